Background: an optimization exercise with open tools, aiming at small area. Do not read the settings as production practice.
Only simulation tests tie the RTL to the original design; equivalence was not proved.
Runs are listed by start time; runs that overlapped did not see each other's results, and the first one shown may already differ from the original design.
The series may have gaps, and a smaller design here may also do less where the tests do not look.
No activity file was given, so power comes from the tool's default toggle rates.

<file path="flow/config.mk">
export PLATFORM = sky130hd
export DESIGN_NAME = interpreter
export DESIGN_NICKNAME = interpreter
export VERILOG_FILES = /design/flow/design.v
export SDC_FILE = /design/flow/constraint.sdc
export NUM_CORES = 4
export LEC_CHECK = 0
export CAP_MARGIN = 20
export CORE_MARGIN = 2
export CORE_UTILIZATION = 40
export SLEW_MARGIN = 20
</file>
<file path="flow/design.v">
module interpreter (
            packet_type_compact,
            data_out,
            data_update_out,
            sampler_idle,
            clk,
            rst_n,
            packet_type,
            payload,
            payload_valid);
parameter integer CHANNEL = 16;
parameter integer DATA_BITS = 16;
parameter integer NUM_BUF_BLOCKS = 6;  
input clk;     
input rst_n;   
input wire[5:0] packet_type;
input wire[47:0] payload;
input wire payload_valid;
output reg[2:0] packet_type_compact;
output reg[DATA_BITS*CHANNEL-1:0] data_out;
output reg data_update_out;
output reg sampler_idle;
reg [47:0] payload_buf[0:NUM_BUF_BLOCKS-1];
reg [2:0]  buf_idx;
reg [12:0] nop_count;
reg update;
always @(*) begin : proc_packet_type
    case (packet_type)
        6'h2a,
        6'h00: begin
            packet_type_compact <= 0;
        end
        6'h11: begin 
            packet_type_compact <= 1;
        end
        6'h22: begin 
            packet_type_compact <= 2;
        end
        6'h33: begin 
            packet_type_compact <= 3;
        end
        default : 
            packet_type_compact <= 4;
    endcase
end
always @(posedge clk or negedge rst_n) begin : proc_payload_buf
    if(~rst_n) begin
        buf_idx <= 0;
        nop_count <= 0;
        update <= 0;
        sampler_idle <= 1;
    end else begin
        update <= 0;
        if(payload_valid)
            case (packet_type)
                6'h2a: begin
                    sampler_idle <= 1;
                end
                6'h00: begin
                    nop_count <= nop_count+1;
                end
                6'h11,
                6'h22: begin 
                    sampler_idle <= 0;
                    buf_idx <= buf_idx+1;
                end
                6'h33: begin 
                    update <= 1;
                    buf_idx <= 0;
                end
                default :  ;
            endcase
    end
end
always @(posedge clk) begin : proc_payload_buf_data
    if(payload_valid)
        case (packet_type)
            6'h11,
            6'h22,
            6'h33: begin 
                if(buf_idx < NUM_BUF_BLOCKS)
                    payload_buf[buf_idx] <= payload;
            end
            default :  ;
        endcase
end
integer i;
reg [CHANNEL*DATA_BITS-1:0] flat_buf;
reg [CHANNEL-1:0] bitset_buf;
wire [CHANNEL*DATA_BITS-1:0] zip_pipeline[0:CHANNEL];
wire [CHANNEL*DATA_BITS-1:0] unzip_pipeline[0:CHANNEL];
wire [CHANNEL-1:0] bitset_pipeline[0:CHANNEL];
reg [CHANNEL:0] update_pipeline;
always @(posedge clk or negedge rst_n) begin : proc_flat_buf
    if(~rst_n) begin
        bitset_buf <= 0;
        for (i = 0; i <= CHANNEL; i=i+1)
            update_pipeline[i] <= 0;
    end else begin
        bitset_buf <= payload_buf[0][15:0];
        update_pipeline[CHANNEL] <= update;
        for (i = 0; i < CHANNEL; i=i+1)
            update_pipeline[i] <= update_pipeline[i+1];
    end
end
always @(posedge clk) begin : proc_flat_buf_data
    for (i = 0; i < CHANNEL; i=i+1)
        flat_buf[i*DATA_BITS +: DATA_BITS] <= payload_buf[(i+1)/3][(i+1)%3*16 +: 16];
end
assign zip_pipeline[CHANNEL] = flat_buf;
assign unzip_pipeline[CHANNEL] = 0;
assign bitset_pipeline[CHANNEL] = bitset_buf;
genvar j;
generate
    for (j = CHANNEL-1; j >= 0; j=j-1) begin : gen_unzip
        uncompress_pipeline
        #(  .CHANNEL(CHANNEL),
            .DATA_BITS(DATA_BITS),
            .INDEX(j))
        pipeline(
            .clk(clk),
            .rst_n(rst_n),
            .zip_in(zip_pipeline[j+1]),
            .zip_out(zip_pipeline[j]),
            .unzip_in(unzip_pipeline[j+1]),
            .unzip_out(unzip_pipeline[j]),
            .bitset_in(bitset_pipeline[j+1]),
            .bitset_out(bitset_pipeline[j])
        );
    end
endgenerate
integer k;
always @(posedge clk or negedge rst_n) begin : proc_data_out
    if(~rst_n) begin
        data_update_out <= 0;
    end else if(update_pipeline[0]) begin
        data_update_out <= 1;
    end else begin 
        data_update_out <= 0;
    end
end
always @(posedge clk) begin : proc_data_out_data
    if(update_pipeline[0]) begin
        for (k = 0; k < CHANNEL; k=k+1) begin
            if(bitset_pipeline[0][k])
                data_out[k*DATA_BITS +: DATA_BITS] <= unzip_pipeline[0][k*DATA_BITS +: DATA_BITS];
        end
    end
end
endmodule
module uncompress_pipeline (
            zip_out,
            bitset_out,
            unzip_out,
            clk,
            rst_n,
            zip_in,
            bitset_in,
            unzip_in);
parameter integer CHANNEL = 16;
parameter integer DATA_BITS = 16;
parameter integer INDEX = 0;
input wire clk;     
input wire rst_n;   
input wire [CHANNEL*DATA_BITS-1:0] zip_in;
input wire [CHANNEL-1:0] bitset_in;
input wire [CHANNEL*DATA_BITS-1:0] unzip_in;
output reg [CHANNEL*DATA_BITS-1:0] zip_out;
output reg [CHANNEL-1:0] bitset_out;
output reg [CHANNEL*DATA_BITS-1:0] unzip_out;
always @(posedge clk or negedge rst_n) begin : proc_bitset_out
    if(~rst_n) begin
        bitset_out <= 0;
    end else begin
        bitset_out <= bitset_in;
    end
end
always @(posedge clk) begin : proc_unzip_out
    unzip_out <= unzip_in;
    if(bitset_in[INDEX])begin 
        unzip_out[INDEX*DATA_BITS +: DATA_BITS] <= zip_in[DATA_BITS-1:0];
        zip_out <= zip_in >> DATA_BITS;
    end else begin 
        zip_out <= zip_in;
    end
end
endmodule
</file>
<file path="flow/constraint.sdc">
create_clock -name core_clock -period 5.0 [get_ports {clk}]
set_input_delay 1.0000 -clock core_clock [delete_from_list [all_inputs] [get_ports {clk}]]
set_output_delay 1.0000 -clock core_clock [all_outputs]
set_load 0.01 [all_outputs]
</file>
<file path="flow/run.sh">
#!/bin/bash
# synth_recipe.tcl (not shown) runs the flow's synth.tcl, then flattens the netlist and writes it again
# the make line also repeats each setting of config.mk as NAME=value (left out here)
make -C /OpenROAD-flow-scripts/flow DESIGN_CONFIG=/design/flow/config.mk WORK_HOME=/design/flow/orfs CLKGATE_MAP_FILE= SYNTH_SCRIPT=/design/flow/synth_recipe.tcl finish
</file>
==> Flow_metrics.wiki, run 1 <==
{| class="wikitable"
! Metric !! Value
|-
| Status || no timing/DRC/antenna violations
|-
| CTS tree || done
|-
| Ys Warns || 17
|-
| Cell types with the largest area share after synthesis || dfxtp_1 64%, mux2_2 16%, edfxtp_1 12%, dfrtp_1 5.4%, and2_1 1.3%
|-
| DRC || 0
|-
| Final-report hold violation count || 0
|-
| Detailed-router iteration count before antenna repair || 7
|-
| Initial Utilization || 0.402
|-
| Type of element launching the critical path || primary input
|-
| Clock transition time at the flip-flop clock pins of the worst setup and hold paths || 0.06 ns
|-
| Most instantiated flip-flop cell in the synthesis netlist || dfxtp_1
|-
| Worst Hold Class || flip-flop to flip-flop
|-
| Critical path endpoint category || primary output
|-
| IO Port Bufs || 317
|-
| Count of unique library cells instantiated by Yosys || 36
|-
| Setup repair after global routing missed its margin || no
|-
| Post-CTS Setup Inserts || 0
|-
| Synthesized area per cell || 17.7 µm²
|-
| Post-synthesis sequential area ratio || 0.816
|-
| Max-cap violations || 0
|-
| Number of pins exceeding their max-slew limit in the final report || 0
|-
| Weighted congestion at the end of routability-driven global placement || 0.779
|-
| Data required, critical path || 4.00 ns
|-
| Area of the mapped netlist || 135000 µm²
|-
| Vertical extent of the die || 585 µm
|-
| Number of vias per cell || 4.14
|-
| Detailed placer's ending HPWL || 162000 µm
|-
| Iter 0 DRT Violations || 2472
|-
| Via count of the first global-routing pass || 58200
|-
| Buffer levels on the longest clock path || 4
|-
| Remaining max-slew budget at the tightest pin || 0.277
|-
| Number of antenna violations at the first check in global routing || 51
|-
| Clock Skews || 0.0892 ns
|-
| Number of H-tree branching levels || 5
|-
| GR Util All Layers || 0.139
|-
| Post-Syn Nets || 7715
|-
| Worst Path Max Fanout || 6
|-
| Residual antenna-violating net count after detailed routing || 0
|-
| Cell at the root of the clock tree || clkbuf_16
|-
| Setup slack after placement || 1.07 ns
|-
| Cell count after synthesis || 7657
|-
| Core area || 337000 µm²
|-
| Post-synthesis sequential element count || 5175
|-
| Shortest clock period the worst path allows after layout || 3.93 ns
|-
| Num ports || 318
|-
| Layout-stage area growth over the synthesis result || 17.7%
|-
| Worst setup path category || primary input to primary output
|-
| Die ar. || 343000 µm²
|-
| Most frequent cell after synthesis || dfxtp_1
|-
| Slew @ Worst Pin || 1.08 ns
|-
| Layout cell share with drive strength beyond 1 || 0.314
|-
| Die boundary width || 585 µm
|-
| Total grt overflow || 0
|-
| Wire per inst || 18.3 µm
|-
| Area share of the largest cell type after synthesis || 0.644
|-
| Clock latency of the later-clocked register in the worst-skew pair || 0.96 ns
|-
| Post-route worst setup slack || 1.07 ns
|-
| Commonest cells post-synth || 4352 x dfxtp_1, 1920 x mux2_2, 528 x edfxtp_1, 294 x dfrtp_1, 272 x and2_1
|-
| Final clock period utilization by the worst path || 0.785
|-
| EDFF count, synth || 528
|-
| Library cell occupying the most area in the post-synthesis netlist || dfxtp_1
|-
| Fmax achieved || 255 MHz
|-
| Num rows || 213
|-
| Fillcell total || 28200
|-
| Net total in the final layout || 8292
|-
| Total vias in the final route || 54600
|-
| WL final || 241000 µm
|-
| Global-route wire length before repair || 364000 µm
|-
| TritonCTS Sinks || 5175
|-
| Proportion of synthesized flip-flops having asynchronous set or reset || 0.0570
|-
| Pin count of the biggest net entering global routing || 162
|-
| CTS buffer count || 467
|-
| Total setup violations reported at the end of the flow || 0
|-
| Arr. time, crit path || 2.93 ns
|}
-- what timing repair did --
item,in CTS,in global routing
hold buffers,1,0
gates resized for setup,0,0
hold endpoints to repair,24,0
-- critical path, stage by stage --
cell	delay (ns)
clkdlybuf4s50_1	0.61
nand2_1	0.20
nor4_1	0.40
buf_4	0.18
clkdlybuf4s50_1	0.53
-- cells by family (layout without fill, tap and decap cells) --
| group | after synthesis | after routing | share of synthesized area |
|---|---|---|---|
| other | 0 | 18 | 0 |
| buffers and inverters | 243 | 1234 | 0.00877 |
| flip-flops | 5175 | 5175 | 0.816 |
| XOR/XNOR | 2 | 2 | 0.000130 |
| adder cells (fa/ha/maj) | 1 | 1 | 0.0000925 |
| multiplexers | 1920 | 1920 | 0.160 |
| AND/OR/NAND/NOR | 304 | 304 | 0.0141 |
| AO/OA/AOI/OAI | 12 | 12 | 0.000685 |
-- per-stage QoR --
stage                util  cell area [µm²]  hold WS, ns  setup TNS (ns)  cells
finish              0.473           159000        0.294               0  13200
floorplan               -           135000        0.310         -254.84   7657
CTS                 0.473           159000        0.292               0  13200
global placement    0.426           143000        0.313               0  12300
global route        0.473           159000        0.302               0  13200
detailed placement  0.426           143000        0.312               0  12300
-- worst paths after layout --
kind | slack (ns) | from | to | depth (start not counted)
min in group asynchronous | 0.59 | rst_n | gen_unzip[7].pipeline.bitset_out[7] | 2
max in group asynchronous | 3.01 | rst_n | bitset_buf[15] | 3
worst max-delay path | 1.07 | packet_type[1] | packet_type_compact[1] | 5
worst min-delay path | 0.29 | gen_unzip[7].pipeline.unzip_out[200] | gen_unzip[6].pipeline.unzip_out[200] | 0
worst max register to register | 2.69 | gen_unzip[11].pipeline.bitset_out[10] | gen_unzip[10].pipeline.zip_out[45] | 2
worst min register to register | 0.29 | gen_unzip[7].pipeline.unzip_out[200] | gen_unzip[6].pipeline.unzip_out[200] | 0
-- sequential cells by signal (all words and copies together) (netlist names) --
register,count
data_out,256
data_update_out,1
update,1
flat_buf,256
gen_unzip.pipeline.bitset_out,256
update_pipeline,17
payload_buf,272
gen_unzip.pipeline.zip_out,1920
gen_unzip.pipeline.unzip_out,2176
bitset_buf,16
sampler_idle,1
buf_idx,3
-- cell usage in the layout (no fill, tap or decap), types with 18 or more instances in the layout --
cell and n:
clkbuf_8 98, bufinv_16 28, mux2_2 1920, clkbuf_16 476
diode_2 18, dfrtp_1 279, and2_1 272, buf_4 23
dfxtp_1 4352, clkdlybuf4s50_1 316, clkinv_1 27, clkbuf_1 124
edfxtp_1 528, clkinv_2 80
-- layout make-up --
type	count	area, µm²	share of cell area
clock buffer	698	13700	0.0862
timing repair buffer	351	3560	0.0224
tap	4515	5650	0.0355
clock inverter	185	2050	0.0129
antenna	18	45.0	0.000283
sequential	5175	110000	0.694
multi-input combinational	2239	23700	0.149
-- metal layers --
metal  wire [µm]  vias to the layer above  global-route usage
met2      111000                      886               0.222
met3       10000                      398              0.0271
met1      115000                    26100               0.192
met5         182                        -                   0
met4        5250                       30              0.0375
li1            -                    27200                   -
Power of run 1 is not shown: the default activity estimate is doubtful for this run.
==> run 2, diff against run 1 <==
==> flow/design.v (replaced) <==
module interpreter (
            packet_type_compact,
            data_out,
            data_update_out,
            sampler_idle,
            clk,
            rst_n,
            packet_type,
            payload,
            payload_valid);
parameter integer CHANNEL = 16;
parameter integer DATA_BITS = 16;
input clk;     
input rst_n;   
input wire[5:0] packet_type;
input wire[47:0] payload;
input wire payload_valid;
output reg[2:0] packet_type_compact;
output reg[DATA_BITS*CHANNEL-1:0] data_out;
output reg data_update_out;
output reg sampler_idle;
always @(*) begin : proc_packet_type
    case (packet_type)
        6'h2a,
        6'h00:   packet_type_compact = 3'd0;
        6'h11: packet_type_compact = 3'd1;
        6'h22:  packet_type_compact = 3'd2;
        6'h33:  packet_type_compact = 3'd3;
        default:         packet_type_compact = 3'd4;
    endcase
end
wire is_idle = payload_valid && packet_type == 6'h2a;
wire is_fn   = payload_valid && (packet_type == 6'h11 || packet_type == 6'h22);
wire is_last = payload_valid && packet_type == 6'h33;
reg [2:0] buf_idx;
reg update;
always @(posedge clk or negedge rst_n) begin : proc_ctrl
    if(~rst_n) begin
        buf_idx <= 0;
        update <= 0;
        sampler_idle <= 1;
        data_update_out <= 0;
    end else begin
        update <= is_last;
        data_update_out <= update;
        if (is_idle)
            sampler_idle <= 1;
        else if (is_fn)
            sampler_idle <= 0;
        if (is_last)
            buf_idx <= 0;
        else if (is_fn)
            buf_idx <= buf_idx + 1;
    end
end
reg [47:0] buf0, buf1, buf2, buf3, buf4;
reg [31:0] buf5;
wire wr = is_fn || is_last;
always @(posedge clk) begin : proc_payload_buf
    if (wr && buf_idx == 3'd0) buf0 <= payload;
    if (wr && buf_idx == 3'd1) buf1 <= payload;
    if (wr && buf_idx == 3'd2) buf2 <= payload;
    if (wr && buf_idx == 3'd3) buf3 <= payload;
    if (wr && buf_idx == 3'd4) buf4 <= payload;
    if (wr && buf_idx == 3'd5) buf5 <= payload[31:0];
end
wire [CHANNEL*DATA_BITS-1:0] words = {buf5, buf4, buf3, buf2, buf1, buf0[47:16]};
wire [CHANNEL-1:0] bitset = buf0[15:0];
wire [CHANNEL*DATA_BITS-1:0] unpacked;
uncompress_pipeline #(.CHANNEL(CHANNEL), .DATA_BITS(DATA_BITS)) expand (
    .bitset(bitset),
    .words(words),
    .unpacked(unpacked)
);
integer k;
always @(posedge clk) begin : proc_data_out
    for (k = 0; k < CHANNEL; k = k + 1)
        if (update && bitset[k])
            data_out[k*DATA_BITS +: DATA_BITS] <= unpacked[k*DATA_BITS +: DATA_BITS];
end
endmodule
module uncompress_pipeline (
            bitset,
            words,
            unpacked);
parameter integer CHANNEL = 16;
parameter integer DATA_BITS = 16;
input wire [CHANNEL-1:0] bitset;
input wire [CHANNEL*DATA_BITS-1:0] words;
output reg [CHANNEL*DATA_BITS-1:0] unpacked;
reg [CHANNEL-1:0] m;
reg [3:0] zeros [0:CHANNEL-1];    
reg [CHANNEL-1:0] sel [0:3];      
reg [DATA_BITS-1:0] v [0:4][0:CHANNEL-1];
integer p, j, x, t;
always @(*) begin : proc_ctrl
    for (p = 0; p < CHANNEL; p = p + 1)
        m[p] = bitset[CHANNEL-1-p];
    zeros[0] = 0;
    for (p = 1; p < CHANNEL; p = p + 1)
        zeros[p] = zeros[p-1] + {3'd0, ~m[p-1]};
    for (j = 0; j < 4; j = j + 1)
        for (x = 0; x < CHANNEL; x = x + 1) begin
            sel[j][x] = 1'b0;
            for (t = 0; t < (1 << j); t = t + 1)
                if (x + t < CHANNEL && x >= (1 << j))
                    if (m[x+t] && zeros[x+t][j] && (zeros[x+t] & ((1 << j) - 1)) == t)
                        sel[j][x] = 1'b1;
        end
end
always @(*) begin : proc_net
    for (x = 0; x < CHANNEL; x = x + 1)
        v[4][x] = words[x*DATA_BITS +: DATA_BITS];
    for (j = 3; j >= 0; j = j - 1)
        for (x = 0; x < CHANNEL; x = x + 1)
            if (x >= (1 << j) && sel[j][x])
                v[j][x] = v[j+1][x - (1 << j)];
            else
                v[j][x] = v[j+1][x];
    for (x = 0; x < CHANNEL; x = x + 1)
        unpacked[(CHANNEL-1-x)*DATA_BITS +: DATA_BITS] = v[0][x];
end
endmodule
--- a/flow/config.mk
+++ b/flow/config.mk
@@ -5,6 +5,7 @@
 export SDC_FILE = /design/flow/constraint.sdc
 export NUM_CORES = 4
 export LEC_CHECK = 0
+export ABC_AREA = 1
 export CAP_MARGIN = 20
 export CORE_MARGIN = 2
 export CORE_UTILIZATION = 40
==> run 2 against run 1 <==
Now fails the layout checks on negative setup slack; worst hold slack gained 0.19 ns; non-clock buffer count grew 290; count of clock-buffer cells in the layout shrank 626; setup slack lost 2.0 ns; utilization grew 9.7 points; largest cell class unchanged; clock skew shrank 0.027 ns.
==> Flow_metrics.wiki, run 2 <==
{| class="wikitable"
! Metric !! Value
|-
| TritonCTS Sinks || 534 (was 5175)
|-
| WL final || 132000 µm (was 241000 µm)
|-
| Total power consumption of the routed design || 12.2 mW
|-
| Detailed-router iteration count before antenna repair || 8 (was 7)
|-
| CTS tree || done (unchanged)
|-
| Startpoint of the lowest-slack register-to-register path || buf0[14] (was gen_unzip[11].pipeline.bitset_out[10])
|-
| Iter 0 DRT Violations || 2992 (was 2472)
|-
| Cell types with the largest area share after synthesis || edfxtp_1 55%, nand3_1 15%, nand2_1 9.8%, inv_1 4.5%, o21ai_0 3.9% (was dfxtp_1 64%, mux2_2 16%, edfxtp_1 12%, dfrtp_1 5.4%, and2_1 1.3%)
|-
| Detailed placer's ending HPWL || 102000 µm (was 162000 µm)
|-
| DRC || 0 (unchanged)
|-
| Most instantiated flip-flop cell in the synthesis netlist || edfxtp_1 (was dfxtp_1)
|-
| Cell at the root of the clock tree || clkbuf_16 (unchanged)
|-
| Pin count of the biggest net entering global routing || 49 (was 162)
|-
| Type of element launching the critical path || flip-flop (was primary input)
|-
| Post-synthesis sequential element count || 534 (was 5175)
|-
| Area share of the largest cell type after synthesis || 0.547 (was 0.644)
|-
| Most frequent standard cell in the layout excluding fill and tap cells || nand2_1 (was dfxtp_1)
|-
| Global-route wire length before repair || 184000 µm (was 364000 µm)
|-
| Cell count after synthesis || 3221 (was 7657)
|-
| Remaining max-slew budget at the tightest pin || 0.165 (was 0.277)
|-
| Total grt overflow || 0 (unchanged)
|-
| Via count of the first global-routing pass || 26800 (was 58200)
|-
| Wire per inst || 27.7 µm (was 18.3 µm)
|-
| Ys Warns || 5 (was 17)
|-
| Violated checks || negative setup slack
|-
| Clock transition time at the flip-flop clock pins of the worst setup and hold paths || 0.06 ns (about the same)
|-
| Lkg Pwr || 16.5 nW
|-
| Number of H-tree branching levels || 2 (was 5)
|-
| Commonest cells post-synth || 866 x nand3_1, 753 x nand2_1, 528 x edfxtp_1, 350 x inv_1, 223 x o21ai_0 (was 4352 x dfxtp_1, 1920 x mux2_2, 528 x edfxtp_1, 294 x dfrtp_1, 272 x and2_1)
|-
| Count of unique library cells instantiated by Yosys || 48 (was 36)
|-
| Number of vias per cell || 5.73 (was 4.14)
|-
| Die boundary width || 273 µm (was 585 µm)
|-
| Worst Hold Class || flip-flop to flip-flop (unchanged)
|-
| Critical path endpoint category || flip-flop (was primary output)
|-
| Total setup violations reported at the end of the flow || 128 (was 0)
|-
| Total vias in the final route || 27400 (was 54600)
|-
| Post-detailed-placement cell area || 35700 µm² (was 143000 µm²)
|-
| Vertical extent of the die || 273 µm (was 585 µm)
|-
| Residual antenna-violating net count after detailed routing || 0 (unchanged)
|-
| Peak supply drop || 0.307 mV
|-
| Layout cell share with drive strength beyond 1 || 0.242 (was 0.314)
|-
| GR Util All Layers || 0.348 (was 0.139)
|-
| Combinational share of power || 0.204
|-
| EDFF count, synth || 528 (unchanged)
|-
| Num ports || 318 (unchanged)
|-
| Core area || 71600 µm² (was 337000 µm²)
|-
| Post-route worst setup slack || -0.946 ns (was 1.07 ns)
|-
| Shortest clock period the worst path allows after layout || 5.95 ns (was 3.93 ns)
|-
| Setup repair after global routing missed its margin || yes (was no)
|-
| CTS Hold Bufs || 0 (was 1)
|-
| Worst Min Path Start || buf0[19] (was gen_unzip[7].pipeline.unzip_out[200])
|-
| Proportion of total power due to net switching || 0.296
|-
| Net switching power figure || 3.61 mW
|-
| Worst Path Max Fanout || 30 (was 6)
|-
| Number of pins exceeding their max-slew limit in the final report || 0 (unchanged)
|-
| Status || complete, but fails checks (was no timing/DRC/antenna violations)
|-
| Slew @ Worst Pin || 1.25 ns (was 1.08 ns)
|-
| Power per cell area || 300 nW/µm²
|-
| Die ar. || 74600 µm² (was 343000 µm²)
|-
| Arr. time, crit path || 6.38 ns (was 2.93 ns)
|-
| Number of antenna violations at the first check in global routing || 4 (was 51)
|-
| Seq pwr share || 0.409
|-
| Number of flip-flops under the largest register name || 256 (was 2176)
|-
| Clock power share || 0.387
|-
| Num rows || 98 (was 213)
|-
| Net total in the final layout || 3880 (was 8292)
|-
| Final clock period utilization by the worst path || 1.19 (was 0.785)
|-
| Fmax achieved || 168 MHz (was 255 MHz)
|-
| Buffer levels on the longest clock path || 3 (was 4)
|-
| Initial Utilization || 0.405 (was 0.402)
|-
| First element of the critical path || buf0[14] (was packet_type[1])
|-
| Clock latency of the later-clocked register in the worst-skew pair || 0.70 ns (was 0.96 ns)
|-
| Reg with most FFs || data_out (was gen_unzip.pipeline.unzip_out)
|-
| Weighted congestion at the end of routability-driven global placement || 1.03 (was 0.779)
|-
| Layout-stage area growth over the synthesis result || 40.7% (was 17.7%)
|-
| Worst setup path category || flip-flop to flip-flop (was primary input to primary output)
|-
| Most frequent cell after synthesis || nand3_1 (was dfxtp_1)
|-
| Clock Skews || 0.0621 ns (was 0.0892 ns)
|-
| Data required, critical path || 5.44 ns (was 4.00 ns)
|-
| Max-cap violations || 0 (unchanged)
|-
| Synthesized area per cell || 9.00 µm² (was 17.7 µm²)
|-
| Proportion of synthesized flip-flops having asynchronous set or reset || 0.0112 (was 0.0570)
|-
| Post-synthesis sequential area ratio || 0.552 (was 0.816)
|-
| Highest-count cells in the layout ignoring fill and taps || 666 x nand2_1, 613 x nand3_1, 528 x edfxtp_1, 344 x inv_1, 317 x clkdlybuf4s50_1 (was 4352 x dfxtp_1, 1920 x mux2_2, 528 x edfxtp_1, 476 x clkbuf_16, 316 x clkdlybuf4s50_1)
|-
| Area of all placed cells without fillers || 40800 µm² (was 159000 µm²)
|-
| CTS buffer count || 60 (was 467)
|-
| Final-report hold violation count || 0 (unchanged)
|-
| Library cell occupying the most area in the post-synthesis netlist || edfxtp_1 (was dfxtp_1)
|-
| IO Port Bufs || 317 (unchanged)
|-
| Post-Syn Nets || 3325 (was 7715)
|-
| Cell-internal power || 8.61 mW
|-
| Area of the mapped netlist || 29000 µm² (was 135000 µm²)
|}
-- run 2: cell types whose count changed in the layout (fill, tap and decap cells not counted), sizes merged, moves of 45 or more --
cell	previous run	this run
dfxtp	4352	0
mux2	1920	32
nand3	1	882
nand2	5	791
clkbuf	698	75
inv	20	357
dfrtp	294	5
buf	34	321
and2	274	1
o21ai	1	235
clkinv	122	27
nor2	3	64
ha	1	46
-- run 2: logic make-up after synthesis --
kind of cell               after synthesis  share of synthesized area
muxes                                   48                     0.0180
AOI/OAI and AO/OA                      273                     0.0508
DFF                                    534                      0.552
buffers and inverters                  506                     0.0685
xor gates and xnor gates                 2                   0.000863
and+or+nand+nor                       1811                      0.289
adders and majority gates               47                     0.0205
-- run 2: worst paths after layout --
path	end	slack (ns)	cells after the start
max	data_out[23]	-0.95	27
min	data_out[243]	0.48	0
max reg2reg	data_out[23]	-0.95	27
min reg2reg	data_out[243]	0.48	0
max in group asynchronous	sampler_idle	4.16	1
min in group asynchronous	data_update_out	0.56	1
-- run 2: final cells by class --
class | instances | area [µm²]
Antenna cell | 1 | 2.50
Clock buffer | 72 | 1570
Clock inverter | 40 | 505
Fill cell | 6349 | 30800
Inverter | 358 | 1350
Multi-Input combinational cell | 2181 | 13800
Sequential cell | 534 | 16000
Tap cell | 950 | 1190
Timing Repair Buffer | 641 | 6340
-- run 2: metrics by stage --
step           hold WS (ns)  std cells  TNS [ns]  worst slack (ns)   util
3_3_place_gp          0.468       4624   -128.67             -1.18  0.498
4_1_cts               0.482       4757    -93.58            -0.823  0.550
5_1_grt               0.491       4776   -124.26             -1.09  0.570
2_1_floorplan         0.352       3221   -161.99            -0.918      -
6_report              0.485       4777   -107.18            -0.946  0.570
3_5_place_dp          0.472       4624   -137.83             -1.24  0.498
-- run 2: repair_timing --
| item | in CTS | in global routing |
|---|---|---|
| hold endpoints to repair | 0 | 0 |
| gates cloned | 2 | 3 |
| setup buffers | 22 | 15 |
| resized for setup | 303 | 232 |
| pin swaps | 80 | 56 |
| endpoints found under the setup margin | 144 | 144 |
-- run 2: critical path, stage by stage, from the launching register on --
cell      delay (ns)
edfxtp_1        0.37
inv_2           0.06
fa_2            0.63
ha_4            0.22
ha_4            0.28
ha_4            0.20
ha_4            0.28
ha_4            0.20
ha_4            0.28
ha_4            0.20
ha_4            0.28
ha_4            0.21
ha_4            0.27
ha_4            0.25
ha_4            0.17
ha_4            0.30
inv_4           0.04
nor3_4          0.24
clkinv_2        0.13
nor2_4          0.14
buf_4           0.14
nor3_4          0.04
buf_4           0.14
buf_12          0.16
nand3_1         0.15
nand3_2         0.13
nand3_1         0.09
nand2_1         0.05
-- run 2: layer usage --
layer | vias up | track usage | share of wire
met5 | - | 0 | 0
met4 | 0 | 0.261 | 0.093
met3 | 420 | 0.0546 | 0.071
met2 | 1420 | 0.573 | 0.47
met1 | 13200 | 0.412 | 0.37
li1 | 12300 | - | -
-- run 2: power by group through the flow --
stage / clock network (mW) / registers, mW / logic (mW)
3_3_place_gp: 0 / 5.10 / 1.99
4_1_cts: 4.74 / 5.00 / 2.22
3_5_place_dp: 0 / 5.10 / 2.00
6_report: 4.73 / 5.01 / 2.49
5_1_grt: 4.92 / 5.00 / 2.64
2_1_floorplan: 0 / 5.09 / 1.06
==> run 3, diff against run 2 <==
--- a/flow/design.v
+++ b/flow/design.v
@@ -56,8 +56,20 @@
 reg [47:0] buf0, buf1, buf2, buf3, buf4;
 reg [31:0] buf5;
 wire wr = is_fn || is_last;
+wire [CHANNEL-1:0] sel8_in, sel4_in;
+reg [CHANNEL-1:8] sel8;
+reg [CHANNEL-1:4] sel4;
+uncompress_ctl #(.CHANNEL(CHANNEL)) expand_ctl (
+    .bitset(payload[CHANNEL-1:0]),
+    .sel8(sel8_in),
+    .sel4(sel4_in)
+);
 always @(posedge clk) begin : proc_payload_buf
-    if (wr && buf_idx == 3'd0) buf0 <= payload;
+    if (wr && buf_idx == 3'd0) begin
+        buf0 <= payload;
+        sel8 <= sel8_in[CHANNEL-1:8];
+        sel4 <= sel4_in[CHANNEL-1:4];
+    end
     if (wr && buf_idx == 3'd1) buf1 <= payload;
     if (wr && buf_idx == 3'd2) buf2 <= payload;
     if (wr && buf_idx == 3'd3) buf3 <= payload;
@@ -66,58 +78,126 @@
 end
 wire [CHANNEL*DATA_BITS-1:0] words = {buf5, buf4, buf3, buf2, buf1, buf0[47:16]};
 wire [CHANNEL-1:0] bitset = buf0[15:0];
-wire [CHANNEL*DATA_BITS-1:0] unpacked;
+wire [CHANNEL*DATA_BITS-1:0] near;
+wire [CHANNEL-1:0] last_shift;
 uncompress_pipeline #(.CHANNEL(CHANNEL), .DATA_BITS(DATA_BITS)) expand (
     .bitset(bitset),
+    .sel8({sel8, 8'd0}),
+    .sel4({sel4, 4'd0}),
     .words(words),
-    .unpacked(unpacked)
+    .near(near),
+    .last_shift(last_shift)
 );
 integer k;
+reg [DATA_BITS-1:0] up;
+reg take, take_up, take_here;
 always @(posedge clk) begin : proc_data_out
-    for (k = 0; k < CHANNEL; k = k + 1)
-        if (update && bitset[k])
-            data_out[k*DATA_BITS +: DATA_BITS] <= unpacked[k*DATA_BITS +: DATA_BITS];
+    if (update && bitset[CHANNEL-1])
+        data_out[(CHANNEL-1)*DATA_BITS +: DATA_BITS] <= near[(CHANNEL-1)*DATA_BITS +: DATA_BITS];
+    for (k = 0; k < CHANNEL-1; k = k + 1) begin
+        take = update & bitset[k];
+        take_up = take & last_shift[k];
+        take_here = take & ~last_shift[k];
+        up = near[(k+1)*DATA_BITS +: DATA_BITS];
+        data_out[k*DATA_BITS +: DATA_BITS] <=
+              ({DATA_BITS{take_here}} & near[k*DATA_BITS +: DATA_BITS])
+            | ({DATA_BITS{take_up}}   & up)
+            | ({DATA_BITS{~take}}     & data_out[k*DATA_BITS +: DATA_BITS]);
+    end
+end
+endmodule
+module uncompress_ctl (
+            bitset,
+            sel8,
+            sel4);
+parameter integer CHANNEL = 16;
+input wire [CHANNEL-1:0] bitset;
+output reg [CHANNEL-1:0] sel8;    
+output reg [CHANNEL-1:0] sel4;    
+reg [CHANNEL-1:0] m;
+reg [3:0] zeros [0:CHANNEL-1];    
+reg [3:0] pre [0:4][0:CHANNEL-1];  
+integer p, j, x, t;
+always @(*) begin : proc_ctl
+    for (p = 0; p < CHANNEL; p = p + 1)
+        m[p] = bitset[CHANNEL-1-p];
+    for (p = 0; p < CHANNEL; p = p + 1)
+        pre[0][p] = {3'd0, ~m[p]};
+    for (j = 0; j < 4; j = j + 1)
+        for (p = 0; p < CHANNEL; p = p + 1)
+            if ((p >> j) & 1)
+                pre[j+1][p] = pre[j][p] + pre[j][((p >> j) << j) - 1];
+            else
+                pre[j+1][p] = pre[j][p];
+    zeros[0] = 0;
+    for (p = 1; p < CHANNEL; p = p + 1)
+        zeros[p] = pre[4][p-1];
+    for (x = 0; x < CHANNEL; x = x + 1) begin
+        sel8[x] = x >= 8 && zeros[x][3];
+        sel4[x] = 1'b0;
+        for (t = 0; t < 4; t = t + 1)
+            if (x + t < CHANNEL && x >= 4)
+                if (m[x+t] && zeros[x+t][2] && zeros[x+t][1:0] == t)
+                    sel4[x] = 1'b1;
+    end
 end
 endmodule
 module uncompress_pipeline (
             bitset,
+            sel8,
+            sel4,
             words,
-            unpacked);
+            near,
+            last_shift);
 parameter integer CHANNEL = 16;
 parameter integer DATA_BITS = 16;
 input wire [CHANNEL-1:0] bitset;
+input wire [CHANNEL-1:0] sel8;
+input wire [CHANNEL-1:0] sel4;
 input wire [CHANNEL*DATA_BITS-1:0] words;
-output reg [CHANNEL*DATA_BITS-1:0] unpacked;
+output reg [CHANNEL*DATA_BITS-1:0] near;
+output reg [CHANNEL-1:0] last_shift;
 reg [CHANNEL-1:0] m;
-reg [3:0] zeros [0:CHANNEL-1];    
-reg [CHANNEL-1:0] sel [0:3];      
-reg [DATA_BITS-1:0] v [0:4][0:CHANNEL-1];
+reg [1:0] zeros [0:CHANNEL-1];    
+reg [1:0] pre [0:4][0:CHANNEL-1];  
+reg [CHANNEL-1:0] sel2;           
+reg [DATA_BITS-1:0] v [1:4][0:CHANNEL-1];
 integer p, j, x, t;
-always @(*) begin : proc_ctrl
+always @(*) begin : proc_ctl
     for (p = 0; p < CHANNEL; p = p + 1)
         m[p] = bitset[CHANNEL-1-p];
+    for (p = 0; p < CHANNEL; p = p + 1)
+        pre[0][p] = {1'b0, ~m[p]};
+    for (j = 0; j < 4; j = j + 1)
+        for (p = 0; p < CHANNEL; p = p + 1)
+            if ((p >> j) & 1)
+                pre[j+1][p] = pre[j][p] + pre[j][((p >> j) << j) - 1];
+            else
+                pre[j+1][p] = pre[j][p];
     zeros[0] = 0;
     for (p = 1; p < CHANNEL; p = p + 1)
-        zeros[p] = zeros[p-1] + {3'd0, ~m[p-1]};
-    for (j = 0; j < 4; j = j + 1)
-        for (x = 0; x < CHANNEL; x = x + 1) begin
-            sel[j][x] = 1'b0;
-            for (t = 0; t < (1 << j); t = t + 1)
-                if (x + t < CHANNEL && x >= (1 << j))
-                    if (m[x+t] && zeros[x+t][j] && (zeros[x+t] & ((1 << j) - 1)) == t)
-                        sel[j][x] = 1'b1;
-        end
+        zeros[p] = pre[4][p-1];
+    for (x = 0; x < CHANNEL; x = x + 1) begin
+        sel2[x] = 1'b0;
+        for (t = 0; t < 2; t = t + 1)
+            if (x + t < CHANNEL && x >= 2)
+                if (m[x+t] && zeros[x+t][1] && zeros[x+t][0] == t)
+                    sel2[x] = 1'b1;
+    end
+    for (p = 0; p < CHANNEL; p = p + 1)
+        last_shift[CHANNEL-1-p] = zeros[p][0];
 end
 always @(*) begin : proc_net
     for (x = 0; x < CHANNEL; x = x + 1)
         v[4][x] = words[x*DATA_BITS +: DATA_BITS];
-    for (j = 3; j >= 0; j = j - 1)
-        for (x = 0; x < CHANNEL; x = x + 1)
-            if (x >= (1 << j) && sel[j][x])
-                v[j][x] = v[j+1][x - (1 << j)];
-            else
-                v[j][x] = v[j+1][x];
-    for (x = 0; x < CHANNEL; x = x + 1)
-        unpacked[(CHANNEL-1-x)*DATA_BITS +: DATA_BITS] = v[0][x];
+    for (x = 0; x < CHANNEL; x = x + 1) begin
+        v[3][x] = (x >= 8 && sel8[x]) ? v[4][(x+8)%CHANNEL] : v[4][x];
+    end
+    for (x = 0; x < CHANNEL; x = x + 1)
+        v[2][x] = (x >= 4 && sel4[x]) ? v[3][(x+12)%CHANNEL] : v[3][x];
+    for (x = 0; x < CHANNEL; x = x + 1)
+        v[1][x] = (x >= 2 && sel2[x]) ? v[2][(x+14)%CHANNEL] : v[2][x];
+    for (x = 0; x < CHANNEL; x = x + 1)
+        near[(CHANNEL-1-x)*DATA_BITS +: DATA_BITS] = v[1][x];
 end
 endmodule
==> flow/flow/run.sh (new file) <==
#!/bin/bash
# Own flow: the standard layout (standard.sh), with these changes:
# - synthesis maps the logic with an area-oriented ABC script (flow/area.abc)
#   instead of ORFS's one, and leaves adders to ABC as plain logic;
#   registers, flattening and renaming are the standard synthesis's;
# - ports are buffered with the smallest buffer (buf_1);
# - CTS inserts no dummy loads;
# - power recovery (downsizing where there is slack) after global route.
set -euo pipefail
W=$PWD
{
    echo 'proc abc {args} {'
    echo '    set i [lsearch -exact $args -script]'
    echo '    if {$i >= 0} { lset args [expr {$i + 1}] $::env(OWN_ABC_SCRIPT) }'
    echo '    puts "own abc: $args"'
    echo '    yosys abc {*}$args'
    echo '}'
    cat "$W/synth_recipe.tcl"
} > "$W/own_synth.tcl"
sed "s#SYNTH_SCRIPT=[^ ]*#SYNTH_SCRIPT=$W/own_synth.tcl#" "$W/standard.sh" > "$W/own_standard.sh"
grep -q "SYNTH_SCRIPT=$W/own_synth.tcl" "$W/own_standard.sh"
export OWN_ABC_SCRIPT="$W/flow/area.abc"
ARGS=(
    "ADDER_MAP_FILE="
    "BUFFER_PORTS_ARGS=-buffer_cell sky130_fd_sc_hd__buf_1"
    "CTS_ARGS=-sink_clustering_enable -repair_clock_nets -dont_use_dummy_load -buf_list {sky130_fd_sc_hd__clkbuf_4 sky130_fd_sc_hd__clkbuf_8}"
    "RECOVER_POWER=100"
)
bash "$W/own_standard.sh" "${ARGS[@]}" synth > "$W/synth.log" 2>&1
grep -q "own abc:" "$W/orfs/logs/$FLOW_PLATFORM/interpreter/base/1_2_yosys.log"
bash "$W/own_standard.sh" "${ARGS[@]}" finish > "$W/layout.log" 2>&1
test -f "$W/out/final.def"
==> flow/flow/area.abc (new file) <==
strash
dch -f
amap
==> flow/standard.sh (new file) <==
#!/bin/bash
# synth_recipe.tcl (not shown) runs the flow's synth.tcl, then flattens the netlist and writes it again
# the make line also repeats each setting of config.mk as NAME=value (left out here)
make -C /OpenROAD-flow-scripts/flow DESIGN_CONFIG=/design/flow/config.mk WORK_HOME=/design/flow/orfs CLKGATE_MAP_FILE= SYNTH_SCRIPT=/design/flow/synth_recipe.tcl "${@:-finish}"
removed: flow/run.sh
==> run 3 against run 2 <==
Fails layout checks on max-capacitance violations, max-slew violations; die area down 18%; setup slack better by 1.2 ns; count of clock-buffer cells in the layout up 24; register-to-register slack better by 1.3 ns; via count down 13%; synthesized area down 19%; combinational power down 55%.
==> Flow_metrics.wiki, run 3 <==
{| class="wikitable"
! Metric !! Value
|-
| Status || complete, but fails checks (unchanged)
|-
| Violated checks || max-capacitance violations, max-slew violations (was negative setup slack)
|-
| Shortest clock period the worst path allows after layout || 4.78 ns (was 5.95 ns)
|-
| Global-route wire length before repair || 166000 µm (was 184000 µm)
|-
| Die boundary width || 247 µm (was 273 µm)
|-
| Count of unique library cells instantiated by Yosys || 35 (was 48)
|-
| Total vias in the final route || 23900 (was 27400)
|-
| Proportion of synthesized flip-flops having asynchronous set or reset || 0.0108 (was 0.0112)
|-
| DRC || 0 (unchanged)
|-
| Clock latency of the later-clocked register in the worst-skew pair || 0.71 ns (was 0.70 ns)
|-
| Fillcell total || 5594 (was 6349)
|-
| Reg with most FFs || data_out (unchanged)
|-
| Residual antenna-violating net count after detailed routing || 0 (unchanged)
|-
| EDFF count, synth || 308 (was 528)
|-
| CTS tree || done (unchanged)
|-
| Highest-count cells in the layout ignoring fill and taps || 380 x nand2_1, 308 x edfxtp_1, 307 x o22ai_1, 276 x buf_1, 240 x dfxtp_1 (was 666 x nand2_1, 613 x nand3_1, 528 x edfxtp_1, 344 x inv_1, 317 x clkdlybuf4s50_1)
|-
| Worst Path Max Fanout || 35 (was 30)
|-
| Commonest cells post-synth || 380 x nand2_1, 319 x o22ai_1, 308 x edfxtp_1, 240 x dfxtp_1, 220 x o221ai_1 (was 866 x nand3_1, 753 x nand2_1, 528 x edfxtp_1, 350 x inv_1, 223 x o21ai_0)
|-
| Cell with the largest stage delay on the worst path || nor2_1 (was fa_2)
|-
| Post-route worst setup slack || 0.223 ns (was -0.946 ns)
|-
| Data required, critical path || 5.28 ns (was 5.44 ns)
|-
| Power per cell area || 338 nW/µm² (was 300 nW/µm²)
|-
| Setup slack after placement || -0.408 ns (was -1.24 ns)
|-
| Vertical extent of the die || 247 µm (was 273 µm)
|-
| Post-synthesis sequential element count || 554 (was 534)
|-
| Aggregate negative setup slack || 0 ns (was -107.18 ns)
|-
| Critical path endpoint category || flip-flop (unchanged)
|-
| Library cell occupying the most area in the post-synthesis netlist || edfxtp_1 (unchanged)
|-
| Detailed-router iteration count before antenna repair || 10 (was 8)
|-
| Slew @ Worst Pin || 2.37 ns (was 1.25 ns)
|-
| Net total in the final layout || 2902 (was 3880)
|-
| Layout Utilization || 0.492 (was 0.570)
|-
| Number of flip-flops under the largest register name || 256 (unchanged)
|-
| Lkg Pwr || 9.52 nW (was 16.5 nW)
|-
| Longest individual stage delay on the worst path || 1.29 ns (was 0.63 ns)
|-
| Most frequent cell after synthesis || nand2_1 (was nand3_1)
|-
| Iter 0 DRT Violations || 2801 (was 2992)
|-
| Number of buffer and inverter stages on the critical path || 3 (was 6)
|-
| Cell count after synthesis || 2249 (was 3221)
|-
| WL final || 122000 µm (was 132000 µm)
|-
| Total setup violations reported at the end of the flow || 0 (was 128)
|-
| Clock transition time at the flip-flop clock pins of the worst setup and hold paths || 0.05 ns (was 0.06 ns)
|-
| Layout cell share with drive strength beyond 1 || 0.102 (was 0.242)
|-
| CTS buffer count || 96 (was 60)
|-
| Inst Count DP || 3509 (was 4624)
|-
| Max-cap violations || 5 (was 0)
|-
| Ys Warns || 8 (was 5)
|-
| Number of H-tree branching levels || 3 (was 2)
|-
| Clock Skews || 0.0841 ns (was 0.0621 ns)
|-
| Non-filler instance count after layout || 3612 (was 4777)
|-
| Final-report hold violation count || 0 (unchanged)
|-
| Worst setup path category || primary input to flip-flop (was flip-flop to flip-flop)
|-
| Num rows || 88 (was 98)
|-
| Post-synthesis sequential area ratio || 0.603 (was 0.552)
|-
| Number of pins exceeding their max-slew limit in the final report || 196 (was 0)
|-
| Most frequent standard cell in the layout excluding fill and tap cells || nand2_1 (unchanged)
|-
| Area of the mapped netlist || 23600 µm² (was 29000 µm²)
|-
| Fmax achieved || 209 MHz (was 168 MHz)
|-
| Post-Syn Nets || 2306 (was 3325)
|-
| Arr. time, crit path || 5.06 ns (was 6.38 ns)
|-
| Pin count of the biggest net entering global routing || 69 (was 49)
|-
| Weighted congestion at the end of routability-driven global placement || 0.994 (was 1.03)
|-
| Num ports || 318 (unchanged)
|-
| Wire per inst || 33.7 µm (was 27.7 µm)
|-
| Most instantiated flip-flop cell in the synthesis netlist || edfxtp_1 (unchanged)
|-
| CTS Hold Bufs || 0 (unchanged)
|-
| Area share of the largest cell type after synthesis || 0.393 (was 0.547)
|-
| IO Port Bufs || 317 (unchanged)
|-
| Layout-stage area growth over the synthesis result || 20.9% (was 40.7%)
|-
| Ordered cell list for the critical path || buf_1 > or2_0 > or3_1 > nor2_1 > or2_0 > o21ai_0 > clkinv_1 > nand3_1 > nor2_1 > clkbuf_2
|-
| TritonCTS Sinks || 554 (was 534)
|-
| Setup repair after global routing missed its margin || yes (unchanged)
|-
| Post-detailed-placement cell area || 27200 µm² (was 35700 µm²)
|-
| Total grt overflow || 0 (unchanged)
|-
| Initial Utilization || 0.407 (was 0.405)
|-
| Area of all placed cells without fillers || 28500 µm² (was 40800 µm²)
|-
| Number of vias per cell || 6.62 (was 5.73)
|-
| Number of antenna violations at the first check in global routing || 4 (unchanged)
|-
| Core area || 57900 µm² (was 71600 µm²)
|-
| Worst Hold Class || primary input to async pin (was flip-flop to flip-flop)
|-
| Remaining max-slew budget at the tightest pin || -0.580 (was 0.165)
|-
| Cell at the root of the clock tree || clkbuf_8 (was clkbuf_16)
|-
| Via count of the first global-routing pass || 22700 (was 26800)
|-
| Detailed placer's ending HPWL || 90800 µm (was 102000 µm)
|-
| GR Util All Layers || 0.389 (was 0.348)
|-
| Cell types with the largest area share after synthesis || edfxtp_1 39%, dfxtp_1 20%, o22ai_1 8.5%, o221ai_1 8.2%, nand2_1 6.1% (was edfxtp_1 55%, nand3_1 15%, nand2_1 9.8%, inv_1 4.5%, o21ai_0 3.9%)
|-
| Synthesized area per cell || 10.5 µm² (was 9.00 µm²)
|-
| Peak supply drop || 0.174 mV (was 0.307 mV)
|-
| Type of element launching the critical path || primary input (was flip-flop)
|-
| Buffer levels on the longest clock path || 3 (unchanged)
|-
| Die ar. || 60800 µm² (was 74600 µm²)
|-
| Final clock period utilization by the worst path || 0.955 (was 1.19)
|-
| Family with the most delay on the worst path || simple AND/OR/NAND/NOR gates (was adder cells)
|}
-- run 3: cell count changes in the layout (fill, tap and decap cells not counted), moves of 240 or more --
cell	change
clkdlybuf4s50_1	-317
inv_1	-344
dfxtp_1	+240
buf_1	+276
nand2_1	-286
nand3_1	-608
o22ai_1	+305
-- run 3: layer usage --
layer,vias to the layer above,global-route usage,routed length [µm]
met5,-,0.000817,26
met4,4,0.257,8900
met3,375,0.123,14000
met2,1677,0.608,55100
met1,11700,0.461,43700
li1,10100,-,-
-- run 3: logic make-up after synthesis --
logic type             share of synthesized area
AOI/OAI and AO/OA                          0.264
buffers and inverters                     0.0312
DFF                                        0.603
and+or+nand+nor                            0.101
-- run 3: area by class of cell --
type	count	area [µm²]	area share
Inverter	196	741	0.0260
Timing Repair Buffer	497	2440	0.0856
Multi-Input combinational cell	1499	8800	0.309
Timing Repair inverter	1	8.76	0.000307
Clock buffer	96	1320	0.0464
Antenna cell	4	10.0	0.000351
Tap cell	765	957	0.0336
Sequential cell	554	14200	0.499
-- run 3: metrics by stage --
stage	hold slack (ns)	total power, mW
2_1_floorplan	0.438	5.71
3_3_place_gp	0.445	6.28
3_5_place_dp	0.448	6.30
4_1_cts	0.188	9.63
5_1_grt	0.239	9.91
6_report	0.228	9.63
-- run 3: worst paths after layout --
kind	startpoint	to	slack, ns	depth (start not counted)
worst min register to register	data_out[98]	data_out[98]	0.46	2
worst max-delay path	packet_type[2]	buf3[32]	0.22	10
worst max register to register	buf0[15]	data_out[121]	0.32	15
worst min-delay path	rst_n	data_update_out	0.23	1
min in group core_clock	data_out[98]	data_out[98]	0.46	2
max in group asynchronous	rst_n	sampler_idle	4.47	1
-- run 3: power by group --
part	internal (mW)	leakage, nW	total, mW	switching (mW)
sequential	4.99	4.81	5.12	0.131
combinational	0.384	4.02	1.11	0.729
clock	1.68	0.690	3.40	1.72
total	7.05	9.52	9.63	2.58
-- run 3: what timing repair did --
item                                    CTS  global route
pin swaps                                 2             2
endpoints found under the setup margin   32           138
buffers inserted                          2             0
gates resized for setup                   8            22
cloned                                    1             0
==> run 4, diff against run 3 <==
==> flow/run.sh (new file) <==
#!/bin/bash
# synth_recipe.tcl (not shown) runs the flow's synth.tcl, then flattens the netlist and writes it again
# the make line also repeats each setting of config.mk as NAME=value (left out here)
make -C /OpenROAD-flow-scripts/flow DESIGN_CONFIG=/design/flow/config.mk WORK_HOME=/design/flow/orfs CLKGATE_MAP_FILE= SYNTH_SCRIPT=/design/flow/synth_recipe.tcl finish
--- a/flow/config.mk
+++ b/flow/config.mk
@@ -8,5 +8,5 @@
 export ABC_AREA = 1
 export CAP_MARGIN = 20
 export CORE_MARGIN = 2
-export CORE_UTILIZATION = 40
+export CORE_UTILIZATION = 50
 export SLEW_MARGIN = 20
removed: flow/flow/run.sh
removed: flow/flow/area.abc
removed: flow/standard.sh
==> run 4 against run 3 <==
Maximum frequency decreased by 0.39%; critical path depth increased by 7; power increased by 18%; now clean on timing, DRC and antenna; sequential cell count unchanged; critical endpoint is now sel4[11]; highest routed layer is now met4.
==> Flow_metrics.wiki, run 4 <==
{| class="wikitable"
! Metric !! Value
|-
| Reg with most FFs || data_out (unchanged)
|-
| Post-Syn Nets || 3423 (was 2306)
|-
| Grt peak-use layer || met2 (unchanged)
|-
| Setup repair after global routing missed its margin || no (was yes)
|-
| Area of the mapped netlist || 27700 µm² (was 23600 µm²)
|-
| Die boundary width || 239 µm (was 247 µm)
|-
| Type of element launching the critical path || primary input (unchanged)
|-
| Global Route met2 Usage || 0.658 (was 0.608)
|-
| XOR/XNOR Fraction of Synth Area || 0.00502 (was 0)
|-
| Arr. time, crit path || 5.16 ns (was 5.06 ns)
|-
| Inst Count DP || 4265 (was 3509)
|-
| Highest-count cells in the layout ignoring fill and taps || 988 x nand2_1, 678 x nand3_1, 317 x clkdlybuf4s50_1, 308 x edfxtp_1, 245 x inv_1 (was 380 x nand2_1, 308 x edfxtp_1, 307 x o22ai_1, 276 x buf_1, 240 x dfxtp_1)
|-
| Pin count of the biggest net entering global routing || 69 (unchanged)
|-
| Number of buffer and inverter stages on the critical path || 4 (was 3)
|-
| Post-synthesis sequential area ratio || 0.514 (was 0.603)
|-
| Critical path endpoint category || flip-flop (unchanged)
|-
| Residual antenna-violating net count after detailed routing || 0 (unchanged)
|-
| Adder-cell share of the synthesized area || 0.0382 (was 0)
|-
| Number of pins exceeding their max-slew limit in the final report || 0 (was 196)
|-
| Core area || 54900 µm² (was 57900 µm²)
|-
| Reg area || 14200 µm² (unchanged)
|-
| Multi-input gate area || 11900 µm² (was 8800 µm²)
|-
| Wire per inst || 26.4 µm (was 33.7 µm)
|-
| IO Port Bufs || 317 (unchanged)
|-
| Post-synthesis sequential element count || 554 (unchanged)
|-
| Aggregate negative setup slack || 0 ns (unchanged)
|-
| Post-Synth Simple-Gate Area || 0.304 (was 0.101)
|-
| Num rows || 86 (was 88)
|-
| Dominant combinational cell family by area after synthesis || simple AND/OR/NAND/NOR gates (was compound AO/OA/AOI/OAI gates)
|-
| Fmax achieved || 209 MHz (about the same)
|-
| GR Util All Layers || 0.400 (was 0.389)
|-
| Total vias in the final route || 27000 (was 23900)
|-
| Family with the most delay on the worst path || adder cells (was simple AND/OR/NAND/NOR gates)
|-
| Slack of the worst reg-to-reg path || 0.25 ns (was 0.32 ns)
|-
| Library cell occupying the most area in the post-synthesis netlist || edfxtp_1 (unchanged)
|-
| Post-CTS Setup Inserts || 0 (was 2)
|-
| Most instantiated flip-flop cell in the synthesis netlist || edfxtp_1 (unchanged)
|-
| Global-route wire length before repair || 166000 µm (about the same)
|-
| Number of H-tree branching levels || 2 (was 3)
|-
| Iter 0 DRT Violations || 3413 (was 2801)
|-
| Worst Min Path Start || data_out[218]
|-
| Die ar. || 57200 µm² (was 60800 µm²)
|-
| Detailed-router iteration count before antenna repair || 7 (was 10)
|-
| Fillcell total || 4702 (was 5594)
|-
| Cell with the largest stage delay on the worst path || fa_1 (was nor2_1)
|-
| Worst setup path category || primary input to flip-flop (unchanged)
|-
| Number of vias per cell || 6.16 (was 6.62)
|-
| EDFF count, synth || 308 (unchanged)
|-
| Worst Path Max Fanout || 3 (was 35)
|-
| Count of unique library cells instantiated by Yosys || 52 (was 35)
|-
| Number of flip-flops under the largest register name || 256 (unchanged)
|-
| Clock latency of the later-clocked register in the worst-skew pair || 0.65 ns (was 0.71 ns)
|-
| Vertical extent of the die || 239 µm (was 247 µm)
|-
| Most frequent standard cell in the layout excluding fill and tap cells || nand2_1 (unchanged)
|-
| Worst Hold Class || flip-flop to flip-flop (was primary input to async pin)
|-
| Total grt overflow || 0 (unchanged)
|-
| WL final || 116000 µm (was 122000 µm)
|-
| Dominant cell type by count on the critical path || fa_1
|-
| Layout cell share with drive strength beyond 1 || 0.0824 (was 0.102)
|-
| Cell types with the largest area share after synthesis || edfxtp_1 33%, dfxtp_1 17%, nand2_1 13%, nand3_1 12%, o21ai_0 3.8% (was edfxtp_1 39%, dfxtp_1 20%, o22ai_1 8.5%, o221ai_1 8.2%, nand2_1 6.1%)
|-
| Weighted congestion at the end of routability-driven global placement || 1.09 (was 0.994)
|-
| Cell count after synthesis || 3299 (was 2249)
|-
| Met3 global-route usage || 0.0569 (was 0.123)
|-
| Met1 Use GR || 0.488 (was 0.461)
|-
| Slew @ Worst Pin || 1.18 ns (was 2.37 ns)
|-
| Number of antenna violations at the first check in global routing || 3 (was 4)
|-
| CTS tree || done (unchanged)
|-
| Num ports || 318 (unchanged)
|-
| CTS buffer count || 59 (was 96)
|-
| Commonest cells post-synth || 988 x nand2_1, 678 x nand3_1, 308 x edfxtp_1, 246 x inv_1, 240 x dfxtp_1 (was 380 x nand2_1, 319 x o22ai_1, 308 x edfxtp_1, 240 x dfxtp_1, 220 x o221ai_1)
|-
| Non-filler instance count after layout || 4383 (was 3612)
|-
| Buffer levels on the longest clock path || 3 (unchanged)
|-
| Startpoint of the lowest-slack register-to-register path || buf0[15] (unchanged)
|-
| Initial Utilization || 0.504 (was 0.407)
|-
| Ys Warns || 8 (unchanged)
|-
| Cell at the root of the clock tree || clkbuf_16 (was clkbuf_8)
|-
| Fraction of the mapped netlist area in compound gates || 0.0713 (was 0.264)
|-
| Lkg Pwr || 13.7 nW (was 9.52 nW)
|-
| Longest individual stage delay on the worst path || 0.52 ns (was 1.29 ns)
|-
| TritonCTS Sinks || 554 (unchanged)
|-
| Total setup violations reported at the end of the flow || 0 (unchanged)
|-
| DRC || 0 (unchanged)
|-
| Proportion of synthesized area in mux cells || 0.00868 (was 0)
|-
| Shortest clock period the worst path allows after layout || 4.80 ns (was 4.78 ns)
|-
| Power per cell area || 335 nW/µm² (was 338 nW/µm²)
|-
| Net total in the final layout || 3750 (was 2902)
|-
| Peak supply drop || 0.334 mV (was 0.174 mV)
|-
| Proportion of synthesized flip-flops having asynchronous set or reset || 0.0108 (unchanged)
|-
| Final clock period utilization by the worst path || 0.959 (was 0.955)
|-
| Ordered cell list for the critical path || clkdlybuf4s50_1 > buf_4 > fa_1 > inv_1 > ha_1 > ha_1 > fa_1 > ha_4 > fa_1 > ha_1 > fa_1 > nand2_1 > inv_1 > nand3_1 > nand2_1 > a31oi_1 > o31ai_1 (was buf_1 > or2_0 > or3_1 > nor2_1 > or2_0 > o21ai_0 > clkinv_1 > nand3_1 > nor2_1 > clkbuf_2)
|-
| Layout-stage area growth over the synthesis result || 22.3% (was 20.9%)
|-
| Number of cells upsized or downsized after cts || 0 (was 8)
|-
| Total power consumption of the routed design || 11.3 mW (was 9.63 mW)
|-
| Final-report hold violation count || 0 (unchanged)
|-
| Status || no timing/DRC/antenna violations (was complete, but fails checks)
|-
| CTS Hold Bufs || 0 (unchanged)
|-
| Clock transition time at the flip-flop clock pins of the worst setup and hold paths || 0.06 ns (was 0.05 ns)
|-
| Max-cap violations || 0 (was 5)
|-
| Synthesized area per cell || 8.39 µm² (was 10.5 µm²)
|-
| Detailed placer's ending HPWL || 88700 µm (was 90800 µm)
|-
| Data required, critical path || 5.36 ns (was 5.28 ns)
|-
| Area share of the largest cell type after synthesis || 0.334 (was 0.393)
|-
| Most frequent cell after synthesis || nand2_1 (unchanged)
|-
| Remaining max-slew budget at the tightest pin || 0.203 (was -0.580)
|-
| First element of the critical path || payload[15] (was packet_type[2])
|-
| Clock Skews || 0.0266 ns (was 0.0841 ns)
|-
| Via count of the first global-routing pass || 25600 (was 22700)
|}
run 4: cell count changes after synthesis, sizes merged, moves of 38 or more:
cell,before,now
clkbuf,0,118
clkinv,196,4
ha,0,38
inv,0,249
nand2,380,1035
nand3,5,686
nand4,0,38
nor2,198,87
o21ai,113,223
o221ai,220,0
o22ai,319,2
run 4: area by class of cell:
type                    instances  share of cell area
diodes                          3            0.000222
flip-flops and latches        554               0.420
well taps                     704              0.0260
repair buffers                416               0.118
inverters                     253              0.0281
clock inverters                27             0.00673
clock buffers                  84              0.0497
multi-input cells            2342               0.352
run 4: final timing paths:
| check | endpoint | cells past startpoint |
|---|---|---|
| max | sel4[11] | 17 |
| min reg2reg | data_out[218] | 2 |
| min in group asynchronous | buf_idx[0] | 1 |
| max in group asynchronous | sampler_idle | 1 |
| min | data_out[218] | 2 |
| max reg2reg | data_out[1] | 17 |
run 4: cells by family after synthesis:
| family | after synthesis |
|---|---|
| buffers and inverters | 403 |
| AO/OA/AOI/OAI | 358 |
| XOR/XNOR | 15 |
| adder cells (fa/ha/maj) | 67 |
| AND/OR/NAND/NOR | 1880 |
| flip-flops | 554 |
| multiplexers | 22 |
run 4: power by group:
part / total [mW] / internal, mW / switching (mW)
clock network: 4.42 / 2.49 / 1.92
registers: 5.12 / 4.99 / 0.128
logic: 1.78 / 0.785 / 0.997
total: 11.3 / 8.27 / 3.05
run 4: tightest hold or removal path: stages (launching register included):
cell and delay [ns]:
dfxtp_1 0.32, nand2_1 0.05, nand3_1 0.06
run 4: per-stage QoR:
stage	utilization	hold slack [ns]	cell area (µm²)	setup WS [ns]
2_1_floorplan	-	0.349	27700	-0.600
3_3_place_gp	0.580	0.459	31800	-0.377
3_5_place_dp	0.580	0.456	31800	-0.416
4_1_cts	0.615	0.471	33700	0.160
5_1_grt	0.616	0.490	33800	0.00599
6_report	0.617	0.471	33800	0.204
run 4: metal layers:
metal / routed length, µm / share of wire
met5: 0 / 0
met4: 9480 / 0.082
met3: 10800 / 0.093
met2: 54300 / 0.47
met1: 41300 / 0.36
==> run 5, diff against run 4 <==
--- a/flow/design.v
+++ b/flow/design.v
@@ -116,22 +116,22 @@
 output reg [CHANNEL-1:0] sel4;    
 reg [CHANNEL-1:0] m;
 reg [3:0] zeros [0:CHANNEL-1];    
-reg [3:0] pre [0:4][0:CHANNEL-1];  
+reg [3:0] pre [0:CHANNEL-1];       
 integer p, j, x, t;
 always @(*) begin : proc_ctl
     for (p = 0; p < CHANNEL; p = p + 1)
         m[p] = bitset[CHANNEL-1-p];
     for (p = 0; p < CHANNEL; p = p + 1)
-        pre[0][p] = {3'd0, ~m[p]};
-    for (j = 0; j < 4; j = j + 1)
-        for (p = 0; p < CHANNEL; p = p + 1)
-            if ((p >> j) & 1)
-                pre[j+1][p] = pre[j][p] + pre[j][((p >> j) << j) - 1];
-            else
-                pre[j+1][p] = pre[j][p];
+        pre[p] = {3'd0, ~m[p]};
+    for (j = 1; j < CHANNEL; j = j * 2)
+        for (p = 2*j - 1; p < CHANNEL; p = p + 2*j)
+            pre[p] = pre[p] + pre[p-j];
+    for (j = CHANNEL / 4; j >= 1; j = j / 2)
+        for (p = 3*j - 1; p < CHANNEL; p = p + 2*j)
+            pre[p] = pre[p] + pre[p-j];
     zeros[0] = 0;
     for (p = 1; p < CHANNEL; p = p + 1)
-        zeros[p] = pre[4][p-1];
+        zeros[p] = pre[p-1];
     for (x = 0; x < CHANNEL; x = x + 1) begin
         sel8[x] = x >= 8 && zeros[x][3];
         sel4[x] = 1'b0;
==> flow/flow/run.sh (new file) <==
#!/bin/bash
# Own flow: the standard layout (standard.sh), with these changes:
# - synthesis maps the logic with an area-oriented ABC script (flow/area.abc)
#   instead of ORFS's one, and leaves adders to ABC as plain logic;
#   registers, flattening and renaming are the standard synthesis's;
# - ports are buffered with the smallest buffer (buf_1);
# - CTS inserts no dummy loads, and clusters up to 16 sinks within 60 um
#   under clkbuf_4/clkbuf_8 buffers.
set -euo pipefail
W=$PWD
{
    echo 'proc abc {args} {'
    echo '    set i [lsearch -exact $args -script]'
    echo '    if {$i >= 0} { lset args [expr {$i + 1}] $::env(OWN_ABC_SCRIPT) }'
    echo '    puts "own abc: $args"'
    echo '    yosys abc {*}$args'
    echo '}'
    cat "$W/synth_recipe.tcl"
} > "$W/own_synth.tcl"
sed "s#SYNTH_SCRIPT=[^ ]*#SYNTH_SCRIPT=$W/own_synth.tcl#" "$W/standard.sh" > "$W/own_standard.sh"
grep -q "SYNTH_SCRIPT=$W/own_synth.tcl" "$W/own_standard.sh"
export OWN_ABC_SCRIPT="$W/flow/area.abc"
ARGS=(
    "ADDER_MAP_FILE="
    "BUFFER_PORTS_ARGS=-buffer_cell sky130_fd_sc_hd__buf_1"
    "CTS_ARGS=-sink_clustering_enable -repair_clock_nets -dont_use_dummy_load -sink_clustering_size 16 -sink_clustering_max_diameter 60 -buf_list {sky130_fd_sc_hd__clkbuf_4 sky130_fd_sc_hd__clkbuf_8}"
)
bash "$W/own_standard.sh" "${ARGS[@]}" synth > "$W/synth.log" 2>&1
grep -q "own abc:" "$W/orfs/logs/$FLOW_PLATFORM/interpreter/base/1_2_yosys.log"
bash "$W/own_standard.sh" "${ARGS[@]}" finish > "$W/layout.log" 2>&1
test -f "$W/out/final.def"
==> flow/flow/area.abc (new file) <==
strash
dch -f
amap
==> flow/standard.sh (new file) <==
#!/bin/bash
# synth_recipe.tcl (not shown) runs the flow's synth.tcl, then flattens the netlist and writes it again
# the make line also repeats each setting of config.mk as NAME=value (left out here)
make -C /OpenROAD-flow-scripts/flow DESIGN_CONFIG=/design/flow/config.mk WORK_HOME=/design/flow/orfs CLKGATE_MAP_FILE= SYNTH_SCRIPT=/design/flow/synth_recipe.tcl "${@:-finish}"
--- a/flow/config.mk
+++ b/flow/config.mk
@@ -8,5 +8,6 @@
 export ABC_AREA = 1
 export CAP_MARGIN = 20
 export CORE_MARGIN = 2
-export CORE_UTILIZATION = 50
+export CORE_UTILIZATION = 42
+export SETUP_SLACK_MARGIN = 0.3
 export SLEW_MARGIN = 20
removed: flow/run.sh
==> run 5 against run 4 <==
Final cell count down 20%; critical path type is now flip-flop to flip-flop; power fell by 27%; synthesized area decreased by 15%; setup slack better by 0.19 ns; clock power is 46% lower; still clean on timing, DRC and antenna; non-clock buffer count rose by 70; first-iteration DRC count is 5.0% higher; wire length up 1.9%; sequential cell count stayed put; highest routed layer is now met5; sequential power is 0.8% lower; utilization shrank 11 points.
==> Flow_metrics.wiki, run 5 <==
{| class="wikitable"
! Metric !! Value
|-
| Status || no timing/DRC/antenna violations (unchanged)
|-
| Count of unique library cells instantiated by Yosys || 40 (was 52)
|-
| Proportion of synthesized flip-flops having asynchronous set or reset || 0.0108 (unchanged)
|-
| Clock latency of the later-clocked register in the worst-skew pair || 0.73 ns (was 0.65 ns)
|-
| Reg with most FFs || data_out (unchanged)
|-
| Worst setup path category || flip-flop to flip-flop (was primary input to flip-flop)
|-
| Number of pins exceeding their max-slew limit in the final report || 0 (unchanged)
|-
| Post-route worst setup slack || 0.397 ns (was 0.204 ns)
|-
| Worst flop-to-flop path endpoint || data_out[118] (was data_out[1])
|-
| Buffer levels on the longest clock path || 3 (unchanged)
|-
| Total grt overflow || 0 (unchanged)
|-
| Proportion of total power due to net switching || 0.261 (was 0.269)
|-
| Net total in the final layout || 2814 (was 3750)
|-
| Remaining max-slew budget at the tightest pin || 0.222 (was 0.203)
|-
| Die ar. || 57700 µm² (was 57200 µm²)
|-
| CTS tree || done (unchanged)
|-
| Weighted congestion at the end of routability-driven global placement || 1.08 (was 1.09)
|-
| Post-Syn Nets || 2275 (was 3423)
|-
| Setup repair after global routing missed its margin || yes (was no)
|-
| Total vias in the final route || 23500 (was 27000)
|-
| Worst Path Max Fanout || 16 (was 3)
|-
| Final-report hold violation count || 0 (unchanged)
|-
| Shortest clock period the worst path allows after layout || 4.60 ns (was 4.80 ns)
|-
| CTS buffer count || 48 (was 59)
|-
| Clock power share || 0.288 (was 0.390)
|-
| Via count of the first global-routing pass || 21900 (was 25600)
|-
| Setup slack after placement || -0.137 ns (was -0.416 ns)
|-
| Area share of the largest cell type after synthesis || 0.395 (was 0.334)
|-
| Layout cell share with drive strength beyond 1 || 0.102 (was 0.0824)
|-
| Cell-internal power || 6.11 mW (was 8.27 mW)
|-
| Layout-stage area growth over the synthesis result || 19.3% (was 22.3%)
|-
| GR Util All Layers || 0.399 (was 0.400)
|-
| Area of the mapped netlist || 23400 µm² (was 27700 µm²)
|-
| Post-detailed-placement cell area || 27000 µm² (was 31800 µm²)
|-
| Fmax achieved || 217 MHz (was 209 MHz)
|-
| Num ports || 318 (unchanged)
|-
| Longest individual stage delay on the worst path || 0.99 ns (was 0.52 ns)
|-
| Post-synthesis sequential area ratio || 0.606 (was 0.514)
|-
| Dominant cell type by count on the critical path || buf_4 (was fa_1)
|-
| Total power consumption of the routed design || 8.26 mW (was 11.3 mW)
|-
| Slew @ Worst Pin || 1.17 ns (was 1.18 ns)
|-
| Initial Utilization || 0.425 (was 0.504)
|-
| Lkg Pwr || 9.24 nW (was 13.7 nW)
|-
| Commonest cells post-synth || 377 x nand2_1, 315 x o22ai_1, 308 x edfxtp_1, 240 x dfxtp_1, 213 x o221ai_1 (was 988 x nand2_1, 678 x nand3_1, 308 x edfxtp_1, 246 x inv_1, 240 x dfxtp_1)
|-
| Vertical extent of the die || 240 µm (was 239 µm)
|-
| Non-filler instance count after layout || 3505 (was 4383)
|-
| Inst Count DP || 3442 (was 4265)
|-
| Post-synthesis sequential element count || 554 (unchanged)
|-
| Worst-case reg-to-reg path depth || 20 (was 17)
|-
| Type of element launching the critical path || flip-flop (was primary input)
|-
| Arr. time, crit path || 5.17 ns (was 5.16 ns)
|-
| WL final || 118000 µm (was 116000 µm)
|-
| DRC || 0 (unchanged)
|-
| Die boundary width || 240 µm (was 239 µm)
|-
| Ys Warns || 8 (unchanged)
|-
| Iter 0 DRT Violations || 3585 (was 3413)
|-
| Cell count after synthesis || 2218 (was 3299)
|-
| Cell at the root of the clock tree || clkbuf_8 (was clkbuf_16)
|-
| Detailed-router iteration count before antenna repair || 8 (was 7)
|-
| Number of vias per cell || 6.70 (was 6.16)
|-
| Total setup violations reported at the end of the flow || 0 (unchanged)
|-
| Cell with the largest stage delay on the worst path || o22ai_1 (was fa_1)
|-
| Global-route wire length before repair || 160000 µm (was 166000 µm)
|-
| Num rows || 86 (unchanged)
|-
| Startpoint of the lowest-slack register-to-register path || buf0[15] (unchanged)
|-
| Ordered cell list for the critical path || nor2_2 > a21oi_2 > clkinv_1 > nor2_4 > nor2_4 > clkinv_1 > o22ai_2 > buf_4 > o22ai_2 > buf_4 > a21oi_2 > nand2_1 > nor2_1 > a21oi_2 > buf_4 > buf_4 > o32ai_2 > clkinv_1 > o22ai_1 > o221ai_1 (was clkdlybuf4s50_1 > buf_4 > fa_1 > inv_1 > ha_1 > ha_1 > fa_1 > ha_4 > fa_1 > ha_1 > fa_1 > nand2_1 > inv_1 > nand3_1 > nand2_1 > a31oi_1 > o31ai_1)
|-
| Highest-count cells in the layout ignoring fill and taps || 377 x nand2_1, 317 x buf_1, 308 x edfxtp_1, 295 x o22ai_1, 240 x dfxtp_1 (was 988 x nand2_1, 678 x nand3_1, 317 x clkdlybuf4s50_1, 308 x edfxtp_1, 245 x inv_1)
|-
| Area of all placed cells without fillers || 27900 µm² (was 33800 µm²)
|-
| Worst Hold Class || primary input to async pin (was flip-flop to flip-flop)
|-
| Detailed placer's ending HPWL || 88400 µm (was 88700 µm)
|-
| Net switching power figure || 2.15 mW (was 3.05 mW)
|-
| Peak supply drop || 0.182 mV (was 0.334 mV)
|-
| Most instantiated flip-flop cell in the synthesis netlist || edfxtp_1 (unchanged)
|-
| Critical path endpoint category || flip-flop (unchanged)
|-
| Final clock period utilization by the worst path || 0.921 (was 0.959)
|-
| Synthesized area per cell || 10.6 µm² (was 8.39 µm²)
|-
| Number of H-tree branching levels || 2 (unchanged)
|-
| CTS Hold Bufs || 0 (unchanged)
|-
| Number of flip-flops under the largest register name || 256 (unchanged)
|-
| Wire per inst || 33.7 µm (was 26.4 µm)
|-
| Clock Skews || 0.0821 ns (was 0.0266 ns)
|-
| Combinational share of power || 0.098 (was 0.157)
|-
| Power per cell area || 296 nW/µm² (was 335 nW/µm²)
|-
| Seq pwr share || 0.614 (was 0.452)
|-
| Residual antenna-violating net count after detailed routing || 0 (unchanged)
|-
| Most frequent standard cell in the layout excluding fill and tap cells || nand2_1 (unchanged)
|-
| Data required, critical path || 5.57 ns (was 5.36 ns)
|-
| Core area || 55100 µm² (was 54900 µm²)
|-
| Layout Utilization || 0.507 (was 0.617)
|-
| Cell types with the largest area share after synthesis || edfxtp_1 39%, dfxtp_1 21%, o22ai_1 8.4%, o221ai_1 8.0%, nand2_1 6.0% (was edfxtp_1 33%, dfxtp_1 17%, nand2_1 13%, nand3_1 12%, o21ai_0 3.8%)
|-
| Slack of the worst reg-to-reg path || 0.40 ns (was 0.25 ns)
|-
| Library cell occupying the most area in the post-synthesis netlist || edfxtp_1 (unchanged)
|-
| TritonCTS Sinks || 554 (unchanged)
|-
| EDFF count, synth || 308 (unchanged)
|-
| Pin count of the biggest net entering global routing || 49 (was 69)
|-
| Clock transition time at the flip-flop clock pins of the worst setup and hold paths || 0.10 ns (was 0.06 ns)
|-
| Most frequent cell after synthesis || nand2_1 (unchanged)
|-
| IO Port Bufs || 317 (unchanged)
|-
| Number of antenna violations at the first check in global routing || 3 (unchanged)
|-
| Max-cap violations || 0 (unchanged)
|}
-- run 5: cell types whose count changed in the layout (fill, tap and decap cells not counted), moves of 39 or more --
| cell | previous run | this run |
|---|---|---|
| nand3_1 | 678 | 4 |
| clkbuf_8 | 9 | 48 |
| clkinv_1 | 11 | 165 |
| o221ai_1 | 0 | 212 |
| buf_4 | 93 | 162 |
| nand2_1 | 988 | 377 |
| o21ai_0 | 208 | 104 |
| clkbuf_16 | 60 | 0 |
| inv_1 | 245 | 0 |
| nor2_1 | 81 | 180 |
| clkdlybuf4s50_1 | 317 | 0 |
| buf_1 | 0 | 317 |
| o211ai_1 | 41 | 2 |
| o22ai_1 | 2 | 295 |
-- run 5: final cells by class --
cell class                      count  area, µm²
Antenna cell                        2       5.00
Tap cell                          748        936
Timing Repair inverter              3       20.0
Multi-Input combinational cell   1489       8900
Fill cell                        5129      27200
Sequential cell                   554      14200
Timing Repair Buffer              486       2540
Clock buffer                       48        661
Inverter                          175        679
-- run 5: through the flow --
stage | TNS (ns) | hold WS [ns]
floorplan | 0 | 0.438
global placement | -0.00495 | 0.445
detailed placement | -3.11 | 0.445
CTS | 0 | 0.129
global route | 0 | 0.152
finish | 0 | 0.132
-- run 5: timing repair --
action	in CTS	in global routing
gates cloned	2	1
endpoints found under the setup margin	84	99
endpoints found under the hold margin	0	0
buffers inserted	6	4
pin swaps	4	6
gates resized for setup	23	33
-- run 5: cells by family (layout without fill, tap and decap cells) --
| kind of cell | after synthesis | count (layout) | share of synthesized area |
|---|---|---|---|
| buffers and inverters | 175 | 712 | 0.0280 |
| other | 0 | 2 | 0 |
| flip-flops | 554 | 554 | 0.606 |
| AO/OA/AOI/OAI | 883 | 883 | 0.265 |
| AND/OR/NAND/NOR | 606 | 606 | 0.100 |
-- run 5: worst max-delay path by stage --
stage / depth (start not counted) / slack, ns / to / start
after floorplan: 6 / 0.23 / buf4[0] / packet_type[3]
after global placement: 26 / -0.005 / data_out[31] / buf0[15]
after detailed placement: 26 / -0.14 / data_out[31] / buf0[15]
after CTS: 28 / 0.32 / data_out[14] / buf0[15]
after global routing: 31 / 0.23 / data_out[27] / buf0[15]
final: 20 / 0.40 / data_out[118] / buf0[15]
-- run 5: routing by layer --
metal / track usage / wire (µm)
met5: 0 / 11
met4: 0.233 / 7650
met3: 0.0975 / 14300
met2: 0.630 / 53600
met1: 0.498 / 42500
-- run 5: worst max-delay path, delay by kind of cell (launching register included) --
| kind | cells | cell delay, ns |
|---|---|---|
| buf+inv | 7 | 1.31 |
| simple gates | 5 | 0.69 |
| flops | 1 | 0.48 |
| compound gates | 8 | 1.97 |
-- run 5: power groups by stage --
stage               clock (mW)  sequential, mW  combinational (mW)
floorplan                    0            5.21               0.358
global placement             0            5.17               0.778
detailed placement           0            5.18               0.791
CTS                       2.37            5.07               0.796
global route              2.51            5.09               0.888
finish                    2.38            5.08               0.810
==> run 6, diff against run 5 <==
--- a/flow/design.v
+++ b/flow/design.v
@@ -56,19 +56,25 @@
 reg [47:0] buf0, buf1, buf2, buf3, buf4;
 reg [31:0] buf5;
 wire wr = is_fn || is_last;
-wire [CHANNEL-1:0] sel8_in, sel4_in;
+wire [CHANNEL-1:0] sel8_in, sel4_in, sel2_in, last_in;
 reg [CHANNEL-1:8] sel8;
 reg [CHANNEL-1:4] sel4;
+reg [CHANNEL-1:2] sel2;
+reg [CHANNEL-2:0] last_shift;
 uncompress_ctl #(.CHANNEL(CHANNEL)) expand_ctl (
     .bitset(payload[CHANNEL-1:0]),
     .sel8(sel8_in),
-    .sel4(sel4_in)
+    .sel4(sel4_in),
+    .sel2(sel2_in),
+    .last_shift(last_in)
 );
 always @(posedge clk) begin : proc_payload_buf
     if (wr && buf_idx == 3'd0) begin
         buf0 <= payload;
         sel8 <= sel8_in[CHANNEL-1:8];
         sel4 <= sel4_in[CHANNEL-1:4];
+        sel2 <= sel2_in[CHANNEL-1:2];
+        last_shift <= last_in[CHANNEL-2:0];
     end
     if (wr && buf_idx == 3'd1) buf1 <= payload;
     if (wr && buf_idx == 3'd2) buf2 <= payload;
@@ -79,14 +85,12 @@
 wire [CHANNEL*DATA_BITS-1:0] words = {buf5, buf4, buf3, buf2, buf1, buf0[47:16]};
 wire [CHANNEL-1:0] bitset = buf0[15:0];
 wire [CHANNEL*DATA_BITS-1:0] near;
-wire [CHANNEL-1:0] last_shift;
 uncompress_pipeline #(.CHANNEL(CHANNEL), .DATA_BITS(DATA_BITS)) expand (
-    .bitset(bitset),
     .sel8({sel8, 8'd0}),
     .sel4({sel4, 4'd0}),
+    .sel2({sel2, 2'd0}),
     .words(words),
-    .near(near),
-    .last_shift(last_shift)
+    .near(near)
 );
 integer k;
 reg [DATA_BITS-1:0] up;
@@ -109,11 +113,15 @@
 module uncompress_ctl (
             bitset,
             sel8,
-            sel4);
+            sel4,
+            sel2,
+            last_shift);
 parameter integer CHANNEL = 16;
 input wire [CHANNEL-1:0] bitset;
-output reg [CHANNEL-1:0] sel8;    
-output reg [CHANNEL-1:0] sel4;    
+output reg [CHANNEL-1:0] sel8;        
+output reg [CHANNEL-1:0] sel4;        
+output reg [CHANNEL-1:0] sel2;        
+output reg [CHANNEL-1:0] last_shift;  
 reg [CHANNEL-1:0] m;
 reg [3:0] zeros [0:CHANNEL-1];    
 reg [3:0] pre [0:CHANNEL-1];       
@@ -139,60 +147,35 @@
             if (x + t < CHANNEL && x >= 4)
                 if (m[x+t] && zeros[x+t][2] && zeros[x+t][1:0] == t)
                     sel4[x] = 1'b1;
-    end
-end
-endmodule
-module uncompress_pipeline (
-            bitset,
-            sel8,
-            sel4,
-            words,
-            near,
-            last_shift);
-parameter integer CHANNEL = 16;
-parameter integer DATA_BITS = 16;
-input wire [CHANNEL-1:0] bitset;
-input wire [CHANNEL-1:0] sel8;
-input wire [CHANNEL-1:0] sel4;
-input wire [CHANNEL*DATA_BITS-1:0] words;
-output reg [CHANNEL*DATA_BITS-1:0] near;
-output reg [CHANNEL-1:0] last_shift;
-reg [CHANNEL-1:0] m;
-reg [1:0] zeros [0:CHANNEL-1];    
-reg [1:0] pre [0:4][0:CHANNEL-1];  
-reg [CHANNEL-1:0] sel2;           
-reg [DATA_BITS-1:0] v [1:4][0:CHANNEL-1];
-integer p, j, x, t;
-always @(*) begin : proc_ctl
-    for (p = 0; p < CHANNEL; p = p + 1)
-        m[p] = bitset[CHANNEL-1-p];
-    for (p = 0; p < CHANNEL; p = p + 1)
-        pre[0][p] = {1'b0, ~m[p]};
-    for (j = 0; j < 4; j = j + 1)
-        for (p = 0; p < CHANNEL; p = p + 1)
-            if ((p >> j) & 1)
-                pre[j+1][p] = pre[j][p] + pre[j][((p >> j) << j) - 1];
-            else
-                pre[j+1][p] = pre[j][p];
-    zeros[0] = 0;
-    for (p = 1; p < CHANNEL; p = p + 1)
-        zeros[p] = pre[4][p-1];
-    for (x = 0; x < CHANNEL; x = x + 1) begin
         sel2[x] = 1'b0;
         for (t = 0; t < 2; t = t + 1)
             if (x + t < CHANNEL && x >= 2)
                 if (m[x+t] && zeros[x+t][1] && zeros[x+t][0] == t)
                     sel2[x] = 1'b1;
+        last_shift[CHANNEL-1-x] = zeros[x][0];
     end
-    for (p = 0; p < CHANNEL; p = p + 1)
-        last_shift[CHANNEL-1-p] = zeros[p][0];
 end
+endmodule
+module uncompress_pipeline (
+            sel8,
+            sel4,
+            sel2,
+            words,
+            near);
+parameter integer CHANNEL = 16;
+parameter integer DATA_BITS = 16;
+input wire [CHANNEL-1:0] sel8;
+input wire [CHANNEL-1:0] sel4;
+input wire [CHANNEL-1:0] sel2;
+input wire [CHANNEL*DATA_BITS-1:0] words;
+output reg [CHANNEL*DATA_BITS-1:0] near;
+reg [DATA_BITS-1:0] v [1:4][0:CHANNEL-1];
+integer x;
 always @(*) begin : proc_net
     for (x = 0; x < CHANNEL; x = x + 1)
         v[4][x] = words[x*DATA_BITS +: DATA_BITS];
-    for (x = 0; x < CHANNEL; x = x + 1) begin
+    for (x = 0; x < CHANNEL; x = x + 1)
         v[3][x] = (x >= 8 && sel8[x]) ? v[4][(x+8)%CHANNEL] : v[4][x];
-    end
     for (x = 0; x < CHANNEL; x = x + 1)
         v[2][x] = (x >= 4 && sel4[x]) ? v[3][(x+12)%CHANNEL] : v[3][x];
     for (x = 0; x < CHANNEL; x = x + 1)
--- a/flow/config.mk
+++ b/flow/config.mk
@@ -9,5 +9,5 @@
 export CAP_MARGIN = 20
 export CORE_MARGIN = 2
 export CORE_UTILIZATION = 42
-export SETUP_SLACK_MARGIN = 0.3
+export SETUP_SLACK_MARGIN = 0.1
 export SLEW_MARGIN = 20
==> run 6 against run 5 <==
Utilization down 1.3 points; register-to-register slack better by 0.86 ns; clock power barely moved; maximum frequency increased by 4.3%; power increased by 5.7%.
==> Flow_metrics.wiki, run 6 <==
{| class="wikitable"
! Metric !! Value
|-
| Status || no timing/DRC/antenna violations (unchanged)
|-
| Detailed-router iteration count before antenna repair || 7 (was 8)
|-
| Critical path endpoint category || flip-flop (unchanged)
|-
| Weighted congestion at the end of routability-driven global placement || 1.01 (was 1.08)
|-
| Area of all placed cells without fillers || 27900 µm² (about the same)
|-
| Number of vias per cell || 6.86 (was 6.70)
|-
| Peak supply drop || 0.168 mV (was 0.182 mV)
|-
| Worst Hold Class || primary input to async pin (unchanged)
|-
| Library cell occupying the most area in the post-synthesis netlist || edfxtp_1 (unchanged)
|-
| CTS tree || done (unchanged)
|-
| Total grt overflow || 0 (unchanged)
|-
| Final-report hold violation count || 0 (unchanged)
|-
| TritonCTS Sinks || 583 (was 554)
|-
| Number of flip-flops under the largest register name || 256 (unchanged)
|-
| GR Util All Layers || 0.378 (was 0.399)
|-
| Proportion of synthesized flip-flops having asynchronous set or reset || 0.0103 (was 0.0108)
|-
| Wire per inst || 34.5 µm (was 33.7 µm)
|-
| Most frequent cell after synthesis || nand2_1 (unchanged)
|-
| Worst setup path category || primary input to flip-flop (was flip-flop to flip-flop)
|-
| Post-detailed-placement cell area || 27300 µm² (was 27000 µm²)
|-
| Clock latency of the later-clocked register in the worst-skew pair || 0.70 ns (was 0.73 ns)
|-
| Fmax achieved || 227 MHz (was 217 MHz)
|-
| Shortest clock period the worst path allows after layout || 4.41 ns (was 4.60 ns)
|-
| Detailed placer's ending HPWL || 81600 µm (was 88400 µm)
|-
| Commonest cells post-synth || 347 x nand2_1, 337 x edfxtp_1, 240 x dfxtp_1, 218 x o22ai_1, 209 x o221ai_1 (was 377 x nand2_1, 315 x o22ai_1, 308 x edfxtp_1, 240 x dfxtp_1, 213 x o221ai_1)
|-
| Post-route worst setup slack || 0.589 ns (was 0.397 ns)
|-
| Setup slack after placement || -0.281 ns (was -0.137 ns)
|-
| Pin count of the biggest net entering global routing || 81 (was 49)
|-
| Count of unique library cells instantiated by Yosys || 39 (was 40)
|-
| Cell count after synthesis || 2069 (was 2218)
|-
| DRC || 0 (unchanged)
|-
| Post-synthesis sequential element count || 583 (was 554)
|-
| Area of the mapped netlist || 24000 µm² (was 23400 µm²)
|-
| Data required, critical path || 5.40 ns (was 5.57 ns)
|-
| Die boundary width || 243 µm (was 240 µm)
|-
| Cell at the root of the clock tree || clkbuf_8 (unchanged)
|-
| Number of pins exceeding their max-slew limit in the final report || 0 (unchanged)
|-
| Ys Warns || 6 (was 8)
|-
| Net switching power figure || 2.28 mW (was 2.15 mW)
|-
| Area share of the largest cell type after synthesis || 0.422 (was 0.395)
|-
| Die ar. || 59100 µm² (was 57700 µm²)
|-
| Clock Skews || 0.0590 ns (was 0.0821 ns)
|-
| Most instantiated flip-flop cell in the synthesis netlist || edfxtp_1 (unchanged)
|-
| Cell-internal power || 6.46 mW (was 6.11 mW)
|-
| Proportion of total power due to net switching || 0.261 (about the same)
|-
| Num rows || 87 (was 86)
|-
| Total setup violations reported at the end of the flow || 0 (unchanged)
|-
| Synthesized area per cell || 11.6 µm² (was 10.6 µm²)
|-
| Power per cell area || 313 nW/µm² (was 296 nW/µm²)
|-
| Clock power share || 0.273 (was 0.288)
|-
| Worst Path Max Fanout || 4 (was 16)
|-
| Post-CTS Setup Inserts || 0 (was 6)
|-
| Worst-case reg-to-reg path depth || 4 (was 20)
|-
| Cell types with the largest area share after synthesis || edfxtp_1 42%, dfxtp_1 20%, o221ai_1 7.6%, o22a_1 7.3%, o22ai_1 5.7% (was edfxtp_1 39%, dfxtp_1 21%, o22ai_1 8.4%, o221ai_1 8.0%, nand2_1 6.0%)
|-
| EDFF count, synth || 337 (was 308)
|-
| Total power consumption of the routed design || 8.73 mW (was 8.26 mW)
|-
| Post-synthesis sequential area ratio || 0.628 (was 0.606)
|-
| Slew @ Worst Pin || 1.27 ns (was 1.17 ns)
|-
| Via count of the first global-routing pass || 22000 (was 21900)
|-
| Arr. time, crit path || 4.81 ns (was 5.17 ns)
|-
| Max-cap violations || 0 (unchanged)
|-
| Most frequent standard cell in the layout excluding fill and tap cells || nand2_1 (unchanged)
|-
| Vertical extent of the die || 243 µm (was 240 µm)
|-
| Combinational share of power || 0.109 (was 0.098)
|-
| Total vias in the final route || 22800 (was 23500)
|-
| Net total in the final layout || 2623 (was 2814)
|-
| Core area || 56500 µm² (was 55100 µm²)
|-
| Inst Count DP || 3273 (was 3442)
|-
| IO Port Bufs || 317 (unchanged)
|-
| Global-route wire length before repair || 159000 µm (was 160000 µm)
|-
| Clock transition time at the flip-flop clock pins of the worst setup and hold paths || 0.10 ns (about the same)
|-
| Buffer levels on the longest clock path || 3 (unchanged)
|-
| Non-filler instance count after layout || 3322 (was 3505)
|-
| Seq pwr share || 0.618 (was 0.614)
|-
| WL final || 115000 µm (was 118000 µm)
|-
| Layout-stage area growth over the synthesis result || 16.3% (was 19.3%)
|-
| Type of element launching the critical path || primary input (was flip-flop)
|-
| Initial Utilization || 0.425 (about the same)
|-
| Number of antenna violations at the first check in global routing || 3 (unchanged)
|-
| Num ports || 318 (unchanged)
|-
| Iter 0 DRT Violations || 3309 (was 3585)
|-
| Reg with most FFs || data_out (unchanged)
|-
| Aggregate negative setup slack || 0 ns (unchanged)
|-
| Residual antenna-violating net count after detailed routing || 0 (unchanged)
|-
| Lkg Pwr || 9.13 nW (was 9.24 nW)
|-
| Remaining max-slew budget at the tightest pin || 0.148 (was 0.222)
|-
| Final clock period utilization by the worst path || 0.882 (was 0.921)
|-
| CTS buffer count || 46 (was 48)
|-
| Post-Syn Nets || 2126 (was 2275)
|-
| Setup repair after global routing missed its margin || no (was yes)
|-
| Layout cell share with drive strength beyond 1 || 0.0753 (was 0.102)
|-
| Highest-count cells in the layout ignoring fill and taps || 346 x nand2_1, 337 x edfxtp_1, 317 x buf_1, 240 x dfxtp_1, 216 x o22ai_1 (was 377 x nand2_1, 317 x buf_1, 308 x edfxtp_1, 295 x o22ai_1, 240 x dfxtp_1)
|-
| Number of H-tree branching levels || 2 (unchanged)
|}
## run 6: cell count changes in the layout (fill, tap and decap cells not counted), sizes merged, moves of 30 or more
cell	before	now
o22a	8	199
nand2	377	347
nor2	191	128
o32ai	36	3
a21oi	97	29
a32oi	31	1
clkinv	171	109
o21ai	111	53
buf	486	449
a31oi	4	50
o22ai	315	218
## run 6: worst max-delay path, stage by stage
cell and delay (ns):
buf_1 0.11, buf_12 0.15, buf_4 0.14, a21oi_2 0.18, clkinv_1 0.14, buf_4 0.15, a21oi_1 0.29, a21oi_1 0.20
a21oi_1 0.30, nor2_1 0.11, a21oi_2 0.14, clkinv_1 0.19, a21oi_1 0.23, nand2_1 0.09, buf_4 0.14, a21oi_1 0.17
clkinv_1 0.16, buf_4 0.18, o221ai_1 0.28, clkinv_1 0.15, a22oi_1 0.21, o21ai_0 0.10
## run 6: repair_timing
| item | 4_1_cts | 5_1_grt |
|---|---|---|
| setup endpoints to repair | 0 | 6 |
| resized for setup | 0 | 6 |
| hold buffers | 0 | 0 |
## run 6: area by class of cell
type	count	area, µm²
well taps	756	946
clock buffers	46	633
fillers	5186	28600
multi-input cells	1377	8610
flip-flops and latches	583	15100
repair buffers	449	2240
inverters	109	409
diodes	2	5.00
## run 6: cell families (layout without fill, tap and decap cells)
group | Yosys count | count (layout) | share of synthesized area
AO/OA/AOI/OAI | 832 | 832 | 0.264
flip-flops | 583 | 583 | 0.628
other | 0 | 2 | 0
AND/OR/NAND/NOR | 545 | 545 | 0.0907
buffers and inverters | 109 | 604 | 0.0170
## run 6: metrics by stage
step	hold WS, ns	utilization
6_report	0.159	0.494
5_1_grt	0.181	0.494
4_1_cts	0.151	0.494
3_5_place_dp	0.446	0.482
3_3_place_gp	0.445	0.482
2_1_floorplan	0.481	-
## run 6: final timing paths
path	start	end	slack, ns
max in group asynchronous	rst_n	sampler_idle	4.55
worst max register to register	update	data_out[11]	1.26
worst min-delay path	rst_n	buf_idx[0]	0.16
worst min register to register	data_out[78]	data_out[78]	0.47
min in group core_clock	data_out[78]	data_out[78]	0.47
worst max-delay path	payload[14]	sel4[12]	0.59
## run 6: routing by layer
metal  track usage  share of wire  up-vias
li1              -              -     9449
met3        0.0910           0.12      366
met2         0.578           0.44     1837
met5             0        0.00011        -
met1         0.497           0.37    11100
met4         0.204          0.064        2
## run 6: power groups by stage
stage / Clock [mW] / Sequential, mW / Combinational, mW
CTS: 2.37 / 5.39 / 0.943
detailed placement: 0 / 5.50 / 0.939
global placement: 0 / 5.49 / 0.922
floorplan: 0 / 5.52 / 0.403
global route: 2.53 / 5.41 / 1.05
finish: 2.38 / 5.40 / 0.954
==> run 7, diff against run 6 <==
--- a/flow/config.mk
+++ b/flow/config.mk
@@ -9,5 +9,6 @@
 export CAP_MARGIN = 20
 export CORE_MARGIN = 2
 export CORE_UTILIZATION = 42
+export GPL_TIMING_DRIVEN = 0
 export SETUP_SLACK_MARGIN = 0.1
 export SLEW_MARGIN = 20
==> run 7 against run 6 <==
Still clean; clock power rose by 3%; setup slack worse by 0.27 ns; sequential power about the same; design area shrank 1.4%; via count rose by 0.28%; first-iteration DRC count up 13%; non-clock buffer count shrank 98; synthesized cell count unchanged; wire length shrank 4.1%; register-to-register slack worse by 0.27 ns; critical path type unchanged.
==> Flow_metrics.wiki, run 7 <==
{| class="wikitable"
! Metric !! Value
|-
| CTS Hold Bufs || 0 (unchanged)
|-
| Slew @ Worst Pin || 1.27 ns (about the same)
|-
| Total vias in the final route || 22900 (was 22800)
|-
| Cell count after synthesis || 2069 (unchanged)
|-
| Post-synthesis sequential element count || 583 (unchanged)
|-
| Max-cap violations || 0 (unchanged)
|-
| Post-Syn Nets || 2126 (unchanged)
|-
| Highest-count cells in the layout ignoring fill and taps || 344 x nand2_1, 337 x edfxtp_1, 311 x buf_1, 240 x dfxtp_1, 217 x o22ai_1 (was 346 x nand2_1, 337 x edfxtp_1, 317 x buf_1, 240 x dfxtp_1, 216 x o22ai_1)
|-
| Number of pins exceeding their max-slew limit in the final report || 0 (unchanged)
|-
| Number of buffer and inverter stages on the critical path || 5 (was 10)
|-
| Vertical extent of the die || 243 µm (unchanged)
|-
| Ys Warns || 6 (unchanged)
|-
| Wire per inst || 34.1 µm (was 34.5 µm)
|-
| Most frequent cell after synthesis || nand2_1 (unchanged)
|-
| Cell with the largest stage delay on the worst path || clkdlybuf4s15_2 (was a21oi_1)
|-
| Die ar. || 59100 µm² (unchanged)
|-
| Layout Utilization || 0.487 (was 0.494)
|-
| Number of antenna violations at the first check in global routing || 5 (was 3)
|-
| Synthesized area per cell || 11.6 µm² (unchanged)
|-
| Dominant cell type by count on the critical path || clkinv_1 (was a21oi_1)
|-
| Area share of the largest cell type after synthesis || 0.422 (unchanged)
|-
| Die boundary width || 243 µm (unchanged)
|-
| Ordered cell list for the critical path || clkdlybuf4s15_2 > clkinv_1 > o22ai_1 > o22ai_2 > nand2_2 > o21ai_2 > buf_4 > o21ai_0 > nor2_1 > o22ai_1 > clkinv_1 > a21oi_1 > clkinv_1 > o221ai_1 > nor3_1 > a211oi_1 > o21ai_0 (was buf_1 > buf_12 > buf_4 > a21oi_2 > clkinv_1 > buf_4 > a21oi_1 > a21oi_1 > a21oi_1 > nor2_1 > a21oi_2 > clkinv_1 > a21oi_1 > nand2_1 > buf_4 > a21oi_1 > clkinv_1 > buf_4 > o221ai_1 > clkinv_1 > a22oi_1 > o21ai_0)
|-
| Most frequent standard cell in the layout excluding fill and tap cells || nand2_1 (unchanged)
|-
| Peak supply drop || 0.156 mV (was 0.168 mV)
|-
| Data required, critical path || 5.45 ns (was 5.40 ns)
|-
| Power per cell area || 315 nW/µm² (was 313 nW/µm²)
|-
| Reg with most FFs || data_out (unchanged)
|-
| Worst Path Max Fanout || 10 (was 4)
|-
| Critical path endpoint category || flip-flop (unchanged)
|-
| Type of element launching the critical path || primary input (unchanged)
|-
| Post-detailed-placement cell area || 26700 µm² (was 27300 µm²)
|-
| Number of vias per cell || 7.09 (was 6.86)
|-
| Weighted congestion at the end of routability-driven global placement || 1.01 (about the same)
|-
| Proportion of synthesized flip-flops having asynchronous set or reset || 0.0103 (unchanged)
|-
| TritonCTS Sinks || 583 (unchanged)
|-
| Post-route worst setup slack || 0.316 ns (was 0.589 ns)
|-
| Total grt overflow || 0 (unchanged)
|-
| Most instantiated flip-flop cell in the synthesis netlist || edfxtp_1 (unchanged)
|-
| Lkg Pwr || 8.80 nW (was 9.13 nW)
|-
| Num ports || 318 (unchanged)
|-
| Number of H-tree branching levels || 2 (unchanged)
|-
| Worst Hold Class || primary input to async pin (unchanged)
|-
| Count of unique library cells instantiated by Yosys || 39 (unchanged)
|-
| Buffer levels on the longest clock path || 3 (unchanged)
|-
| DRC || 0 (unchanged)
|-
| Commonest cells post-synth || 347 x nand2_1, 337 x edfxtp_1, 240 x dfxtp_1, 218 x o22ai_1, 209 x o221ai_1 (unchanged)
|-
| Net total in the final layout || 2527 (was 2623)
|-
| GR Util All Layers || 0.361 (was 0.378)
|-
| Remaining max-slew budget at the tightest pin || 0.154 (was 0.148)
|-
| Layout-stage area growth over the synthesis result || 14.7% (was 16.3%)
|-
| Cell types with the largest area share after synthesis || edfxtp_1 42%, dfxtp_1 20%, o221ai_1 7.6%, o22a_1 7.3%, o22ai_1 5.7% (unchanged)
|-
| Final clock period utilization by the worst path || 0.937 (was 0.882)
|-
| Pin count of the biggest net entering global routing || 33 (was 81)
|-
| EDFF count, synth || 337 (unchanged)
|-
| Clock Skews || 0.0631 ns (was 0.0590 ns)
|-
| Library cell occupying the most area in the post-synthesis netlist || edfxtp_1 (unchanged)
|-
| Arr. time, crit path || 5.13 ns (was 4.81 ns)
|-
| Post-synthesis sequential area ratio || 0.628 (unchanged)
|-
| Family with the most delay on the worst path || compound AO/OA/AOI/OAI gates (unchanged)
|-
| Initial Utilization || 0.425 (unchanged)
|-
| Longest individual stage delay on the worst path || 0.54 ns (was 0.30 ns)
|-
| WL final || 110000 µm (was 115000 µm)
|-
| Hold_ws || 0.134 ns (was 0.159 ns)
|-
| Setup slack after placement || -2.09 ns (was -0.281 ns)
|-
| CTS buffer count || 48 (was 46)
|-
| Num rows || 87 (unchanged)
|-
| Global-route wire length before repair || 153000 µm (was 159000 µm)
|-
| Total setup violations reported at the end of the flow || 0 (unchanged)
|-
| Status || no timing/DRC/antenna violations (unchanged)
|-
| Worst setup path category || primary input to flip-flop (unchanged)
|-
| Fmax achieved || 213 MHz (was 227 MHz)
|-
| IO Port Bufs || 317 (unchanged)
|-
| Residual antenna-violating net count after detailed routing || 0 (unchanged)
|-
| Aggregate negative setup slack || 0 ns (unchanged)
|-
| CTS tree || done (unchanged)
|-
| Layout cell share with drive strength beyond 1 || 0.0506 (was 0.0753)
|-
| Core area || 56500 µm² (unchanged)
|-
| Setup repair after global routing missed its margin || no (unchanged)
|-
| Clock transition time at the flip-flop clock pins of the worst setup and hold paths || 0.10 ns (about the same)
|-
| Number of flip-flops under the largest register name || 256 (unchanged)
|-
| Cell at the root of the clock tree || clkbuf_8 (unchanged)
|-
| Via count of the first global-routing pass || 21700 (was 22000)
|-
| Detailed-router iteration count before antenna repair || 7 (unchanged)
|-
| Area of the mapped netlist || 24000 µm² (unchanged)
|-
| Iter 0 DRT Violations || 3753 (was 3309)
|-
| Clock latency of the later-clocked register in the worst-skew pair || 0.71 ns (was 0.70 ns)
|-
| Final-report hold violation count || 0 (unchanged)
|-
| Shortest clock period the worst path allows after layout || 4.68 ns (was 4.41 ns)
|-
| Detailed placer's ending HPWL || 79100 µm (was 81600 µm)
|-
| Area of all placed cells without fillers || 27500 µm² (was 27900 µm²)
|}
-- run 7: metrics by stage --
stage | instances | power, mW
2_1_floorplan | 2069 | 5.92
3_3_place_gp | 3142 | 6.26
3_5_place_dp | 3170 | 6.30
4_1_cts | 3220 | 8.64
5_1_grt | 3224 | 8.93
6_report | 3226 | 8.68
-- run 7: cell families after synthesis --
group	after synthesis	share of synthesized area
buffers and inverters	109	0.0170
AO/OA/AOI/OAI	832	0.264
AND/OR/NAND/NOR	545	0.0907
flip-flops	583	0.628
-- run 7: where the power goes --
part / switching, mW / internal [mW] / leakage (nW)
logic: 0.567 / 0.276 / 3.38
registers: 0.145 / 5.25 / 5.07
clock network: 1.58 / 0.857 / 0.345
total: 2.29 / 6.39 / 8.80
-- run 7: final cells by class --
| type | instances | area (µm²) |
|---|---|---|
| fillers | 5157 | 29000 |
| flip-flops and latches | 583 | 15100 |
| diodes | 2 | 5.00 |
| multi-input cells | 1377 | 8690 |
| well taps | 756 | 946 |
| clock buffers | 48 | 661 |
| inverters | 109 | 413 |
| repair buffers | 351 | 1730 |
-- run 7: what timing repair did --
| action | CTS | global route |
|---|---|---|
| setup buffers | 2 | 1 |
| setup endpoints to repair | 22 | 10 |
| resized for setup | 30 | 17 |
| pin swaps | 1 | 1 |
-- run 7: metal layers --
metal	part of all wire	routed length, µm	vias to the layer above	global-route usage
met5	0.00017	19	-	0
met4	0.056	6160	6	0.177
met3	0.13	14000	311	0.0908
met2	0.45	49100	1949	0.560
met1	0.37	40700	11300	0.471
li1	-	-	9267	-
-- run 7: final timing paths --
check	depth (start not counted)	to	slack (ns)	startpoint
max in group asynchronous	1	data_update_out	4.58	rst_n
min in group core_clock	2	data_out[64]	0.47	data_out[64]
worst max-delay path	17	sel4[9]	0.32	payload[12]
worst min-delay path	1	buf_idx[1]	0.13	rst_n
worst min register to register	2	data_out[64]	0.47	data_out[64]
worst max register to register	5	data_out[107]	0.99	sel8[8]
-- run 7: worst reg2reg max path, stage by stage, from the launching register on --
cell and delay [ns]:
edfxtp_1 1.14, clkinv_1 1.12, o22a_1 0.48, o22a_1 0.26, o22ai_1 0.61, o221ai_1 0.23
==> run 8, diff against run 7 <==
--- a/flow/design.v
+++ b/flow/design.v
@@ -56,25 +56,23 @@
 reg [47:0] buf0, buf1, buf2, buf3, buf4;
 reg [31:0] buf5;
 wire wr = is_fn || is_last;
-wire [CHANNEL-1:0] sel8_in, sel4_in, sel2_in, last_in;
+wire [CHANNEL-1:0] sel8_in, sel4_in;
+wire [5:0] zq_in;
 reg [CHANNEL-1:8] sel8;
 reg [CHANNEL-1:4] sel4;
-reg [CHANNEL-1:2] sel2;
-reg [CHANNEL-2:0] last_shift;
+reg [5:0] zq;
 uncompress_ctl #(.CHANNEL(CHANNEL)) expand_ctl (
     .bitset(payload[CHANNEL-1:0]),
     .sel8(sel8_in),
     .sel4(sel4_in),
-    .sel2(sel2_in),
-    .last_shift(last_in)
+    .zq(zq_in)
 );
 always @(posedge clk) begin : proc_payload_buf
     if (wr && buf_idx == 3'd0) begin
         buf0 <= payload;
         sel8 <= sel8_in[CHANNEL-1:8];
         sel4 <= sel4_in[CHANNEL-1:4];
-        sel2 <= sel2_in[CHANNEL-1:2];
-        last_shift <= last_in[CHANNEL-2:0];
+        zq <= zq_in;
     end
     if (wr && buf_idx == 3'd1) buf1 <= payload;
     if (wr && buf_idx == 3'd2) buf2 <= payload;
@@ -85,12 +83,15 @@
 wire [CHANNEL*DATA_BITS-1:0] words = {buf5, buf4, buf3, buf2, buf1, buf0[47:16]};
 wire [CHANNEL-1:0] bitset = buf0[15:0];
 wire [CHANNEL*DATA_BITS-1:0] near;
+wire [CHANNEL-1:0] last_shift;
 uncompress_pipeline #(.CHANNEL(CHANNEL), .DATA_BITS(DATA_BITS)) expand (
+    .bitset(bitset),
+    .zq(zq),
     .sel8({sel8, 8'd0}),
     .sel4({sel4, 4'd0}),
-    .sel2({sel2, 2'd0}),
     .words(words),
-    .near(near)
+    .near(near),
+    .last_shift(last_shift)
 );
 integer k;
 reg [DATA_BITS-1:0] up;
@@ -114,14 +115,12 @@
             bitset,
             sel8,
             sel4,
-            sel2,
-            last_shift);
+            zq);
 parameter integer CHANNEL = 16;
 input wire [CHANNEL-1:0] bitset;
 output reg [CHANNEL-1:0] sel8;        
 output reg [CHANNEL-1:0] sel4;        
-output reg [CHANNEL-1:0] sel2;        
-output reg [CHANNEL-1:0] last_shift;  
+output reg [5:0] zq;                  
 reg [CHANNEL-1:0] m;
 reg [3:0] zeros [0:CHANNEL-1];    
 reg [3:0] pre [0:CHANNEL-1];       
@@ -147,30 +146,51 @@
             if (x + t < CHANNEL && x >= 4)
                 if (m[x+t] && zeros[x+t][2] && zeros[x+t][1:0] == t)
                     sel4[x] = 1'b1;
-        sel2[x] = 1'b0;
-        for (t = 0; t < 2; t = t + 1)
-            if (x + t < CHANNEL && x >= 2)
-                if (m[x+t] && zeros[x+t][1] && zeros[x+t][0] == t)
-                    sel2[x] = 1'b1;
-        last_shift[CHANNEL-1-x] = zeros[x][0];
-    end
+    end
+    zq = {zeros[12][1:0], zeros[8][1:0], zeros[4][1:0]};
 end
 endmodule
 module uncompress_pipeline (
+            bitset,
+            zq,
             sel8,
             sel4,
-            sel2,
             words,
-            near);
+            near,
+            last_shift);
 parameter integer CHANNEL = 16;
 parameter integer DATA_BITS = 16;
+input wire [CHANNEL-1:0] bitset;
+input wire [5:0] zq;
 input wire [CHANNEL-1:0] sel8;
 input wire [CHANNEL-1:0] sel4;
-input wire [CHANNEL-1:0] sel2;
 input wire [CHANNEL*DATA_BITS-1:0] words;
 output reg [CHANNEL*DATA_BITS-1:0] near;
+output reg [CHANNEL-1:0] last_shift;
+reg [CHANNEL:0] m;
+reg [1:0] zeros [0:CHANNEL-1];    
+reg [CHANNEL-1:0] sel2;           
 reg [DATA_BITS-1:0] v [1:4][0:CHANNEL-1];
-integer x;
+integer p, x;
+always @(*) begin : proc_ctl
+    for (p = 0; p < CHANNEL; p = p + 1)
+        m[p] = bitset[CHANNEL-1-p];
+    m[CHANNEL] = 1'b0;
+    for (p = 0; p < CHANNEL; p = p + 1)
+        if (p % 4 == 0)
+            zeros[p] = (p == 0) ? 2'd0 : zq[(p/4-1)*2 +: 2];
+        else
+            zeros[p] = zeros[p-1] + {1'b0, ~m[p-1]};
+    for (x = 0; x < CHANNEL; x = x + 1) begin
+        if (x < 2)
+            sel2[x] = 1'b0;
+        else if (m[x])
+            sel2[x] = zeros[x][1] & (~zeros[x][0] | m[x+1]);
+        else
+            sel2[x] = m[x+1] & zeros[x][1] & ~zeros[x][0];
+        last_shift[CHANNEL-1-x] = zeros[x][0];
+    end
+end
 always @(*) begin : proc_net
     for (x = 0; x < CHANNEL; x = x + 1)
         v[4][x] = words[x*DATA_BITS +: DATA_BITS];
--- a/flow/config.mk
+++ b/flow/config.mk
@@ -10,5 +10,5 @@
 export CORE_MARGIN = 2
 export CORE_UTILIZATION = 42
 export GPL_TIMING_DRIVEN = 0
-export SETUP_SLACK_MARGIN = 0.1
+export SETUP_SLACK_MARGIN = 0.25
 export SLEW_MARGIN = 20
==> run 8 against run 7 <==
Still clean on timing, DRC and antenna; critical path depth is 5 higher; global-route usage grew 0.68 points; setup slack improved by 0.23 ns; register-to-register slack worse by 0.33 ns; combinational power fell by 5.8%; non-clock buffer count up 3; synthesized cell count up 2.6%; via count down 2.1%; count of clock-buffer cells in the layout shrank 2; power down 4.5%; sequential power is 4.4% lower; critical endpoint is now sel4[12]; highest routed layer unchanged.
==> Flow_metrics.wiki, run 8 <==
{| class="wikitable"
! Metric !! Value
|-
| Clock Skews || 0.0694 ns (was 0.0631 ns)
|-
| Number of pins exceeding their max-slew limit in the final report || 0 (unchanged)
|-
| Total vias in the final route || 22400 (was 22900)
|-
| Num ports || 318 (unchanged)
|-
| Iter 0 DRT Violations || 2931 (was 3753)
|-
| IO Port Bufs || 317 (unchanged)
|-
| Path length in cells of the critical path || 22 (was 17)
|-
| Post-synthesis sequential area ratio || 0.611 (was 0.628)
|-
| Cell types with the largest area share after synthesis || edfxtp_1 40%, dfxtp_1 20%, o221ai_1 8.3%, o22a_1 7.0%, o22ai_1 5.8% (was edfxtp_1 42%, dfxtp_1 20%, o221ai_1 7.6%, o22a_1 7.3%, o22ai_1 5.7%)
|-
| Shortest clock period the worst path allows after layout || 4.45 ns (was 4.68 ns)
|-
| Clock latency of the later-clocked register in the worst-skew pair || 0.71 ns (about the same)
|-
| Wire per inst || 33.4 µm (was 34.1 µm)
|-
| Highest-count cells in the layout ignoring fill and taps || 338 x nand2_1, 314 x edfxtp_1, 310 x buf_1, 240 x dfxtp_1, 220 x o221ai_1 (was 344 x nand2_1, 337 x edfxtp_1, 311 x buf_1, 240 x dfxtp_1, 217 x o22ai_1)
|-
| Family with the most delay on the worst path || compound AO/OA/AOI/OAI gates (unchanged)
|-
| Final clock period utilization by the worst path || 0.891 (was 0.937)
|-
| Die ar. || 57900 µm² (was 59100 µm²)
|-
| Number of antenna violations at the first check in global routing || 7 (was 5)
|-
| Data required, critical path || 5.49 ns (was 5.45 ns)
|-
| Layout Utilization || 0.491 (was 0.487)
|-
| Total power consumption of the routed design || 8.29 mW (was 8.68 mW)
|-
| Vertical extent of the die || 241 µm (was 243 µm)
|-
| Number of vias per cell || 6.84 (was 7.09)
|-
| Detailed placer's ending HPWL || 81100 µm (was 79100 µm)
|-
| TritonCTS Sinks || 560 (was 583)
|-
| Total grt overflow || 0 (unchanged)
|-
| Power per cell area || 306 nW/µm² (was 315 nW/µm²)
|-
| Commonest cells post-synth || 339 x nand2_1, 314 x edfxtp_1, 240 x dfxtp_1, 223 x o221ai_1, 217 x o22ai_1 (was 347 x nand2_1, 337 x edfxtp_1, 240 x dfxtp_1, 218 x o22ai_1, 209 x o221ai_1)
|-
| Reg with most FFs || data_out (unchanged)
|-
| Final-report hold violation count || 0 (unchanged)
|-
| Ordered cell list for the critical path || buf_4 > nor2_1 > a21o_1 > nor2_1 > a21oi_1 > o21ai_0 > o21ai_1 > o21ai_2 > inv_4 > o21ai_4 > nor2_2 > a21oi_4 > inv_4 > nor2_4 > clkinv_1 > o22ai_4 > nor2_1 > a21oi_1 > nand2_1 > nor3_2 > nor3_2 > o31ai_1 (was clkdlybuf4s15_2 > clkinv_1 > o22ai_1 > o22ai_2 > nand2_2 > o21ai_2 > buf_4 > o21ai_0 > nor2_1 > o22ai_1 > clkinv_1 > a21oi_1 > clkinv_1 > o221ai_1 > nor3_1 > a211oi_1 > o21ai_0)
|-
| Proportion of synthesized flip-flops having asynchronous set or reset || 0.0107 (was 0.0103)
|-
| Longest individual stage delay on the worst path || 0.61 ns (was 0.54 ns)
|-
| WL final || 109000 µm (was 110000 µm)
|-
| Num rows || 86 (was 87)
|-
| Core area || 55200 µm² (was 56500 µm²)
|-
| CTS buffer count || 46 (was 48)
|-
| Post-Syn Nets || 2180 (was 2126)
|-
| Synthesized area per cell || 11.1 µm² (was 11.6 µm²)
|-
| Arr. time, crit path || 4.94 ns (was 5.13 ns)
|-
| Worst setup path category || primary input to flip-flop (unchanged)
|-
| Residual antenna-violating net count after detailed routing || 0 (unchanged)
|-
| DRC || 0 (unchanged)
|-
| Status || no timing/DRC/antenna violations (unchanged)
|-
| Global-route wire length before repair || 150000 µm (was 153000 µm)
|-
| First element of the critical path || payload[12] (unchanged)
|-
| Inst Count DP || 3222 (was 3170)
|-
| Library cell occupying the most area in the post-synthesis netlist || edfxtp_1 (unchanged)
|-
| Cell at the root of the clock tree || clkbuf_8 (unchanged)
|-
| Initial Utilization || 0.426 (was 0.425)
|-
| CTS Hold Bufs || 0 (unchanged)
|-
| Number of H-tree branching levels || 2 (unchanged)
|-
| CTS tree || done (unchanged)
|-
| Setup repair after global routing missed its margin || no (unchanged)
|-
| Number of flip-flops under the largest register name || 256 (unchanged)
|-
| Slew @ Worst Pin || 1.28 ns (was 1.27 ns)
|-
| Layout-stage area growth over the synthesis result || 15.1% (was 14.7%)
|-
| Critical path endpoint category || flip-flop (unchanged)
|-
| Area of the mapped netlist || 23500 µm² (was 24000 µm²)
|-
| Most instantiated flip-flop cell in the synthesis netlist || edfxtp_1 (unchanged)
|-
| Detailed-router iteration count before antenna repair || 7 (unchanged)
|-
| Layout cell share with drive strength beyond 1 || 0.0527 (was 0.0506)
|-
| Non-filler instance count after layout || 3275 (was 3226)
|-
| Net total in the final layout || 2582 (was 2527)
|-
| Worst Path Max Fanout || 8 (was 10)
|-
| GR Util All Layers || 0.368 (was 0.361)
|-
| Weighted congestion at the end of routability-driven global placement || 1.01 (about the same)
|-
| Cell count after synthesis || 2123 (was 2069)
|-
| Via count of the first global-routing pass || 21200 (was 21700)
|-
| Ys Warns || 7 (was 6)
|-
| Fmax achieved || 225 MHz (was 213 MHz)
|-
| Buffer levels on the longest clock path || 3 (unchanged)
|-
| Pin count of the biggest net entering global routing || 35 (was 33)
|-
| Type of element launching the critical path || primary input (unchanged)
|-
| Most frequent standard cell in the layout excluding fill and tap cells || nand2_1 (unchanged)
|-
| Count of unique library cells instantiated by Yosys || 35 (was 39)
|-
| Worst-case reg-to-reg path depth || 12 (was 5)
|-
| Dominant cell type by count on the critical path || nor2_1 (was clkinv_1)
|-
| Worst Hold Class || primary input to async pin (unchanged)
|-
| Most frequent cell after synthesis || nand2_1 (unchanged)
|-
| Clock transition time at the flip-flop clock pins of the worst setup and hold paths || 0.09 ns (was 0.10 ns)
|-
| Die boundary width || 241 µm (was 243 µm)
|-
| Lkg Pwr || 8.70 nW (was 8.80 nW)
|-
| Post-synthesis sequential element count || 560 (was 583)
|-
| Remaining max-slew budget at the tightest pin || 0.147 (was 0.154)
|-
| Max-cap violations || 0 (unchanged)
|-
| Area share of the largest cell type after synthesis || 0.401 (was 0.422)
|-
| Startpoint of the lowest-slack register-to-register path || buf0[7] (was sel8[8])
|-
| Cell with the largest stage delay on the worst path || o21ai_0 (was clkdlybuf4s15_2)
|-
| Number of buffer and inverter stages on the critical path || 4 (was 5)
|-
| Aggregate negative setup slack || 0 ns (unchanged)
|-
| Total setup violations reported at the end of the flow || 0 (unchanged)
|-
| Fillcell total || 5145 (was 5157)
|-
| EDFF count, synth || 314 (was 337)
|-
| Peak supply drop || 0.168 mV (was 0.156 mV)
|}
==> run 8: changes by cell type after synthesis, sizes merged, moves of 14 or more <==
cell    before  now
o221ai     209  223
a31oi       50   16
a32oi        1   19
clkinv     109  131
a21oi       29  117
nor2       128  165
edfxtp     337  314
a221oi      16    0
==> run 8: worst paths after layout <==
path                           endpoint  slack, ns
max in group asynchronous  sampler_idle       4.52
setup reg to reg           data_out[88]       0.66
min in group core_clock    data_out[92]       0.46
hold reg to reg            data_out[92]       0.46
hold / removal               buf_idx[0]       0.18
setup / recovery               sel4[12]       0.55
==> run 8: metrics by stage <==
step                      hold slack, ns  setup slack [ns]  instance area (µm²)
after floorplan                    0.487            -0.209                23600
after global placement             0.445             -3.20                25700
after detailed placement           0.445             -1.77                26300
after CTS                          0.166             0.253                27000
after global routing               0.186             0.228                27100
final                              0.183             0.547                27100
==> run 8: worst reg2reg max path: cells and delay by family (launching register included) <==
kind	cells	cell delay, ns
DFF	1	0.38
AOI/OAI and AO/OA	5	1.30
and+or+nand+nor	2	0.67
buffers and inverters	5	1.80
==> run 8: where the power goes <==
| group | switching [mW] | total, mW | internal (mW) |
|---|---|---|---|
| Sequential | 0.139 | 5.16 | 5.02 |
| Clock | 1.51 | 2.33 | 0.823 |
| Combinational | 0.526 | 0.794 | 0.268 |
| Total | 2.18 | 8.29 | 6.12 |
==> run 8: cell families (layout without fill, tap and decap cells) <==
logic type             count (synthesis)  count (layout)  share of synthesized area
other                                  0               4                          0
AND/OR/NAND/NOR                      563             563                     0.0943
buffers and inverters                131             531                     0.0209
AO/OA/AOI/OAI                        869             869                      0.273
flip-flops                           560             560                      0.611
==> run 8: layer usage <==
metal,GRT usage,vias up,share of wire
li1,-,9382,-
met1,0.458,11000,0.36
met2,0.577,1679,0.45
met3,0.0904,348,0.11
met4,0.226,8,0.071
met5,0,-,0.00053
==> run 8: timing repair <==
action	CTS	global route
setup buffers	0	2
gates resized for setup	28	18
endpoints found under the setup margin	10	8
==> run 8: cell type report <==
cell class / count / area (µm²) / area share
flip-flops and latches: 560 / 14400 / 0.531
well taps: 748 / 936 / 0.0346
diodes: 4 / 10.0 / 0.000370
repair buffers: 354 / 1750 / 0.0647
multi-input cells: 1432 / 8870 / 0.327
clock buffers: 46 / 633 / 0.0234
inverters: 131 / 498 / 0.0184
==> run 9, diff against run 8 <==
--- a/flow/design.v
+++ b/flow/design.v
@@ -123,22 +123,22 @@
 output reg [5:0] zq;                  
 reg [CHANNEL-1:0] m;
 reg [3:0] zeros [0:CHANNEL-1];    
-reg [3:0] pre [0:CHANNEL-1];       
+reg [3:0] pre [0:4][0:CHANNEL-1];  
 integer p, j, x, t;
 always @(*) begin : proc_ctl
     for (p = 0; p < CHANNEL; p = p + 1)
         m[p] = bitset[CHANNEL-1-p];
     for (p = 0; p < CHANNEL; p = p + 1)
-        pre[p] = {3'd0, ~m[p]};
-    for (j = 1; j < CHANNEL; j = j * 2)
-        for (p = 2*j - 1; p < CHANNEL; p = p + 2*j)
-            pre[p] = pre[p] + pre[p-j];
-    for (j = CHANNEL / 4; j >= 1; j = j / 2)
-        for (p = 3*j - 1; p < CHANNEL; p = p + 2*j)
-            pre[p] = pre[p] + pre[p-j];
+        pre[0][p] = {3'd0, ~m[p]};
+    for (j = 0; j < 4; j = j + 1)
+        for (p = 0; p < CHANNEL; p = p + 1)
+            if ((p >> j) & 1)
+                pre[j+1][p] = pre[j][p] + pre[j][((p >> j) << j) - 1];
+            else
+                pre[j+1][p] = pre[j][p];
     zeros[0] = 0;
     for (p = 1; p < CHANNEL; p = p + 1)
-        zeros[p] = pre[p-1];
+        zeros[p] = pre[4][p-1];
     for (x = 0; x < CHANNEL; x = x + 1) begin
         sel8[x] = x >= 8 && zeros[x][3];
         sel4[x] = 1'b0;
--- a/flow/config.mk
+++ b/flow/config.mk
@@ -10,5 +10,5 @@
 export CORE_MARGIN = 2
 export CORE_UTILIZATION = 42
 export GPL_TIMING_DRIVEN = 0
-export SETUP_SLACK_MARGIN = 0.25
+export SETUP_SLACK_MARGIN = 0.15
 export SLEW_MARGIN = 20
==> run 9 against run 8 <==
Sequential cell count unchanged; critical endpoint unchanged; utilization up 0.15 points; critical path type unchanged; synthesized cell count up 1.1%.
==> Flow_metrics.wiki, run 9 <==
{| class="wikitable"
! Metric !! Value
|-
| Area of all placed cells without fillers || 27300 µm² (was 27100 µm²)
|-
| Buffer levels on the longest clock path || 3 (unchanged)
|-
| Peak supply drop || 0.200 mV (was 0.168 mV)
|-
| Highest-count cells in the layout ignoring fill and taps || 337 x nand2_1, 314 x edfxtp_1, 314 x buf_1, 240 x dfxtp_1, 218 x o221ai_1 (was 338 x nand2_1, 314 x edfxtp_1, 310 x buf_1, 240 x dfxtp_1, 220 x o221ai_1)
|-
| DRC || 0 (unchanged)
|-
| GR Util All Layers || 0.371 (was 0.368)
|-
| Layout cell share with drive strength beyond 1 || 0.0560 (was 0.0527)
|-
| Detailed-router iteration count before antenna repair || 8 (was 7)
|-
| Synthesized area per cell || 11.0 µm² (was 11.1 µm²)
|-
| Longest individual stage delay on the worst path || 0.40 ns (was 0.61 ns)
|-
| Detailed placer's ending HPWL || 81500 µm (was 81100 µm)
|-
| Count of unique library cells instantiated by Yosys || 37 (was 35)
|-
| Clock latency of the later-clocked register in the worst-skew pair || 0.70 ns (was 0.71 ns)
|-
| Cell with the largest stage delay on the worst path || or3_1 (was o21ai_0)
|-
| Die boundary width || 241 µm (about the same)
|-
| Residual antenna-violating net count after detailed routing || 0 (unchanged)
|-
| Reg with most FFs || data_out (unchanged)
|-
| Layout Utilization || 0.492 (was 0.491)
|-
| Post-synthesis sequential area ratio || 0.609 (was 0.611)
|-
| Proportion of synthesized area in mux cells || 0 (unchanged)
|-
| Number of flip-flops under the largest register name || 256 (unchanged)
|-
| Number of pins exceeding their max-slew limit in the final report || 0 (unchanged)
|-
| Commonest cells post-synth || 340 x nand2_1, 314 x edfxtp_1, 240 x dfxtp_1, 221 x o221ai_1, 216 x o22ai_1 (was 339 x nand2_1, 314 x edfxtp_1, 240 x dfxtp_1, 223 x o221ai_1, 217 x o22ai_1)
|-
| Number of antenna violations at the first check in global routing || 5 (was 7)
|-
| Die ar. || 58200 µm² (was 57900 µm²)
|-
| Most instantiated flip-flop cell in the synthesis netlist || edfxtp_1 (unchanged)
|-
| Total vias in the final route || 22800 (was 22400)
|-
| Slew @ Worst Pin || 1.28 ns (about the same)
|-
| Adder-cell share of the synthesized area || 0 (unchanged)
|-
| Total setup violations reported at the end of the flow || 0 (unchanged)
|-
| Cell types with the largest area share after synthesis || edfxtp_1 40%, dfxtp_1 20%, o221ai_1 8.2%, o22a_1 6.9%, o22ai_1 5.7% (was edfxtp_1 40%, dfxtp_1 20%, o221ai_1 8.3%, o22a_1 7.0%, o22ai_1 5.8%)
|-
| Fmax achieved || 215 MHz (was 225 MHz)
|-
| Number of H-tree branching levels || 2 (unchanged)
|-
| Num ports || 318 (unchanged)
|-
| Setup slack after placement || -1.71 ns (was -1.77 ns)
|-
| Post-Synth Simple-Gate Area || 0.0935 (was 0.0943)
|-
| Most frequent cell after synthesis || nand2_1 (unchanged)
|-
| XOR/XNOR Fraction of Synth Area || 0 (unchanged)
|-
| Final-report hold violation count || 0 (unchanged)
|-
| Status || no timing/DRC/antenna violations (unchanged)
|-
| Max-cap violations || 0 (unchanged)
|-
| Ys Warns || 7 (unchanged)
|-
| Total grt overflow || 0 (unchanged)
|-
| Iter 0 DRT Violations || 3535 (was 2931)
|-
| Slack of the worst reg-to-reg path || 0.46 ns (was 0.66 ns)
|-
| Total power consumption of the routed design || 8.38 mW (was 8.29 mW)
|-
| EDFF count, synth || 314 (unchanged)
|-
| Clock Skews || 0.0625 ns (was 0.0694 ns)
|-
| Cell at the root of the clock tree || clkbuf_8 (unchanged)
|-
| Vertical extent of the die || 241 µm (about the same)
|-
| Post-Syn Nets || 2204 (was 2180)
|-
| Post-synthesis sequential element count || 560 (unchanged)
|-
| IO Port Bufs || 317 (unchanged)
|-
| Worst setup path category || primary input to flip-flop (unchanged)
|-
| CTS Hold Bufs || 0 (unchanged)
|-
| Area of the mapped netlist || 23600 µm² (was 23500 µm²)
|-
| Initial Utilization || 0.427 (was 0.426)
|-
| Power per cell area || 307 nW/µm² (was 306 nW/µm²)
|-
| Shortest clock period the worst path allows after layout || 4.66 ns (was 4.45 ns)
|-
| Proportion of synthesized flip-flops having asynchronous set or reset || 0.0107 (unchanged)
|-
| Net total in the final layout || 2614 (was 2582)
|-
| Lkg Pwr || 8.77 nW (was 8.70 nW)
|-
| Layout-stage area growth over the synthesis result || 15.4% (was 15.1%)
|-
| Fillcell total || 5092 (was 5145)
|-
| Area share of the largest cell type after synthesis || 0.399 (was 0.401)
|-
| Worst flop-to-flop path endpoint || data_out[88] (unchanged)
|-
| Startpoint of the lowest-slack register-to-register path || buf0[7] (unchanged)
|-
| Num rows || 86 (unchanged)
|-
| Dominant combinational cell family by area after synthesis || compound AO/OA/AOI/OAI gates (unchanged)
|-
| Arr. time, crit path || 5.09 ns (was 4.94 ns)
|-
| Fraction of the mapped netlist area in compound gates || 0.275 (was 0.273)
|-
| Library cell occupying the most area in the post-synthesis netlist || edfxtp_1 (unchanged)
|-
| Critical path endpoint category || flip-flop (unchanged)
|-
| TritonCTS Sinks || 560 (unchanged)
|-
| Type of element launching the critical path || primary input (unchanged)
|-
| Pin count of the biggest net entering global routing || 35 (unchanged)
|-
| Family with the most delay on the worst path || compound AO/OA/AOI/OAI gates (unchanged)
|-
| Global-route wire length before repair || 151000 µm (was 150000 µm)
|-
| Post-route worst setup slack || 0.344 ns (was 0.547 ns)
|-
| Worst Path Max Fanout || 8 (unchanged)
|-
| Clock transition time at the flip-flop clock pins of the worst setup and hold paths || 0.09 ns (about the same)
|-
| Most frequent standard cell in the layout excluding fill and tap cells || nand2_1 (unchanged)
|-
| Weighted congestion at the end of routability-driven global placement || 0.992 (was 1.01)
|-
| Data required, critical path || 5.44 ns (was 5.49 ns)
|-
| Final clock period utilization by the worst path || 0.931 (was 0.891)
|-
| Cell count after synthesis || 2147 (was 2123)
|-
| Number of buffer and inverter stages on the critical path || 3 (was 4)
|-
| Via count of the first global-routing pass || 21000 (was 21200)
|-
| Remaining max-slew budget at the tightest pin || 0.143 (was 0.147)
|-
| Number of vias per cell || 6.88 (was 6.84)
|-
| Setup repair after global routing missed its margin || no (unchanged)
|-
| Worst-case reg-to-reg path depth || 10 (was 12)
|-
| Wire per inst || 33.6 µm (was 33.4 µm)
|-
| CTS tree || done (unchanged)
|-
| Core area || 55400 µm² (was 55200 µm²)
|-
| Non-filler instance count after layout || 3306 (was 3275)
|-
| Worst Hold Class || primary input to async pin (unchanged)
|-
| Inst Count DP || 3248 (was 3222)
|-
| WL final || 111000 µm (was 109000 µm)
|-
| Post-detailed-placement cell area || 26400 µm² (was 26300 µm²)
|-
| CTS buffer count || 46 (unchanged)
|}
-- run 9: changes by cell type in the layout (fill, tap and decap cells not counted), moves of 4 or more --
cell      previous run  this run
buf_4               11        19
buf_1              310       314
clkinv_1           126       139
nor2_1             152       147
buf_8                5        10
nor3_1              11        16
buf_6               12         7
o21ai_0             36        46
-- run 9: where the power goes --
part	total [mW]	switching, mW	internal [mW]
logic	0.846	0.560	0.286
registers	5.17	0.140	5.03
clock network	2.37	1.54	0.824
total	8.38	2.24	6.14
-- run 9: per-stage QoR --
step / hold WS, ns / TNS (ns)
after global placement: 0.445 / -573.92
after floorplan: 0.497 / 0
after detailed placement: 0.449 / -15.09
after CTS: 0.155 / 0
final: 0.163 / 0
after global routing: 0.177 / 0
-- run 9: worst max path at each step --
| stage | startpoint | endpoint | slack (ns) | cells after the start |
|---|---|---|---|---|
| final | payload[12] | sel4[12] | 0.34 | 25 |
| after global routing | payload[12] | sel4[12] | 0.12 | 23 |
| after CTS | payload[12] | sel4[12] | 0.15 | 24 |
| after detailed placement | payload[12] | sel4[12] | -1.71 | 24 |
| after global placement | buf0[3] | data_out[12] | -2.60 | 11 |
| after floorplan | payload[12] | sel4[13] | 0.16 | 19 |
-- run 9: kinds of logic (layout without fill, tap and decap cells) --
| logic type | Yosys count | in the layout |
|---|---|---|
| compound gates | 882 | 882 |
| simple gates | 561 | 561 |
| flops | 560 | 560 |
| buf+inv | 144 | 552 |
| other cells | 0 | 3 |
-- run 9: layout make-up --
class                      instances  area (µm²)  share of cell area
clock buffer                      46         633              0.0232
sequential                       560       14400               0.528
inverter                         144         544              0.0200
timing repair buffer             362        1810              0.0664
multi-input combinational       1443        8950               0.328
tap                              748         936              0.0343
antenna                            3        7.51            0.000275
-- run 9: worst register-to-register path, cell delays in order (launching register included) --
cell      delay (ns)
edfxtp_1        0.38
clkinv_1        0.20
nor2_1          0.22
o21ai_0         0.15
nor2_2          0.59
clkinv_1        1.01
o21ai_0         0.46
o21ai_2         0.28
clkinv_1        0.54
o22a_1          0.37
o221ai_1        0.17
-- run 9: per-layer routing --
metal / track usage / vias up / routed length (µm)
li1: - / 9475 / -
met1: 0.484 / 11200 / 41600
met2: 0.567 / 1752 / 48600
met3: 0.0729 / 348 / 12700
met4: 0.235 / 2 / 8130
met5: 0 / - / 12
-- run 9: timing repair --
| item | 4_1_cts | 5_1_grt |
|---|---|---|
| pin swaps | 1 | 2 |
| gates resized for setup | 24 | 19 |
| setup endpoints to repair | 11 | 8 |
| setup buffers | 1 | 4 |
==> run 10, diff against run 9 <==
--- a/flow/design.v
+++ b/flow/design.v
@@ -56,22 +56,15 @@
 reg [47:0] buf0, buf1, buf2, buf3, buf4;
 reg [31:0] buf5;
 wire wr = is_fn || is_last;
-wire [CHANNEL-1:0] sel8_in, sel4_in;
-wire [5:0] zq_in;
-reg [CHANNEL-1:8] sel8;
-reg [CHANNEL-1:4] sel4;
-reg [5:0] zq;
+wire [11:0] zq_in;
+reg [11:0] zq;
 uncompress_ctl #(.CHANNEL(CHANNEL)) expand_ctl (
     .bitset(payload[CHANNEL-1:0]),
-    .sel8(sel8_in),
-    .sel4(sel4_in),
     .zq(zq_in)
 );
 always @(posedge clk) begin : proc_payload_buf
     if (wr && buf_idx == 3'd0) begin
         buf0 <= payload;
-        sel8 <= sel8_in[CHANNEL-1:8];
-        sel4 <= sel4_in[CHANNEL-1:4];
         zq <= zq_in;
     end
     if (wr && buf_idx == 3'd1) buf1 <= payload;
@@ -87,8 +80,6 @@
 uncompress_pipeline #(.CHANNEL(CHANNEL), .DATA_BITS(DATA_BITS)) expand (
     .bitset(bitset),
     .zq(zq),
-    .sel8({sel8, 8'd0}),
-    .sel4({sel4, 4'd0}),
     .words(words),
     .near(near),
     .last_shift(last_shift)
@@ -113,32 +104,53 @@
 endmodule
 module uncompress_ctl (
             bitset,
-            sel8,
-            sel4,
             zq);
 parameter integer CHANNEL = 16;
 input wire [CHANNEL-1:0] bitset;
-output reg [CHANNEL-1:0] sel8;        
-output reg [CHANNEL-1:0] sel4;        
-output reg [5:0] zq;                  
-reg [CHANNEL-1:0] m;
+output reg [11:0] zq;             
+reg [CHANNEL-1:0] u;
+reg [2:0] z0, z1, z2;             
+integer p;
+always @(*) begin : proc_ctl
+    for (p = 0; p < CHANNEL; p = p + 1)
+        u[p] = ~bitset[CHANNEL-1-p];
+    z0 = {2'd0, u[0]} + {2'd0, u[1]} + {2'd0, u[2]} + {2'd0, u[3]};
+    z1 = {2'd0, u[4]} + {2'd0, u[5]} + {2'd0, u[6]} + {2'd0, u[7]};
+    z2 = {2'd0, u[8]} + {2'd0, u[9]} + {2'd0, u[10]} + {2'd0, u[11]};
+    zq[3:0] = {1'b0, z0};
+    zq[7:4] = {1'b0, z0} + {1'b0, z1};
+    zq[11:8] = {1'b0, z0} + {1'b0, z1} + {1'b0, z2};
+end
+endmodule
+module uncompress_pipeline (
+            bitset,
+            zq,
+            words,
+            near,
+            last_shift);
+parameter integer CHANNEL = 16;
+parameter integer DATA_BITS = 16;
+input wire [CHANNEL-1:0] bitset;
+input wire [11:0] zq;
+input wire [CHANNEL*DATA_BITS-1:0] words;
+output reg [CHANNEL*DATA_BITS-1:0] near;
+output reg [CHANNEL-1:0] last_shift;
+reg [CHANNEL:0] m;
 reg [3:0] zeros [0:CHANNEL-1];    
-reg [3:0] pre [0:4][0:CHANNEL-1];  
-integer p, j, x, t;
+reg [CHANNEL-1:0] sel8;           
+reg [CHANNEL-1:0] sel4;           
+reg [CHANNEL-1:0] sel2;           
+reg [DATA_BITS-1:0] v [1:4][0:CHANNEL-1];
+integer p, x, t;
 always @(*) begin : proc_ctl
     for (p = 0; p < CHANNEL; p = p + 1)
         m[p] = bitset[CHANNEL-1-p];
+    m[CHANNEL] = 1'b0;
     for (p = 0; p < CHANNEL; p = p + 1)
-        pre[0][p] = {3'd0, ~m[p]};
-    for (j = 0; j < 4; j = j + 1)
-        for (p = 0; p < CHANNEL; p = p + 1)
-            if ((p >> j) & 1)
-                pre[j+1][p] = pre[j][p] + pre[j][((p >> j) << j) - 1];
-            else
-                pre[j+1][p] = pre[j][p];
-    zeros[0] = 0;
-    for (p = 1; p < CHANNEL; p = p + 1)
-        zeros[p] = pre[4][p-1];
+        if (p % 4 == 0)
+            zeros[p] = (p == 0) ? 4'd0 : zq[(p/4-1)*4 +: 4];
+        else
+            zeros[p] = zeros[p-1] + {3'd0, ~m[p-1]};
     for (x = 0; x < CHANNEL; x = x + 1) begin
         sel8[x] = x >= 8 && zeros[x][3];
         sel4[x] = 1'b0;
@@ -146,42 +158,6 @@
             if (x + t < CHANNEL && x >= 4)
                 if (m[x+t] && zeros[x+t][2] && zeros[x+t][1:0] == t)
                     sel4[x] = 1'b1;
-    end
-    zq = {zeros[12][1:0], zeros[8][1:0], zeros[4][1:0]};
-end
-endmodule
-module uncompress_pipeline (
-            bitset,
-            zq,
-            sel8,
-            sel4,
-            words,
-            near,
-            last_shift);
-parameter integer CHANNEL = 16;
-parameter integer DATA_BITS = 16;
-input wire [CHANNEL-1:0] bitset;
-input wire [5:0] zq;
-input wire [CHANNEL-1:0] sel8;
-input wire [CHANNEL-1:0] sel4;
-input wire [CHANNEL*DATA_BITS-1:0] words;
-output reg [CHANNEL*DATA_BITS-1:0] near;
-output reg [CHANNEL-1:0] last_shift;
-reg [CHANNEL:0] m;
-reg [1:0] zeros [0:CHANNEL-1];    
-reg [CHANNEL-1:0] sel2;           
-reg [DATA_BITS-1:0] v [1:4][0:CHANNEL-1];
-integer p, x;
-always @(*) begin : proc_ctl
-    for (p = 0; p < CHANNEL; p = p + 1)
-        m[p] = bitset[CHANNEL-1-p];
-    m[CHANNEL] = 1'b0;
-    for (p = 0; p < CHANNEL; p = p + 1)
-        if (p % 4 == 0)
-            zeros[p] = (p == 0) ? 2'd0 : zq[(p/4-1)*2 +: 2];
-        else
-            zeros[p] = zeros[p-1] + {1'b0, ~m[p-1]};
-    for (x = 0; x < CHANNEL; x = x + 1) begin
         if (x < 2)
             sel2[x] = 1'b0;
         else if (m[x])
--- a/flow/config.mk
+++ b/flow/config.mk
@@ -9,6 +9,5 @@
 export CAP_MARGIN = 20
 export CORE_MARGIN = 2
 export CORE_UTILIZATION = 42
-export GPL_TIMING_DRIVEN = 0
-export SETUP_SLACK_MARGIN = 0.15
+export SETUP_SLACK_MARGIN = 0.25
 export SLEW_MARGIN = 20
==> run 10 against run 9 <==
Count of clock-buffer cells in the layout did not move; power shrank 2.8%; utilization decreased by 0.45 points; wire length grew 3.9%; largest cell class unchanged; still clean.
==> Flow_metrics.wiki, run 10 <==
{| class="wikitable"
! Metric !! Value
|-
| Cell at the root of the clock tree || clkbuf_8 (unchanged)
|-
| Worst Hold Class || primary input to async pin (unchanged)
|-
| Die boundary width || 237 µm (was 241 µm)
|-
| EDFF count, synth || 299 (was 314)
|-
| Wire per inst || 35.7 µm (was 33.6 µm)
|-
| Number of flip-flops under the largest register name || 256 (unchanged)
|-
| Detailed-router iteration count before antenna repair || 7 (was 8)
|-
| Die ar. || 56300 µm² (was 58200 µm²)
|-
| Aggregate negative setup slack || 0 ns (unchanged)
|-
| Data required, critical path || 5.52 ns (was 5.44 ns)
|-
| Ys Warns || 5 (was 7)
|-
| TritonCTS Sinks || 545 (was 560)
|-
| Buffer levels on the longest clock path || 3 (unchanged)
|-
| Remaining max-slew budget at the tightest pin || 0.337 (was 0.143)
|-
| Initial Utilization || 0.425 (was 0.427)
|-
| Post-synthesis sequential element count || 545 (was 560)
|-
| First element of the critical path || buf0[3] (was payload[12])
|-
| Longest individual stage delay on the worst path || 0.46 ns (was 0.40 ns)
|-
| GR Util All Layers || 0.399 (was 0.371)
|-
| Synthesized area per cell || 10.9 µm² (was 11.0 µm²)
|-
| Num rows || 85 (was 86)
|-
| Post-route worst setup slack || 0.482 ns (was 0.344 ns)
|-
| Weighted congestion at the end of routability-driven global placement || 0.983 (was 0.992)
|-
| Worst setup path category || flip-flop to flip-flop (was primary input to flip-flop)
|-
| Number of buffer and inverter stages on the critical path || 6 (was 3)
|-
| Most instantiated flip-flop cell in the synthesis netlist || edfxtp_1 (unchanged)
|-
| Post-Syn Nets || 2157 (was 2204)
|-
| Total setup violations reported at the end of the flow || 0 (unchanged)
|-
| Area share of the largest cell type after synthesis || 0.393 (was 0.399)
|-
| Post-synthesis sequential area ratio || 0.610 (was 0.609)
|-
| Cell count after synthesis || 2100 (was 2147)
|-
| Shortest clock period the worst path allows after layout || 4.52 ns (was 4.66 ns)
|-
| Number of vias per cell || 6.93 (was 6.88)
|-
| IO Port Bufs || 317 (unchanged)
|-
| Number of antenna violations at the first check in global routing || 1 (was 5)
|-
| Area of the mapped netlist || 22900 µm² (was 23600 µm²)
|-
| Core area || 53800 µm² (was 55400 µm²)
|-
| Final clock period utilization by the worst path || 0.904 (was 0.931)
|-
| Clock transition time at the flip-flop clock pins of the worst setup and hold paths || 0.10 ns (was 0.09 ns)
|-
| Net total in the final layout || 2590 (was 2614)
|-
| Proportion of synthesized flip-flops having asynchronous set or reset || 0.0110 (was 0.0107)
|-
| Clock Skews || 0.0554 ns (was 0.0625 ns)
|-
| Vertical extent of the die || 237 µm (was 241 µm)
|-
| Path length in cells of the critical path || 20 (was 25)
|-
| Num ports || 318 (unchanged)
|-
| DRC || 0 (unchanged)
|-
| Highest-count cells in the layout ignoring fill and taps || 338 x nand2_1, 317 x buf_1, 299 x edfxtp_1, 240 x dfxtp_1, 237 x o22ai_1 (was 337 x nand2_1, 314 x edfxtp_1, 314 x buf_1, 240 x dfxtp_1, 218 x o221ai_1)
|-
| Power per cell area || 311 nW/µm² (was 307 nW/µm²)
|-
| Total grt overflow || 0 (unchanged)
|-
| Cell with the largest stage delay on the worst path || o22ai_1 (was or3_1)
|-
| Final-report hold violation count || 0 (unchanged)
|-
| Clock latency of the later-clocked register in the worst-skew pair || 0.68 ns (was 0.70 ns)
|-
| Total vias in the final route || 22400 (was 22800)
|-
| Commonest cells post-synth || 338 x nand2_1, 299 x edfxtp_1, 240 x dfxtp_1, 238 x o22ai_1, 223 x o221ai_1 (was 340 x nand2_1, 314 x edfxtp_1, 240 x dfxtp_1, 221 x o221ai_1, 216 x o22ai_1)
|-
| Setup slack after placement || 0.612 ns (was -1.71 ns)
|-
| Type of element launching the critical path || flip-flop (was primary input)
|-
| Family with the most delay on the worst path || simple AND/OR/NAND/NOR gates (was compound AO/OA/AOI/OAI gates)
|-
| Max-cap violations || 0 (unchanged)
|-
| Critical path endpoint category || flip-flop (unchanged)
|-
| Detailed placer's ending HPWL || 85200 µm (was 81500 µm)
|-
| Via count of the first global-routing pass || 21400 (was 21000)
|-
| Global-route wire length before repair || 158000 µm (was 151000 µm)
|-
| Worst Path Max Fanout || 27 (was 8)
|-
| Layout-stage area growth over the synthesis result || 14.8% (was 15.4%)
|-
| Pin count of the biggest net entering global routing || 60 (was 35)
|-
| CTS tree || done (unchanged)
|-
| Status || no timing/DRC/antenna violations (unchanged)
|-
| CTS buffer count || 46 (unchanged)
|-
| Slew @ Worst Pin || 0.992 ns (was 1.28 ns)
|-
| Residual antenna-violating net count after detailed routing || 0 (unchanged)
|-
| Setup repair after global routing missed its margin || no (unchanged)
|-
| Number of H-tree branching levels || 2 (unchanged)
|-
| Most frequent standard cell in the layout excluding fill and tap cells || nand2_1 (unchanged)
|-
| Iter 0 DRT Violations || 2851 (was 3535)
|-
| Count of unique library cells instantiated by Yosys || 35 (was 37)
|-
| Arr. time, crit path || 5.04 ns (was 5.09 ns)
|-
| Peak supply drop || 0.234 mV (was 0.200 mV)
|-
| Reg with most FFs || data_out (unchanged)
|-
| WL final || 115000 µm (was 111000 µm)
|-
| Lkg Pwr || 8.44 nW (was 8.77 nW)
|-
| Most frequent cell after synthesis || nand2_1 (unchanged)
|-
| Startpoint of the lowest-slack register-to-register path || buf0[3] (was buf0[7])
|-
| Ordered cell list for the critical path || clkinv_1 > nor2_1 > nor2_1 > clkinv_1 > nor2_1 > nor2_1 > clkinv_1 > nor2_1 > clkinv_1 > nor2_1 > nand2_1 > o211ai_1 > nor3_1 > nor4_4 > buf_4 > clkinv_1 > o22ai_1 > nor2_1 > a21oi_1 > o221ai_1
|-
| Number of pins exceeding their max-slew limit in the final report || 0 (unchanged)
|-
| Layout cell share with drive strength beyond 1 || 0.0533 (was 0.0560)
|-
| Worst-case reg-to-reg path depth || 20 (was 10)
|-
| Cell types with the largest area share after synthesis || edfxtp_1 39%, dfxtp_1 21%, o221ai_1 8.5%, o22ai_1 6.5%, o22a_1 5.6% (was edfxtp_1 40%, dfxtp_1 20%, o221ai_1 8.2%, o22a_1 6.9%, o22ai_1 5.7%)
|-
| Library cell occupying the most area in the post-synthesis netlist || edfxtp_1 (unchanged)
|-
| Dominant cell type by count on the critical path || nor2_1
|-
| Fmax achieved || 221 MHz (was 215 MHz)
|}
==> run 10: logic make-up (layout without fill, tap and decap cells) <==
group	after synthesis	after routing	share of synthesized area
AOI/OAI and AO/OA	858	858	0.272
buffers and inverters	135	566	0.0222
DFF	545	545	0.610
other	0	1	0
and+or+nand+nor	562	562	0.0960
==> run 10: where the power goes <==
| part | total [mW] | switching (mW) | internal (mW) |
|---|---|---|---|
| logic | 0.767 | 0.526 | 0.240 |
| registers | 5.06 | 0.161 | 4.89 |
| clock network | 2.33 | 1.51 | 0.822 |
==> run 10: per-layer routing <==
metal | global-route usage | up-vias | wire length [µm]
met2 | 0.646 | 1612 | 52900
li1 | - | 9312 | -
met5 | 0 | - | 0
met1 | 0.492 | 11000 | 42200
met3 | 0.0649 | 407 | 10500
met4 | 0.271 | 0 | 9600
==> run 10: final timing paths <==
check	end	slack, ns
setup / recovery	data_out[30]	0.48
hold / removal	buf_idx[1]	0.18
setup reg to reg	data_out[30]	0.48
hold reg to reg	data_out[41]	0.47
max in group asynchronous	sampler_idle	4.54
min in group core_clock	data_out[41]	0.47
==> run 10: worst reg2reg max path: stages, from the launching register on <==
cell and delay, ns:
edfxtp_1 0.43, clkinv_1 0.13, nor2_1 0.22, nor2_1 0.13, clkinv_1 0.11, nor2_1 0.06, nor2_1 0.23, clkinv_1 0.18
nor2_1 0.16, clkinv_1 0.13, nor2_1 0.19, nand2_1 0.13, o211ai_1 0.21, nor3_1 0.14, nor4_4 0.24, buf_4 0.43
clkinv_1 0.24, o22ai_1 0.46, nor2_1 0.10, a21oi_1 0.31, o221ai_1 0.15
==> run 10: layout make-up <==
class	count	area, µm²
tap	696	871
inverter	135	518
sequential	545	13900
multi-input combinational	1420	8550
clock buffer	46	633
fill	5076	27600
timing repair buffer	385	1730
antenna	1	2.50
==> run 10: metrics by stage <==
stage / util / total power [mW] / hold slack [ns] / area (µm²) / instances
detailed placement: 0.476 / 5.90 / 0.446 / 25600 / 3181
global route: 0.488 / 8.38 / 0.171 / 26200 / 3227
global placement: 0.476 / 5.89 / 0.443 / 25600 / 3181
CTS: 0.487 / 8.13 / 0.157 / 26200 / 3227
floorplan: - / 5.48 / 0.494 / 22900 / 2100
finish: 0.488 / 8.15 / 0.178 / 26200 / 3228
==> run 10: what timing repair did <==
item | CTS | global route
setup buffers | 0 | 0
setup endpoints to repair | 0 | 14
hold buffers | 0 | 0
gates resized for setup | 0 | 3
==> run 11, diff against run 10 <==
--- a/flow/config.mk
+++ b/flow/config.mk
@@ -9,5 +9,5 @@
 export CAP_MARGIN = 20
 export CORE_MARGIN = 2
 export CORE_UTILIZATION = 42
-export SETUP_SLACK_MARGIN = 0.25
+export SETUP_SLACK_MARGIN = 0.1
 export SLEW_MARGIN = 20
==> run 11 against run 10 <==
Register-to-register slack got worse by 0.03 ns; sequential power is essentially flat; sequential cell count unchanged; synthesized cell count did not move; first-iteration DRC count is 18% higher; power about the same; largest cell class unchanged; highest routed layer unchanged; wire length grew 1.7%.
==> Flow_metrics.wiki, run 11 <==
{| class="wikitable"
! Metric !! Value
|-
| Shortest clock period the worst path allows after layout || 4.55 ns (was 4.52 ns)
|-
| Area of the mapped netlist || 22900 µm² (unchanged)
|-
| WL final || 117000 µm (was 115000 µm)
|-
| Post-Synth Simple-Gate Area || 0.0960 (unchanged)
|-
| Total setup violations reported at the end of the flow || 0 (unchanged)
|-
| CTS buffer count || 46 (unchanged)
|-
| CTS Hold Bufs || 0 (unchanged)
|-
| Global-route wire length before repair || 160000 µm (was 158000 µm)
|-
| Number of antenna violations at the first check in global routing || 0 (was 1)
|-
| Library cell occupying the most area in the post-synthesis netlist || edfxtp_1 (unchanged)
|-
| Proportion of synthesized flip-flops having asynchronous set or reset || 0.0110 (unchanged)
|-
| IO Port Bufs || 317 (unchanged)
|-
| XOR/XNOR Fraction of Synth Area || 0 (unchanged)
|-
| TritonCTS Sinks || 545 (unchanged)
|-
| Reg with most FFs || data_out (unchanged)
|-
| Power per cell area || 310 nW/µm² (was 311 nW/µm²)
|-
| Worst-case reg-to-reg path depth || 15 (was 20)
|-
| Num ports || 318 (unchanged)
|-
| Detailed placer's ending HPWL || 84500 µm (was 85200 µm)
|-
| Number of pins exceeding their max-slew limit in the final report || 0 (unchanged)
|-
| Layout cell share with drive strength beyond 1 || 0.0567 (was 0.0533)
|-
| Worst flop-to-flop path endpoint || data_out[112] (was data_out[30])
|-
| Post-synthesis sequential area ratio || 0.610 (unchanged)
|-
| Most frequent standard cell in the layout excluding fill and tap cells || nand2_1 (unchanged)
|-
| Post-Syn Nets || 2157 (unchanged)
|-
| Initial Utilization || 0.425 (unchanged)
|-
| CTS tree || done (unchanged)
|-
| Num rows || 85 (unchanged)
|-
| Critical path endpoint category || flip-flop (unchanged)
|-
| Proportion of synthesized area in mux cells || 0 (unchanged)
|-
| Arr. time, crit path || 5.03 ns (was 5.04 ns)
|-
| Via count of the first global-routing pass || 21800 (was 21400)
|-
| Most frequent cell after synthesis || nand2_1 (unchanged)
|-
| Weighted congestion at the end of routability-driven global placement || 1.03 (was 0.983)
|-
| Most instantiated flip-flop cell in the synthesis netlist || edfxtp_1 (unchanged)
|-
| Area share of the largest cell type after synthesis || 0.393 (unchanged)
|-
| Cell count after synthesis || 2100 (unchanged)
|-
| Startpoint of the lowest-slack register-to-register path || buf0[11] (was buf0[3])
|-
| Count of unique library cells instantiated by Yosys || 35 (unchanged)
|-
| Peak supply drop || 0.197 mV (was 0.234 mV)
|-
| Core area || 53800 µm² (unchanged)
|-
| Clock latency of the later-clocked register in the worst-skew pair || 0.72 ns (was 0.68 ns)
|-
| Net total in the final layout || 2598 (was 2590)
|-
| Fillcell total || 5024 (was 5076)
|-
| Number of flip-flops under the largest register name || 256 (unchanged)
|-
| Highest-count cells in the layout ignoring fill and taps || 336 x nand2_1, 317 x buf_1, 299 x edfxtp_1, 240 x dfxtp_1, 237 x o22ai_1 (was 338 x nand2_1, 317 x buf_1, 299 x edfxtp_1, 240 x dfxtp_1, 237 x o22ai_1)
|-
| Vertical extent of the die || 237 µm (unchanged)
|-
| Commonest cells post-synth || 338 x nand2_1, 299 x edfxtp_1, 240 x dfxtp_1, 238 x o22ai_1, 223 x o221ai_1 (unchanged)
|-
| Setup repair after global routing missed its margin || no (unchanged)
|-
| Buffer levels on the longest clock path || 3 (unchanged)
|-
| Total vias in the final route || 23000 (was 22400)
|-
| Adder-cell share of the synthesized area || 0 (unchanged)
|-
| Wire per inst || 36.2 µm (was 35.7 µm)
|-
| Total grt overflow || 0 (unchanged)
|-
| Post-route worst setup slack || 0.455 ns (was 0.482 ns)
|-
| Non-filler instance count after layout || 3237 (was 3228)
|-
| Residual antenna-violating net count after detailed routing || 0 (unchanged)
|-
| Worst Hold Class || primary input to async pin (unchanged)
|-
| Layout-stage area growth over the synthesis result || 15.1% (was 14.8%)
|-
| Multi-input gate area || 8550 µm² (unchanged)
|-
| Final clock period utilization by the worst path || 0.909 (was 0.904)
|-
| Worst Path Max Fanout || 18 (was 27)
|-
| Fmax achieved || 220 MHz (was 221 MHz)
|-
| Clock transition time at the flip-flop clock pins of the worst setup and hold paths || 0.10 ns (about the same)
|-
| Max-cap violations || 0 (unchanged)
|-
| Reg area || 13900 µm² (unchanged)
|-
| Number of cells upsized or downsized after cts || 0 (unchanged)
|-
| Post-synthesis sequential element count || 545 (unchanged)
|-
| EDFF count, synth || 299 (unchanged)
|-
| Lkg Pwr || 8.49 nW (was 8.44 nW)
|-
| Clock Skews || 0.103 ns (was 0.0554 ns)
|-
| Ys Warns || 5 (unchanged)
|-
| Die ar. || 56300 µm² (unchanged)
|-
| Cell at the root of the clock tree || clkbuf_8 (unchanged)
|-
| Die boundary width || 237 µm (unchanged)
|-
| Worst setup path category || flip-flop to flip-flop (unchanged)
|-
| Detailed-router iteration count before antenna repair || 7 (unchanged)
|-
| GR Util All Layers || 0.404 (was 0.399)
|-
| Iter 0 DRT Violations || 3376 (was 2851)
|-
| Slew @ Worst Pin || 1.20 ns (was 0.992 ns)
|-
| Cell types with the largest area share after synthesis || edfxtp_1 39%, dfxtp_1 21%, o221ai_1 8.5%, o22ai_1 6.5%, o22a_1 5.6% (unchanged)
|-
| Inst Count DP || 3189 (was 3181)
|-
| DRC || 0 (unchanged)
|-
| Fraction of the mapped netlist area in compound gates || 0.272 (unchanged)
|-
| Setup slack after placement || 0.579 ns (was 0.612 ns)
|-
| Synthesized area per cell || 10.9 µm² (unchanged)
|-
| Pin count of the biggest net entering global routing || 60 (unchanged)
|-
| Type of element launching the critical path || flip-flop (unchanged)
|-
| Layout Utilization || 0.489 (was 0.488)
|-
| Dominant combinational cell family by area after synthesis || compound AO/OA/AOI/OAI gates (unchanged)
|-
| Final-report hold violation count || 0 (unchanged)
|-
| Remaining max-slew budget at the tightest pin || 0.199 (was 0.337)
|-
| Post-CTS Setup Inserts || 0 (unchanged)
|-
| Slack of the worst reg-to-reg path || 0.45 ns (was 0.48 ns)
|-
| Data required, critical path || 5.48 ns (was 5.52 ns)
|-
| Number of vias per cell || 7.12 (was 6.93)
|-
| Number of H-tree branching levels || 2 (unchanged)
|-
| Status || no timing/DRC/antenna violations (unchanged)
|}
==> run 11: cell types whose count changed in the layout (fill, tap and decap cells not counted) <==
cell	before	now
diode_2	1	2
buf_4	66	73
a21oi_4	1	0
clkinvlp_4	3	1
nand2_2	0	2
nor2_2	0	1
a21oi_2	1	2
nand2_1	338	336
clkinv_1	132	134
o21ai_0	49	50
buf_12	2	3
o21ai_1	5	4
nor2_1	171	170
==> run 11: cell type report <==
class                   count  area share
flip-flops and latches    545       0.530
multi-input cells        1420       0.325
repair buffers            393      0.0684
well taps                 696      0.0331
clock buffers              46      0.0241
inverters                 135      0.0194
diodes                      2    0.000190
==> run 11: cell families after synthesis <==
family | Yosys count
AO/OA/AOI/OAI | 858
buffers and inverters | 135
flip-flops | 545
AND/OR/NAND/NOR | 562
==> run 11: how the worst max path moves through the flow <==
stage / from / end / slack (ns) / depth (start not counted)
final: buf0[11] / data_out[112] / 0.45 / 15
after global routing: buf0[11] / data_out[112] / 0.15 / 16
after CTS: buf0[11] / data_out[112] / 0.48 / 15
after detailed placement: buf0[11] / data_out[86] / 0.58 / 15
after global placement: buf0[11] / data_out[112] / 0.59 / 15
after floorplan: packet_type[3] / buf2[0] / -0.24 / 6
==> run 11: routing by layer <==
| metal | share of wire | global-route usage |
|---|---|---|
| met5 | 0 | 0 |
| met4 | 0.082 | 0.283 |
| met3 | 0.11 | 0.0775 |
| met2 | 0.44 | 0.613 |
| met1 | 0.37 | 0.522 |
==> run 11: worst max-delay path: stages, from the launching register on <==
cell,delay [ns]
edfxtp_1,0.43
clkinv_1,0.11
nor2_1,0.08
a21oi_1,0.29
clkinv_1,0.20
nor2_1,0.19
a21oi_1,0.09
a31oi_1,0.36
nor2_1,0.09
a211oi_1,0.52
nand2_1,0.17
o21ai_0,0.42
clkinvlp_4,0.54
o22a_1,0.39
o22ai_1,0.27
o221ai_1,0.19
==> run 11: power breakdown <==
group,internal [mW],total (mW),switching [mW]
registers,4.89,5.05,0.155
logic,0.241,0.757,0.516
clock network,0.822,2.35,1.52
total,5.96,8.15,2.19
==> run 11: per-stage QoR <==
step	TNS [ns]	hold WS, ns	cell area, µm²	power, mW
2_1_floorplan	-11.67	0.494	22900	5.47
3_3_place_gp	0	0.444	25700	5.87
3_5_place_dp	0	0.446	25700	5.88
4_1_cts	0	0.154	26300	8.11
5_1_grt	0	0.160	26300	8.34
6_report	0	0.163	26300	8.15
==> run 12, diff against run 11 <==
--- a/flow/config.mk
+++ b/flow/config.mk
@@ -8,6 +8,6 @@
 export ABC_AREA = 1
 export CAP_MARGIN = 20
 export CORE_MARGIN = 2
-export CORE_UTILIZATION = 42
-export SETUP_SLACK_MARGIN = 0.1
+export CORE_UTILIZATION = 50
+export SETUP_SLACK_MARGIN = 0.25
 export SLEW_MARGIN = 20
==> run 12 against run 11 <==
Sequential cell count unchanged; still clean; largest cell class unchanged; wire length decreased by 1.3%; power decreased by 1.0%; global-route usage increased by 7.3 points; clock skew decreased by 0.021 ns.
==> Flow_metrics.wiki, run 12 <==
{| class="wikitable"
! Metric !! Value
|-
| Status || no timing/DRC/antenna violations (unchanged)
|-
| Cell at the root of the clock tree || clkbuf_8 (unchanged)
|-
| Longest individual stage delay on the worst path || 0.70 ns (was 0.54 ns)
|-
| Critical path endpoint category || flip-flop (unchanged)
|-
| CTS buffer count || 44 (was 46)
|-
| IO Port Bufs || 317 (unchanged)
|-
| Num rows || 78 (was 85)
|-
| Max-cap violations || 0 (unchanged)
|-
| Highest-count cells in the layout ignoring fill and taps || 331 x nand2_1, 317 x buf_1, 299 x edfxtp_1, 240 x dfxtp_1, 236 x o22ai_1 (was 336 x nand2_1, 317 x buf_1, 299 x edfxtp_1, 240 x dfxtp_1, 237 x o22ai_1)
|-
| Remaining max-slew budget at the tightest pin || 0.133 (was 0.199)
|-
| Pin count of the biggest net entering global routing || 60 (unchanged)
|-
| Family with the most delay on the worst path || compound AO/OA/AOI/OAI gates (unchanged)
|-
| Hold_ws || 0.185 ns (was 0.163 ns)
|-
| Final-report hold violation count || 0 (unchanged)
|-
| Die boundary width || 218 µm (was 237 µm)
|-
| Number of buffer and inverter stages on the critical path || 4 (was 3)
|-
| Layout-stage area growth over the synthesis result || 14.7% (was 15.1%)
|-
| Total vias in the final route || 23600 (was 23000)
|-
| Arr. time, crit path || 5.07 ns (was 5.03 ns)
|-
| Total grt overflow || 0 (unchanged)
|-
| Cell count after synthesis || 2100 (unchanged)
|-
| Most frequent cell after synthesis || nand2_1 (unchanged)
|-
| Slack of the worst reg-to-reg path || 0.47 ns (was 0.45 ns)
|-
| Clock transition time at the flip-flop clock pins of the worst setup and hold paths || 0.11 ns (was 0.10 ns)
|-
| Power per cell area || 308 nW/µm² (was 310 nW/µm²)
|-
| Global-route wire length before repair || 158000 µm (was 160000 µm)
|-
| Layout cell share with drive strength beyond 1 || 0.0591 (was 0.0567)
|-
| Detailed placer's ending HPWL || 79100 µm (was 84500 µm)
|-
| Synthesized area per cell || 10.9 µm² (unchanged)
|-
| Worst setup path category || flip-flop to flip-flop (unchanged)
|-
| Iter 0 DRT Violations || 4535 (was 3376)
|-
| Number of antenna violations at the first check in global routing || 2 (was 0)
|-
| Slew @ Worst Pin || 1.30 ns (was 1.20 ns)
|-
| Via count of the first global-routing pass || 21900 (was 21800)
|-
| Number of pins exceeding their max-slew limit in the final report || 0 (unchanged)
|-
| Vertical extent of the die || 218 µm (was 237 µm)
|-
| Residual antenna-violating net count after detailed routing || 0 (unchanged)
|-
| Final clock period utilization by the worst path || 0.906 (was 0.909)
|-
| Total setup violations reported at the end of the flow || 0 (unchanged)
|-
| Clock latency of the later-clocked register in the worst-skew pair || 0.72 ns (about the same)
|-
| Ys Warns || 5 (unchanged)
|-
| Clock Skews || 0.0820 ns (was 0.103 ns)
|-
| Area of the mapped netlist || 22900 µm² (unchanged)
|-
| Initial Utilization || 0.505 (was 0.425)
|-
| Number of flip-flops under the largest register name || 256 (unchanged)
|-
| Shortest clock period the worst path allows after layout || 4.53 ns (was 4.55 ns)
|-
| Dominant cell type by count on the critical path || nor2_1 (unchanged)
|-
| Commonest cells post-synth || 338 x nand2_1, 299 x edfxtp_1, 240 x dfxtp_1, 238 x o22ai_1, 223 x o221ai_1 (unchanged)
|-
| Data required, critical path || 5.55 ns (was 5.48 ns)
|-
| Area share of the largest cell type after synthesis || 0.393 (unchanged)
|-
| Most instantiated flip-flop cell in the synthesis netlist || edfxtp_1 (unchanged)
|-
| Ordered cell list for the critical path || clkinv_1 > nor2_1 > nor2_1 > clkinv_1 > nor2_1 > nor2_1 > clkinv_1 > nor2_1 > nand2_1 > a21oi_1 > nand3_1 > o2111ai_1 > clkinv_1 > o22a_1 > o22ai_1 > o221ai_1 (was clkinv_1 > nor2_1 > a21oi_1 > clkinv_1 > nor2_1 > a21oi_1 > a31oi_1 > nor2_1 > a211oi_1 > nand2_1 > o21ai_0 > clkinvlp_4 > o22a_1 > o22ai_1 > o221ai_1)
|-
| Post-synthesis sequential element count || 545 (unchanged)
|-
| Type of element launching the critical path || flip-flop (unchanged)
|-
| Worst Path Max Fanout || 15 (was 18)
|-
| Cell types with the largest area share after synthesis || edfxtp_1 39%, dfxtp_1 21%, o221ai_1 8.5%, o22ai_1 6.5%, o22a_1 5.6% (unchanged)
|-
| Weighted congestion at the end of routability-driven global placement || 1.11 (was 1.03)
|-
| GR Util All Layers || 0.477 (was 0.404)
|-
| Count of unique library cells instantiated by Yosys || 35 (unchanged)
|-
| Post-Syn Nets || 2157 (unchanged)
|-
| TritonCTS Sinks || 545 (unchanged)
|-
| Num ports || 318 (unchanged)
|-
| Wire per inst || 36.8 µm (was 36.2 µm)
|-
| DRC || 0 (unchanged)
|-
| Detailed-router iteration count before antenna repair || 7 (unchanged)
|-
| Post-CTS Setup Inserts || 0 (unchanged)
|-
| Core area || 45300 µm² (was 53800 µm²)
|-
| Number of vias per cell || 7.51 (was 7.12)
|-
| Cell with the largest stage delay on the worst path || clkinv_1 (was clkinvlp_4)
|-
| Proportion of synthesized flip-flops having asynchronous set or reset || 0.0110 (unchanged)
|-
| Peak supply drop || 0.240 mV (was 0.197 mV)
|-
| EDFF count, synth || 299 (unchanged)
|-
| Setup repair after global routing missed its margin || yes (was no)
|-
| Library cell occupying the most area in the post-synthesis netlist || edfxtp_1 (unchanged)
|-
| Die ar. || 47400 µm² (was 56300 µm²)
|-
| Post-synthesis sequential area ratio || 0.610 (unchanged)
|-
| Net total in the final layout || 2596 (was 2598)
|-
| Lkg Pwr || 8.48 nW (was 8.49 nW)
|-
| Number of H-tree branching levels || 2 (unchanged)
|-
| Aggregate negative setup slack || 0 ns (unchanged)
|-
| Reg with most FFs || data_out (unchanged)
|-
| Fmax achieved || 221 MHz (was 220 MHz)
|-
| WL final || 116000 µm (was 117000 µm)
|-
| Buffer levels on the longest clock path || 3 (unchanged)
|-
| CTS tree || done (unchanged)
|-
| Worst Hold Class || primary input to async pin (unchanged)
|-
| Most frequent standard cell in the layout excluding fill and tap cells || nand2_1 (unchanged)
|}
run 12: cell counts after synthesis:
Identical to the previous run, type by type.
run 12: path summary, 6_finish.rpt:
path / start / end / cells after the start
max: buf0[7] / data_out[65] / 16
min: rst_n / buf_idx[2] / 1
max reg2reg: buf0[7] / data_out[65] / 16
min reg2reg: data_out[233] / data_out[233] / 2
max in group asynchronous: rst_n / sampler_idle / 1
min in group core_clock: data_out[233] / data_out[233] / 2
run 12: power by group:
group          total (mW)  switching (mW)  internal, mW
Combinational       0.759           0.518         0.241
Clock                2.27            1.48         0.787
Sequential           5.04           0.149          4.89
Total                8.07            2.15          5.92
run 12: per-stage QoR:
step	area [µm²]	power, mW	util	instances	setup slack (ns)
after floorplan	22900	5.48	-	2100	0.256
after global placement	25500	5.85	0.564	3091	0.743
after global routing	26200	8.23	0.579	3137	0.207
final	26200	8.07	0.579	3141	0.471
after detailed placement	25500	5.86	0.564	3091	0.659
after CTS	26100	8.00	0.577	3135	0.666
run 12: logic make-up (layout without fill, tap and decap cells):
kind of cell,count (synthesis),after routing,synth area share
simple gates,562,562,0.0960
flops,545,545,0.610
compound gates,858,858,0.272
buf+inv,135,572,0.0222
other cells,0,4,0
run 12: metal layers:
layer | wire, µm | track usage
met5 | 0 | 0
met1 | 38700 | 0.597
met4 | 10800 | 0.335
met2 | 47900 | 0.695
met3 | 18300 | 0.160
run 12: what timing repair did:
item	4_1_cts	5_1_grt
hold buffers	0	0
endpoints found under the hold margin	0	0
setup endpoints to repair	0	28
resized for setup	0	3
run 12: cell type report:
cell class / count / area [µm²]
Sequential cell: 545 / 13900
Tap cell: 600 / 751
Inverter: 135 / 514
Fill cell: 3978 / 19100
Multi-Input combinational cell: 1420 / 8580
Clock buffer: 44 / 606
Antenna cell: 4 / 10.0
Timing Repair Buffer: 393 / 1810
## Run 13: large edit since run 12, in outline
flow/design.v: 182 -> 2627 lines; modules unchanged: 1
  interpreter: edited, 104 -> 92 lines
  unc_o22ai: new, 3 lines
  unc_o22a: new, 3 lines
  unc_o221ai: new, 3 lines
  unc_nand2: new, 3 lines
  unc_inv: new, 3 lines
  uncompress_pipeline: edited, 58 -> 2500 lines, shown in part
==> module interpreter, changes in run 13 <==
@@ -75,30 +75,18 @@
 end
 wire [CHANNEL*DATA_BITS-1:0] words = {buf5, buf4, buf3, buf2, buf1, buf0[47:16]};
 wire [CHANNEL-1:0] bitset = buf0[15:0];
-wire [CHANNEL*DATA_BITS-1:0] near;
-wire [CHANNEL-1:0] last_shift;
+wire [(CHANNEL-1)*DATA_BITS-1:0] d_next;
 uncompress_pipeline #(.CHANNEL(CHANNEL), .DATA_BITS(DATA_BITS)) expand (
     .bitset(bitset),
     .zq(zq),
+    .update(update),
     .words(words),
-    .near(near),
-    .last_shift(last_shift)
+    .q(data_out),
+    .d_next(d_next)
 );
-integer k;
-reg [DATA_BITS-1:0] up;
-reg take, take_up, take_here;
 always @(posedge clk) begin : proc_data_out
+    data_out[(CHANNEL-1)*DATA_BITS-1:0] <= d_next;
     if (update && bitset[CHANNEL-1])
-        data_out[(CHANNEL-1)*DATA_BITS +: DATA_BITS] <= near[(CHANNEL-1)*DATA_BITS +: DATA_BITS];
-    for (k = 0; k < CHANNEL-1; k = k + 1) begin
-        take = update & bitset[k];
-        take_up = take & last_shift[k];
-        take_here = take & ~last_shift[k];
-        up = near[(k+1)*DATA_BITS +: DATA_BITS];
-        data_out[k*DATA_BITS +: DATA_BITS] <=
-              ({DATA_BITS{take_here}} & near[k*DATA_BITS +: DATA_BITS])
-            | ({DATA_BITS{take_up}}   & up)
-            | ({DATA_BITS{~take}}     & data_out[k*DATA_BITS +: DATA_BITS]);
-    end
+        data_out[(CHANNEL-1)*DATA_BITS +: DATA_BITS] <= words[DATA_BITS-1:0];
 end
 endmodule
==> module unc_o22ai as of run 13 <==
module unc_o22ai (input A1, input A2, input B1, input B2, output Y);
assign Y = ~((A1 | A2) & (B1 | B2));
endmodule
==> module unc_o22a as of run 13 <==
module unc_o22a (input A1, input A2, input B1, input B2, output X);
assign X = (A1 | A2) & (B1 | B2);
endmodule
==> module unc_o221ai as of run 13 <==
module unc_o221ai (input A1, input A2, input B1, input B2, input C1, output Y);
assign Y = ~((A1 | A2) & (B1 | B2) & C1);
endmodule
==> module unc_nand2 as of run 13 <==
module unc_nand2 (input A, input B, output Y);
assign Y = ~(A & B);
endmodule
==> module unc_inv as of run 13 <==
module unc_inv (input A, output Y);
assign Y = ~A;
endmodule
==> module uncompress_pipeline, changes in run 13, first 51 of 2503 lines <==
@@ -1,22 +1,25 @@
 module uncompress_pipeline (
             bitset,
             zq,
+            update,
             words,
-            near,
-            last_shift);
+            q,
+            d_next);
 parameter integer CHANNEL = 16;
 parameter integer DATA_BITS = 16;
 input wire [CHANNEL-1:0] bitset;
 input wire [11:0] zq;
+input wire update;
 input wire [CHANNEL*DATA_BITS-1:0] words;
-output reg [CHANNEL*DATA_BITS-1:0] near;
-output reg [CHANNEL-1:0] last_shift;
+input wire [CHANNEL*DATA_BITS-1:0] q;         
+output wire [(CHANNEL-1)*DATA_BITS-1:0] d_next;
 reg [CHANNEL:0] m;
 reg [3:0] zeros [0:CHANNEL-1];    
 reg [CHANNEL-1:0] sel8;           
 reg [CHANNEL-1:0] sel4;           
 reg [CHANNEL-1:0] sel2;           
-reg [DATA_BITS-1:0] v [1:4][0:CHANNEL-1];
+reg [CHANNEL-1:0] last;           
+reg [CHANNEL-1:0] here_n, up_n, hold;  
 integer p, x, t;
 always @(*) begin : proc_ctl
     for (p = 0; p < CHANNEL; p = p + 1)
@@ -40,19 +43,2458 @@
             sel2[x] = zeros[x][1] & (~zeros[x][0] | m[x+1]);
         else
             sel2[x] = m[x+1] & zeros[x][1] & ~zeros[x][0];
-        last_shift[CHANNEL-1-x] = zeros[x][0];
+        last[x] = zeros[x][0];
+        here_n[x] = ~(update & m[x] & ~last[x]);
+        up_n[x] = ~(update & m[x] & last[x]);
+        hold[x] = ~(update & m[x]);
     end
 end
-always @(*) begin : proc_net
-    for (x = 0; x < CHANNEL; x = x + 1)
-        v[4][x] = words[x*DATA_BITS +: DATA_BITS];
-    for (x = 0; x < CHANNEL; x = x + 1)
-        v[3][x] = (x >= 8 && sel8[x]) ? v[4][(x+8)%CHANNEL] : v[4][x];
-    for (x = 0; x < CHANNEL; x = x + 1)
-        v[2][x] = (x >= 4 && sel4[x]) ? v[3][(x+12)%CHANNEL] : v[3][x];
-    for (x = 0; x < CHANNEL; x = x + 1)
-        v[1][x] = (x >= 2 && sel2[x]) ? v[2][(x+14)%CHANNEL] : v[2][x];
--- a/flow/config.mk
+++ b/flow/config.mk
@@ -8,6 +8,7 @@
 export ABC_AREA = 1
 export CAP_MARGIN = 20
 export CORE_MARGIN = 2
-export CORE_UTILIZATION = 50
+export CORE_UTILIZATION = 42
 export SETUP_SLACK_MARGIN = 0.25
 export SLEW_MARGIN = 20
+export SYNTH_HIERARCHICAL = 1
==> run 13 against run 12 <==
Global-route usage shrank 8.4 points; clock skew down 0.044 ns; combinational power fell by 4.7%; wire length down 2.0%.
==> Flow_metrics.wiki, run 13 <==
{| class="wikitable"
! Metric !! Value
|-
| Status || no timing/DRC/antenna violations (unchanged)
|-
| Dominant cell type by count on the critical path || clkinv_1 (was nor2_1)
|-
| Shortest clock period the worst path allows after layout || 4.45 ns (was 4.53 ns)
|-
| Critical path endpoint category || flip-flop (unchanged)
|-
| Longest individual stage delay on the worst path || 0.51 ns (was 0.70 ns)
|-
| Lkg Pwr || 8.23 nW (was 8.48 nW)
|-
| Clock transition time at the flip-flop clock pins of the worst setup and hold paths || 0.10 ns (was 0.11 ns)
|-
| Cell count after synthesis || 2032 (was 2100)
|-
| Area of all placed cells without fillers || 26100 µm² (was 26200 µm²)
|-
| Family with the most delay on the worst path || compound AO/OA/AOI/OAI gates (unchanged)
|-
| Setup repair after global routing missed its margin || no (was yes)
|-
| Number of H-tree branching levels || 2 (unchanged)
|-
| Weighted congestion at the end of routability-driven global placement || 1.00 (was 1.11)
|-
| CTS tree || done (unchanged)
|-
| WL final || 113000 µm (was 116000 µm)
|-
| Core area || 52800 µm² (was 45300 µm²)
|-
| Number of antenna violations at the first check in global routing || 3 (was 2)
|-
| Met1 Use GR || 0.510 (was 0.597)
|-
| Clock latency of the later-clocked register in the worst-skew pair || 0.69 ns (was 0.72 ns)
|-
| Initial Utilization || 0.427 (was 0.505)
|-
| DRC || 0 (unchanged)
|-
| Number of pins exceeding their max-slew limit in the final report || 0 (unchanged)
|-
| Type of element launching the critical path || flip-flop (unchanged)
|-
| Non-filler instance count after layout || 3163 (was 3141)
|-
| Final clock period utilization by the worst path || 0.890 (was 0.906)
|-
| Area of the mapped netlist || 22500 µm² (was 22900 µm²)
|-
| Most frequent standard cell in the layout excluding fill and tap cells || o22ai_1 (was nand2_1)
|-
| Vertical extent of the die || 236 µm (was 218 µm)
|-
| Ordered cell list for the critical path || clkinv_1 > nor2_1 > nand2_1 > o21ai_0 > clkinv_1 > nand2_1 > nor2_1 > a21oi_1 > clkinv_1 > nor2_1 > a211oi_1 > clkinv_1 > nor3_1 > nor4_2 > clkinv_2 > o22ai_1 > o22ai_1 > o221ai_1 (was clkinv_1 > nor2_1 > nor2_1 > clkinv_1 > nor2_1 > nor2_1 > clkinv_1 > nor2_1 > nand2_1 > a21oi_1 > nand3_1 > o2111ai_1 > clkinv_1 > o22a_1 > o22ai_1 > o221ai_1)
|-
| Fmax achieved || 225 MHz (was 221 MHz)
|-
| Highest-count cells in the layout ignoring fill and taps || 482 x o22ai_1, 317 x buf_1, 299 x edfxtp_1, 294 x nand2_1, 241 x o221ai_1 (was 331 x nand2_1, 317 x buf_1, 299 x edfxtp_1, 240 x dfxtp_1, 236 x o22ai_1)
|-
| Data required, critical path || 5.54 ns (was 5.55 ns)
|-
| Peak supply drop || 0.209 mV (was 0.240 mV)
|-
| Cell with the largest stage delay on the worst path || o22ai_1 (was clkinv_1)
|-
| Total vias in the final route || 22400 (was 23600)
|-
| IO Port Bufs || 317 (unchanged)
|-
| Number of vias per cell || 7.09 (was 7.51)
|-
| Synthesized area per cell || 11.1 µm² (was 10.9 µm²)
|-
| Worst Hold Class || primary input to async pin (unchanged)
|-
| Buffer levels on the longest clock path || 3 (unchanged)
|-
| GR Util All Layers || 0.393 (was 0.477)
|-
| Global-route wire length before repair || 155000 µm (was 158000 µm)
|-
| Grt peak-use layer || met2 (unchanged)
|-
| Via count of the first global-routing pass || 21200 (was 21900)
|-
| Post-detailed-placement cell area || 25400 µm² (was 25500 µm²)
|-
| Slew @ Worst Pin || 1.27 ns (was 1.30 ns)
|-
| Number of buffer and inverter stages on the critical path || 5 (was 4)
|-
| Iter 0 DRT Violations || 3735 (was 4535)
|-
| Clock Skews || 0.0381 ns (was 0.0820 ns)
|-
| Wire per inst || 35.9 µm (was 36.8 µm)
|-
| Reg with most FFs || data_out (unchanged)
|-
| Met3 global-route usage || 0.100 (was 0.160)
|-
| Worst setup path category || flip-flop to flip-flop (unchanged)
|-
| TritonCTS Sinks || 545 (unchanged)
|-
| Total power consumption of the routed design || 8.05 mW (was 8.07 mW)
|-
| Layout cell share with drive strength beyond 1 || 0.0635 (was 0.0591)
|-
| Remaining max-slew budget at the tightest pin || 0.150 (was 0.133)
|-
| CTS buffer count || 45 (was 44)
|-
| Layout-stage area growth over the synthesis result || 15.6% (was 14.7%)
|-
| Final-report hold violation count || 0 (unchanged)
|-
| Detailed-router iteration count before antenna repair || 7 (unchanged)
|-
| Pin count of the biggest net entering global routing || 49 (was 60)
|-
| Die ar. || 55500 µm² (was 47400 µm²)
|-
| Global Route met2 Usage || 0.600 (was 0.695)
|-
| Setup slack after placement || 0.202 ns (was 0.659 ns)
|-
| Worst Path Max Fanout || 16 (was 15)
|-
| Number of flip-flops under the largest register name || 256 (unchanged)
|-
| Residual antenna-violating net count after detailed routing || 0 (unchanged)
|-
| CTS Hold Bufs || 0 (unchanged)
|-
| Detailed placer's ending HPWL || 80900 µm (was 79100 µm)
|-
| Num ports || 318 (unchanged)
|-
| Post-Syn Nets || 2089 (was 2157)
|-
| Total setup violations reported at the end of the flow || 0 (unchanged)
|-
| Post-route worst setup slack || 0.551 ns (was 0.471 ns)
|-
| Num rows || 84 (was 78)
|-
| Ys Warns || 10 (was 5)
|-
| Cell at the root of the clock tree || clkbuf_8 (unchanged)
|-
| Net total in the final layout || 2531 (was 2596)
|-
| Total grt overflow || 0 (unchanged)
|-
| Inst Count DP || 3115 (was 3091)
|-
| Max-cap violations || 0 (unchanged)
|-
| Arr. time, crit path || 4.99 ns (was 5.07 ns)
|-
| Aggregate negative setup slack || 0 ns (unchanged)
|-
| Die boundary width || 236 µm (was 218 µm)
|-
| Power per cell area || 309 nW/µm² (was 308 nW/µm²)
|}
[run 13: stage by stage]
stage                      util  hold WS [ns]
final                     0.494         0.174
after global routing      0.494         0.216
after CTS                 0.493         0.176
after detailed placement  0.481         0.448
after global placement    0.481         0.449
after floorplan               -         0.504
[run 13: metal layers]
layer | routed length, µm | share of wire
met5 | 10 | 0.000088
met4 | 7600 | 0.067
met3 | 14200 | 0.13
met2 | 49700 | 0.44
met1 | 41900 | 0.37
[run 13: what timing repair did]
action	CTS	global route
setup buffers	0	0
resized for setup	1	9
setup endpoints to repair	22	96
[run 13: worst paths after layout]
check                             start  cells past startpoint  slack (ns)              end
max reg2reg                       zq[8]                     18        0.55     data_out[53]
min reg2reg                data_out[78]                      2        0.47     data_out[78]
max                               zq[8]                     18        0.55     data_out[53]
min                               rst_n                      1        0.17  data_update_out
min in group core_clock    data_out[78]                      2        0.47     data_out[78]
max in group asynchronous         rst_n                      1        4.54     sampler_idle
[run 13: worst register-to-register path: cells and delay by family, from the launching register on]
kind                   cells  cell delay (ns)
AO/OA/AOI/OAI              6             1.57
AND/OR/NAND/NOR            7             1.25
buffers and inverters      5             1.08
flip-flops                 1             0.43
[run 13: area by class of cell]
cell class / instances / area [µm²]
diodes: 3 / 7.51
clock buffers: 45 / 619
fillers: 4912 / 26700
inverters: 180 / 681
multi-input cells: 1307 / 8120
flip-flops and latches: 545 / 13900
well taps: 688 / 861
repair buffers: 395 / 1840
[run 13: report_power, final]
| part | total, mW | leakage (nW) | switching, mW | internal, mW |
|---|---|---|---|---|
| registers | 5.03 | 4.72 | 0.143 | 4.89 |
| logic | 0.723 | 3.18 | 0.483 | 0.240 |
| clock network | 2.30 | 0.324 | 1.49 | 0.805 |
==> run 14, diff against run 13 <==
--- a/flow/design.v
+++ b/flow/design.v
@@ -96,6 +96,9 @@
 module unc_o22a (input A1, input A2, input B1, input B2, output X);
 assign X = (A1 | A2) & (B1 | B2);
 endmodule
+module unc_o2bb2ai (input A1_N, input A2_N, input B1, input B2, output Y);
+assign Y = ~((~A1_N | ~A2_N) & (B1 | B2));
+endmodule
 module unc_o221ai (input A1, input A2, input B1, input B2, input C1, output Y);
 assign Y = ~((A1 | A2) & (B1 | B2) & C1);
 endmodule
@@ -216,13 +219,9 @@
 wire c_5_0;
 wire c_6_0;
 wire c_7_0;
-wire ai_8_0;
 wire c_8_0;
-wire ai_9_0;
 wire c_9_0;
-wire ai_10_0;
 wire c_10_0;
-wire ai_11_0;
 wire c_11_0;
 wire c_12_0;
 wire c_13_0;
@@ -299,13 +298,9 @@
 wire c_5_1;
 wire c_6_1;
 wire c_7_1;
-wire ai_8_1;
 wire c_8_1;
-wire ai_9_1;
 wire c_9_1;
-wire ai_10_1;
 wire c_10_1;
-wire ai_11_1;
 wire c_11_1;
 wire c_12_1;
 wire c_13_1;
@@ -382,13 +377,9 @@
 wire c_5_2;
 wire c_6_2;
 wire c_7_2;
-wire ai_8_2;
 wire c_8_2;
-wire ai_9_2;
 wire c_9_2;
-wire ai_10_2;
 wire c_10_2;
-wire ai_11_2;
 wire c_11_2;
 wire c_12_2;
 wire c_13_2;
@@ -465,13 +456,9 @@
 wire c_5_3;
 wire c_6_3;
 wire c_7_3;
-wire ai_8_3;
 wire c_8_3;
-wire ai_9_3;
 wire c_9_3;
-wire ai_10_3;
 wire c_10_3;
-wire ai_11_3;
 wire c_11_3;
 wire c_12_3;
 wire c_13_3;
@@ -548,13 +535,9 @@
 wire c_5_4;
 wire c_6_4;
 wire c_7_4;
-wire ai_8_4;
 wire c_8_4;
-wire ai_9_4;
 wire c_9_4;
-wire ai_10_4;
 wire c_10_4;
-wire ai_11_4;
 wire c_11_4;
 wire c_12_4;
 wire c_13_4;
@@ -631,13 +614,9 @@
 wire c_5_5;
 wire c_6_5;
 wire c_7_5;
-wire ai_8_5;
 wire c_8_5;
-wire ai_9_5;
 wire c_9_5;
-wire ai_10_5;
 wire c_10_5;
-wire ai_11_5;
 wire c_11_5;
 wire c_12_5;
 wire c_13_5;
@@ -714,13 +693,9 @@
 wire c_5_6;
 wire c_6_6;
 wire c_7_6;
-wire ai_8_6;
 wire c_8_6;
-wire ai_9_6;
 wire c_9_6;
-wire ai_10_6;
 wire c_10_6;
-wire ai_11_6;
 wire c_11_6;
 wire c_12_6;
 wire c_13_6;
@@ -797,13 +772,9 @@
 wire c_5_7;
 wire c_6_7;
 wire c_7_7;
-wire ai_8_7;
 wire c_8_7;
-wire ai_9_7;
 wire c_9_7;
-wire ai_10_7;
 wire c_10_7;
-wire ai_11_7;
 wire c_11_7;
 wire c_12_7;
 wire c_13_7;
@@ -880,13 +851,9 @@
 wire c_5_8;
 wire c_6_8;
 wire c_7_8;
-wire ai_8_8;
 wire c_8_8;
-wire ai_9_8;
 wire c_9_8;
-wire ai_10_8;
 wire c_10_8;
-wire ai_11_8;
 wire c_11_8;
 wire c_12_8;
 wire c_13_8;
@@ -963,13 +930,9 @@
 wire c_5_9;
 wire c_6_9;
 wire c_7_9;
-wire ai_8_9;
 wire c_8_9;
-wire ai_9_9;
 wire c_9_9;
-wire ai_10_9;
 wire c_10_9;
-wire ai_11_9;
 wire c_11_9;
 wire c_12_9;
 wire c_13_9;
@@ -1046,13 +1009,9 @@
 wire c_5_10;
 wire c_6_10;
 wire c_7_10;
-wire ai_8_10;
 wire c_8_10;
-wire ai_9_10;
 wire c_9_10;
-wire ai_10_10;
 wire c_10_10;
-wire ai_11_10;
 wire c_11_10;
 wire c_12_10;
 wire c_13_10;
@@ -1129,13 +1088,9 @@
 wire c_5_11;
 wire c_6_11;
 wire c_7_11;
-wire ai_8_11;
 wire c_8_11;
-wire ai_9_11;
 wire c_9_11;
-wire ai_10_11;
 wire c_10_11;
-wire ai_11_11;
 wire c_11_11;
 wire c_12_11;
 wire c_13_11;
@@ -1212,13 +1167,9 @@
 wire c_5_12;
 wire c_6_12;
 wire c_7_12;
-wire ai_8_12;
 wire c_8_12;
-wire ai_9_12;
 wire c_9_12;
-wire ai_10_12;
 wire c_10_12;
-wire ai_11_12;
 wire c_11_12;
 wire c_12_12;
 wire c_13_12;
@@ -1295,13 +1246,9 @@
 wire c_5_13;
 wire c_6_13;
 wire c_7_13;
-wire ai_8_13;
 wire c_8_13;
-wire ai_9_13;
 wire c_9_13;
-wire ai_10_13;
 wire c_10_13;
-wire ai_11_13;
 wire c_11_13;
 wire c_12_13;
 wire c_13_13;
@@ -1378,13 +1325,9 @@
 wire c_5_14;
 wire c_6_14;
 wire c_7_14;
-wire ai_8_14;
 wire c_8_14;
-wire ai_9_14;
 wire c_9_14;
-wire ai_10_14;
 wire c_10_14;
-wire ai_11_14;
 wire c_11_14;
 wire c_12_14;
 wire c_13_14;
@@ -1461,13 +1404,9 @@
 wire c_5_15;
 wire c_6_15;
 wire c_7_15;
-wire ai_8_15;
 wire c_8_15;
-wire ai_9_15;
 wire c_9_15;
-wire ai_10_15;
 wire c_10_15;
-wire ai_11_15;
 wire c_11_15;
 wire c_12_15;
 wire c_13_15;
@@ -1516,14 +1455,10 @@
 unc_o22a s4_5_0 (.A1(a_1_0), .A2(~sel4[5]), .B1(a_5_0), .B2(sel4[5]), .X(c_5_0));
 unc_o22a s4_6_0 (.A1(a_2_0), .A2(~sel4[6]), .B1(a_6_0), .B2(sel4[6]), .X(c_6_0));
 unc_o22a s4_7_0 (.A1(a_3_0), .A2(~sel4[7]), .B1(a_7_0), .B2(sel4[7]), .X(c_7_0));
-unc_inv s4i_8_0 (.A(a_4_0), .Y(ai_8_0));
-unc_o22ai s4_8_0 (.A1(ai_8_0), .A2(~sel4[8]), .B1(a_8_0), .B2(sel4[8]), .Y(c_8_0));
-unc_inv s4i_9_0 (.A(a_5_0), .Y(ai_9_0));
-unc_o22ai s4_9_0 (.A1(ai_9_0), .A2(~sel4[9]), .B1(a_9_0), .B2(sel4[9]), .Y(c_9_0));
-unc_inv s4i_10_0 (.A(a_6_0), .Y(ai_10_0));
-unc_o22ai s4_10_0 (.A1(ai_10_0), .A2(~sel4[10]), .B1(a_10_0), .B2(sel4[10]), .Y(c_10_0));
-unc_inv s4i_11_0 (.A(a_7_0), .Y(ai_11_0));
-unc_o22ai s4_11_0 (.A1(ai_11_0), .A2(~sel4[11]), .B1(a_11_0), .B2(sel4[11]), .Y(c_11_0));
+unc_o2bb2ai s4_8_0 (.A1_N(sel4[8]), .A2_N(a_4_0), .B1(a_8_0), .B2(sel4[8]), .Y(c_8_0));
+unc_o2bb2ai s4_9_0 (.A1_N(sel4[9]), .A2_N(a_5_0), .B1(a_9_0), .B2(sel4[9]), .Y(c_9_0));
+unc_o2bb2ai s4_10_0 (.A1_N(sel4[10]), .A2_N(a_6_0), .B1(a_10_0), .B2(sel4[10]), .Y(c_10_0));
+unc_o2bb2ai s4_11_0 (.A1_N(sel4[11]), .A2_N(a_7_0), .B1(a_11_0), .B2(sel4[11]), .Y(c_11_0));
 unc_o22ai s4_12_0 (.A1(a_8_0), .A2(~sel4[12]), .B1(a_12_0), .B2(sel4[12]), .Y(c_12_0));
 unc_o22ai s4_13_0 (.A1(a_9_0), .A2(~sel4[13]), .B1(a_13_0), .B2(sel4[13]), .Y(c_13_0));
 unc_o22ai s4_14_0 (.A1(a_10_0), .A2(~sel4[14]), .B1(a_14_0), .B2(sel4[14]), .Y(c_14_0));
@@ -1586,14 +1521,10 @@
 unc_o22a s4_5_1 (.A1(a_1_1), .A2(~sel4[5]), .B1(a_5_1), .B2(sel4[5]), .X(c_5_1));
 unc_o22a s4_6_1 (.A1(a_2_1), .A2(~sel4[6]), .B1(a_6_1), .B2(sel4[6]), .X(c_6_1));
 unc_o22a s4_7_1 (.A1(a_3_1), .A2(~sel4[7]), .B1(a_7_1), .B2(sel4[7]), .X(c_7_1));
-unc_inv s4i_8_1 (.A(a_4_1), .Y(ai_8_1));
-unc_o22ai s4_8_1 (.A1(ai_8_1), .A2(~sel4[8]), .B1(a_8_1), .B2(sel4[8]), .Y(c_8_1));
-unc_inv s4i_9_1 (.A(a_5_1), .Y(ai_9_1));
-unc_o22ai s4_9_1 (.A1(ai_9_1), .A2(~sel4[9]), .B1(a_9_1), .B2(sel4[9]), .Y(c_9_1));
-unc_inv s4i_10_1 (.A(a_6_1), .Y(ai_10_1));
-unc_o22ai s4_10_1 (.A1(ai_10_1), .A2(~sel4[10]), .B1(a_10_1), .B2(sel4[10]), .Y(c_10_1));
-unc_inv s4i_11_1 (.A(a_7_1), .Y(ai_11_1));
-unc_o22ai s4_11_1 (.A1(ai_11_1), .A2(~sel4[11]), .B1(a_11_1), .B2(sel4[11]), .Y(c_11_1));
+unc_o2bb2ai s4_8_1 (.A1_N(sel4[8]), .A2_N(a_4_1), .B1(a_8_1), .B2(sel4[8]), .Y(c_8_1));
+unc_o2bb2ai s4_9_1 (.A1_N(sel4[9]), .A2_N(a_5_1), .B1(a_9_1), .B2(sel4[9]), .Y(c_9_1));
+unc_o2bb2ai s4_10_1 (.A1_N(sel4[10]), .A2_N(a_6_1), .B1(a_10_1), .B2(sel4[10]), .Y(c_10_1));
+unc_o2bb2ai s4_11_1 (.A1_N(sel4[11]), .A2_N(a_7_1), .B1(a_11_1), .B2(sel4[11]), .Y(c_11_1));
 unc_o22ai s4_12_1 (.A1(a_8_1), .A2(~sel4[12]), .B1(a_12_1), .B2(sel4[12]), .Y(c_12_1));
 unc_o22ai s4_13_1 (.A1(a_9_1), .A2(~sel4[13]), .B1(a_13_1), .B2(sel4[13]), .Y(c_13_1));
 unc_o22ai s4_14_1 (.A1(a_10_1), .A2(~sel4[14]), .B1(a_14_1), .B2(sel4[14]), .Y(c_14_1));
@@ -1656,14 +1587,10 @@
 unc_o22a s4_5_2 (.A1(a_1_2), .A2(~sel4[5]), .B1(a_5_2), .B2(sel4[5]), .X(c_5_2));
 unc_o22a s4_6_2 (.A1(a_2_2), .A2(~sel4[6]), .B1(a_6_2), .B2(sel4[6]), .X(c_6_2));
 unc_o22a s4_7_2 (.A1(a_3_2), .A2(~sel4[7]), .B1(a_7_2), .B2(sel4[7]), .X(c_7_2));
-unc_inv s4i_8_2 (.A(a_4_2), .Y(ai_8_2));
-unc_o22ai s4_8_2 (.A1(ai_8_2), .A2(~sel4[8]), .B1(a_8_2), .B2(sel4[8]), .Y(c_8_2));
-unc_inv s4i_9_2 (.A(a_5_2), .Y(ai_9_2));
-unc_o22ai s4_9_2 (.A1(ai_9_2), .A2(~sel4[9]), .B1(a_9_2), .B2(sel4[9]), .Y(c_9_2));
-unc_inv s4i_10_2 (.A(a_6_2), .Y(ai_10_2));
-unc_o22ai s4_10_2 (.A1(ai_10_2), .A2(~sel4[10]), .B1(a_10_2), .B2(sel4[10]), .Y(c_10_2));
-unc_inv s4i_11_2 (.A(a_7_2), .Y(ai_11_2));
-unc_o22ai s4_11_2 (.A1(ai_11_2), .A2(~sel4[11]), .B1(a_11_2), .B2(sel4[11]), .Y(c_11_2));
+unc_o2bb2ai s4_8_2 (.A1_N(sel4[8]), .A2_N(a_4_2), .B1(a_8_2), .B2(sel4[8]), .Y(c_8_2));
+unc_o2bb2ai s4_9_2 (.A1_N(sel4[9]), .A2_N(a_5_2), .B1(a_9_2), .B2(sel4[9]), .Y(c_9_2));
+unc_o2bb2ai s4_10_2 (.A1_N(sel4[10]), .A2_N(a_6_2), .B1(a_10_2), .B2(sel4[10]), .Y(c_10_2));
+unc_o2bb2ai s4_11_2 (.A1_N(sel4[11]), .A2_N(a_7_2), .B1(a_11_2), .B2(sel4[11]), .Y(c_11_2));
 unc_o22ai s4_12_2 (.A1(a_8_2), .A2(~sel4[12]), .B1(a_12_2), .B2(sel4[12]), .Y(c_12_2));
 unc_o22ai s4_13_2 (.A1(a_9_2), .A2(~sel4[13]), .B1(a_13_2), .B2(sel4[13]), .Y(c_13_2));
 unc_o22ai s4_14_2 (.A1(a_10_2), .A2(~sel4[14]), .B1(a_14_2), .B2(sel4[14]), .Y(c_14_2));
@@ -1726,14 +1653,10 @@
 unc_o22a s4_5_3 (.A1(a_1_3), .A2(~sel4[5]), .B1(a_5_3), .B2(sel4[5]), .X(c_5_3));
 unc_o22a s4_6_3 (.A1(a_2_3), .A2(~sel4[6]), .B1(a_6_3), .B2(sel4[6]), .X(c_6_3));
 unc_o22a s4_7_3 (.A1(a_3_3), .A2(~sel4[7]), .B1(a_7_3), .B2(sel4[7]), .X(c_7_3));
-unc_inv s4i_8_3 (.A(a_4_3), .Y(ai_8_3));
-unc_o22ai s4_8_3 (.A1(ai_8_3), .A2(~sel4[8]), .B1(a_8_3), .B2(sel4[8]), .Y(c_8_3));
-unc_inv s4i_9_3 (.A(a_5_3), .Y(ai_9_3));
-unc_o22ai s4_9_3 (.A1(ai_9_3), .A2(~sel4[9]), .B1(a_9_3), .B2(sel4[9]), .Y(c_9_3));
-unc_inv s4i_10_3 (.A(a_6_3), .Y(ai_10_3));
-unc_o22ai s4_10_3 (.A1(ai_10_3), .A2(~sel4[10]), .B1(a_10_3), .B2(sel4[10]), .Y(c_10_3));
-unc_inv s4i_11_3 (.A(a_7_3), .Y(ai_11_3));
-unc_o22ai s4_11_3 (.A1(ai_11_3), .A2(~sel4[11]), .B1(a_11_3), .B2(sel4[11]), .Y(c_11_3));
+unc_o2bb2ai s4_8_3 (.A1_N(sel4[8]), .A2_N(a_4_3), .B1(a_8_3), .B2(sel4[8]), .Y(c_8_3));
+unc_o2bb2ai s4_9_3 (.A1_N(sel4[9]), .A2_N(a_5_3), .B1(a_9_3), .B2(sel4[9]), .Y(c_9_3));
+unc_o2bb2ai s4_10_3 (.A1_N(sel4[10]), .A2_N(a_6_3), .B1(a_10_3), .B2(sel4[10]), .Y(c_10_3));
+unc_o2bb2ai s4_11_3 (.A1_N(sel4[11]), .A2_N(a_7_3), .B1(a_11_3), .B2(sel4[11]), .Y(c_11_3));
 unc_o22ai s4_12_3 (.A1(a_8_3), .A2(~sel4[12]), .B1(a_12_3), .B2(sel4[12]), .Y(c_12_3));
 unc_o22ai s4_13_3 (.A1(a_9_3), .A2(~sel4[13]), .B1(a_13_3), .B2(sel4[13]), .Y(c_13_3));
 unc_o22ai s4_14_3 (.A1(a_10_3), .A2(~sel4[14]), .B1(a_14_3), .B2(sel4[14]), .Y(c_14_3));
@@ -1796,14 +1719,10 @@
 unc_o22a s4_5_4 (.A1(a_1_4), .A2(~sel4[5]), .B1(a_5_4), .B2(sel4[5]), .X(c_5_4));
 unc_o22a s4_6_4 (.A1(a_2_4), .A2(~sel4[6]), .B1(a_6_4), .B2(sel4[6]), .X(c_6_4));
 unc_o22a s4_7_4 (.A1(a_3_4), .A2(~sel4[7]), .B1(a_7_4), .B2(sel4[7]), .X(c_7_4));
-unc_inv s4i_8_4 (.A(a_4_4), .Y(ai_8_4));
-unc_o22ai s4_8_4 (.A1(ai_8_4), .A2(~sel4[8]), .B1(a_8_4), .B2(sel4[8]), .Y(c_8_4));
-unc_inv s4i_9_4 (.A(a_5_4), .Y(ai_9_4));
-unc_o22ai s4_9_4 (.A1(ai_9_4), .A2(~sel4[9]), .B1(a_9_4), .B2(sel4[9]), .Y(c_9_4));
-unc_inv s4i_10_4 (.A(a_6_4), .Y(ai_10_4));
-unc_o22ai s4_10_4 (.A1(ai_10_4), .A2(~sel4[10]), .B1(a_10_4), .B2(sel4[10]), .Y(c_10_4));
-unc_inv s4i_11_4 (.A(a_7_4), .Y(ai_11_4));
-unc_o22ai s4_11_4 (.A1(ai_11_4), .A2(~sel4[11]), .B1(a_11_4), .B2(sel4[11]), .Y(c_11_4));
+unc_o2bb2ai s4_8_4 (.A1_N(sel4[8]), .A2_N(a_4_4), .B1(a_8_4), .B2(sel4[8]), .Y(c_8_4));
+unc_o2bb2ai s4_9_4 (.A1_N(sel4[9]), .A2_N(a_5_4), .B1(a_9_4), .B2(sel4[9]), .Y(c_9_4));
+unc_o2bb2ai s4_10_4 (.A1_N(sel4[10]), .A2_N(a_6_4), .B1(a_10_4), .B2(sel4[10]), .Y(c_10_4));
+unc_o2bb2ai s4_11_4 (.A1_N(sel4[11]), .A2_N(a_7_4), .B1(a_11_4), .B2(sel4[11]), .Y(c_11_4));
 unc_o22ai s4_12_4 (.A1(a_8_4), .A2(~sel4[12]), .B1(a_12_4), .B2(sel4[12]), .Y(c_12_4));
 unc_o22ai s4_13_4 (.A1(a_9_4), .A2(~sel4[13]), .B1(a_13_4), .B2(sel4[13]), .Y(c_13_4));
 unc_o22ai s4_14_4 (.A1(a_10_4), .A2(~sel4[14]), .B1(a_14_4), .B2(sel4[14]), .Y(c_14_4));
@@ -1866,14 +1785,10 @@
 unc_o22a s4_5_5 (.A1(a_1_5), .A2(~sel4[5]), .B1(a_5_5), .B2(sel4[5]), .X(c_5_5));
 unc_o22a s4_6_5 (.A1(a_2_5), .A2(~sel4[6]), .B1(a_6_5), .B2(sel4[6]), .X(c_6_5));
 unc_o22a s4_7_5 (.A1(a_3_5), .A2(~sel4[7]), .B1(a_7_5), .B2(sel4[7]), .X(c_7_5));
-unc_inv s4i_8_5 (.A(a_4_5), .Y(ai_8_5));
-unc_o22ai s4_8_5 (.A1(ai_8_5), .A2(~sel4[8]), .B1(a_8_5), .B2(sel4[8]), .Y(c_8_5));
-unc_inv s4i_9_5 (.A(a_5_5), .Y(ai_9_5));
-unc_o22ai s4_9_5 (.A1(ai_9_5), .A2(~sel4[9]), .B1(a_9_5), .B2(sel4[9]), .Y(c_9_5));
-unc_inv s4i_10_5 (.A(a_6_5), .Y(ai_10_5));
-unc_o22ai s4_10_5 (.A1(ai_10_5), .A2(~sel4[10]), .B1(a_10_5), .B2(sel4[10]), .Y(c_10_5));
-unc_inv s4i_11_5 (.A(a_7_5), .Y(ai_11_5));
-unc_o22ai s4_11_5 (.A1(ai_11_5), .A2(~sel4[11]), .B1(a_11_5), .B2(sel4[11]), .Y(c_11_5));
+unc_o2bb2ai s4_8_5 (.A1_N(sel4[8]), .A2_N(a_4_5), .B1(a_8_5), .B2(sel4[8]), .Y(c_8_5));
+unc_o2bb2ai s4_9_5 (.A1_N(sel4[9]), .A2_N(a_5_5), .B1(a_9_5), .B2(sel4[9]), .Y(c_9_5));
+unc_o2bb2ai s4_10_5 (.A1_N(sel4[10]), .A2_N(a_6_5), .B1(a_10_5), .B2(sel4[10]), .Y(c_10_5));
+unc_o2bb2ai s4_11_5 (.A1_N(sel4[11]), .A2_N(a_7_5), .B1(a_11_5), .B2(sel4[11]), .Y(c_11_5));
 unc_o22ai s4_12_5 (.A1(a_8_5), .A2(~sel4[12]), .B1(a_12_5), .B2(sel4[12]), .Y(c_12_5));
 unc_o22ai s4_13_5 (.A1(a_9_5), .A2(~sel4[13]), .B1(a_13_5), .B2(sel4[13]), .Y(c_13_5));
 unc_o22ai s4_14_5 (.A1(a_10_5), .A2(~sel4[14]), .B1(a_14_5), .B2(sel4[14]), .Y(c_14_5));
@@ -1936,14 +1851,10 @@
 unc_o22a s4_5_6 (.A1(a_1_6), .A2(~sel4[5]), .B1(a_5_6), .B2(sel4[5]), .X(c_5_6));
 unc_o22a s4_6_6 (.A1(a_2_6), .A2(~sel4[6]), .B1(a_6_6), .B2(sel4[6]), .X(c_6_6));
 unc_o22a s4_7_6 (.A1(a_3_6), .A2(~sel4[7]), .B1(a_7_6), .B2(sel4[7]), .X(c_7_6));
-unc_inv s4i_8_6 (.A(a_4_6), .Y(ai_8_6));
-unc_o22ai s4_8_6 (.A1(ai_8_6), .A2(~sel4[8]), .B1(a_8_6), .B2(sel4[8]), .Y(c_8_6));
-unc_inv s4i_9_6 (.A(a_5_6), .Y(ai_9_6));
-unc_o22ai s4_9_6 (.A1(ai_9_6), .A2(~sel4[9]), .B1(a_9_6), .B2(sel4[9]), .Y(c_9_6));
-unc_inv s4i_10_6 (.A(a_6_6), .Y(ai_10_6));
-unc_o22ai s4_10_6 (.A1(ai_10_6), .A2(~sel4[10]), .B1(a_10_6), .B2(sel4[10]), .Y(c_10_6));
-unc_inv s4i_11_6 (.A(a_7_6), .Y(ai_11_6));
-unc_o22ai s4_11_6 (.A1(ai_11_6), .A2(~sel4[11]), .B1(a_11_6), .B2(sel4[11]), .Y(c_11_6));
+unc_o2bb2ai s4_8_6 (.A1_N(sel4[8]), .A2_N(a_4_6), .B1(a_8_6), .B2(sel4[8]), .Y(c_8_6));
+unc_o2bb2ai s4_9_6 (.A1_N(sel4[9]), .A2_N(a_5_6), .B1(a_9_6), .B2(sel4[9]), .Y(c_9_6));
+unc_o2bb2ai s4_10_6 (.A1_N(sel4[10]), .A2_N(a_6_6), .B1(a_10_6), .B2(sel4[10]), .Y(c_10_6));
+unc_o2bb2ai s4_11_6 (.A1_N(sel4[11]), .A2_N(a_7_6), .B1(a_11_6), .B2(sel4[11]), .Y(c_11_6));
 unc_o22ai s4_12_6 (.A1(a_8_6), .A2(~sel4[12]), .B1(a_12_6), .B2(sel4[12]), .Y(c_12_6));
 unc_o22ai s4_13_6 (.A1(a_9_6), .A2(~sel4[13]), .B1(a_13_6), .B2(sel4[13]), .Y(c_13_6));
 unc_o22ai s4_14_6 (.A1(a_10_6), .A2(~sel4[14]), .B1(a_14_6), .B2(sel4[14]), .Y(c_14_6));
@@ -2006,14 +1917,10 @@
 unc_o22a s4_5_7 (.A1(a_1_7), .A2(~sel4[5]), .B1(a_5_7), .B2(sel4[5]), .X(c_5_7));
 unc_o22a s4_6_7 (.A1(a_2_7), .A2(~sel4[6]), .B1(a_6_7), .B2(sel4[6]), .X(c_6_7));
 unc_o22a s4_7_7 (.A1(a_3_7), .A2(~sel4[7]), .B1(a_7_7), .B2(sel4[7]), .X(c_7_7));
-unc_inv s4i_8_7 (.A(a_4_7), .Y(ai_8_7));
-unc_o22ai s4_8_7 (.A1(ai_8_7), .A2(~sel4[8]), .B1(a_8_7), .B2(sel4[8]), .Y(c_8_7));
-unc_inv s4i_9_7 (.A(a_5_7), .Y(ai_9_7));
-unc_o22ai s4_9_7 (.A1(ai_9_7), .A2(~sel4[9]), .B1(a_9_7), .B2(sel4[9]), .Y(c_9_7));
-unc_inv s4i_10_7 (.A(a_6_7), .Y(ai_10_7));
-unc_o22ai s4_10_7 (.A1(ai_10_7), .A2(~sel4[10]), .B1(a_10_7), .B2(sel4[10]), .Y(c_10_7));
-unc_inv s4i_11_7 (.A(a_7_7), .Y(ai_11_7));
-unc_o22ai s4_11_7 (.A1(ai_11_7), .A2(~sel4[11]), .B1(a_11_7), .B2(sel4[11]), .Y(c_11_7));
+unc_o2bb2ai s4_8_7 (.A1_N(sel4[8]), .A2_N(a_4_7), .B1(a_8_7), .B2(sel4[8]), .Y(c_8_7));
+unc_o2bb2ai s4_9_7 (.A1_N(sel4[9]), .A2_N(a_5_7), .B1(a_9_7), .B2(sel4[9]), .Y(c_9_7));
+unc_o2bb2ai s4_10_7 (.A1_N(sel4[10]), .A2_N(a_6_7), .B1(a_10_7), .B2(sel4[10]), .Y(c_10_7));
+unc_o2bb2ai s4_11_7 (.A1_N(sel4[11]), .A2_N(a_7_7), .B1(a_11_7), .B2(sel4[11]), .Y(c_11_7));
 unc_o22ai s4_12_7 (.A1(a_8_7), .A2(~sel4[12]), .B1(a_12_7), .B2(sel4[12]), .Y(c_12_7));
 unc_o22ai s4_13_7 (.A1(a_9_7), .A2(~sel4[13]), .B1(a_13_7), .B2(sel4[13]), .Y(c_13_7));
 unc_o22ai s4_14_7 (.A1(a_10_7), .A2(~sel4[14]), .B1(a_14_7), .B2(sel4[14]), .Y(c_14_7));
@@ -2076,14 +1983,10 @@
 unc_o22a s4_5_8 (.A1(a_1_8), .A2(~sel4[5]), .B1(a_5_8), .B2(sel4[5]), .X(c_5_8));
 unc_o22a s4_6_8 (.A1(a_2_8), .A2(~sel4[6]), .B1(a_6_8), .B2(sel4[6]), .X(c_6_8));
 unc_o22a s4_7_8 (.A1(a_3_8), .A2(~sel4[7]), .B1(a_7_8), .B2(sel4[7]), .X(c_7_8));
-unc_inv s4i_8_8 (.A(a_4_8), .Y(ai_8_8));
-unc_o22ai s4_8_8 (.A1(ai_8_8), .A2(~sel4[8]), .B1(a_8_8), .B2(sel4[8]), .Y(c_8_8));
-unc_inv s4i_9_8 (.A(a_5_8), .Y(ai_9_8));
-unc_o22ai s4_9_8 (.A1(ai_9_8), .A2(~sel4[9]), .B1(a_9_8), .B2(sel4[9]), .Y(c_9_8));
-unc_inv s4i_10_8 (.A(a_6_8), .Y(ai_10_8));
-unc_o22ai s4_10_8 (.A1(ai_10_8), .A2(~sel4[10]), .B1(a_10_8), .B2(sel4[10]), .Y(c_10_8));
-unc_inv s4i_11_8 (.A(a_7_8), .Y(ai_11_8));
-unc_o22ai s4_11_8 (.A1(ai_11_8), .A2(~sel4[11]), .B1(a_11_8), .B2(sel4[11]), .Y(c_11_8));
+unc_o2bb2ai s4_8_8 (.A1_N(sel4[8]), .A2_N(a_4_8), .B1(a_8_8), .B2(sel4[8]), .Y(c_8_8));
+unc_o2bb2ai s4_9_8 (.A1_N(sel4[9]), .A2_N(a_5_8), .B1(a_9_8), .B2(sel4[9]), .Y(c_9_8));
+unc_o2bb2ai s4_10_8 (.A1_N(sel4[10]), .A2_N(a_6_8), .B1(a_10_8), .B2(sel4[10]), .Y(c_10_8));
+unc_o2bb2ai s4_11_8 (.A1_N(sel4[11]), .A2_N(a_7_8), .B1(a_11_8), .B2(sel4[11]), .Y(c_11_8));
 unc_o22ai s4_12_8 (.A1(a_8_8), .A2(~sel4[12]), .B1(a_12_8), .B2(sel4[12]), .Y(c_12_8));
 unc_o22ai s4_13_8 (.A1(a_9_8), .A2(~sel4[13]), .B1(a_13_8), .B2(sel4[13]), .Y(c_13_8));
 unc_o22ai s4_14_8 (.A1(a_10_8), .A2(~sel4[14]), .B1(a_14_8), .B2(sel4[14]), .Y(c_14_8));
@@ -2146,14 +2049,10 @@
 unc_o22a s4_5_9 (.A1(a_1_9), .A2(~sel4[5]), .B1(a_5_9), .B2(sel4[5]), .X(c_5_9));
 unc_o22a s4_6_9 (.A1(a_2_9), .A2(~sel4[6]), .B1(a_6_9), .B2(sel4[6]), .X(c_6_9));
 unc_o22a s4_7_9 (.A1(a_3_9), .A2(~sel4[7]), .B1(a_7_9), .B2(sel4[7]), .X(c_7_9));
-unc_inv s4i_8_9 (.A(a_4_9), .Y(ai_8_9));
-unc_o22ai s4_8_9 (.A1(ai_8_9), .A2(~sel4[8]), .B1(a_8_9), .B2(sel4[8]), .Y(c_8_9));
-unc_inv s4i_9_9 (.A(a_5_9), .Y(ai_9_9));
-unc_o22ai s4_9_9 (.A1(ai_9_9), .A2(~sel4[9]), .B1(a_9_9), .B2(sel4[9]), .Y(c_9_9));
-unc_inv s4i_10_9 (.A(a_6_9), .Y(ai_10_9));
-unc_o22ai s4_10_9 (.A1(ai_10_9), .A2(~sel4[10]), .B1(a_10_9), .B2(sel4[10]), .Y(c_10_9));
-unc_inv s4i_11_9 (.A(a_7_9), .Y(ai_11_9));
-unc_o22ai s4_11_9 (.A1(ai_11_9), .A2(~sel4[11]), .B1(a_11_9), .B2(sel4[11]), .Y(c_11_9));
+unc_o2bb2ai s4_8_9 (.A1_N(sel4[8]), .A2_N(a_4_9), .B1(a_8_9), .B2(sel4[8]), .Y(c_8_9));
+unc_o2bb2ai s4_9_9 (.A1_N(sel4[9]), .A2_N(a_5_9), .B1(a_9_9), .B2(sel4[9]), .Y(c_9_9));
+unc_o2bb2ai s4_10_9 (.A1_N(sel4[10]), .A2_N(a_6_9), .B1(a_10_9), .B2(sel4[10]), .Y(c_10_9));
+unc_o2bb2ai s4_11_9 (.A1_N(sel4[11]), .A2_N(a_7_9), .B1(a_11_9), .B2(sel4[11]), .Y(c_11_9));
 unc_o22ai s4_12_9 (.A1(a_8_9), .A2(~sel4[12]), .B1(a_12_9), .B2(sel4[12]), .Y(c_12_9));
 unc_o22ai s4_13_9 (.A1(a_9_9), .A2(~sel4[13]), .B1(a_13_9), .B2(sel4[13]), .Y(c_13_9));
 unc_o22ai s4_14_9 (.A1(a_10_9), .A2(~sel4[14]), .B1(a_14_9), .B2(sel4[14]), .Y(c_14_9));
@@ -2216,14 +2115,10 @@
 unc_o22a s4_5_10 (.A1(a_1_10), .A2(~sel4[5]), .B1(a_5_10), .B2(sel4[5]), .X(c_5_10));
 unc_o22a s4_6_10 (.A1(a_2_10), .A2(~sel4[6]), .B1(a_6_10), .B2(sel4[6]), .X(c_6_10));
 unc_o22a s4_7_10 (.A1(a_3_10), .A2(~sel4[7]), .B1(a_7_10), .B2(sel4[7]), .X(c_7_10));
-unc_inv s4i_8_10 (.A(a_4_10), .Y(ai_8_10));
-unc_o22ai s4_8_10 (.A1(ai_8_10), .A2(~sel4[8]), .B1(a_8_10), .B2(sel4[8]), .Y(c_8_10));
-unc_inv s4i_9_10 (.A(a_5_10), .Y(ai_9_10));
-unc_o22ai s4_9_10 (.A1(ai_9_10), .A2(~sel4[9]), .B1(a_9_10), .B2(sel4[9]), .Y(c_9_10));
-unc_inv s4i_10_10 (.A(a_6_10), .Y(ai_10_10));
-unc_o22ai s4_10_10 (.A1(ai_10_10), .A2(~sel4[10]), .B1(a_10_10), .B2(sel4[10]), .Y(c_10_10));
-unc_inv s4i_11_10 (.A(a_7_10), .Y(ai_11_10));
-unc_o22ai s4_11_10 (.A1(ai_11_10), .A2(~sel4[11]), .B1(a_11_10), .B2(sel4[11]), .Y(c_11_10));
+unc_o2bb2ai s4_8_10 (.A1_N(sel4[8]), .A2_N(a_4_10), .B1(a_8_10), .B2(sel4[8]), .Y(c_8_10));
+unc_o2bb2ai s4_9_10 (.A1_N(sel4[9]), .A2_N(a_5_10), .B1(a_9_10), .B2(sel4[9]), .Y(c_9_10));
+unc_o2bb2ai s4_10_10 (.A1_N(sel4[10]), .A2_N(a_6_10), .B1(a_10_10), .B2(sel4[10]), .Y(c_10_10));
+unc_o2bb2ai s4_11_10 (.A1_N(sel4[11]), .A2_N(a_7_10), .B1(a_11_10), .B2(sel4[11]), .Y(c_11_10));
 unc_o22ai s4_12_10 (.A1(a_8_10), .A2(~sel4[12]), .B1(a_12_10), .B2(sel4[12]), .Y(c_12_10));
 unc_o22ai s4_13_10 (.A1(a_9_10), .A2(~sel4[13]), .B1(a_13_10), .B2(sel4[13]), .Y(c_13_10));
 unc_o22ai s4_14_10 (.A1(a_10_10), .A2(~sel4[14]), .B1(a_14_10), .B2(sel4[14]), .Y(c_14_10));
@@ -2286,14 +2181,10 @@
 unc_o22a s4_5_11 (.A1(a_1_11), .A2(~sel4[5]), .B1(a_5_11), .B2(sel4[5]), .X(c_5_11));
 unc_o22a s4_6_11 (.A1(a_2_11), .A2(~sel4[6]), .B1(a_6_11), .B2(sel4[6]), .X(c_6_11));
 unc_o22a s4_7_11 (.A1(a_3_11), .A2(~sel4[7]), .B1(a_7_11), .B2(sel4[7]), .X(c_7_11));
-unc_inv s4i_8_11 (.A(a_4_11), .Y(ai_8_11));
-unc_o22ai s4_8_11 (.A1(ai_8_11), .A2(~sel4[8]), .B1(a_8_11), .B2(sel4[8]), .Y(c_8_11));
-unc_inv s4i_9_11 (.A(a_5_11), .Y(ai_9_11));
-unc_o22ai s4_9_11 (.A1(ai_9_11), .A2(~sel4[9]), .B1(a_9_11), .B2(sel4[9]), .Y(c_9_11));
-unc_inv s4i_10_11 (.A(a_6_11), .Y(ai_10_11));
-unc_o22ai s4_10_11 (.A1(ai_10_11), .A2(~sel4[10]), .B1(a_10_11), .B2(sel4[10]), .Y(c_10_11));
-unc_inv s4i_11_11 (.A(a_7_11), .Y(ai_11_11));
-unc_o22ai s4_11_11 (.A1(ai_11_11), .A2(~sel4[11]), .B1(a_11_11), .B2(sel4[11]), .Y(c_11_11));
+unc_o2bb2ai s4_8_11 (.A1_N(sel4[8]), .A2_N(a_4_11), .B1(a_8_11), .B2(sel4[8]), .Y(c_8_11));
+unc_o2bb2ai s4_9_11 (.A1_N(sel4[9]), .A2_N(a_5_11), .B1(a_9_11), .B2(sel4[9]), .Y(c_9_11));
+unc_o2bb2ai s4_10_11 (.A1_N(sel4[10]), .A2_N(a_6_11), .B1(a_10_11), .B2(sel4[10]), .Y(c_10_11));
+unc_o2bb2ai s4_11_11 (.A1_N(sel4[11]), .A2_N(a_7_11), .B1(a_11_11), .B2(sel4[11]), .Y(c_11_11));
 unc_o22ai s4_12_11 (.A1(a_8_11), .A2(~sel4[12]), .B1(a_12_11), .B2(sel4[12]), .Y(c_12_11));
 unc_o22ai s4_13_11 (.A1(a_9_11), .A2(~sel4[13]), .B1(a_13_11), .B2(sel4[13]), .Y(c_13_11));
 unc_o22ai s4_14_11 (.A1(a_10_11), .A2(~sel4[14]), .B1(a_14_11), .B2(sel4[14]), .Y(c_14_11));
@@ -2356,14 +2247,10 @@
 unc_o22a s4_5_12 (.A1(a_1_12), .A2(~sel4[5]), .B1(a_5_12), .B2(sel4[5]), .X(c_5_12));
 unc_o22a s4_6_12 (.A1(a_2_12), .A2(~sel4[6]), .B1(a_6_12), .B2(sel4[6]), .X(c_6_12));
 unc_o22a s4_7_12 (.A1(a_3_12), .A2(~sel4[7]), .B1(a_7_12), .B2(sel4[7]), .X(c_7_12));
-unc_inv s4i_8_12 (.A(a_4_12), .Y(ai_8_12));
-unc_o22ai s4_8_12 (.A1(ai_8_12), .A2(~sel4[8]), .B1(a_8_12), .B2(sel4[8]), .Y(c_8_12));
-unc_inv s4i_9_12 (.A(a_5_12), .Y(ai_9_12));
-unc_o22ai s4_9_12 (.A1(ai_9_12), .A2(~sel4[9]), .B1(a_9_12), .B2(sel4[9]), .Y(c_9_12));
-unc_inv s4i_10_12 (.A(a_6_12), .Y(ai_10_12));
-unc_o22ai s4_10_12 (.A1(ai_10_12), .A2(~sel4[10]), .B1(a_10_12), .B2(sel4[10]), .Y(c_10_12));
-unc_inv s4i_11_12 (.A(a_7_12), .Y(ai_11_12));
-unc_o22ai s4_11_12 (.A1(ai_11_12), .A2(~sel4[11]), .B1(a_11_12), .B2(sel4[11]), .Y(c_11_12));
+unc_o2bb2ai s4_8_12 (.A1_N(sel4[8]), .A2_N(a_4_12), .B1(a_8_12), .B2(sel4[8]), .Y(c_8_12));
+unc_o2bb2ai s4_9_12 (.A1_N(sel4[9]), .A2_N(a_5_12), .B1(a_9_12), .B2(sel4[9]), .Y(c_9_12));
+unc_o2bb2ai s4_10_12 (.A1_N(sel4[10]), .A2_N(a_6_12), .B1(a_10_12), .B2(sel4[10]), .Y(c_10_12));
+unc_o2bb2ai s4_11_12 (.A1_N(sel4[11]), .A2_N(a_7_12), .B1(a_11_12), .B2(sel4[11]), .Y(c_11_12));
 unc_o22ai s4_12_12 (.A1(a_8_12), .A2(~sel4[12]), .B1(a_12_12), .B2(sel4[12]), .Y(c_12_12));
 unc_o22ai s4_13_12 (.A1(a_9_12), .A2(~sel4[13]), .B1(a_13_12), .B2(sel4[13]), .Y(c_13_12));
 unc_o22ai s4_14_12 (.A1(a_10_12), .A2(~sel4[14]), .B1(a_14_12), .B2(sel4[14]), .Y(c_14_12));
@@ -2426,14 +2313,10 @@
 unc_o22a s4_5_13 (.A1(a_1_13), .A2(~sel4[5]), .B1(a_5_13), .B2(sel4[5]), .X(c_5_13));
 unc_o22a s4_6_13 (.A1(a_2_13), .A2(~sel4[6]), .B1(a_6_13), .B2(sel4[6]), .X(c_6_13));
 unc_o22a s4_7_13 (.A1(a_3_13), .A2(~sel4[7]), .B1(a_7_13), .B2(sel4[7]), .X(c_7_13));
-unc_inv s4i_8_13 (.A(a_4_13), .Y(ai_8_13));
-unc_o22ai s4_8_13 (.A1(ai_8_13), .A2(~sel4[8]), .B1(a_8_13), .B2(sel4[8]), .Y(c_8_13));
-unc_inv s4i_9_13 (.A(a_5_13), .Y(ai_9_13));
-unc_o22ai s4_9_13 (.A1(ai_9_13), .A2(~sel4[9]), .B1(a_9_13), .B2(sel4[9]), .Y(c_9_13));
-unc_inv s4i_10_13 (.A(a_6_13), .Y(ai_10_13));
-unc_o22ai s4_10_13 (.A1(ai_10_13), .A2(~sel4[10]), .B1(a_10_13), .B2(sel4[10]), .Y(c_10_13));
-unc_inv s4i_11_13 (.A(a_7_13), .Y(ai_11_13));
-unc_o22ai s4_11_13 (.A1(ai_11_13), .A2(~sel4[11]), .B1(a_11_13), .B2(sel4[11]), .Y(c_11_13));
+unc_o2bb2ai s4_8_13 (.A1_N(sel4[8]), .A2_N(a_4_13), .B1(a_8_13), .B2(sel4[8]), .Y(c_8_13));
+unc_o2bb2ai s4_9_13 (.A1_N(sel4[9]), .A2_N(a_5_13), .B1(a_9_13), .B2(sel4[9]), .Y(c_9_13));
+unc_o2bb2ai s4_10_13 (.A1_N(sel4[10]), .A2_N(a_6_13), .B1(a_10_13), .B2(sel4[10]), .Y(c_10_13));
+unc_o2bb2ai s4_11_13 (.A1_N(sel4[11]), .A2_N(a_7_13), .B1(a_11_13), .B2(sel4[11]), .Y(c_11_13));
 unc_o22ai s4_12_13 (.A1(a_8_13), .A2(~sel4[12]), .B1(a_12_13), .B2(sel4[12]), .Y(c_12_13));
 unc_o22ai s4_13_13 (.A1(a_9_13), .A2(~sel4[13]), .B1(a_13_13), .B2(sel4[13]), .Y(c_13_13));
 unc_o22ai s4_14_13 (.A1(a_10_13), .A2(~sel4[14]), .B1(a_14_13), .B2(sel4[14]), .Y(c_14_13));
@@ -2496,14 +2379,10 @@
 unc_o22a s4_5_14 (.A1(a_1_14), .A2(~sel4[5]), .B1(a_5_14), .B2(sel4[5]), .X(c_5_14));
 unc_o22a s4_6_14 (.A1(a_2_14), .A2(~sel4[6]), .B1(a_6_14), .B2(sel4[6]), .X(c_6_14));
 unc_o22a s4_7_14 (.A1(a_3_14), .A2(~sel4[7]), .B1(a_7_14), .B2(sel4[7]), .X(c_7_14));
-unc_inv s4i_8_14 (.A(a_4_14), .Y(ai_8_14));
-unc_o22ai s4_8_14 (.A1(ai_8_14), .A2(~sel4[8]), .B1(a_8_14), .B2(sel4[8]), .Y(c_8_14));
-unc_inv s4i_9_14 (.A(a_5_14), .Y(ai_9_14));
-unc_o22ai s4_9_14 (.A1(ai_9_14), .A2(~sel4[9]), .B1(a_9_14), .B2(sel4[9]), .Y(c_9_14));
-unc_inv s4i_10_14 (.A(a_6_14), .Y(ai_10_14));
-unc_o22ai s4_10_14 (.A1(ai_10_14), .A2(~sel4[10]), .B1(a_10_14), .B2(sel4[10]), .Y(c_10_14));
-unc_inv s4i_11_14 (.A(a_7_14), .Y(ai_11_14));
-unc_o22ai s4_11_14 (.A1(ai_11_14), .A2(~sel4[11]), .B1(a_11_14), .B2(sel4[11]), .Y(c_11_14));
+unc_o2bb2ai s4_8_14 (.A1_N(sel4[8]), .A2_N(a_4_14), .B1(a_8_14), .B2(sel4[8]), .Y(c_8_14));
+unc_o2bb2ai s4_9_14 (.A1_N(sel4[9]), .A2_N(a_5_14), .B1(a_9_14), .B2(sel4[9]), .Y(c_9_14));
+unc_o2bb2ai s4_10_14 (.A1_N(sel4[10]), .A2_N(a_6_14), .B1(a_10_14), .B2(sel4[10]), .Y(c_10_14));
+unc_o2bb2ai s4_11_14 (.A1_N(sel4[11]), .A2_N(a_7_14), .B1(a_11_14), .B2(sel4[11]), .Y(c_11_14));
 unc_o22ai s4_12_14 (.A1(a_8_14), .A2(~sel4[12]), .B1(a_12_14), .B2(sel4[12]), .Y(c_12_14));
 unc_o22ai s4_13_14 (.A1(a_9_14), .A2(~sel4[13]), .B1(a_13_14), .B2(sel4[13]), .Y(c_13_14));
 unc_o22ai s4_14_14 (.A1(a_10_14), .A2(~sel4[14]), .B1(a_14_14), .B2(sel4[14]), .Y(c_14_14));
@@ -2566,14 +2445,10 @@
 unc_o22a s4_5_15 (.A1(a_1_15), .A2(~sel4[5]), .B1(a_5_15), .B2(sel4[5]), .X(c_5_15));
 unc_o22a s4_6_15 (.A1(a_2_15), .A2(~sel4[6]), .B1(a_6_15), .B2(sel4[6]), .X(c_6_15));
 unc_o22a s4_7_15 (.A1(a_3_15), .A2(~sel4[7]), .B1(a_7_15), .B2(sel4[7]), .X(c_7_15));
-unc_inv s4i_8_15 (.A(a_4_15), .Y(ai_8_15));
-unc_o22ai s4_8_15 (.A1(ai_8_15), .A2(~sel4[8]), .B1(a_8_15), .B2(sel4[8]), .Y(c_8_15));
-unc_inv s4i_9_15 (.A(a_5_15), .Y(ai_9_15));
-unc_o22ai s4_9_15 (.A1(ai_9_15), .A2(~sel4[9]), .B1(a_9_15), .B2(sel4[9]), .Y(c_9_15));
-unc_inv s4i_10_15 (.A(a_6_15), .Y(ai_10_15));
-unc_o22ai s4_10_15 (.A1(ai_10_15), .A2(~sel4[10]), .B1(a_10_15), .B2(sel4[10]), .Y(c_10_15));
-unc_inv s4i_11_15 (.A(a_7_15), .Y(ai_11_15));
-unc_o22ai s4_11_15 (.A1(ai_11_15), .A2(~sel4[11]), .B1(a_11_15), .B2(sel4[11]), .Y(c_11_15));
+unc_o2bb2ai s4_8_15 (.A1_N(sel4[8]), .A2_N(a_4_15), .B1(a_8_15), .B2(sel4[8]), .Y(c_8_15));
+unc_o2bb2ai s4_9_15 (.A1_N(sel4[9]), .A2_N(a_5_15), .B1(a_9_15), .B2(sel4[9]), .Y(c_9_15));
+unc_o2bb2ai s4_10_15 (.A1_N(sel4[10]), .A2_N(a_6_15), .B1(a_10_15), .B2(sel4[10]), .Y(c_10_15));
+unc_o2bb2ai s4_11_15 (.A1_N(sel4[11]), .A2_N(a_7_15), .B1(a_11_15), .B2(sel4[11]), .Y(c_11_15));
 unc_o22ai s4_12_15 (.A1(a_8_15), .A2(~sel4[12]), .B1(a_12_15), .B2(sel4[12]), .Y(c_12_15));
 unc_o22ai s4_13_15 (.A1(a_9_15), .A2(~sel4[13]), .B1(a_13_15), .B2(sel4[13]), .Y(c_13_15));
 unc_o22ai s4_14_15 (.A1(a_10_15), .A2(~sel4[14]), .B1(a_14_15), .B2(sel4[14]), .Y(c_14_15));
==> run 14 against run 13 <==
Final cell count up 0.16%; sequential cell count is the same; clock skew rose by 0.030 ns; still clean on timing, DRC and antenna; utilization rose by 0.36 points.
==> Flow_metrics.wiki, run 14 <==
{| class="wikitable"
! Metric !! Value
|-
| Worst setup path category || flip-flop to flip-flop (unchanged)
|-
| Total setup violations reported at the end of the flow || 0 (unchanged)
|-
| Clock Skews || 0.0685 ns (was 0.0381 ns)
|-
| Total grt overflow || 0 (unchanged)
|-
| Pin count of the biggest net entering global routing || 54 (was 49)
|-
| Longest individual stage delay on the worst path || 0.71 ns (was 0.51 ns)
|-
| IO Port Bufs || 317 (unchanged)
|-
| Data required, critical path || 5.58 ns (was 5.54 ns)
|-
| TritonCTS Sinks || 545 (unchanged)
|-
| Die boundary width || 235 µm (was 236 µm)
|-
| Peak supply drop || 0.180 mV (was 0.209 mV)
|-
| Die ar. || 55300 µm² (was 55500 µm²)
|-
| Final clock period utilization by the worst path || 0.941 (was 0.890)
|-
| Number of pins exceeding their max-slew limit in the final report || 0 (unchanged)
|-
| Post-detailed-placement cell area || 25400 µm² (about the same)
|-
| Worst Hold Class || primary input to async pin (unchanged)
|-
| Clock latency of the later-clocked register in the worst-skew pair || 0.70 ns (was 0.69 ns)
|-
| Cell count after synthesis || 2025 (was 2032)
|-
| Vertical extent of the die || 235 µm (was 236 µm)
|-
| Ordered cell list for the critical path || clkinv_1 > nand2_1 > clkinv_1 > nor2_2 > clkinv_1 > nor2_2 > clkinv_1 > nor2_1 > clkinv_1 > nor2_1 > clkinv_1 > o21ai_2 > nor3_1 > a221oi_2 > o31ai_4 > buf_12 > buf_4 > o21ai_0 > o22ai_1 > o221ai_1 (was clkinv_1 > nor2_1 > nand2_1 > o21ai_0 > clkinv_1 > nand2_1 > nor2_1 > a21oi_1 > clkinv_1 > nor2_1 > a211oi_1 > clkinv_1 > nor3_1 > nor4_2 > clkinv_2 > o22ai_1 > o22ai_1 > o221ai_1)
|-
| Post-Syn Nets || 2082 (was 2089)
|-
| Residual antenna-violating net count after detailed routing || 0 (unchanged)
|-
| Total vias in the final route || 22800 (was 22400)
|-
| Post-route worst setup slack || 0.293 ns (was 0.551 ns)
|-
| Total power consumption of the routed design || 8.10 mW (was 8.05 mW)
|-
| Worst Path Max Fanout || 16 (unchanged)
|-
| CTS Hold Bufs || 0 (unchanged)
|-
| Cell with the largest stage delay on the worst path || a221oi_2 (was o22ai_1)
|-
| Number of H-tree branching levels || 2 (unchanged)
|-
| Number of antenna violations at the first check in global routing || 4 (was 3)
|-
| Layout-stage area growth over the synthesis result || 16.7% (was 15.6%)
|-
| Weighted congestion at the end of routability-driven global placement || 1.06 (was 1.00)
|-
| GR Util All Layers || 0.398 (was 0.393)
|-
| Arr. time, crit path || 5.29 ns (was 4.99 ns)
|-
| Num ports || 318 (unchanged)
|-
| Fillcell total || 4887 (was 4912)
|-
| Type of element launching the critical path || flip-flop (unchanged)
|-
| Net total in the final layout || 2538 (was 2531)
|-
| Hold_ws || 0.211 ns (was 0.174 ns)
|-
| Most frequent standard cell in the layout excluding fill and tap cells || o22ai_1 (unchanged)
|-
| Layout cell share with drive strength beyond 1 || 0.0714 (was 0.0635)
|-
| Status || no timing/DRC/antenna violations (unchanged)
|-
| Critical path endpoint category || flip-flop (unchanged)
|-
| Remaining max-slew budget at the tightest pin || 0.102 (was 0.150)
|-
| Core area || 52700 µm² (was 52800 µm²)
|-
| Reg with most FFs || data_out (unchanged)
|-
| Wire per inst || 36.5 µm (was 35.9 µm)
|-
| Ys Warns || 10 (unchanged)
|-
| DRC || 0 (unchanged)
|-
| Cell at the root of the clock tree || clkbuf_8 (unchanged)
|-
| Area of the mapped netlist || 22400 µm² (was 22500 µm²)
|-
| Final-report hold violation count || 0 (unchanged)
|-
| Lkg Pwr || 8.29 nW (was 8.23 nW)
|-
| Global-route wire length before repair || 157000 µm (was 155000 µm)
|-
| Slew @ Worst Pin || 1.34 ns (was 1.27 ns)
|-
| Reg area || 13900 µm² (unchanged)
|-
| Max-cap violations || 0 (unchanged)
|-
| Number of vias per cell || 7.20 (was 7.09)
|-
| CTS buffer count || 47 (was 45)
|-
| Dominant cell type by count on the critical path || clkinv_1 (unchanged)
|-
| Detailed placer's ending HPWL || 80400 µm (was 80900 µm)
|-
| Number of flip-flops under the largest register name || 256 (unchanged)
|-
| Num rows || 84 (unchanged)
|-
| Fmax achieved || 212 MHz (was 225 MHz)
|-
| Area of all placed cells without fillers || 26200 µm² (was 26100 µm²)
|-
| Shortest clock period the worst path allows after layout || 4.71 ns (was 4.45 ns)
|-
| Multi-input gate area || 8360 µm² (was 8120 µm²)
|-
| Clock transition time at the flip-flop clock pins of the worst setup and hold paths || 0.10 ns (about the same)
|-
| CTS tree || done (unchanged)
|-
| Via count of the first global-routing pass || 21700 (was 21200)
|-
| Buffer levels on the longest clock path || 3 (unchanged)
|-
| WL final || 116000 µm (was 113000 µm)
|-
| Synthesized area per cell || 11.1 µm² (about the same)
|-
| Power per cell area || 309 nW/µm² (about the same)
|-
| Iter 0 DRT Violations || 3862 (was 3735)
|-
| Setup slack after placement || 0.381 ns (was 0.202 ns)
|-
| Highest-count cells in the layout ignoring fill and taps || 419 x o22ai_1, 354 x nand2_1, 317 x buf_1, 299 x edfxtp_1 (was 482 x o22ai_1, 317 x buf_1, 299 x edfxtp_1, 294 x nand2_1, 241 x o221ai_1)
|-
| Detailed-router iteration count before antenna repair || 6 (was 7)
|-
| Initial Utilization || 0.426 (was 0.427)
|}
[run 14: cell type report]
| class | instances | area share |
|---|---|---|
| antenna | 1 | 0.0000955 |
| clock buffer | 47 | 0.0247 |
| inverter | 114 | 0.0165 |
| multi-input combinational | 1367 | 0.319 |
| sequential | 545 | 0.532 |
| tap | 688 | 0.0329 |
| timing repair buffer | 406 | 0.0751 |
[run 14: timing repair]
| item | 4_1_cts | 5_1_grt |
|---|---|---|
| resized for setup | 0 | 15 |
| endpoints found under the hold margin | 0 | 0 |
| setup buffers | 0 | 6 |
| endpoints found under the setup margin | 0 | 103 |
[run 14: per-stage QoR]
stage,setup TNS [ns],cells,util
detailed placement,0,3111,0.481
global placement,0,3110,0.481
finish,0,3168,0.498
CTS,0,3158,0.494
global route,-0.395,3167,0.498
floorplan,0,2025,-
[run 14: layer usage]
layer  share of wire  routed length, µm  global-route usage
met1            0.35              41000               0.506
met2            0.44              50700               0.611
met4           0.071               8240               0.225
met3            0.14              15700               0.110
met5        0.000086                 10                   0
[run 14: path summary, 6_finish.rpt]
check                             start            to  slack [ns]  depth (start not counted)
setup / recovery                  zq[8]  data_out[47]        0.29                         20
hold / removal                    rst_n    buf_idx[1]        0.21                          1
setup reg to reg                  zq[8]  data_out[47]        0.29                         20
hold reg to reg            data_out[93]  data_out[93]        0.47                          2
max in group asynchronous         rst_n  sampler_idle        4.51                          1
min in group core_clock    data_out[93]  data_out[93]        0.47                          2
[run 14: report_power, final]
part / switching, mW / internal (mW)
combinational: 0.480 / 0.239
sequential: 0.151 / 4.89
clock: 1.50 / 0.839
[run 14: critical path: cells and delay by family (launching register included)]
kind / cells / cell delay (ns)
buffers and inverters: 8 / 1.28
DFF: 1 / 0.44
and+or+nand+nor: 6 / 1.08
AOI/OAI and AO/OA: 6 / 1.84

==> what the ideal ports hide <==
In the flow no input, the clock included, has a driving cell. The finished layouts below were timed again as built, in two steps.
Step 1, drivers: a clkbuf_16 drives clk and a buf_2 each remaining input, both assumed.
Step 2 adds t to the input delays and takes it off the output delays; t is the mean of the earliest and latest rising clock arrival at the registers after step 1. Input paths then give back, and output paths get back, about the clock's delay inside the block.
a / b / c = ideal ports / drivers / drivers and shift; a / b = the first two.
run	shift t [ns]	setup slack, ns	worst data-port slew with drivers (ns)
run 1	1.014	1.073 / 1.044 / 1.044	0.12
run 2	0.737	-0.946 / -0.946 / -0.946	0.11
run 3	0.727	0.223 / 0.249 / -0.478	0.06
run 4	0.698	0.204 / 0.246 / -0.452	0.09
run 5	0.750	0.397 / 0.397 / 0.019	0.08
run 6	0.735	0.589 / 0.621 / -0.114	0.11
run 7	0.743	0.316 / 0.353 / -0.390	0.13
run 8	0.734	0.547 / 0.572 / -0.161	0.12
run 9	0.730	0.344 / 0.373 / -0.357	0.10
run 10	0.716	0.482 / 0.482 / 0.482	0.09
run 11	0.728	0.455 / 0.455 / 0.455	0.09
run 12	0.738	0.471 / 0.471 / 0.471	0.09
run 13	0.724	0.551 / 0.551 / 0.202	0.12
run 14	0.726	0.293 / 0.293 / 0.293	0.11
For run 8, which loses most, drivers alone change the setup slack by +0.025 ns; drivers and shift together by -0.708 ns.
